Context: an optimization exercise on an open-source flow, tuned for small area and a short achievable clock period. The choices shown serve that exercise and are no tape-out recipe.
RTL that was checked went through simulation tests only; none was proved equivalent to the original.
Runs are listed by start time; runs that overlapped did not see each other's results, and the first one shown may already differ from the original design.
The series may have gaps, and a smaller design here may also do less where the tests do not look.
Function not checked in runs 1 to 5, 7 to 10, 12 and 13: the RTL went through the layout flow alone.

File: design.v
module multiCycleDatapath #(parameter N = 32)(
	input [N-1:0] program_data, addr, init_PC,
	input pmode,
	input clk, reset,
	input SysCallAddr,
	output [1:0] flags,
	output wb_en,
	output [4:0] wb_addr,
	output [N-1:0] wb_data
);
function [3:0] encode;
	input [5:0] op;
	input [5:0] fn;
	begin
		if (op == 6'b000000) begin
			case (fn)
				6'b100000: encode = 4'b1000;
				6'b100010: encode = 4'b1001;
				6'b101010: encode = 4'b1010;
				6'b100100: encode = 4'b1011;
				6'b100110: encode = 4'b1101;
				6'b100111: encode = 4'b1110;
				6'b001000, 6'b001100: encode = 4'b1111;
				default: encode = 4'b1100;
			endcase
		end else begin
			case (op)
				6'b000001, 6'b000010, 6'b000011, 6'b000100, 6'b000101,
				6'b001111: encode = 4'b1111;
				6'b100011: encode = 4'b0111;
				6'b101011: encode = 4'b0001;
				6'b001000: encode = 4'b0000;
				6'b001010: encode = 4'b0010;
				6'b001100: encode = 4'b0011;
				6'b001101: encode = 4'b0110;
				6'b001110: encode = 4'b0101;
				default: encode = 4'b0100;
			endcase
		end
	end
endfunction
wire rst = reset & ~pmode;
reg        pm_r;
reg [5:0]  pa_r;
reg [29:0] pd_r;
always @(posedge clk) begin
	pm_r <= pmode;
	pa_r <= addr[5:0];
	pd_r <= {encode(program_data[31:26], program_data[5:0]), program_data[25:0]};
end
reg S0, S1, S2, S3, S4, S5, S6, S7, S8;
reg [N-1:0] PC;
reg [29:0]  IR;             
reg [5:0]   addr_r;         
reg [1:0]   flags_r;
reg         wb_en_r;
reg [4:0]   wb_addr_r;
reg [N-1:0] wb_data_r;
assign flags   = flags_r;
assign wb_en   = wb_en_r;
assign wb_addr = wb_addr_r;
assign wb_data = wb_data_r;
wire [3:0]  cls = IR[29:26];
wire [4:0]  rs  = IR[25:21];
wire [4:0]  rt  = IR[20:16];
wire [4:0]  rd  = IR[15:11];
wire [15:0] imm = IR[15:0];
wire useY  = cls[3];
wire [2:0] k = cls[2:0];
wire isBR  = (cls == 4'b1111);
wire isMem = ~cls[3] & k[0] & (k[1] == k[2]);    
wire isSW  = (cls == 4'b0001);
wire sub   = (k == 3'b010) | (useY & (k == 3'b001)) | isBR;
reg [29:0]  imem [0:63];
reg [N-1:0] dmem [0:63];
reg [N-1:0] rf   [1:31];
always @(posedge clk) begin
	if (pm_r) imem[pa_r] <= pd_r;
end
wire [29:0] fetch = imem[PC[7:2]];
wire [N-1:0] X = (rs == 5'd0) ? {N{1'b0}} : rf[rs];
wire [N-1:0] Y = (rt == 5'd0) ? {N{1'b0}} : rf[rt];
always @(posedge clk) begin
	if (wb_en_r && wb_addr_r != 5'd0) rf[wb_addr_r] <= wb_data_r;
end
always @(posedge clk) begin
	if (S6) dmem[addr_r] <= Y;
end
wire [N-1:0] dout = dmem[addr_r];
function [1:0] f0;
	input [N-1:0] p;
	begin
		f0[1] = (&p[31:2]) & ~p[1] & ~p[0];
		f0[0] = ~p[31] & (&p[30:2]);
	end
endfunction
function zsum;
	input [N-1:0] a, b;
	input cin;
	begin
		zsum = &(~(a ^ b ^ {a[N-2:0] | b[N-2:0], cin}));
	end
endfunction
wire [N-1:0] PCp4 = {PC[31:2] + 30'd1, PC[1:0]};
wire [N-1:0] bimm = {{14{fetch[15]}}, fetch[15:0], 2'b00};
wire [N-1:0] c31a = {1'b0, PCp4[30:0]} + {1'b0, bimm[30:0]};
wire zS1 = zsum(PCp4, bimm, 1'b0);
wire oS1 = (PCp4[31] == bimm[31]) & (c31a[31] ^ PCp4[31]);
wire [N-1:0] B   = useY ? Y : {{16{imm[15]}}, imm};
wire [N-1:0] Bx  = B ^ {N{sub}};
wire [N-1:0] sum = X + Bx + {{N-1{1'b0}}, sub};
wire zE = zsum(X, Bx, sub);
wire oE = (X[31] == Bx[31]) & (sum[31] ^ X[31]);
wire slt = sum[31] & ~oE;
reg [N-1:0] res;
always @(*) begin
	case (k)
		3'b000, 3'b001: res = sum;
		3'b010: res = {{N-1{1'b0}}, slt};
		3'b011: res = X & B;
		3'b100: res = {B[15:0], 16'b0};
		3'b101: res = X ^ B;
		default: res = useY ? ~(X | B) : (X | B);
	endcase
end
always @(posedge clk) begin
	if (rst) begin
		{S0, S1, S2, S3, S4, S5, S6, S7, S8} <= 9'b100000000;
	end else begin
		S0 <= S4 | S5 | S6 | S8;
		S1 <= S0;
		S2 <= S1 & isMem;
		S5 <= S1 & isBR;
		S7 <= S1 & ~isMem & ~isBR;
		S3 <= S2 & ~isSW;
		S6 <= S2 & isSW;
		S4 <= S3;
		S8 <= S7;
	end
	if (rst) PC <= init_PC;
	else if (S0) PC <= PCp4;
	if (S0) IR <= fetch;
	addr_r <= sum[5:0];
	if (rst) flags_r <= f0(init_PC);
	else if (S0) flags_r <= {zS1, oS1};
	else if (S1) flags_r <= {zE, oE};
	else flags_r <= f0(PC);
	wb_en_r <= ~rst & (S3 | S7);
	wb_addr_r <= useY ? rd : rt;
	wb_data_r <= S3 ? dout : res;
end
endmodule
File: run.sh
#!/bin/bash
# synth_recipe.tcl (not shown) runs the flow's synth.tcl, then flattens the netlist and writes it again
# the make line also repeats each setting of config.mk as NAME=value (left out here)
make -C /OpenROAD-flow-scripts/flow DESIGN_CONFIG=/design/flow/config.mk WORK_HOME=/design/flow/orfs CLKGATE_MAP_FILE= SYNTH_SCRIPT=/design/flow/synth_recipe.tcl finish
File: config.mk
export PLATFORM = sky130hd
export DESIGN_NAME = multiCycleDatapath
export DESIGN_NICKNAME = multiCycleDatapath
export VERILOG_FILES = /design/flow/design.v
export SDC_FILE = /design/flow/constraint.sdc
export NUM_CORES = 8
export LEC_CHECK = 0
export CAP_MARGIN = 20
export CORE_MARGIN = 2
export CORE_UTILIZATION = 40
export SLEW_MARGIN = 20
export SYNTH_MEMORY_MAX_BITS = 8192
File: constraint.sdc
create_clock -name core_clock -period 17.5 [get_ports {clk}]
set_input_delay 3.5000 -clock core_clock [delete_from_list [all_inputs] [get_ports {clk}]]
set_output_delay 3.5000 -clock core_clock [all_outputs]
set_load 0.01 [all_outputs]
==> summary.md, run 1 <==
| Metric | Value |
|---|---|
| Post-layout min period | 8.515 ns |
| Max-Cap Viols | 0 |
| Initial antenna violation count | 31 |
| # fillers | 42430 |
| Reg-to-reg setup timing slack | 8.99 ns |
| I/O pin count | 140 |
| Crit end category | register |
| Worst path arrival time | 9.48 ns |
| Routed vias | 110000 |
| Multi-input logic area | 0.05076 sq mm |
| Pin count of the biggest net entering global routing | 148 |
| CP startpoint kind | register |
| First-pass DRT Iterations | 5 |
| Number of flops mapped to enable cells by yosys | 5022 |
| FF-to-FF path depth | 20 |
| Clock latency on the worst-skew pair | 1.08 ns |
| Area of placed instances | 0.2171 sq mm |
| Hold buffers post-CTS | 0 |
| Avg Inst Size Synth | 19.99 sq um |
| GPL Wtd Cong | 0.8725 |
| Max frequency | 117.4 MHz |
| Asr flop ratio synth | 0% |
| Most frequent cell after synthesis | edfxtp_1 |
| PnR worst setup slack | 8.985 ns |
| Cts repair resizes | 0 |
| CP max stage delay | 0.93 ns |
| Clk_skew | 0.07647 ns |
| Syn Nets | 10560 |
| Die footprint | 0.5189 sq mm |
| Post-detail-place hpwl | 339300 um |
| Area leader, netlist | edfxtp_1 |
| Seq/Total Area, Yosys | 74.52% |
| Die Span X | 720.3 um |
| Slew HR | 17.13% |
| CP Cell Sequence | buf_12 > buf_12 > buf_4 > mux4_2 > mux4_2 > nand2_1 > a21oi_1 > inv_2 > mux2i_2 > fa_1 > a21o_1 > a21oi_1 > o21a_1 > o32a_1 > nor3b_1 > o31ai_1 > o21ai_0 > or4b_1 > o31a_1 > o21ai_1 |
| Min Hold Slack | 0.3718 ns |
| Critical path type | register to register |
| WL final | 608200 um |
| Max-slew violation count | 0 |
| Layout area overhead | 14.21% |
| Design area | 0.2344 sq mm |
| CTS tree | built |
| Final Hold Vio Count | 0 |
| Area share of the leading cell type in the synthesized netlist | 73.47% |
| First-pass GRT wire length | 846500 um |
| CTS sink count | 5130 |
| Share of layout cells above drive strength 1 | 23.98% |
| Crit path capture | wb_data_r[28] |
| Grt ovf | 0 |
| Initial Util | 40.09% |
| # DRC | 0 |
| Die Span Y | 720.3 um |
| Least-Margin Pin Slew | 1.232 ns |
| Input/output buffers | 112 |
| Mapped Area | 0.2053 sq mm |
| Initial DRC Count | 14020 |
| Core area | 0.5120 sq mm |
| Final-report setup violation count | 0 |
| Part of the cycle the worst path needs | 48.65% |
| Tightest Hold Check Type | register to register |
| Crit-path leading delay family | compound AO/OA/AOI/OAI gates |
| Post-synthesis cell type count | 83 |
| FP Rows | 263 |
| Via-to-Cell Ratio | 6.168 |
| Ys flop type | edfxtp_1 |
| Seq cells post-synth | 5130 |
| Outcome | no timing/DRC/antenna violations |
| Yosys warning count | 1 |
| Clock root cell | clkbuf_16 |
| Longest Clk Path Bufs | 4 |
| Cts bufs inserted | 531 |
| Post-Synthesis Cells | 10270 |
| H-tree depth | 6 |
| Storage element area | 0.1531 sq mm |
| Post-detailed-route wirelength per cell | 34.10 um |
| Buffers plus inverters on the worst setup path | 4 |
| Gr usage total | 22.91% |
| Fin nets | 10930 |
| Clk pin slew, worst setup/hold paths | 0.06 ns |
| Post-route ant nets | 0 |
| Required @ worst endpoint | 18.46 ns |
| Worst reg2reg path endpoint | wb_data_r[28] |
| Critical path depth | 20 |
| CP max stage cell | buf_4 |
| RSZ-0062 raised after global routing | false |
| Pre-CTS setup slack | 8.930 ns |
| CP max FO | 90 |
| Setup TNS Final | 0 ns |
| Post-CTS Setup Inserts | 0 |
| Number of global-route vias before repair | 110400 |
| Synth top area cells | edfxtp_1 (73%), mux4_2 (13%), a22oi_1 (2.6%) |
| Most frequent cells after synthesis | edfxtp_1 (5022), mux4_2 (1203), a22oi_1 (722), clkbuf_1 (438), nor2_1 (368) |
registers in the layout, indices dropped and copies added (netlist names), 2 cells and up, named ones only:
register / count
wb_data_r: 32
PC: 32
wb_addr_r: 5
IR: 30
addr_r: 6
pd_r: 30
pa_r: 6
rf: 992
imem: 1920
dmem: 2048
flags_r: 2
cells in the final DEF, fill, tap and decap left out, drive strengths merged, types with 186 or more instances in the layout:
cell	count
edfxtp	5022
mux4	1203
a22oi	722
clkbuf	686
buf	369
nor2	368
a21oi	266
nand2	210
inv	202
clkinv	191
ha	186
metal layers:
metal / share of wire (%) / vias up / global-route usage [%] / wire [um]
li1: - / 44220 / - / -
met1: 38 / 58740 / 30.63 / 231900
met2: 48 / 5859 / 37.27 / 292300
met3: 9.1 / 1174 / 4.093 / 55430
met4: 4.7 / 20 / 9.368 / 28410
met5: 0.021 / - / 0 / 130
worst min-delay path: stages (launching register included):
cell and delay [ns]:
dfxtp_1 0.30, nor4_1 0.04, nand2_1 0.05
worst min-delay path by stage:
stage | start | endpoint | slack (ns) | cells after the start
after floorplan | S8 | S0 | 0.40 | 2
after global placement | S8 | S0 | 0.41 | 2
after detailed placement | S8 | S0 | 0.41 | 2
after CTS | S8 | S0 | 0.39 | 2
after global routing | S8 | S0 | 0.43 | 2
final | S8 | S0 | 0.37 | 2
logic make-up after synthesis:
family                     after synthesis  share of synthesized area, %
xor gates and xnor gates               176                        0.7601
DFF                                   5130                         74.52
buffers and inverters                  811                         1.533
and+or+nand+nor                        919                         2.088
adders and majority gates              187                         1.144
AOI/OAI and AO/OA                     1698                         6.026
muxes                                 1347                         13.93
through the flow:
stage | utilization (%) | cells
floorplan | - | 10270
global placement | 42.38 | 16860
detailed placement | 42.40 | 16860
CTS | 45.75 | 17820
global route | 45.78 | 17820
finish | 45.78 | 17840
cell type report:
| cell class | instances | share of cell area, % |
|---|---|---|
| multi-input combinational | 4327 | 21.65 |
| antenna | 13 | 0.01388 |
| inverter | 172 | 0.2754 |
| tap | 6757 | 3.606 |
| sequential | 5130 | 65.33 |
| clock inverter | 269 | 1.250 |
| clock buffer | 686 | 6.071 |
| timing repair buffer | 481 | 1.803 |
Power of run 1 is not shown: the default activity estimate is doubtful for this run.
==> run 2: changes to the inputs <==
--- a/design.v
+++ b/design.v
@@ -1 +1,43 @@
+module ramOneHot #(parameter W = 32, parameter D = 64)(
+	input clk,
+	input [D-1:0] we,
+	input [W-1:0] din,
+	input [D-1:0] rsel,
+	output [W-1:0] dout
+);
+wire [W-1:0] acc [0:D];
+assign acc[0] = {W{1'b0}};
+genvar i;
+generate
+	for (i = 0; i < D; i = i + 1) begin: word
+		reg [W-1:0] m;
+		always @(posedge clk) if (we[i]) m <= din;
+		assign acc[i+1] = acc[i] | (m & {W{rsel[i]}});
+	end
+endgenerate
+assign dout = acc[D];
+endmodule
+module ramOneHot2 #(parameter W = 32, parameter D = 32)(
+	input clk,
+	input [D-1:0] we,
+	input [W-1:0] din,
+	input [D-1:0] rsel1, rsel2,
+	output [W-1:0] dout1, dout2
+);
+wire [W-1:0] acc1 [0:D];
+wire [W-1:0] acc2 [0:D];
+assign acc1[0] = {W{1'b0}};
+assign acc2[0] = {W{1'b0}};
+genvar i;
+generate
+	for (i = 0; i < D; i = i + 1) begin: word
+		reg [W-1:0] m;
+		always @(posedge clk) if (we[i]) m <= din;
+		assign acc1[i+1] = acc1[i] | (m & {W{rsel1[i]}});
+		assign acc2[i+1] = acc2[i] | (m & {W{rsel2[i]}});
+	end
+endgenerate
+assign dout1 = acc1[D];
+assign dout2 = acc2[D];
+endmodule
 module multiCycleDatapath #(parameter N = 32)(
@@ -73,18 +115,16 @@
 wire sub   = (k == 3'b010) | (useY & (k == 3'b001)) | isBR;
-reg [29:0]  imem [0:63];
-reg [N-1:0] dmem [0:63];
-reg [N-1:0] rf   [1:31];
-always @(posedge clk) begin
-	if (pm_r) imem[pa_r] <= pd_r;
-end
-wire [29:0] fetch = imem[PC[7:2]];
-wire [N-1:0] X = (rs == 5'd0) ? {N{1'b0}} : rf[rs];
-wire [N-1:0] Y = (rt == 5'd0) ? {N{1'b0}} : rf[rt];
-always @(posedge clk) begin
-	if (wb_en_r && wb_addr_r != 5'd0) rf[wb_addr_r] <= wb_data_r;
-end
-always @(posedge clk) begin
-	if (S6) dmem[addr_r] <= Y;
-end
-wire [N-1:0] dout = dmem[addr_r];
+wire [63:0] ia_dec = 64'd1 << pa_r;
+wire [63:0] pc_dec = 64'd1 << PC[7:2];
+wire [63:0] da_dec = 64'd1 << addr_r;
+wire [31:0] rs_dec = 32'd1 << rs;
+wire [31:0] rt_dec = 32'd1 << rt;
+wire [31:0] wa_dec = 32'd1 << wb_addr_r;
+wire [29:0] fetch;
+ramOneHot #(30, 64) IMEM(.clk(clk), .we(ia_dec & {64{pm_r}}), .din(pd_r),
+	.rsel(pc_dec), .dout(fetch));
+wire [N-1:0] X, Y, dout;
+ramOneHot2 #(N, 31) RF(.clk(clk), .we(wa_dec[31:1] & {31{wb_en_r}}), .din(wb_data_r),
+	.rsel1(rs_dec[31:1]), .rsel2(rt_dec[31:1]), .dout1(X), .dout2(Y));
+ramOneHot #(N, 64) DMEM(.clk(clk), .we(da_dec & {64{S6}}), .din(Y),
+	.rsel(da_dec), .dout(dout));
 function [1:0] f0;
==> flow/run.sh (new file) <==
#!/bin/bash
# Standard ORFS layout, with repair_timing aiming at a setup slack margin so
# that the optimiser works on the real critical paths (the clock period and
# the SDC are the design's, unchanged).
set -euo pipefail
bash standard.sh SETUP_SLACK_MARGIN=12 finish > standard_flow.log 2>&1
==> standard.sh (new file) <==
#!/bin/bash
# synth_recipe.tcl (not shown) runs the flow's synth.tcl, then flattens the netlist and writes it again
# the make line also repeats each setting of config.mk as NAME=value (left out here)
make -C /OpenROAD-flow-scripts/flow DESIGN_CONFIG=/design/flow/config.mk WORK_HOME=/design/flow/orfs CLKGATE_MAP_FILE= SYNTH_SCRIPT=/design/flow/synth_recipe.tcl "${@:-finish}"
--- a/config.mk
+++ b/config.mk
@@ -9,3 +9,6 @@
 export CORE_MARGIN = 2
-export CORE_UTILIZATION = 40
+export CORE_UTILIZATION = 55
+export CTS_BUF_LIST = sky130_fd_sc_hd__clkbuf_16
+export CTS_CLUSTER_DIAMETER = 60
+export CTS_CLUSTER_SIZE = 30
 export SLEW_MARGIN = 20
removed: run.sh
==> run 2 against run 1 <==
Net effect: clock skew up 0.028 ns; critical path depth up 5; critical endpoint is now wb_data_r[30]; non-clock buffer count up 656; via count up 24%; sequential share of layout area up 1.4 points; cell count down 2.0%; synthesized area down 4.7%; hold slack better by 0.065 ns; global-route usage up 25 points.
==> summary.md, run 2 <==
| Metric | Value |
|---|---|
| FF-to-FF Start | IR[16] |
| Max-Cap Viols | 0 |
| Min Hold Slack | 0.4373 ns |
| Post-synthesis cell type count | 94 |
| Max-slew violation count | 0 |
| Met1 usage | 61.04% |
| First-pass GRT wire length | 1148000 um |
| RSZ-0062 raised after global routing | true |
| Crit. Startpoint | IR[16] |
| Outcome | no timing/DRC/antenna violations |
| Initial Util | 55.10% |
| Largest reg by FF count | DMEM.word.m |
| Hold wc startpoint | S8 |
| GPL Wtd Cong | 0.9482 |
| Compound-Gate Fraction of Synth Area | 12.97% |
| # fillers | 24850 |
| Most frequent cell after synthesis | edfxtp_1 |
| Global route hottest layer | met2 |
| Seq cells post-synth | 5114 |
| Initial antenna violation count | 50 |
| Dpl cells | 16260 |
| Longest Clk Path Bufs | 4 |
| Post-Synthesis Cells | 11560 |
| Required @ worst endpoint | 18.38 ns |
| Max frequency | 174.6 MHz |
| Final Hold Vio Count | 0 |
| Part of the cycle the worst path needs | 32.73% |
| Cell Count, Final, Fillers Out | 17470 |
| Critical path type | register to register |
| Clock root cell | clkbuf_16 |
| Mux contribution to synthesized area | 0.2449% |
| Post-layout min period | 5.729 ns |
| Post-detail-place hpwl | 464500 um |
| Tightest Hold Check Type | register to register |
| First-pass DRT Iterations | 9 |
| Clk pin slew, worst setup/hold paths | 0.08 ns |
| Grt ovf | 0 |
| Synth Area in Simple Gates | 5.139% |
| Top flop regs | DMEM.word.m (2048), IMEM.word.m (1920), RF.word.m (992) |
| CTS sink count | 5114 |
| Share of layout cells above drive strength 1 | 19.55% |
| Layout area overhead | 16.98% |
| CP max FO | 11 |
| Clk_skew | 0.1042 ns |
| Synth top area cells | edfxtp_1 (77%), a22oi_1 (6.8%), a221oi_1 (2.5%) |
| Core area | 0.3551 sq mm |
| Syn Nets | 11830 |
| Adder-cell share of the synthesized area | 1.123% |
| Commonest non-fill, non-tap cell in the layout | edfxtp_1 |
| Die Span Y | 600.5 um |
| Die footprint | 0.3606 sq mm |
| Cts bufs inserted | 360 |
| Avg Inst Size Synth | 16.93 sq um |
| Via-to-Cell Ratio | 7.826 |
| Max FFs per register | 2048 |
| XOR/XNOR share of the synthesized area | 0.7692% |
| FP Rows | 219 |
| Setup TNS Final | 0 ns |
| Most frequent cells after synthesis | edfxtp_1 (5022), a22oi_1 (1765), a221oi_1 (556), clkbuf_1 (534), a22o_1 (515) |
| Routed vias | 136800 |
| Yosys warning count | 4 |
| Mapped Area | 0.1957 sq mm |
| I/O pin count | 140 |
| Area leader, netlist | edfxtp_1 |
| Fin nets | 12640 |
| Final-report setup violation count | 0 |
| CP startpoint kind | register |
| # DRC | 0 |
| Asr flop ratio synth | 0% |
| Post-detailed-route wirelength per cell | 50.31 um |
| Input/output buffers | 112 |
| Combinational family with the most area after synthesis | compound AO/OA/AOI/OAI gates |
| WL final | 879100 um |
| Slew HR | 13.16% |
| GR Util met2 | 67.73% |
| Gr usage total | 47.74% |
| H-tree depth | 5 |
| Die Span X | 600.5 um |
| Initial DRC Count | 29120 |
| Clock latency on the worst-skew pair | 1.06 ns |
| Seq/Total Area, Yosys | 78.01% |
| Leading cell types in the layout, fill and taps excluded | edfxtp_1 (5022), a22oi_1 (1756), buf_4 (753) |
| CTS tree | built |
| Pin count of the biggest net entering global routing | 66 |
| Area share of the leading cell type in the synthesized netlist | 77.06% |
| Least-Margin Pin Slew | 1.296 ns |
| Ys flop type | edfxtp_1 |
| Global routing usage on met3 | 14.92% |
| Worst path arrival time | 6.61 ns |
| Crit end category | register |
| Number of flops mapped to enable cells by yosys | 5022 |
| Number of global-route vias before repair | 126100 |
| Post-layout util | 64.46% |
| Post-route ant nets | 0 |
## run 2: worst max-delay path, cell delays in order, from the launching register on
cell,delay [ns]
edfxtp_1,0.53
buf_6,0.20
nand2b_4,0.10
buf_12,0.12
buf_4,0.11
nor2_4,0.09
buf_4,0.21
buf_16,0.21
a221oi_2,0.33
nand4_1,0.17
or3_4,0.44
mux2_4,0.38
xnor2_4,0.17
ha_4,0.32
a21o_1,0.16
a21o_1,0.20
a21oi_4,0.21
a211oi_4,0.12
nor2_2,0.18
o21a_4,0.21
buf_6,0.12
o31ai_4,0.07
o41a_1,0.44
xor2_1,0.16
a221oi_1,0.25
o21ai_1,0.09
## run 2: worst paths after layout
path              endpoint  slack [ns]  depth (start not counted)
min reg2reg             S0        0.44                          2
min                     S0        0.44                          2
max reg2reg  wb_data_r[30]       11.77                         25
max          wb_data_r[30]       11.77                         25
## run 2: area by class of cell
class                   instances  area, sq um  share of cell area (%)
repair buffers               1137        11840                   5.170
clock inverters               303         4244                   1.854
flip-flops and latches       5114       152800                   66.77
multi-input cells            5564        44060                   19.25
inverters                     187        704.4                  0.3077
well taps                    4751         5944                   2.597
diodes                         52        130.1                 0.05684
clock buffers                 366         9159                   4.001
## run 2: logic make-up (layout without fill, tap and decap cells)
group                    Yosys count  after routing
flip-flops                      5114           5114
AO/OA/AOI/OAI                   3213           3213
AND/OR/NAND/NOR                 1952           1960
buffers and inverters            886           1993
adder cells (fa/ha/maj)          175            175
XOR/XNOR                         171            171
multiplexers                      45             45
other                              0             52
## run 2: metrics by stage
stage	setup slack [ns]	area [sq um]
floorplan	11.58	195900
global placement	9.148	206600
detailed placement	9.139	206600
CTS	12.00	227000
global route	11.70	228800
finish	11.77	228900
## run 2: metal layers
metal / vias to the layer above / wire length, um / share of wire [%]
met5: - / 221 / 0.025
met1: 68730 / 282600 / 32
met2: 14290 / 364700 / 41
met4: 28 / 90930 / 10
met3: 3722 / 140600 / 16
li1: 49990 / - / -
## run 2: what timing repair did
| action | CTS | global route |
|---|---|---|
| pin swaps | 171 | 71 |
| cloned | 44 | 8 |
| setup buffers | 360 | 78 |
| setup endpoints to repair | 79 | 27 |
| hold buffers | 0 | 0 |
| resized for setup | 668 | 149 |
Power of run 2 is not shown: the default activity estimate is doubtful for this run.
==> run 3: changes to the inputs <==
==> run.sh (new file) <==
#!/bin/bash
# synth_recipe.tcl (not shown) runs the flow's synth.tcl, then flattens the netlist and writes it again
# the make line also repeats each setting of config.mk as NAME=value (left out here)
make -C /OpenROAD-flow-scripts/flow DESIGN_CONFIG=/design/flow/config.mk WORK_HOME=/design/flow/orfs CLKGATE_MAP_FILE= SYNTH_SCRIPT=/design/flow/synth_recipe.tcl finish
--- a/config.mk
+++ b/config.mk
@@ -7,2 +7,3 @@
 export LEC_CHECK = 0
+export ABC_CLOCK_PERIOD_IN_PS = 5000
 export CAP_MARGIN = 20
removed: flow/run.sh
removed: standard.sh
==> run 3 against run 2 <==
Net effect: still clean on timing, DRC and antenna; synthesized area stayed put; non-clock buffer count is 512 lower; synthesized cell count stayed put; fmax is 34% lower; clock skew is 0.041 ns lower; cell count is 3.2% lower; via count is 3.5% lower; hold slack better by 0.014 ns; register-to-register slack worse by 3.0 ns; count of clock-buffer cells in the layout is 9 lower; critical path type unchanged.
==> summary.md, run 3 <==
| Metric | Value |
|---|---|
| Largest reg by FF count | DMEM.word.m |
| Clock root cell | clkbuf_16 |
| Share of layout cells above drive strength 1 | 13.53% |
| Worst Hold End | S8 |
| Max FFs per register | 2048 |
| Cts repair resizes | 0 |
| Cts bufs inserted | 350 |
| Post-Synthesis Cells | 11560 |
| Clock latency on the worst-skew pair | 1.02 ns |
| Max-slew violation count | 0 |
| GR Util met2 | 67.12% |
| Longest Clk Path Bufs | 4 |
| Yosys warning count | 4 |
| Core area | 0.3551 sq mm |
| Die footprint | 0.3606 sq mm |
| Hold buffers post-CTS | 0 |
| Hold path depth | 1 |
| Pre-CTS setup slack | 8.887 ns |
| Post-route ant nets | 0 |
| Outcome | no timing/DRC/antenna violations |
| CP Cell Sequence | nand2b_1 > nor3_2 > buf_4 > a22o_1 > a221oi_1 > and3_1 > nand4_1 > buf_4 > mux2_2 > xnor2_1 > ha_1 > nand3_1 > o221ai_1 > nand3_1 > a211oi_1 > nor2_1 > o21a_1 > o21ai_0 > nand2_1 > mux2i_1 > a21oi_1 > a211oi_1 |
| Worst path arrival time | 9.50 ns |
| Clk_skew | 0.06306 ns |
| Top flop regs | DMEM.word.m (2048), IMEM.word.m (1920), RF.word.m (992) |
| Initial Util | 55.10% |
| Max-Cap Viols | 0 |
| Global route hottest layer | met2 |
| Critical path type | register to register |
| Leading cell types in the layout, fill and taps excluded | edfxtp_1 (5022), a22oi_1 (1765), a221oi_1 (556) |
| Via-to-Cell Ratio | 7.801 |
| Mapped Area | 0.1957 sq mm |
| Seq cells post-synth | 5114 |
| Post-detailed-route wirelength per cell | 49.79 um |
| GPL Wtd Cong | 0.9287 |
| Asr flop ratio synth | 0% |
| Commonest non-fill, non-tap cell in the layout | edfxtp_1 |
| FF-to-FF Start | IR[16] |
| CP startpoint kind | register |
| Design area | 0.2193 sq mm |
| Area share of the leading cell type in the synthesized netlist | 77.06% |
| Synth top area cells | edfxtp_1 (77%), a22oi_1 (6.8%), a221oi_1 (2.5%) |
| I/O pin count | 140 |
| Storage element area | 0.1527 sq mm |
| Max frequency | 115.1 MHz |
| Post-detail-place hpwl | 462500 um |
| Final-report setup violation count | 0 |
| Input/output buffers | 112 |
| Post-synthesis cell type count | 94 |
| # DRC | 0 |
| Avg Inst Size Synth | 16.93 sq um |
| Seq/Total Area, Yosys | 78.01% |
| FF-to-FF path depth | 22 |
| Initial antenna violation count | 37 |
| WL final | 842300 um |
| Post-layout min period | 8.686 ns |
| Part of the cycle the worst path needs | 49.63% |
| PnR worst setup slack | 8.814 ns |
| Multi-input logic area | 0.04200 sq mm |
| Setup TNS Final | 0 ns |
| Crit-path leading delay family | compound AO/OA/AOI/OAI gates |
| Crit end category | register |
| Pin count of the biggest net entering global routing | 66 |
| Worst reg2reg path endpoint | wb_data_r[24] |
| Post-CTS Setup Inserts | 0 |
| Slew HR | 15.24% |
| # fillers | 25700 |
| Met1 usage | 60.06% |
| Critical path depth | 22 |
| Area leader, netlist | edfxtp_1 |
| Number of flops mapped to enable cells by yosys | 5022 |
| Gr usage total | 45.86% |
| Post-layout util | 61.76% |
| Final Hold Vio Count | 0 |
| Hold wc startpoint | S7 |
| Most frequent cells after synthesis | edfxtp_1 (5022), a22oi_1 (1765), a221oi_1 (556), clkbuf_1 (534), a22o_1 (515) |
| Least-Margin Pin Slew | 1.271 ns |
| Ys flop type | edfxtp_1 |
| Fin nets | 12110 |
| First-pass GRT wire length | 1107000 um |
| Number of global-route vias before repair | 122300 |
| CP max stage cell | edfxtp_1 |
| FP Rows | 219 |
| First-pass DRT Iterations | 7 |
| Initial DRC Count | 28160 |
| H-tree depth | 5 |
| Required @ worst endpoint | 18.31 ns |
| CTS tree | built |
| CP max stage delay | 0.84 ns |
| Most frequent cell after synthesis | edfxtp_1 |
| Grt ovf | 0 |
| CTS sink count | 5114 |
| Tightest Hold Check Type | register to register |
| Die Span Y | 600.5 um |
| Routed vias | 132000 |
| CP max FO | 65 |
| RSZ-0062 raised after global routing | false |
| Global routing usage on met3 | 12.11% |
| Area of placed instances | 0.2063 sq mm |
| Buffers plus inverters on the worst setup path | 2 |
| Die Span X | 600.5 um |
| Layout area overhead | 12.09% |
| Reg-to-reg setup timing slack | 8.81 ns |
| Clk pin slew, worst setup/hold paths | 0.09 ns |
| Syn Nets | 11830 |
run 3: cell counts after synthesis:
Identical to the previous run, type by type.
run 3: layout make-up:
type | instances | share of cell area [%]
multi-input combinational | 5556 | 19.15
inverter | 187 | 0.3200
clock buffer | 357 | 4.073
tap | 4751 | 2.710
clock inverter | 291 | 1.791
timing repair buffer | 625 | 2.285
antenna | 35 | 0.03993
sequential | 5114 | 69.63
run 3: worst max-delay path by stage:
stage                      start             to  slack, ns
after floorplan           IR[20]  wb_data_r[30]      11.07
after global placement    IR[16]     flags_r[0]       8.96
after detailed placement  IR[16]     flags_r[0]       8.89
after CTS                 IR[16]     flags_r[0]       8.77
after global routing      IR[16]  wb_data_r[24]       8.78
final                     IR[16]  wb_data_r[24]       8.81
run 3: cells by family after synthesis:
logic type               after synthesis  share of synthesized area (%)
AO/OA/AOI/OAI                       3213                          12.97
XOR/XNOR                             171                         0.7692
adder cells (fa/ha/maj)              175                          1.123
buffers and inverters                886                          1.746
flip-flops                          5114                          78.01
multiplexers                          45                         0.2449
AND/OR/NAND/NOR                     1952                          5.139
run 3: routing by layer:
layer,vias to the layer above,wire length [um],part of all wire (%)
met2,13140,361900,43
li1,48820,-,-
met4,32,76250,9.1
met1,66900,276600,33
met5,-,286,0.034
met3,3066,127300,15
run 3: through the flow:
stage / cells / hold slack (ns)
3_5_place_dp: 16230 / 0.4346
2_1_floorplan: 11560 / 0.3960
3_3_place_gp: 16230 / 0.4182
4_1_cts: 16880 / 0.4545
5_1_grt: 16890 / 0.4551
6_report: 16920 / 0.4515
Power of run 3 is not shown: the default activity estimate is doubtful for this run.
==> run 4: changes to the inputs <==
--- a/design.v
+++ b/design.v
@@ -18,25 +18,2 @@
 assign dout = acc[D];
-endmodule
-module ramOneHot2 #(parameter W = 32, parameter D = 32)(
-	input clk,
-	input [D-1:0] we,
-	input [W-1:0] din,
-	input [D-1:0] rsel1, rsel2,
-	output [W-1:0] dout1, dout2
-);
-wire [W-1:0] acc1 [0:D];
-wire [W-1:0] acc2 [0:D];
-assign acc1[0] = {W{1'b0}};
-assign acc2[0] = {W{1'b0}};
-genvar i;
-generate
-	for (i = 0; i < D; i = i + 1) begin: word
-		reg [W-1:0] m;
-		always @(posedge clk) if (we[i]) m <= din;
-		assign acc1[i+1] = acc1[i] | (m & {W{rsel1[i]}});
-		assign acc2[i+1] = acc2[i] | (m & {W{rsel2[i]}});
-	end
-endgenerate
-assign dout1 = acc1[D];
-assign dout2 = acc2[D];
 endmodule
@@ -84,13 +61,5 @@
 wire rst = reset & ~pmode;
-reg        pm_r;
-reg [5:0]  pa_r;
-reg [29:0] pd_r;
-always @(posedge clk) begin
-	pm_r <= pmode;
-	pa_r <= addr[5:0];
-	pd_r <= {encode(program_data[31:26], program_data[5:0]), program_data[25:0]};
-end
 reg S0, S1, S2, S3, S4, S5, S6, S7, S8;
 reg [N-1:0] PC;
-reg [29:0]  IR;             
+reg [24:0]  IR;             
 reg [5:0]   addr_r;         
@@ -104,4 +73,3 @@
 assign wb_data = wb_data_r;
-wire [3:0]  cls = IR[29:26];
-wire [4:0]  rs  = IR[25:21];
+wire [3:0]  cls = IR[24:21];
 wire [4:0]  rt  = IR[20:16];
@@ -115,15 +83,19 @@
 wire sub   = (k == 3'b010) | (useY & (k == 3'b001)) | isBR;
-wire [63:0] ia_dec = 64'd1 << pa_r;
+wire [63:0] ia_dec = 64'd1 << addr[5:0];
 wire [63:0] pc_dec = 64'd1 << PC[7:2];
 wire [63:0] da_dec = 64'd1 << addr_r;
-wire [31:0] rs_dec = 32'd1 << rs;
-wire [31:0] rt_dec = 32'd1 << rt;
 wire [31:0] wa_dec = 32'd1 << wb_addr_r;
 wire [29:0] fetch;
-ramOneHot #(30, 64) IMEM(.clk(clk), .we(ia_dec & {64{pm_r}}), .din(pd_r),
+ramOneHot #(30, 64) IMEM(.clk(clk), .we(ia_dec & {64{pmode}}),
+	.din({encode(program_data[31:26], program_data[5:0]), program_data[25:0]}),
 	.rsel(pc_dec), .dout(fetch));
-wire [N-1:0] X, Y, dout;
-ramOneHot2 #(N, 31) RF(.clk(clk), .we(wa_dec[31:1] & {31{wb_en_r}}), .din(wb_data_r),
-	.rsel1(rs_dec[31:1]), .rsel2(rt_dec[31:1]), .dout1(X), .dout2(Y));
-ramOneHot #(N, 64) DMEM(.clk(clk), .we(da_dec & {64{S6}}), .din(Y),
+wire [4:0]  ra = S0 ? fetch[25:21] : rt;
+wire [31:0] ra_dec = 32'd1 << ra;
+wire [N-1:0] rdata, Y, dout;
+ramOneHot #(N, 31) RF(.clk(clk), .we(wa_dec[31:1] & {31{wb_en_r}}), .din(wb_data_r),
+	.rsel(ra_dec[31:1]), .dout(rdata));
+assign Y = rdata;
+reg [N-1:0] X;
+always @(posedge clk) if (S0) X <= rdata;
+ramOneHot #(N, 64) DMEM(.clk(clk), .we(da_dec & {64{S6}}), .din(Yr),
 	.rsel(da_dec), .dout(dout));
@@ -148,8 +120,15 @@
 wire oS1 = (PCp4[31] == bimm[31]) & (c31a[31] ^ PCp4[31]);
-wire [N-1:0] B   = useY ? Y : {{16{imm[15]}}, imm};
+wire [N-1:0] BF  = useY ? Y : {{16{imm[15]}}, imm};
+wire [N-1:0] BFx = BF ^ {N{sub}};
+wire [N:0]   sF  = {X, 1'b1} + {BFx, sub};
+wire zE = zsum(X, BFx, sub);
+wire oE = (X[31] == BFx[31]) & (sF[N] ^ X[31]);
+reg [N-1:0] Yr;
+always @(posedge clk) Yr <= Y;
+wire [N-1:0] B   = useY ? Yr : {{16{imm[15]}}, imm};
 wire [N-1:0] Bx  = B ^ {N{sub}};
-wire [N-1:0] sum = X + Bx + {{N-1{1'b0}}, sub};
-wire zE = zsum(X, Bx, sub);
-wire oE = (X[31] == Bx[31]) & (sum[31] ^ X[31]);
-wire slt = sum[31] & ~oE;
+wire [N:0]   sR  = {X, 1'b1} + {Bx, sub};
+wire [N-1:0] sum = sR[N:1];
+wire oR  = (X[31] == Bx[31]) & (sum[31] ^ X[31]);
+wire slt = sum[31] & ~oR;
 reg [N-1:0] res;
@@ -181,3 +160,3 @@
 	else if (S0) PC <= PCp4;
-	if (S0) IR <= fetch;
+	if (S0) IR <= {fetch[29:26], fetch[20:0]};
 	addr_r <= sum[5:0];
==> flow/run.sh (new file) <==
#!/bin/bash
# Standard ORFS layout, with repair_timing aiming at a setup slack margin so
# that the optimiser works on the real critical paths (the clock period and
# the SDC are the design's, unchanged).
set -euo pipefail
bash standard.sh SETUP_SLACK_MARGIN=12.5 finish > standard_flow.log 2>&1
==> standard.sh (new file) <==
#!/bin/bash
# synth_recipe.tcl (not shown) runs the flow's synth.tcl, then flattens the netlist and writes it again
# the make line also repeats each setting of config.mk as NAME=value (left out here)
make -C /OpenROAD-flow-scripts/flow DESIGN_CONFIG=/design/flow/config.mk WORK_HOME=/design/flow/orfs CLKGATE_MAP_FILE= SYNTH_SCRIPT=/design/flow/synth_recipe.tcl "${@:-finish}"
--- a/config.mk
+++ b/config.mk
@@ -7,3 +7,2 @@
 export LEC_CHECK = 0
-export ABC_CLOCK_PERIOD_IN_PS = 5000
 export CAP_MARGIN = 20
removed: run.sh
==> run 4 against run 3 <==
Net effect: still clean on timing, DRC and antenna; synthesized cell count shrank 4.9%; cell area up 2.3%; wire length decreased by 7.4%; first-iteration DRC count is 12% lower; fmax up 15%; count of clock-buffer cells in the layout down 10; critical path depth grew 10; critical path type unchanged; critical endpoint is now flags_r[0].
==> summary.md, run 4 <==
| Metric | Value |
|---|---|
| Cts bufs inserted | 340 |
| Worst path arrival time | 8.41 ns |
| Number of flops mapped to enable cells by yosys | 5049 |
| Post-layout min period | 7.546 ns |
| H-tree depth | 5 |
| Global route hottest layer | met2 |
| Area share of the leading cell type in the synthesized netlist | 78.53% |
| Max-slew violation count | 0 |
| Max FFs per register | 2048 |
| Post-detail-place hpwl | 409300 um |
| Clock latency on the worst-skew pair | 1.04 ns |
| Avg Inst Size Synth | 17.57 sq um |
| Initial DRC Count | 24760 |
| CTS tree | built |
| Die footprint | 0.3558 sq mm |
| Pin count of the biggest net entering global routing | 70 |
| Clock root cell | clkbuf_16 |
| WL final | 780200 um |
| Initial antenna violation count | 39 |
| Largest reg by FF count | DMEM.word.m |
| First-pass GRT wire length | 1030000 um |
| Clk pin slew, worst setup/hold paths | 0.08 ns |
| Post-route ant nets | 0 |
| Ys flop type | edfxtp_1 |
| Hold path depth | 2 |
| GPL Wtd Cong | 0.9149 |
| Initial Util | 55.25% |
| RSZ-0062 raised after global routing | true |
| Min Hold Slack | 0.4406 ns |
| Mapped Area | 0.1931 sq mm |
| Seq/Total Area, Yosys | 79.44% |
| CTS sink count | 5136 |
| Die Span X | 596.5 um |
| First-pass DRT Iterations | 8 |
| Slew HR | 12.70% |
| Number of global-route vias before repair | 116600 |
| # DRC | 0 |
| Final Hold Vio Count | 0 |
| Critical path type | register to register |
| Global routing usage on met3 | 11.22% |
| Commonest non-fill, non-tap cell in the layout | edfxtp_1 |
| Asr flop ratio synth | 0% |
| Gr usage total | 43.30% |
| Input/output buffers | 112 |
| Least-Margin Pin Slew | 1.310 ns |
| CP max stage delay | 0.55 ns |
| Layout area overhead | 16.27% |
| Leading cell types in the layout, fill and taps excluded | edfxtp_1 (5049), a22oi_1 (1243), buf_4 (698) |
| GR Util met2 | 64.28% |
| Die Span Y | 596.5 um |
| Max frequency | 132.5 MHz |
| Crit end category | register |
| I/O pin count | 140 |
| Setup TNS Final | 0 ns |
| Most frequent cell after synthesis | edfxtp_1 |
| Post-Synthesis Cells | 10990 |
| Hold buffers post-CTS | 0 |
| Fin nets | 12170 |
| Via-to-Cell Ratio | 7.485 |
| Top flop regs | DMEM.word.m (2048), IMEM.word.m (1920), RF.word.m (992) |
| Seq cells post-synth | 5136 |
| FP Rows | 217 |
| Share of layout cells above drive strength 1 | 19.27% |
| Met1 usage | 56.52% |
| Clk_skew | 0.08178 ns |
| Longest Clk Path Bufs | 4 |
| Post-detailed-route wirelength per cell | 46.50 um |
| Core area | 0.3494 sq mm |
| Synth top area cells | edfxtp_1 (79%), a22oi_1 (4.9%), a221oi_1 (2.1%) |
| Part of the cycle the worst path needs | 43.12% |
| Design area | 0.2245 sq mm |
| Routed vias | 125600 |
| Required @ worst endpoint | 18.37 ns |
| Outcome | no timing/DRC/antenna violations |
| CP startpoint kind | register |
| Syn Nets | 11310 |
| Grt ovf | 0 |
| # fillers | 24000 |
| Most frequent cells after synthesis | edfxtp_1 (5049), a22oi_1 (1248), a221oi_1 (456), a22o_1 (447), nand2_1 (427) |
| Yosys warning count | 4 |
| Area of placed instances | 0.2036 sq mm |
| CP max stage cell | or4_4 |
| Post-synthesis cell type count | 95 |
| Final-report setup violation count | 0 |
| CP max FO | 28 |
| Area leader, netlist | edfxtp_1 |
| Max-Cap Viols | 0 |
| Tightest Hold Check Type | register to register |
| FF-to-FF path depth | 32 |
-- run 4: area by class of cell --
cell class | count | area [sq um] | area share (%)
multi-input combinational | 5139 | 40530 | 18.06
inverter | 145 | 546.8 | 0.2436
clock buffer | 347 | 8683 | 3.869
antenna | 40 | 100.1 | 0.04459
sequential | 5136 | 153600 | 68.41
clock inverter | 282 | 3597 | 1.603
timing repair buffer | 1090 | 11690 | 5.207
tap | 4599 | 5754 | 2.564
-- run 4: repair_timing --
item | in CTS | in global routing
endpoints found under the hold margin | 0 | 0
gates cloned | 54 | 2
endpoints found under the setup margin | 1671 | 1051
buffers inserted | 353 | 53
pin swaps | 142 | 86
resized for setup | 838 | 165
-- run 4: path summary, 6_finish.rpt --
| check | to | start | slack [ns] |
|---|---|---|---|
| worst min register to register | S0 | S5 | 0.44 |
| worst max register to register | flags_r[0] | PC[7] | 9.95 |
| worst min-delay path | S0 | S5 | 0.44 |
| worst max-delay path | flags_r[0] | PC[7] | 9.95 |
-- run 4: worst max-delay path: cells and delay by family (launching register included) --
family | cells | cell delay (ns)
DFF | 1 | 0.37
xor gates and xnor gates | 1 | 0.26
adders and majority gates | 1 | 0.39
and+or+nand+nor | 12 | 2.79
buffers and inverters | 8 | 1.71
AOI/OAI and AO/OA | 9 | 1.72
muxes | 1 | 0.15
-- run 4: per-layer routing --
layer	vias up	wire length, um
met5	-	136
met4	22	67350
met3	2584	115500
met2	11550	340800
met1	64090	256400
li1	47330	-
-- run 4: cell families after synthesis --
| logic type | synth area share, % |
|---|---|
| simple gates | 5.152 |
| flops | 79.44 |
| fa+ha+maj | 1.439 |
| xor+xnor | 1.084 |
| compound gates | 11.14 |
| mux | 0.2288 |
| buf+inv | 1.522 |
-- run 4: metrics by stage --
stage | utilization [%] | cells | setup WS, ns
6_report | 64.24 | 16780 | 9.954
5_1_grt | 64.22 | 16760 | 9.866
4_1_cts | 63.86 | 16680 | 10.33
3_5_place_dp | 58.27 | 15650 | 7.305
3_3_place_gp | 58.27 | 15650 | 7.253
2_1_floorplan | - | 10990 | 11.32
Power of run 4 is not shown: the default activity estimate is doubtful for this run.
==> run 5: changes to the inputs <==
--- a/flow/run.sh
+++ b/flow/run.sh
@@ -5,2 +5,2 @@
 set -euo pipefail
-bash standard.sh SETUP_SLACK_MARGIN=12.5 finish > standard_flow.log 2>&1
+bash standard.sh SETUP_SLACK_MARGIN=13 finish > standard_flow.log 2>&1
==> run 5 against run 4 <==
Net effect: still clean; global-route usage up 1.2 points; critical path depth is 3 higher; sequential cell count is the same; fmax is 1.1% lower; cell count increased by 1.2%; count of clock-buffer cells in the layout is 10 higher; via count is 3.0% higher; register-to-register slack worse by 0.08 ns.
==> summary.md, run 5 <==
| Metric | Value |
|---|---|
| Layout area overhead | 18.29% |
| Syn Nets | 11310 |
| Post-detail-place hpwl | 421800 um |
| WL final | 805300 um |
| Setup TNS Final | 0 ns |
| Core area | 0.3494 sq mm |
| Area leader, netlist | edfxtp_1 |
| FF-to-FF path depth | 35 |
| Post-layout util | 65.35% |
| Cts bufs inserted | 355 |
| Yosys warning count | 4 |
| First-pass GRT wire length | 1052000 um |
| Number of global-route vias before repair | 117000 |
| Design area | 0.2284 sq mm |
| Least-Margin Pin Slew | 1.299 ns |
| CTS sink count | 5136 |
| Initial Util | 55.25% |
| Gr usage total | 44.45% |
| Pin count of the biggest net entering global routing | 71 |
| # fillers | 23580 |
| Synth Area in Simple Gates | 5.152% |
| Outcome | no timing/DRC/antenna violations |
| XOR/XNOR share of the synthesized area | 1.084% |
| Tightest Hold Check Type | register to register |
| Top flop regs | DMEM.word.m (2048), IMEM.word.m (1920), RF.word.m (992) |
| Clock latency on the worst-skew pair | 1.03 ns |
| Avg Inst Size Synth | 17.57 sq um |
| Slew HR | 13.41% |
| Crit end category | register |
| Routed vias | 129400 |
| Commonest non-fill, non-tap cell in the layout | edfxtp_1 |
| CTS tree | built |
| Post-synthesis cell type count | 95 |
| Min Hold Slack | 0.4424 ns |
| Clock root cell | clkbuf_16 |
| Required @ worst endpoint | 18.47 ns |
| CP max stage cell | or4_4 |
| Ys flop type | edfxtp_1 |
| Hold path depth | 2 |
| Mapped Area | 0.1931 sq mm |
| Seq cells post-synth | 5136 |
| Input/output buffers | 112 |
| Share of layout cells above drive strength 1 | 21.36% |
| Final-report setup violation count | 0 |
| Compound-Gate Fraction of Synth Area | 11.14% |
| Post-route ant nets | 0 |
| Die footprint | 0.3558 sq mm |
| CP max FO | 13 |
| Clk pin slew, worst setup/hold paths | 0.10 ns |
| Critical path type | register to register |
| Max-Cap Viols | 0 |
| Adder-cell share of the synthesized area | 1.439% |
| Post-detailed-route wirelength per cell | 47.44 um |
| Combinational family with the most area after synthesis | compound AO/OA/AOI/OAI gates |
| Post-Synthesis Cells | 10990 |
| CP max stage delay | 0.60 ns |
| FP Rows | 217 |
| CP startpoint kind | register |
| Largest reg by FF count | DMEM.word.m |
| Fin nets | 12340 |
| RSZ-0062 raised after global routing | true |
| H-tree depth | 5 |
| Die Span X | 596.5 um |
| Number of flops mapped to enable cells by yosys | 5049 |
| Seq/Total Area, Yosys | 79.44% |
| GPL Wtd Cong | 0.9391 |
| Leading cell types in the layout, fill and taps excluded | edfxtp_1 (5049), a22oi_1 (1230), buf_4 (731) |
| Post-layout min period | 7.629 ns |
| Most frequent cell after synthesis | edfxtp_1 |
| Mux contribution to synthesized area | 0.2288% |
| Area of placed instances | 0.2037 sq mm |
| Longest Clk Path Bufs | 4 |
| Grt ovf | 0 |
| Via-to-Cell Ratio | 7.622 |
| Max FFs per register | 2048 |
| Part of the cycle the worst path needs | 43.59% |
| Initial antenna violation count | 72 |
| Most frequent cells after synthesis | edfxtp_1 (5049), a22oi_1 (1248), a221oi_1 (456), a22o_1 (447), nand2_1 (427) |
| Asr flop ratio synth | 0% |
| Die Span Y | 596.5 um |
| Worst path arrival time | 8.60 ns |
| Max frequency | 131.1 MHz |
| # DRC | 0 |
| Initial DRC Count | 26910 |
| I/O pin count | 140 |
| Final Hold Vio Count | 0 |
| First-pass DRT Iterations | 9 |
| Synth top area cells | edfxtp_1 (79%), a22oi_1 (4.9%), a221oi_1 (2.1%) |
| Area share of the leading cell type in the synthesized netlist | 78.53% |
| Clk_skew | 0.05586 ns |
| Max-slew violation count | 0 |
[run 5: area by class of cell]
class                           count  area [sq um]  area share, %
Sequential cell                  5136        153600          67.25
Multi-Input combinational cell   5140         41310          18.09
Timing Repair Buffer             1236         13880          6.080
Clock buffer                      357          8934          3.912
Tap cell                         4599          5754          2.520
Clock inverter                    309          4210          1.844
Inverter                          145         556.8         0.2438
Antenna cell                       52         130.1        0.05698
Timing Repair inverter              1         7.507       0.003287
[run 5: final timing paths]
path              startpoint          to  slack, ns
setup / recovery       PC[6]  flags_r[0]       9.87
hold / removal            S2          S3       0.44
setup reg to reg       PC[6]  flags_r[0]       9.87
hold reg to reg           S2          S3       0.44
[run 5: repair_timing]
item / 4_1_cts / 5_1_grt
hold buffers: 0 / 0
gates resized for setup: 1134 / 197
pin swaps: 181 / 141
gates cloned: 67 / 11
buffers inserted: 447 / 107
setup endpoints to repair: 2469 / 1381
[run 5: critical path, delay by kind of cell (launching register included)]
family	cells	cell delay, ns
compound gates	13	3.04
buf+inv	11	1.81
simple gates	8	1.47
flops	1	0.48
mux	1	0.42
fa+ha+maj	1	0.20
xor+xnor	1	0.15
[run 5: per-layer routing]
metal	part of all wire, %	GRT usage, %	up-vias
li1	-	-	47770
met1	34	60.57	65600
met2	41	61.71	13320
met3	18	16.03	2644
met4	7.7	26.01	52
met5	0.059	0	-
[run 5: cells by family after synthesis]
group / count (synthesis)
and+or+nand+nor: 1908
xor gates and xnor gates: 239
adders and majority gates: 222
DFF: 5136
AOI/OAI and AO/OA: 2721
buffers and inverters: 720
muxes: 42
[run 5: stage by stage]
stage	cells	setup WS [ns]
after floorplan	10990	11.32
after global placement	15620	6.773
after detailed placement	15620	6.845
after CTS	16800	10.14
after global routing	16930	9.751
final	16980	9.871
Power of run 5 is not shown: the default activity estimate is doubtful for this run.
==> run 6: changes to the inputs <==
--- a/design.v
+++ b/design.v
@@ -84,3 +84,4 @@
 wire [63:0] ia_dec = 64'd1 << addr[5:0];
-wire [63:0] pc_dec = 64'd1 << PC[7:2];
+wire [5:0]  fa     = reset ? init_PC[7:2] : PC[7:2];
+wire [63:0] fa_dec = 64'd1 << fa;
 wire [63:0] da_dec = 64'd1 << addr_r;
@@ -90,4 +91,6 @@
 	.din({encode(program_data[31:26], program_data[5:0]), program_data[25:0]}),
-	.rsel(pc_dec), .dout(fetch));
-wire [4:0]  ra = S0 ? fetch[25:21] : rt;
+	.rsel(fa_dec), .dout(fetch));
+reg [29:0] NIR;             
+always @(posedge clk) NIR <= fetch;
+wire [4:0]  ra = S0 ? NIR[25:21] : rt;
 wire [31:0] ra_dec = 32'd1 << ra;
@@ -116,3 +119,3 @@
 wire [N-1:0] PCp4 = {PC[31:2] + 30'd1, PC[1:0]};
-wire [N-1:0] bimm = {{14{fetch[15]}}, fetch[15:0], 2'b00};
+wire [N-1:0] bimm = {{14{NIR[15]}}, NIR[15:0], 2'b00};
 wire [N-1:0] c31a = {1'b0, PCp4[30:0]} + {1'b0, bimm[30:0]};
@@ -160,3 +163,3 @@
 	else if (S0) PC <= PCp4;
-	if (S0) IR <= {fetch[29:26], fetch[20:0]};
+	if (S0) IR <= {NIR[29:26], NIR[20:0]};
 	addr_r <= sum[5:0];
--- a/flow/run.sh
+++ b/flow/run.sh
@@ -5,2 +5,2 @@
 set -euo pipefail
-bash standard.sh SETUP_SLACK_MARGIN=13 finish > standard_flow.log 2>&1
+bash standard.sh SETUP_SLACK_MARGIN=12.5 finish > standard_flow.log 2>&1
==> run 6 against run 5 <==
Net effect: still clean on timing, DRC and antenna; synthesized area up 0.18%; fmax up 41%; cell area down 0.88%; count of clock-buffer cells in the layout down 5; sequential cell count up 30; via count down 1.2%; hold slack worse by 0.033 ns; non-clock buffer count down 266.
==> summary.md, run 6 <==
| Metric | Value |
|---|---|
| Outcome | no timing/DRC/antenna violations |
| # DRC | 0 |
| Compound-Gate Fraction of Synth Area | 11.69% |
| Hold buffers post-CTS | 0 |
| Pre-CTS setup slack | 9.313 ns |
| Grt ovf | 0 |
| Combinational family with the most area after synthesis | compound AO/OA/AOI/OAI gates |
| Worst path arrival time | 6.32 ns |
| RSZ-0062 raised after global routing | true |
| FP Rows | 217 |
| Critical path type | register to register |
| Fin nets | 11970 |
| Initial DRC Count | 26340 |
| Via-to-Cell Ratio | 7.695 |
| First-pass DRT Iterations | 6 |
| Longest Clk Path Bufs | 4 |
| WL final | 823900 um |
| Initial Util | 55.30% |
| Share of layout cells above drive strength 1 | 20.68% |
| XOR/XNOR share of the synthesized area | 1.064% |
| Syn Nets | 11240 |
| Ys flop type | edfxtp_1 |
| Clock root cell | clkbuf_16 |
| Dpl cells | 15460 |
| Number of global-route vias before repair | 114800 |
| PnR worst setup slack | 12.09 ns |
| Most frequent cell after synthesis | edfxtp_1 |
| First-pass GRT wire length | 1065000 um |
| Post-detailed-route wirelength per cell | 49.58 um |
| Layout area overhead | 17.04% |
| Required @ worst endpoint | 18.41 ns |
| Top flop regs | DMEM.word.m (2048), IMEM.word.m (1920), RF.word.m (992) |
| Yosys warning count | 4 |
| Die footprint | 0.3564 sq mm |
| Max frequency | 184.9 MHz |
| Tightest Hold Check Type | register to register |
| Cell Count, Final, Fillers Out | 16620 |
| CTS sink count | 5166 |
| Largest reg by FF count | DMEM.word.m |
| CP max FO | 15 |
| Post-route ant nets | 0 |
| Gr usage total | 45.30% |
| Mux contribution to synthesized area | 0.1999% |
| Initial antenna violation count | 61 |
| Post-detail-place hpwl | 422500 um |
| Area share of the leading cell type in the synthesized netlist | 78.39% |
| Max FFs per register | 2048 |
| Avg Inst Size Synth | 17.71 sq um |
| Clock latency on the worst-skew pair | 1.07 ns |
| Asr flop ratio synth | 0% |
| CP startpoint kind | register |
| Leading cell types in the layout, fill and taps excluded | edfxtp_1 (5049), a22oi_1 (1411), buf_4 (526) |
| H-tree depth | 5 |
| Pin count of the biggest net entering global routing | 71 |
| Commonest non-fill, non-tap cell in the layout | edfxtp_1 |
| Setup TNS Final | 0 ns |
| Post-synthesis cell type count | 99 |
| Synth top area cells | edfxtp_1 (78%), a22oi_1 (5.6%), a22o_1 (2.3%) |
| CTS tree | built |
| # fillers | 23750 |
| Final-report setup violation count | 0 |
| Number of flops mapped to enable cells by yosys | 5049 |
| Clk_skew | 0.09648 ns |
| Input/output buffers | 112 |
| Seq cells post-synth | 5166 |
| I/O pin count | 140 |
| Most frequent cells after synthesis | edfxtp_1 (5049), a22oi_1 (1433), a22o_1 (498), a221oi_1 (495), clkbuf_1 (425) |
| Final Hold Vio Count | 0 |
| Die Span X | 597.0 um |
| Die Span Y | 597.0 um |
| Seq/Total Area, Yosys | 79.61% |
| Area leader, netlist | edfxtp_1 |
| Cts bufs inserted | 350 |
| Adder-cell share of the synthesized area | 1.404% |
| Post-Synthesis Cells | 10920 |
| Max-slew violation count | 0 |
| Post-layout util | 64.73% |
| Mapped Area | 0.1934 sq mm |
| Clk pin slew, worst setup/hold paths | 0.09 ns |
| Synth Area in Simple Gates | 4.487% |
| Post-layout min period | 5.407 ns |
| Routed vias | 127900 |
| Reg-to-reg setup timing slack | 12.09 ns |
| Least-Margin Pin Slew | 1.270 ns |
| Part of the cycle the worst path needs | 30.90% |
| Core area | 0.3497 sq mm |
| Crit end category | register |
| Slew HR | 15.30% |
| GPL Wtd Cong | 0.9252 |
| Max-Cap Viols | 0 |
## run 6: metal layers
layer | share of wire, % | global-route usage, % | vias to the layer above
met4 | 9.8 | 34.40 | 26
li1 | - | - | 47000
met5 | 0.020 | 0 | -
met1 | 32 | 57.68 | 64810
met3 | 15 | 12.33 | 3171
met2 | 43 | 66.69 | 12850
## run 6: cell families after synthesis
| logic type | count (synthesis) |
|---|---|
| buf+inv | 748 |
| xor+xnor | 234 |
| flops | 5166 |
| fa+ha+maj | 217 |
| compound gates | 2876 |
| mux | 34 |
| simple gates | 1646 |
## run 6: timing repair
item / CTS / global route
gates resized for setup: 941 / 307
gates cloned: 38 / 10
endpoints found under the setup margin: 2146 / 826
buffers inserted: 297 / 86
pin swaps: 151 / 140
hold endpoints to repair: 0 / 0
## run 6: final timing paths
path,startpoint,end,cells after the start
hold / removal,NIR[17],IR[17],0
setup / recovery,S0,flags_r[0],26
setup reg to reg,S0,flags_r[0],26
hold reg to reg,NIR[17],IR[17],0
## run 6: stage by stage
step	area, sq um	hold slack [ns]
after floorplan	195900	0.3855
after global routing	226200	0.4155
after global placement	204100	0.3889
after CTS	223900	0.4054
after detailed placement	204200	0.3887
final	226400	0.4098
## run 6: cell type report
type	count	area [sq um]	area share (%)
repair buffers	970	11310	4.997
clock buffers	352	8808	3.892
well taps	4599	5754	2.542
inverters	149	565.5	0.2499
flip-flops and latches	5166	154200	68.11
diodes	67	167.7	0.07407
multi-input cells	5010	41360	18.27
clock inverters	303	4210	1.860
repair inverters	1	5.005	0.002211
## run 6: critical path, stage by stage, from the launching register on
cell and delay (ns):
dfxtp_4 0.39, buf_6 0.11, buf_12 0.13, buf_12 0.15
nor4b_4 0.06, nor2_2 0.22, buf_6 0.15, nor2_4 0.07
buf_4 0.15, clkbuf_16 0.20, a22oi_1 0.20, nand3_1 0.23
or4_1 0.73, a21o_1 0.26, xor2_1 0.18, inv_1 0.07
ha_1 0.36, nand4_1 0.13, nor2_2 0.23, o2111ai_4 0.18
nor2_4 0.24, a211oi_2 0.08, o311a_4 0.20, o41ai_4 0.08
buf_12 0.19, o311a_1 0.17, o311ai_2 0.10
Power of run 6 is not shown: the default activity estimate is doubtful for this run.
==> run 7: changes to the inputs <==
--- a/design.v
+++ b/design.v
@@ -18,2 +18,25 @@
 assign dout = acc[D];
+endmodule
+module ramOneHot2 #(parameter W = 32, parameter D = 32)(
+	input clk,
+	input [D-1:0] we,
+	input [W-1:0] din,
+	input [D-1:0] rsel1, rsel2,
+	output [W-1:0] dout1, dout2
+);
+wire [W-1:0] acc1 [0:D];
+wire [W-1:0] acc2 [0:D];
+assign acc1[0] = {W{1'b0}};
+assign acc2[0] = {W{1'b0}};
+genvar i;
+generate
+	for (i = 0; i < D; i = i + 1) begin: word
+		reg [W-1:0] m;
+		always @(posedge clk) if (we[i]) m <= din;
+		assign acc1[i+1] = acc1[i] | (m & {W{rsel1[i]}});
+		assign acc2[i+1] = acc2[i] | (m & {W{rsel2[i]}});
+	end
+endgenerate
+assign dout1 = acc1[D];
+assign dout2 = acc2[D];
 endmodule
@@ -60,2 +83,22 @@
 endfunction
+function [1:0] f0;
+	input [N-1:0] p;
+	begin
+		f0[1] = (&p[31:2]) & ~p[1] & ~p[0];
+		f0[0] = ~p[31] & (&p[30:2]);
+	end
+endfunction
+function zsum;
+	input [N-1:0] a, b;
+	input cin;
+	begin
+		zsum = &(~(a ^ b ^ {a[N-2:0] | b[N-2:0], cin}));
+	end
+endfunction
+function [7:0] dec3;
+	input [2:0] a;
+	begin
+		dec3 = 8'd1 << a;
+	end
+endfunction
 wire rst = reset & ~pmode;
@@ -63,4 +106,5 @@
 reg [N-1:0] PC;
-reg [24:0]  IR;             
-reg [5:0]   addr_r;         
+reg [29:0]  IR;             
+reg [N-1:0] Xr, Yr;         
+reg [7:0]   aLo, aHi;       
 reg [1:0]   flags_r;
@@ -73,3 +117,4 @@
 assign wb_data = wb_data_r;
-wire [3:0]  cls = IR[24:21];
+wire [3:0]  cls = IR[29:26];
+wire [4:0]  rs  = IR[25:21];
 wire [4:0]  rt  = IR[20:16];
@@ -83,39 +128,33 @@
 wire sub   = (k == 3'b010) | (useY & (k == 3'b001)) | isBR;
-wire [63:0] ia_dec = 64'd1 << addr[5:0];
-wire [5:0]  fa     = reset ? init_PC[7:2] : PC[7:2];
-wire [63:0] fa_dec = 64'd1 << fa;
-wire [63:0] da_dec = 64'd1 << addr_r;
+wire [7:0] pmLo = dec3(addr[2:0]);
+wire [7:0] pmHi = dec3(addr[5:3]) & {8{pmode}};
+wire [29:0] pdin = {encode(program_data[31:26], program_data[5:0]), program_data[25:0]};
+wire [63:0] ime;
+genvar gi;
+generate
+	for (gi = 0; gi < 64; gi = gi + 1) begin: imwe
+		assign ime[gi] = pmHi[gi / 8] & pmLo[gi % 8];
+	end
+endgenerate
+wire [63:0] fa_dec = 64'd1 << PC[7:2];
+wire [29:0] fetch;
+ramOneHot #(30, 64) IMEM(.clk(clk), .we(ime), .din(pdin),
+	.rsel(fa_dec), .dout(fetch));
 wire [31:0] wa_dec = 32'd1 << wb_addr_r;
-wire [29:0] fetch;
-ramOneHot #(30, 64) IMEM(.clk(clk), .we(ia_dec & {64{pmode}}),
-	.din({encode(program_data[31:26], program_data[5:0]), program_data[25:0]}),
-	.rsel(fa_dec), .dout(fetch));
-reg [29:0] NIR;             
-always @(posedge clk) NIR <= fetch;
-wire [4:0]  ra = S0 ? NIR[25:21] : rt;
-wire [31:0] ra_dec = 32'd1 << ra;
-wire [N-1:0] rdata, Y, dout;
-ramOneHot #(N, 31) RF(.clk(clk), .we(wa_dec[31:1] & {31{wb_en_r}}), .din(wb_data_r),
-	.rsel(ra_dec[31:1]), .dout(rdata));
-assign Y = rdata;
-reg [N-1:0] X;
-always @(posedge clk) if (S0) X <= rdata;
-ramOneHot #(N, 64) DMEM(.clk(clk), .we(da_dec & {64{S6}}), .din(Yr),
-	.rsel(da_dec), .dout(dout));
-function [1:0] f0;
-	input [N-1:0] p;
-	begin
-		f0[1] = (&p[31:2]) & ~p[1] & ~p[0];
-		f0[0] = ~p[31] & (&p[30:2]);
-	end
-endfunction
-function zsum;
-	input [N-1:0] a, b;
-	input cin;
-	begin
-		zsum = &(~(a ^ b ^ {a[N-2:0] | b[N-2:0], cin}));
-	end
-endfunction
+wire [31:0] rs_dec = 32'd1 << rs;
+wire [31:0] rt_dec = 32'd1 << rt;
+wire [N-1:0] X, Y;
+ramOneHot2 #(N, 31) RF(.clk(clk), .we(wa_dec[31:1] & {31{wb_en_r}}), .din(wb_data_r),
+	.rsel1(rs_dec[31:1]), .rsel2(rt_dec[31:1]), .dout1(X), .dout2(Y));
+wire [63:0] dsel;
+generate
+	for (gi = 0; gi < 64; gi = gi + 1) begin: dmsel
+		assign dsel[gi] = aHi[gi / 8] & aLo[gi % 8];
+	end
+endgenerate
+wire [N-1:0] dout;
+ramOneHot #(N, 64) DMEM(.clk(clk), .we(dsel & {64{S6}}), .din(Yr),
+	.rsel(dsel), .dout(dout));
 wire [N-1:0] PCp4 = {PC[31:2] + 30'd1, PC[1:0]};
-wire [N-1:0] bimm = {{14{NIR[15]}}, NIR[15:0], 2'b00};
+wire [N-1:0] bimm = {{14{fetch[15]}}, fetch[15:0], 2'b00};
 wire [N-1:0] c31a = {1'b0, PCp4[30:0]} + {1'b0, bimm[30:0]};
@@ -128,9 +167,7 @@
 wire oE = (X[31] == BFx[31]) & (sF[N] ^ X[31]);
-reg [N-1:0] Yr;
-always @(posedge clk) Yr <= Y;
 wire [N-1:0] B   = useY ? Yr : {{16{imm[15]}}, imm};
 wire [N-1:0] Bx  = B ^ {N{sub}};
-wire [N:0]   sR  = {X, 1'b1} + {Bx, sub};
+wire [N:0]   sR  = {Xr, 1'b1} + {Bx, sub};
 wire [N-1:0] sum = sR[N:1];
-wire oR  = (X[31] == Bx[31]) & (sum[31] ^ X[31]);
+wire oR  = (Xr[31] == Bx[31]) & (sum[31] ^ Xr[31]);
 wire slt = sum[31] & ~oR;
@@ -141,6 +178,6 @@
 		3'b010: res = {{N-1{1'b0}}, slt};
-		3'b011: res = X & B;
+		3'b011: res = Xr & B;
 		3'b100: res = {B[15:0], 16'b0};
-		3'b101: res = X ^ B;
-		default: res = useY ? ~(X | B) : (X | B);
+		3'b101: res = Xr ^ B;
+		default: res = useY ? ~(Xr | B) : (Xr | B);
 	endcase
@@ -163,4 +200,7 @@
 	else if (S0) PC <= PCp4;
-	if (S0) IR <= {NIR[29:26], NIR[20:0]};
-	addr_r <= sum[5:0];
+	if (S0) IR <= fetch;
+	Xr <= X;
+	Yr <= Y;
+	aLo <= dec3(sum[2:0]);
+	aHi <= dec3(sum[5:3]);
 	if (rst) flags_r <= f0(init_PC);
--- a/flow/run.sh
+++ b/flow/run.sh
@@ -5,2 +5,2 @@
 set -euo pipefail
-bash standard.sh SETUP_SLACK_MARGIN=12.5 finish > standard_flow.log 2>&1
+bash standard.sh SETUP_SLACK_MARGIN=13 finish > standard_flow.log 2>&1
--- a/config.mk
+++ b/config.mk
@@ -9,3 +9,3 @@
 export CORE_MARGIN = 2
-export CORE_UTILIZATION = 55
+export CORE_UTILIZATION = 60
 export CTS_BUF_LIST = sky130_fd_sc_hd__clkbuf_16
==> run 7 against run 6 <==
Net effect: wire length rose by 5.1%; count of clock-buffer cells in the layout is 20 lower; die area shrank 5.8%; still clean on timing, DRC and antenna; setup slack got worse by 0.013 ns; synthesized cell count grew 8.5%; synthesized area is 2.7% higher; fmax is 0.24% lower.
==> summary.md, run 7 <==
| Metric | Value |
|---|---|
| Mapped Area | 0.1986 sq mm |
| Layout area overhead | 14.00% |
| Initial antenna violation count | 57 |
| Max-Cap Viols | 0 |
| Cell Count, Final, Fillers Out | 17070 |
| Required @ worst endpoint | 18.42 ns |
| Dpl cells | 16080 |
| Initial Util | 60.22% |
| Post-layout min period | 5.420 ns |
| Ys flop type | edfxtp_1 |
| Mux contribution to synthesized area | 0.1537% |
| Post-layout util | 68.65% |
| Pre-CTS setup slack | 10.53 ns |
| Outcome | no timing/DRC/antenna violations |
| First-pass GRT wire length | 1131000 um |
| I/O pin count | 140 |
| Pin count of the biggest net entering global routing | 71 |
| Post-detail-place hpwl | 467200 um |
| Max frequency | 184.5 MHz |
| Most frequent cells after synthesis | edfxtp_1 (5022), a22oi_1 (1690), clkbuf_1 (539), a22o_1 (513), a221oi_1 (498) |
| XOR/XNOR share of the synthesized area | 0.9571% |
| Hold buffers post-CTS | 0 |
| Top flop regs | DMEM.word.m (2048), IMEM.word.m (1920), RF.word.m (992) |
| Critical path type | register to register |
| Crit end category | register |
| Commonest non-fill, non-tap cell in the layout | edfxtp_1 |
| RSZ-0062 raised after global routing | true |
| Seq/Total Area, Yosys | 77.24% |
| Slew HR | 10.62% |
| Least-Margin Pin Slew | 1.341 ns |
| Synth Area in Simple Gates | 5.457% |
| Tightest Hold Check Type | register to register |
| Area leader, netlist | edfxtp_1 |
| CP max FO | 26 |
| Clk_skew | 0.06707 ns |
| Post-route ant nets | 0 |
| # DRC | 0 |
| Post-synthesis cell type count | 112 |
| CTS sink count | 5151 |
| CTS tree | built |
| Post-Synthesis Cells | 11850 |
| Worst path arrival time | 6.34 ns |
| Core area | 0.3297 sq mm |
| Gr usage total | 50.99% |
| Max FFs per register | 2048 |
| First-pass DRT Iterations | 10 |
| Seq cells post-synth | 5151 |
| Most frequent cell after synthesis | edfxtp_1 |
| Input/output buffers | 112 |
| CP startpoint kind | register |
| Compound-Gate Fraction of Synth Area | 13.02% |
| Yosys warning count | 4 |
| Adder-cell share of the synthesized area | 1.292% |
| GPL Wtd Cong | 0.9634 |
| Fin nets | 12670 |
| Die footprint | 0.3356 sq mm |
| PnR worst setup slack | 12.08 ns |
| Longest Clk Path Bufs | 4 |
| Clock root cell | clkbuf_16 |
| Grt ovf | 0 |
| Number of flops mapped to enable cells by yosys | 5022 |
| Synth top area cells | edfxtp_1 (76%), a22oi_1 (6.4%), a22o_1 (2.3%) |
| Share of layout cells above drive strength 1 | 17.05% |
| Part of the cycle the worst path needs | 30.97% |
| Clock latency on the worst-skew pair | 1.05 ns |
| WL final | 865900 um |
| Clk pin slew, worst setup/hold paths | 0.08 ns |
| Avg Inst Size Synth | 16.76 sq um |
| Cts bufs inserted | 321 |
| Die Span Y | 579.3 um |
| H-tree depth | 5 |
| Post-detailed-route wirelength per cell | 50.74 um |
| Largest reg by FF count | DMEM.word.m |
| Final Hold Vio Count | 0 |
| Final-report setup violation count | 0 |
| Combinational family with the most area after synthesis | compound AO/OA/AOI/OAI gates |
| Area share of the leading cell type in the synthesized netlist | 75.94% |
| Leading cell types in the layout, fill and taps excluded | edfxtp_1 (5022), a22oi_1 (1685), buf_4 (620) |
| Syn Nets | 12150 |
| Reg-to-reg setup timing slack | 12.08 ns |
| Asr flop ratio synth | 0% |
| Initial DRC Count | 31180 |
| Number of global-route vias before repair | 127300 |
| Via-to-Cell Ratio | 8.111 |
| Routed vias | 138400 |
| Die Span X | 579.3 um |
| Max-slew violation count | 0 |
| FP Rows | 211 |
| Setup TNS Final | 0 ns |
[run 7: cell families after synthesis]
logic type	count (synthesis)
buffers and inverters	938
DFF	5151
adders and majority gates	205
AOI/OAI and AO/OA	3262
and+or+nand+nor	2044
xor gates and xnor gates	217
muxes	29
[run 7: cell type report]
type / count / area [sq um]
Antenna cell: 56 / 140.1
Clock buffer: 332 / 8308
Clock inverter: 265 / 3694
Fill cell: 21600 / 103400
Inverter: 184 / 714.4
Multi-Input combinational cell: 5758 / 44550
Sequential cell: 5151 / 153600
Tap cell: 4366 / 5463
Timing Repair Buffer: 952 / 9898
Timing Repair inverter: 1 / 7.507
[run 7: critical path, cell delays in order (launching register included)]
cell	delay [ns]
edfxtp_1	0.57
or3b_4	0.51
nor2_4	0.39
buf_4	0.79
a22oi_1	0.31
and4_1	0.31
nand4_1	0.50
inv_1	0.11
ha_1	0.22
xor2_1	0.26
nand4_1	0.14
nor4_1	0.28
nand4_1	0.27
o31ai_1	0.38
a21oi_1	0.16
o31ai_1	0.08
[run 7: path summary, 6_finish.rpt]
kind                from          to  cells after the start
setup reg to reg  IR[25]  flags_r[1]                     15
hold reg to reg       S8          S0                      2
hold / removal        S8          S0                      2
setup / recovery  IR[25]  flags_r[1]                     15
[run 7: repair_timing]
action | in CTS | in global routing
setup buffers | 256 | 37
gates cloned | 25 | 9
setup endpoints to repair | 2238 | 1171
resized for setup | 804 | 129
endpoints found under the hold margin | 0 | 0
pin swaps | 98 | 39
[run 7: metal layers]
layer	routed length [um]	GRT usage, %	vias to the layer above	part of all wire [%]
met3	161400	21.44	4005	19
met5	500	0.8508	-	0.058
li1	-	-	50460	-
met4	81680	36.48	34	9.4
met2	356800	71.59	15390	41
met1	265500	63.87	68510	31
[run 7: metrics by stage]
step | instance area (sq um) | hold slack, ns
floorplan | 199400 | 0.3960
global placement | 208000 | 0.4169
detailed placement | 208100 | 0.4276
CTS | 225100 | 0.4481
global route | 226300 | 0.4660
finish | 226400 | 0.4506
Power of run 7 is not shown: the default activity estimate is doubtful for this run.
==> run 8: changes to the inputs <==
--- a/design.v
+++ b/design.v
@@ -109,2 +109,3 @@
 reg [7:0]   aLo, aHi;       
+reg [31:1]  rsSel, rtSel;   
 reg [1:0]   flags_r;
@@ -143,7 +144,5 @@
 wire [31:0] wa_dec = 32'd1 << wb_addr_r;
-wire [31:0] rs_dec = 32'd1 << rs;
-wire [31:0] rt_dec = 32'd1 << rt;
 wire [N-1:0] X, Y;
 ramOneHot2 #(N, 31) RF(.clk(clk), .we(wa_dec[31:1] & {31{wb_en_r}}), .din(wb_data_r),
-	.rsel1(rs_dec[31:1]), .rsel2(rt_dec[31:1]), .dout1(X), .dout2(Y));
+	.rsel1(rsSel), .rsel2(rtSel), .dout1(X), .dout2(Y));
 wire [63:0] dsel;
@@ -184,2 +183,6 @@
 end
+wire [4:0]  nrs = S0 ? fetch[25:21] : rs;
+wire [4:0]  nrt = S0 ? fetch[20:16] : rt;
+wire [31:0] nrs_dec = 32'd1 << nrs;
+wire [31:0] nrt_dec = 32'd1 << nrt;
 always @(posedge clk) begin
@@ -201,2 +204,4 @@
 	if (S0) IR <= fetch;
+	rsSel <= nrs_dec[31:1];
+	rtSel <= nrt_dec[31:1];
 	Xr <= X;
--- a/flow/run.sh
+++ b/flow/run.sh
@@ -5,2 +5,2 @@
 set -euo pipefail
-bash standard.sh SETUP_SLACK_MARGIN=13 finish > standard_flow.log 2>&1
+bash standard.sh SETUP_SLACK_MARGIN=12.5 finish > standard_flow.log 2>&1
==> run 8 against run 7 <==
Net effect: first-iteration DRC count decreased by 2.8%; sequential share of layout area grew 0.56 points; hold slack got worse by 0.015 ns; cell count hardly changed; critical path depth is 7 higher; synthesized area up 0.32%; clock skew down 0.0076 ns; critical path type unchanged.
==> summary.md, run 8 <==
| Metric | Value |
|---|---|
| Outcome | no timing/DRC/antenna violations |
| Final-report setup violation count | 0 |
| Clock latency on the worst-skew pair | 1.03 ns |
| RSZ-0062 raised after global routing | true |
| Synth top area cells | edfxtp_1 (76%), a22oi_1 (6.4%), a221oi_1 (2.4%) |
| Max frequency | 176.5 MHz |
| Worst reg2reg path endpoint | flags_r[0] |
| Required @ worst endpoint | 18.35 ns |
| First-pass GRT wire length | 1112000 um |
| FF-to-FF Start | PC[2] |
| Largest reg by FF count | DMEM.word.m |
| Clock root cell | clkbuf_16 |
| Syn Nets | 12150 |
| Asr flop ratio synth | 0% |
| CTS tree | built |
| Cts bufs inserted | 339 |
| Setup TNS Final | 0 ns |
| Post-synthesis cell type count | 84 |
| Top flop regs | DMEM.word.m (2048), IMEM.word.m (1920), RF.word.m (992) |
| Die Span Y | 580.2 um |
| Share of layout cells above drive strength 1 | 16.89% |
| CTS sink count | 5213 |
| Reg-to-reg setup timing slack | 11.83 ns |
| Max FFs per register | 2048 |
| Post-detailed-route wirelength per cell | 49.56 um |
| Most frequent cells after synthesis | edfxtp_1 (5022), a22oi_1 (1699), clkbuf_1 (579), a221oi_1 (546), a22o_1 (538) |
| Number of flops mapped to enable cells by yosys | 5022 |
| Max-slew violation count | 0 |
| Die footprint | 0.3366 sq mm |
| I/O pin count | 140 |
| Gr usage total | 49.40% |
| FF-to-FF path depth | 22 |
| Grt ovf | 0 |
| Routed vias | 137800 |
| Cell Count, Final, Fillers Out | 17060 |
| Input/output buffers | 112 |
| Core area | 0.3303 sq mm |
| CP max FO | 14 |
| Most frequent cell after synthesis | edfxtp_1 |
| Tightest Hold Check Type | register to register |
| Dpl cells | 16140 |
| Final Hold Vio Count | 0 |
| Area leader, netlist | edfxtp_1 |
| Die Span X | 580.2 um |
| Fin nets | 12680 |
| Initial antenna violation count | 31 |
| Longest Clk Path Bufs | 4 |
| Slew HR | 11.25% |
| Hold path depth | 2 |
| CP startpoint kind | register |
| Clk pin slew, worst setup/hold paths | 0.09 ns |
| Mapped Area | 0.1992 sq mm |
| Max-Cap Viols | 0 |
| Via-to-Cell Ratio | 8.078 |
| Yosys warning count | 4 |
| Crit end category | register |
| Area share of the leading cell type in the synthesized netlist | 75.70% |
| Post-Synthesis Cells | 11850 |
| Post-layout min period | 5.666 ns |
| Avg Inst Size Synth | 16.81 sq um |
| H-tree depth | 5 |
| Post-layout util | 68.57% |
| Initial DRC Count | 30320 |
| Commonest non-fill, non-tap cell in the layout | edfxtp_1 |
| Post-route ant nets | 0 |
| Least-Margin Pin Slew | 1.321 ns |
| Part of the cycle the worst path needs | 32.38% |
| Clk_skew | 0.05948 ns |
| Critical path type | register to register |
| Leading cell types in the layout, fill and taps excluded | edfxtp_1 (5022), a22oi_1 (1692), buf_4 (610) |
| WL final | 845700 um |
| GPL Wtd Cong | 0.9706 |
| Pin count of the biggest net entering global routing | 70 |
| Number of global-route vias before repair | 126500 |
| Min Hold Slack | 0.4359 ns |
| Layout area overhead | 13.69% |
| Ys flop type | edfxtp_1 |
| Post-detail-place hpwl | 454900 um |
| Initial Util | 60.32% |
| Seq cells post-synth | 5213 |
| Seq/Total Area, Yosys | 77.62% |
| FP Rows | 211 |
| Worst path arrival time | 6.52 ns |
| # DRC | 0 |
| First-pass DRT Iterations | 14 |
| Hold wc startpoint | S8 |
| Worst Hold End | S0 |
run 8: changes by cell type after synthesis, moves of 27 or more:
cell / delta
clkbuf_1: +40
nand4_1: -33
nand3_1: -27
a221o_1: -28
nor2_1: -30
mux2i_1: +27
dfxtp_1: +62
buf_2: -34
a21oi_1: +29
a221oi_1: +48
run 8: repair_timing:
item	4_1_cts	5_1_grt
cloned	24	2
gates resized for setup	662	141
endpoints found under the setup margin	1631	519
pin swaps	72	53
hold buffers	0	0
setup buffers	192	42
run 8: layer usage:
layer / up-vias / routed length (um) / global-route usage, %
li1: 50300 / - / -
met1: 68600 / 266900 / 63.02
met2: 15030 / 352600 / 70.62
met3: 3885 / 144200 / 17.63
met4: 24 / 81850 / 35.13
met5: - / 257 / 0.1843
run 8: how the worst max path moves through the flow:
stage | start | to | slack [ns]
2_1_floorplan | program_data[5] | IMEM.word[0].m[27] | 11.93
3_3_place_gp | PC[2] | flags_r[0] | 10.21
3_5_place_dp | PC[2] | flags_r[0] | 10.16
4_1_cts | PC[2] | flags_r[0] | 11.97
5_1_grt | PC[2] | flags_r[0] | 11.81
6_report | PC[2] | flags_r[0] | 11.83
run 8: kinds of logic (layout without fill, tap and decap cells):
family,count (synthesis),after routing,share of synthesized area [%]
buf+inv,943,1762,1.836
xor+xnor,210,210,0.9233
simple gates,1915,1915,5.003
flops,5213,5213,77.62
fa+ha+maj,205,205,1.288
mux,57,57,0.3002
compound gates,3306,3306,13.03
other cells,0,30,0
run 8: through the flow:
stage	setup slack, ns	cell area [sq um]
finish	11.83	226500
global route	11.81	226400
CTS	11.97	225300
global placement	10.21	208600
floorplan	11.93	200000
detailed placement	10.16	208600
run 8: layout make-up:
class / count / area (sq um)
clock buffers: 343 / 8583
diodes: 30 / 75.07
repair buffers: 920 / 9102
well taps: 4366 / 5463
fillers: 21660 / 103800
clock inverters: 290 / 4000
flip-flops and latches: 5213 / 154900
multi-input cells: 5693 / 43520
inverters: 209 / 789.5
run 8: critical path, cell delays in order (launching register included):
cell and delay (ns):
edfxtp_1 0.50, inv_2 0.17, ha_4 0.25, nand2b_4 0.16
buf_4 0.18, nor2_4 0.48, buf_4 0.45, buf_4 0.34
a22oi_1 0.14, and3_1 0.21, nand3_1 0.08, or2_4 0.22
ha_4 0.23, a2111o_1 0.47, a211oi_2 0.21, nand2_1 0.11
o22ai_4 0.21, o41a_1 0.23, o22ai_2 0.09, o31ai_2 0.25
nand4_1 0.17, mux2i_1 0.20, o311ai_1 0.11
Power of run 8 is not shown: the default activity estimate is doubtful for this run.
==> run 9: changes to the inputs <==
--- a/design.v
+++ b/design.v
@@ -110,2 +110,3 @@
 reg [31:1]  rsSel, rtSel;   
+reg [7:0]   pcLo, pcHi;     
 reg [1:0]   flags_r;
@@ -139,3 +140,8 @@
 endgenerate
-wire [63:0] fa_dec = 64'd1 << PC[7:2];
+wire [63:0] fa_dec;
+generate
+	for (gi = 0; gi < 64; gi = gi + 1) begin: fasel
+		assign fa_dec[gi] = pcHi[gi / 8] & pcLo[gi % 8];
+	end
+endgenerate
 wire [29:0] fetch;
@@ -203,2 +209,9 @@
 	else if (S0) PC <= PCp4;
+	if (rst) begin
+		pcLo <= dec3(init_PC[4:2]);
+		pcHi <= dec3(init_PC[7:5]);
+	end else if (S0) begin
+		pcLo <= {pcLo[6:0], pcLo[7]};
+		if (pcLo[7]) pcHi <= {pcHi[6:0], pcHi[7]};
+	end
 	if (S0) IR <= fetch;
--- a/flow/run.sh
+++ b/flow/run.sh
@@ -5,2 +5,2 @@
 set -euo pipefail
-bash standard.sh SETUP_SLACK_MARGIN=12.5 finish > standard_flow.log 2>&1
+bash standard.sh SETUP_SLACK_MARGIN=13 finish > standard_flow.log 2>&1
==> run 9 against run 8 <==
Net effect: count of clock-buffer cells in the layout down 7; synthesized area up 0.22%; critical endpoint is now flags_r[1]; first-iteration DRC count increased by 8.9%; die area rose by 0.22%; highest routed layer unchanged; clock skew grew 0.0091 ns.
==> summary.md, run 9 <==
| Metric | Value |
|---|---|
| Outcome | no timing/DRC/antenna violations |
| Die footprint | 0.3374 sq mm |
| Final-report setup violation count | 0 |
| Yosys warning count | 4 |
| Max-Cap Viols | 0 |
| Layout area overhead | 14.28% |
| Slew HR | 14.19% |
| Die Span Y | 580.9 um |
| CP max stage cell | o31ai_4 |
| Clk_skew | 0.06855 ns |
| First-pass DRT Iterations | 10 |
| Storage element area | 0.1555 sq mm |
| Post-detailed-route wirelength per cell | 52.50 um |
| Post-synthesis cell type count | 80 |
| Post-detail-place hpwl | 469600 um |
| # fillers | 21510 |
| Clock root cell | clkbuf_16 |
| Required @ worst endpoint | 18.44 ns |
| Initial DRC Count | 33020 |
| Most frequent cells after synthesis | edfxtp_1 (5038), a22oi_1 (1540), a22o_1 (672), a221oi_1 (609), clkbuf_1 (574) |
| Via-to-Cell Ratio | 8.289 |
| Synth top area cells | edfxtp_1 (76%), a22oi_1 (5.8%), a22o_1 (2.9%) |
| Tightest Hold Check Type | register to register |
| FF-to-FF Start | rsSel[17] |
| Post-layout min period | 5.262 ns |
| Syn Nets | 12150 |
| Share of layout cells above drive strength 1 | 17.38% |
| Reg-to-reg setup timing slack | 12.24 ns |
| Number of flops mapped to enable cells by yosys | 5038 |
| Die Span X | 580.9 um |
| Max frequency | 190.1 MHz |
| CP Cell Sequence | buf_4 > a22oi_1 > nand4_1 > nor3_1 > nand2_1 > ha_4 > xor2_4 > nand4_1 > nor4_4 > nand4_1 > o31ai_4 > a221o_1 |
| Fin nets | 12740 |
| Crit end category | register |
| Seq/Total Area, Yosys | 77.69% |
| CTS tree | built |
| Pin count of the biggest net entering global routing | 70 |
| Initial Util | 60.36% |
| Crit-path leading delay family | simple AND/OR/NAND/NOR gates |
| CP startpoint kind | register |
| Number of global-route vias before repair | 129200 |
| Leading cell types in the layout, fill and taps excluded | edfxtp_1 (5038), a22oi_1 (1534), a22o_1 (672) |
| Initial antenna violation count | 56 |
| Seq cells post-synth | 5229 |
| Buffers plus inverters on the worst setup path | 1 |
| WL final | 900500 um |
| Design area | 0.2282 sq mm |
| CP max stage delay | 0.83 ns |
| Critical path type | register to register |
| Max FFs per register | 2048 |
| H-tree depth | 5 |
| Crit path capture | flags_r[1] |
| Global route hottest layer | met2 |
| Input/output buffers | 112 |
| Gr usage total | 52.41% |
| Hold buffers post-CTS | 0 |
| GR Util met2 | 71.77% |
| Cts bufs inserted | 331 |
| Top flop regs | DMEM.word.m (2048), IMEM.word.m (1920), RF.word.m (992) |
| CP max FO | 25 |
| First-pass GRT wire length | 1169000 um |
| Met1 usage | 65.68% |
| Clk pin slew, worst setup/hold paths | 0.09 ns |
| Clock latency on the worst-skew pair | 1.05 ns |
| Worst reg2reg path endpoint | flags_r[1] |
| Mapped Area | 0.1997 sq mm |
| Largest reg by FF count | DMEM.word.m |
| Critical path depth | 12 |
| CTS sink count | 5229 |
| Asr flop ratio synth | 0% |
| FP Rows | 211 |
| Routed vias | 142200 |
| Part of the cycle the worst path needs | 30.07% |
| Setup TNS Final | 0 ns |
| Core area | 0.3308 sq mm |
| RSZ-0062 raised after global routing | true |
| Max-slew violation count | 0 |
| Least-Margin Pin Slew | 1.287 ns |
| Most frequent cell after synthesis | edfxtp_1 |
| Global routing usage on met3 | 20.90% |
| FF-to-FF path depth | 12 |
| Area share of the leading cell type in the synthesized netlist | 75.77% |
| Ys flop type | edfxtp_1 |
| Crit. Startpoint | rsSel[17] |
| Final Hold Vio Count | 0 |
| Worst path arrival time | 6.21 ns |
| Post-Synthesis Cells | 11850 |
| Grt ovf | 0 |
| Area leader, netlist | edfxtp_1 |
| Commonest non-fill, non-tap cell in the layout | edfxtp_1 |
| I/O pin count | 140 |
| Area of placed instances | 0.2088 sq mm |
| Most frequent CP cell | nand4_1 |
| Multi-input logic area | 0.04347 sq mm |
| Longest Clk Path Bufs | 4 |
| # DRC | 0 |
| Avg Inst Size Synth | 16.85 sq um |
| Post-route ant nets | 0 |
| Post-layout util | 68.98% |
| GPL Wtd Cong | 0.9522 |
## run 9: per-layer routing
layer,part of all wire [%],wire length [um]
met1,30,274000
met3,18,165500
met2,40,362800
met4,11,97800
met5,0.046,417
## run 9: worst min-delay path by stage
stage	cells past startpoint	to	slack, ns	startpoint
after floorplan	2	S0	0.40	S8
final	2	S0	0.44	S5
after detailed placement	2	S0	0.42	S5
after global placement	2	S0	0.41	S8
after global routing	2	S0	0.48	S8
after CTS	2	S0	0.44	S5
## run 9: cell families after synthesis
family | Yosys count | share of synthesized area (%)
AO/OA/AOI/OAI | 3423 | 13.57
XOR/XNOR | 206 | 0.9037
adder cells (fa/ha/maj) | 201 | 1.259
buffers and inverters | 958 | 1.831
flip-flops | 5229 | 77.69
multiplexers | 20 | 0.1072
AND/OR/NAND/NOR | 1809 | 4.643
## run 9: stage by stage
step / setup WS, ns / instances / hold WS, ns
finish: 12.24 / 17150 / 0.4372
global route: 12.29 / 17100 / 0.4804
CTS: 12.25 / 17030 / 0.4442
detailed placement: 10.47 / 16110 / 0.4195
global placement: 10.57 / 16110 / 0.4128
floorplan: 12.07 / 11850 / 0.3953
## run 9: worst register-to-register path, delay by kind of cell (launching register included)
family / cells / cell delay [ns]
fa+ha+maj: 1 / 0.32
xor+xnor: 1 / 0.28
buf+inv: 1 / 0.77
compound gates: 3 / 1.44
simple gates: 6 / 1.71
flops: 1 / 0.68
## run 9: layout make-up
| type | instances | area share, % |
|---|---|---|
| Clock inverter | 282 | 1.626 |
| Clock buffer | 336 | 3.685 |
| Timing Repair Buffer | 991 | 4.652 |
| Tap cell | 4366 | 2.394 |
| Multi-Input combinational cell | 5660 | 19.05 |
| Sequential cell | 5229 | 68.13 |
| Antenna cell | 61 | 0.06690 |
| Timing Repair inverter | 2 | 0.006580 |
| Inverter | 225 | 0.3855 |
## run 9: repair_timing
| item | in CTS | in global routing |
|---|---|---|
| resized for setup | 884 | 137 |
| endpoints found under the hold margin | 0 | 0 |
| pin swaps | 110 | 43 |
| setup endpoints to repair | 2288 | 883 |
| gates cloned | 33 | 5 |
| buffers inserted | 268 | 56 |
Power of run 9 is not shown: the default activity estimate is doubtful for this run.
==> run 10: changes to the inputs <==
--- a/design.v
+++ b/design.v
@@ -1 +1,27 @@
+module ksCarry #(parameter W = 32)(
+	input [W-1:0] a, b,
+	input cin,
+	output cout
+);
+localparam L = $clog2(W + 1);
+wire [W:0] g [0:L];
+wire [W:0] p [0:L];
+assign g[0] = {a & b, cin};
+assign p[0] = {a | b, 1'b0};
+genvar l, i;
+generate
+	for (l = 0; l < L; l = l + 1) begin: lv
+		for (i = 0; i <= W; i = i + 1) begin: bt
+			if (i >= (1 << l)) begin: m
+				assign g[l+1][i] = g[l][i] | (p[l][i] & g[l][i - (1 << l)]);
+				assign p[l+1][i] = p[l][i] & p[l][i - (1 << l)];
+			end else begin: k
+				assign g[l+1][i] = g[l][i];
+				assign p[l+1][i] = p[l][i];
+			end
+		end
+	end
+endgenerate
+assign cout = g[L][W];
+endmodule
 module ramOneHot #(parameter W = 32, parameter D = 64)(
@@ -115,2 +141,5 @@
 reg [N-1:0] wb_data_r;
+reg         rfw_en;
+reg [4:0]   rfw_addr;
+reg [N-1:0] rfw_data;
 assign flags   = flags_r;
@@ -149,5 +178,5 @@
 	.rsel(fa_dec), .dout(fetch));
-wire [31:0] wa_dec = 32'd1 << wb_addr_r;
+wire [31:0] wa_dec = 32'd1 << rfw_addr;
 wire [N-1:0] X, Y;
-ramOneHot2 #(N, 31) RF(.clk(clk), .we(wa_dec[31:1] & {31{wb_en_r}}), .din(wb_data_r),
+ramOneHot2 #(N, 31) RF(.clk(clk), .we(wa_dec[31:1] & {31{rfw_en}}), .din(rfw_data),
 	.rsel1(rsSel), .rsel2(rtSel), .dout1(X), .dout2(Y));
@@ -164,10 +193,13 @@
 wire [N-1:0] bimm = {{14{fetch[15]}}, fetch[15:0], 2'b00};
-wire [N-1:0] c31a = {1'b0, PCp4[30:0]} + {1'b0, bimm[30:0]};
 wire zS1 = zsum(PCp4, bimm, 1'b0);
-wire oS1 = (PCp4[31] == bimm[31]) & (c31a[31] ^ PCp4[31]);
+wire c18a;
+ksCarry #(16) C18A(.a(PCp4[17:2]), .b(fetch[15:0]), .cin(1'b0), .cout(c18a));
+wire c31a = fetch[15] ? (c18a | (|PCp4[30:18])) : (c18a & (&PCp4[30:18]));
+wire oS1 = (PCp4[31] == fetch[15]) & (c31a ^ PCp4[31]);
 wire [N-1:0] BF  = useY ? Y : {{16{imm[15]}}, imm};
 wire [N-1:0] BFx = BF ^ {N{sub}};
-wire [N:0]   sF  = {X, 1'b1} + {BFx, sub};
+wire c31e;
+ksCarry #(31) C31E(.a(X[30:0]), .b(BFx[30:0]), .cin(sub), .cout(c31e));
 wire zE = zsum(X, BFx, sub);
-wire oE = (X[31] == BFx[31]) & (sF[N] ^ X[31]);
+wire oE = (X[31] == BFx[31]) & (c31e ^ X[31]);
 wire [N-1:0] B   = useY ? Yr : {{16{imm[15]}}, imm};
@@ -230,2 +262,5 @@
 	wb_data_r <= S3 ? dout : res;
+	rfw_en   <= wb_en_r;
+	rfw_addr <= wb_addr_r;
+	rfw_data <= wb_data_r;
 end
==> flow/run.sh (replaced) <==
#!/bin/bash
set -euo pipefail
bash standard.sh place > standard_place.log 2>&1
bash standard.sh SETUP_SLACK_MARGIN=13 finish > standard_finish.log 2>&1
==> run 10 against run 9 <==
Net effect: still clean; register-to-register slack improved by 0.60 ns; critical path depth fell by 11; count of clock-buffer cells in the layout is 22 higher; setup slack better by 0.072 ns; cell area rose by 0.20%; synthesized cell count is 0.62% higher; critical endpoint is now wb_data[12]; largest cell class unchanged; highest routed layer unchanged.
==> summary.md, run 10 <==
| Metric | Value |
|---|---|
| Most frequent cells after synthesis | edfxtp_1 (5038), a22oi_1 (1551), a22o_1 (654), a221oi_1 (619), clkbuf_1 (562) |
| Longest Clk Path Bufs | 4 |
| Post-detailed-route wirelength per cell | 51.99 um |
| Layout area overhead | 13.98% |
| Number of flops mapped to enable cells by yosys | 5038 |
| Post-route ant nets | 0 |
| Die Span X | 582.2 um |
| Yosys warning count | 6 |
| First-pass GRT wire length | 1159000 um |
| Min Hold Slack | 0.3962 ns |
| Mapped Area | 0.2006 sq mm |
| Avg Inst Size Synth | 16.83 sq um |
| Buffers plus inverters on the worst setup path | 1 |
| Gr usage total | 51.76% |
| Top flop regs | DMEM.word.m (2048), IMEM.word.m (1920), RF.word.m (992) |
| Routed vias | 141900 |
| Area share of the leading cell type in the synthesized netlist | 75.42% |
| First-pass DRT Iterations | 10 |
| Max frequency | 192.7 MHz |
| Via-to-Cell Ratio | 8.258 |
| Seq cells post-synth | 5267 |
| Synth top area cells | edfxtp_1 (75%), a22oi_1 (5.8%), a22o_1 (2.9%) |
| Fin nets | 12720 |
| CP max stage cell | dfxtp_4 |
| CP Cell Sequence | buf_6 |
| Asr flop ratio synth | 0% |
| Syn Nets | 12220 |
| Leading cell types in the layout, fill and taps excluded | edfxtp_1 (5038), a22oi_1 (1549), a22o_1 (654) |
| Post-layout util | 68.62% |
| Clock latency on the worst-skew pair | 1.05 ns |
| # DRC | 0 |
| CP max FO | 4 |
| Input/output buffers | 112 |
| FF-to-FF Start | pcHi[3] |
| Part of the cycle the worst path needs | 29.65% |
| Number of global-route vias before repair | 127300 |
| Initial Util | 60.20% |
| Crit-path leading delay family | flip-flops |
| WL final | 893200 um |
| H-tree depth | 5 |
| Tightest Hold Check Type | register to register |
| Worst path arrival time | 1.69 ns |
| CTS sink count | 5267 |
| Clock root cell | clkbuf_16 |
| Cell Count, Final, Fillers Out | 17180 |
| Initial DRC Count | 32700 |
| Seq/Total Area, Yosys | 77.71% |
| # fillers | 21680 |
| Reg-to-reg setup timing slack | 12.84 ns |
| I/O pin count | 140 |
| Max FFs per register | 2048 |
| CP startpoint kind | register |
| CTS tree | built |
| Ys flop type | edfxtp_1 |
| Critical path type | register to output port |
| Post-Synthesis Cells | 11920 |
| RSZ-0062 raised after global routing | true |
| Die Span Y | 582.2 um |
| Outcome | no timing/DRC/antenna violations |
| Hold path depth | 0 |
| Clk_skew | 0.07509 ns |
| Initial antenna violation count | 79 |
| Most frequent cell after synthesis | edfxtp_1 |
| Largest reg by FF count | DMEM.word.m |
| Final Hold Vio Count | 0 |
| Multi-input logic area | 0.04344 sq mm |
| Hold wc startpoint | wb_data_r[25] |
| Core area | 0.3332 sq mm |
| Setup TNS Final | 0 ns |
| FP Rows | 212 |
| Post-layout min period | 5.190 ns |
| Least-Margin Pin Slew | 1.307 ns |
| Post-detail-place hpwl | 476600 um |
| Storage element area | 0.1562 sq mm |
| Crit end category | output port |
| Pin count of the biggest net entering global routing | 70 |
| Area leader, netlist | edfxtp_1 |
| Commonest non-fill, non-tap cell in the layout | edfxtp_1 |
| Slew HR | 12.77% |
| Required @ worst endpoint | 14.00 ns |
| Grt ovf | 0 |
| Clk pin slew, worst setup/hold paths | 0.09 ns |
| Dpl cells | 16190 |
| FF-to-FF path depth | 20 |
| Max-Cap Viols | 0 |
| GPL Wtd Cong | 0.9524 |
| Final-report setup violation count | 0 |
| Cts bufs inserted | 353 |
| Die footprint | 0.3389 sq mm |
| Post-synthesis cell type count | 80 |
| CP max stage delay | 0.52 ns |
| Worst Hold End | rfw_data[25] |
| Worst reg2reg path endpoint | flags_r[0] |
| Share of layout cells above drive strength 1 | 16.82% |
| Max-slew violation count | 0 |
[run 10: changes by cell type in the layout (fill, tap and decap cells not counted), sizes merged, moves of 10 or more]
cell | before | now
a21oi | 195 | 208
bufbuf | 29 | 18
and2 | 115 | 131
a22o | 672 | 654
a221oi | 609 | 621
dfxtp | 191 | 229
a22oi | 1541 | 1551
xor2 | 71 | 112
clkbuf | 347 | 371
xnor2 | 135 | 102
nor2 | 418 | 439
clkinv | 108 | 119
buf | 908 | 811
inv | 364 | 391
[run 10: area by class of cell]
type	count	share of cell area [%]
well taps	4387	2.401
repair buffers	884	4.105
clock buffers	358	3.918
inverters	229	0.3918
flip-flops and latches	5267	68.34
diodes	69	0.07552
clock inverters	303	1.767
multi-input cells	5684	19.00
[run 10: cells by family after synthesis]
family / count (synthesis) / synth area share [%]
XOR/XNOR: 215 / 0.9457
flip-flops: 5267 / 77.71
multiplexers: 15 / 0.08359
buffers and inverters: 970 / 1.851
AO/OA/AOI/OAI: 3414 / 13.44
adder cells (fa/ha/maj): 204 / 1.273
AND/OR/NAND/NOR: 1835 / 4.696
[run 10: metrics by stage]
step                instance area, sq um  setup slack [ns]
floorplan                         200600             6.759
global placement                  209300             10.61
detailed placement                209300             10.59
CTS                               226900             12.34
global route                      228500             12.35
finish                            228600             12.31
[run 10: how the worst max path moves through the flow]
| stage | cells past startpoint | start | to | slack (ns) |
|---|---|---|---|---|
| after floorplan | 3 | program_data[29] | IMEM.word[0].m[29] | 6.76 |
| after global placement | 5 | addr[3] | IMEM.word[30].m[1] | 10.61 |
| after detailed placement | 5 | addr[3] | IMEM.word[30].m[27] | 10.59 |
| after CTS | 1 | wb_addr_r[4] | wb_addr[4] | 12.34 |
| after global routing | 1 | wb_data_r[1] | wb_data[1] | 12.35 |
| final | 1 | wb_data_r[12] | wb_data[12] | 12.31 |
[run 10: repair_timing]
item,in CTS,in global routing
hold buffers,0,0
setup endpoints to repair,2401,1720
setup buffers,180,59
resized for setup,815,207
gates cloned,19,7
pin swaps,92,63
[run 10: metal layers]
metal | vias to the layer above | wire [um] | track usage, % | share of wire [%]
met5 | - | 743 | 0.6662 | 0.083
met4 | 68 | 77410 | 32.38 | 8.7
met3 | 4240 | 179300 | 24.57 | 20
met2 | 16740 | 354400 | 69.99 | 40
met1 | 70200 | 281400 | 67.28 | 32
li1 | 50630 | - | - | -
Power of run 10 is not shown: the default activity estimate is doubtful for this run.
==> run 11: changes to the inputs <==
--- a/design.v
+++ b/design.v
@@ -141,5 +141,2 @@
 reg [N-1:0] wb_data_r;
-reg         rfw_en;
-reg [4:0]   rfw_addr;
-reg [N-1:0] rfw_data;
 assign flags   = flags_r;
@@ -178,5 +175,5 @@
 	.rsel(fa_dec), .dout(fetch));
-wire [31:0] wa_dec = 32'd1 << rfw_addr;
+wire [31:0] wa_dec = 32'd1 << wb_addr_r;
 wire [N-1:0] X, Y;
-ramOneHot2 #(N, 31) RF(.clk(clk), .we(wa_dec[31:1] & {31{rfw_en}}), .din(rfw_data),
+ramOneHot2 #(N, 31) RF(.clk(clk), .we(wa_dec[31:1] & {31{wb_en_r}}), .din(wb_data_r),
 	.rsel1(rsSel), .rsel2(rtSel), .dout1(X), .dout2(Y));
@@ -262,5 +259,2 @@
 	wb_data_r <= S3 ? dout : res;
-	rfw_en   <= wb_en_r;
-	rfw_addr <= wb_addr_r;
-	rfw_data <= wb_data_r;
 end
==> run 11 against run 10 <==
Net effect: register-to-register slack worse by 0.32 ns; fmax is 1.0% higher; hold slack better by 0.046 ns; wire length is 0.46% higher; sequential cell count is 38 lower; largest cell class unchanged; highest routed layer unchanged.
==> summary.md, run 11 <==
| Metric | Value |
|---|---|
| Mapped Area | 0.2000 sq mm |
| Worst path arrival time | 1.64 ns |
| Layout area overhead | 14.79% |
| Ys flop type | edfxtp_1 |
| FP Rows | 212 |
| Die Span Y | 581.4 um |
| H-tree depth | 5 |
| Final Hold Vio Count | 0 |
| Crit-path leading delay family | flip-flops |
| Number of global-route vias before repair | 129000 |
| CP max stage cell | dfxtp_4 |
| Via-to-Cell Ratio | 8.239 |
| Leading cell types in the layout, fill and taps excluded | edfxtp_1 (5038), a22oi_1 (1441), a22o_1 (739) |
| CP max FO | 2 |
| Outcome | no timing/DRC/antenna violations |
| Post-detail-place hpwl | 461700 um |
| Cell Count, Final, Fillers Out | 17180 |
| Clock latency on the worst-skew pair | 1.04 ns |
| Setup TNS Final | 0 ns |
| PnR worst setup slack | 12.36 ns |
| GPL Wtd Cong | 0.9507 |
| Largest reg by FF count | DMEM.word.m |
| Most frequent cell after synthesis | edfxtp_1 |
| Area share of the leading cell type in the synthesized netlist | 75.64% |
| Fin nets | 12740 |
| Seq/Total Area, Yosys | 77.55% |
| Max FFs per register | 2048 |
| RSZ-0062 raised after global routing | true |
| Commonest non-fill, non-tap cell in the layout | edfxtp_1 |
| Tightest Hold Check Type | register to register |
| Core area | 0.3326 sq mm |
| Grt ovf | 0 |
| Slew HR | 16.40% |
| Clk pin slew, worst setup/hold paths | 0.09 ns |
| Post-Synthesis Cells | 11840 |
| Top flop regs | DMEM.word.m (2048), IMEM.word.m (1920), RF.word.m (992) |
| CP Cell Sequence | buf_12 > buf_8 |
| CTS tree | built |
| Buffers plus inverters on the worst setup path | 2 |
| Gr usage total | 52.03% |
| Max-Cap Viols | 0 |
| Final-report setup violation count | 0 |
| First-pass GRT wire length | 1164000 um |
| Part of the cycle the worst path needs | 29.35% |
| Area leader, netlist | edfxtp_1 |
| Avg Inst Size Synth | 16.89 sq um |
| Clk_skew | 0.06852 ns |
| Die footprint | 0.3380 sq mm |
| First-pass DRT Iterations | 13 |
| Crit end category | output port |
| Clock root cell | clkbuf_16 |
| Cts bufs inserted | 355 |
| # fillers | 21660 |
| Die Span X | 581.4 um |
| Pre-CTS setup slack | 10.51 ns |
| Max-slew violation count | 0 |
| Most frequent cells after synthesis | edfxtp_1 (5038), a22oi_1 (1446), a22o_1 (742), a221oi_1 (656), clkbuf_1 (547) |
| Asr flop ratio synth | 0% |
| Seq cells post-synth | 5229 |
| # DRC | 0 |
| Max frequency | 194.7 MHz |
| Share of layout cells above drive strength 1 | 17.85% |
| Initial DRC Count | 31990 |
| Input/output buffers | 112 |
| Post-synthesis cell type count | 83 |
| CP max stage delay | 0.37 ns |
| Synth top area cells | edfxtp_1 (76%), a22oi_1 (5.4%), a22o_1 (3.2%) |
| Initial Util | 60.13% |
| CP startpoint kind | register |
| Syn Nets | 12150 |
| Number of flops mapped to enable cells by yosys | 5038 |
| Hold buffers post-CTS | 0 |
| CTS sink count | 5229 |
| Post-route ant nets | 0 |
| Required @ worst endpoint | 14.00 ns |
| Post-layout util | 69.02% |
| Yosys warning count | 6 |
| I/O pin count | 140 |
| Pin count of the biggest net entering global routing | 71 |
| WL final | 897300 um |
| Longest Clk Path Bufs | 4 |
| Post-layout min period | 5.136 ns |
| Routed vias | 141600 |
| Critical path type | register to output port |
| Least-Margin Pin Slew | 1.254 ns |
| Dpl cells | 16130 |
| Post-detailed-route wirelength per cell | 52.22 um |
| Initial antenna violation count | 60 |
==> run 11: changes by cell type after synthesis, sizes merged, moves of 15 or more <==
cell    previous run  this run
xnor2            102       130
buf              179       197
nor2             439       381
a21oi            208       187
and2             131       147
nand2            234       215
dfxtp            229       191
clkbuf           562       547
a221oi           621       656
a22o             654       742
xor2             112        81
a22oi           1551      1447
==> run 11: cells by family (layout without fill, tap and decap cells) <==
family                     Yosys count  count (layout)  synth area share [%]
DFF                               5229            5229                 77.55
AOI/OAI and AO/OA                 3420            3420                 13.61
and+or+nand+nor                   1773            1775                 4.628
buffers and inverters              987            1889                 1.921
xor gates and xnor gates           211             211                0.9239
adders and majority gates          204             204                 1.276
muxes                               17              17               0.09383
other                                0              52                     0
==> run 11: worst min-delay path, cell delays in order (launching register included) <==
cell and delay [ns]:
dfxtp_1 0.32, nor4_1 0.04, nand2_1 0.06
==> run 11: timing repair <==
item / in CTS / in global routing
resized for setup: 938 / 168
pin swaps: 131 / 106
setup buffers: 219 / 69
endpoints found under the setup margin: 2323 / 1349
cloned: 40 / 10
==> run 11: cell type report <==
class	instances	area (sq um)	area share (%)
clock buffer	362	9059	3.946
clock inverter	304	4035	1.758
tap	4387	5489	2.391
antenna	52	130.1	0.05668
inverter	243	925.9	0.4033
sequential	5229	155500	67.72
timing repair buffer	980	10850	4.725
multi-input combinational	5627	43620	19.00
==> run 11: final timing paths <==
path                       from           to  slack (ns)  cells after the start
hold reg to reg              S8           S0        0.44                      2
setup / recovery  wb_data_r[19]  wb_data[19]       12.36                      2
setup reg to reg      rsSel[12]   flags_r[1]       12.52                     14
hold / removal               S8           S0        0.44                      2
==> run 11: metal layers <==
metal / track usage [%] / part of all wire [%]
met1: 65.80 / 31
met2: 72.46 / 41
met3: 19.12 / 18
met4: 41.51 / 11
met5: 0.5953 / 0.060
==> run 11: through the flow <==
step	area (sq um)	hold slack [ns]
floorplan	200000	0.3960
global placement	208800	0.4120
detailed placement	208800	0.4210
CTS	227800	0.4462
global route	229500	0.4637
finish	229600	0.4422
Power of run 11 is not shown: the default activity estimate is doubtful for this run.
==> run 12: changes to the inputs <==
--- a/design.v
+++ b/design.v
@@ -141,2 +141,5 @@
 reg [N-1:0] wb_data_r;
+reg         rfw_en;
+reg [4:0]   rfw_addr;
+reg [N-1:0] rfw_data;
 assign flags   = flags_r;
@@ -175,5 +178,5 @@
 	.rsel(fa_dec), .dout(fetch));
-wire [31:0] wa_dec = 32'd1 << wb_addr_r;
+wire [31:0] wa_dec = 32'd1 << rfw_addr;
 wire [N-1:0] X, Y;
-ramOneHot2 #(N, 31) RF(.clk(clk), .we(wa_dec[31:1] & {31{wb_en_r}}), .din(wb_data_r),
+ramOneHot2 #(N, 31) RF(.clk(clk), .we(wa_dec[31:1] & {31{rfw_en}}), .din(rfw_data),
 	.rsel1(rsSel), .rsel2(rtSel), .dout1(X), .dout2(Y));
@@ -259,2 +262,5 @@
 	wb_data_r <= S3 ? dout : res;
+	rfw_en   <= wb_en_r;
+	rfw_addr <= wb_addr_r;
+	rfw_data <= wb_data_r;
 end
==> flow/run.sh (replaced) <==
#!/bin/bash
set -euo pipefail
bash standard.sh place > standard_place.log 2>&1
bash standard.sh SETUP_SLACK_MARGIN=12.8 TNS_END_PERCENT=10 finish > standard_finish.log 2>&1
--- a/config.mk
+++ b/config.mk
@@ -9,3 +9,3 @@
 export CORE_MARGIN = 2
-export CORE_UTILIZATION = 60
+export CORE_UTILIZATION = 70
 export CTS_BUF_LIST = sky130_fd_sc_hd__clkbuf_16
==> run 12 against run 11 <==
Net effect: register-to-register slack got worse by 0.13 ns; core utilization rose by 8.6 points; count of clock-buffer cells in the layout fell by 66; hold slack got worse by 0.032 ns; wire length fell by 6.7%; via count rose by 1.1%; first-iteration DRC count rose by 12%; fmax fell by 1.9%; clock skew rose by 0.021 ns; critical path depth rose by 3; cell count fell by 5.2%; critical path type is now input port to register; largest cell class unchanged; highest routed layer unchanged.
==> summary.md, run 12 <==
| Metric | Value |
|---|---|
| Outcome | no timing/DRC/antenna violations |
| Required @ worst endpoint | 18.04 ns |
| Seq/Total Area, Yosys | 77.71% |
| # fillers | 15360 |
| Worst path arrival time | 5.78 ns |
| Worst reg2reg path endpoint | flags_r[1] |
| CP max FO | 30 |
| Most frequent cell after synthesis | edfxtp_1 |
| Tightest Hold Check Type | register to register |
| Post-detailed-route wirelength per cell | 51.38 um |
| Die footprint | 0.2908 sq mm |
| Initial DRC Count | 35760 |
| Yosys warning count | 6 |
| Post-route ant nets | 0 |
| Gr usage total | 56.71% |
| Worst Hold End | rfw_data[17] |
| Min Hold Slack | 0.4105 ns |
| Layout area overhead | 10.40% |
| Share of layout cells above drive strength 1 | 13.73% |
| Mapped Area | 0.2006 sq mm |
| First-pass DRT Iterations | 12 |
| Hold buffers post-CTS | 0 |
| FP Rows | 196 |
| Part of the cycle the worst path needs | 29.93% |
| CTS sink count | 5267 |
| Multi-input logic area | 0.04243 sq mm |
| # DRC | 0 |
| Grt ovf | 0 |
| Hold path depth | 0 |
| Core area | 0.2852 sq mm |
| Ys flop type | edfxtp_1 |
| RSZ-0062 raised after global routing | true |
| Most frequent cells after synthesis | edfxtp_1 (5038), a22oi_1 (1551), a22o_1 (654), a221oi_1 (619), clkbuf_1 (562) |
| Routed vias | 143100 |
| Area of placed instances | 0.2084 sq mm |
| Via-to-Cell Ratio | 8.783 |
| Area share of the leading cell type in the synthesized netlist | 75.42% |
| FF-to-FF Start | rtSel[6] |
| Design area | 0.2214 sq mm |
| Avg Inst Size Synth | 16.83 sq um |
| Critical path type | input port to register |
| H-tree depth | 5 |
| Post-synthesis cell type count | 80 |
| Clk pin slew, worst setup/hold paths | 0.09 ns |
| Max-Cap Viols | 0 |
| Commonest non-fill, non-tap cell in the layout | edfxtp_1 |
| Longest Clk Path Bufs | 4 |
| Hold wc startpoint | wb_data_r[17] |
| Die Span Y | 539.3 um |
| Slew HR | 12.71% |
| Number of flops mapped to enable cells by yosys | 5038 |
| Clock root cell | clkbuf_16 |
| Initial antenna violation count | 85 |
| Syn Nets | 12220 |
| Pin count of the biggest net entering global routing | 82 |
| Max FFs per register | 2048 |
| Max frequency | 190.9 MHz |
| Post-Synthesis Cells | 11920 |
| First-pass GRT wire length | 1101000 um |
| Largest reg by FF count | DMEM.word.m |
| Max-slew violation count | 0 |
| CTS tree | built |
| Clk_skew | 0.08976 ns |
| WL final | 837200 um |
| Asr flop ratio synth | 0% |
| Cts bufs inserted | 287 |
| Die Span X | 539.3 um |
| Input/output buffers | 112 |
| CP startpoint kind | input port |
| Area leader, netlist | edfxtp_1 |
| Initial Util | 70.33% |
| Setup TNS Final | 0 ns |
| Fin nets | 12530 |
| Synth top area cells | edfxtp_1 (75%), a22oi_1 (5.8%), a22o_1 (2.9%) |
| Least-Margin Pin Slew | 1.299 ns |
| Final-report setup violation count | 0 |
| Clock latency on the worst-skew pair | 1.01 ns |
| GPL Wtd Cong | 0.9879 |
| Top flop regs | DMEM.word.m (2048), IMEM.word.m (1920), RF.word.m (992) |
| Post-layout min period | 5.238 ns |
| Number of global-route vias before repair | 130300 |
| Seq cells post-synth | 5267 |
| Crit end category | register |
| FF-to-FF path depth | 16 |
| Reg-to-reg setup timing slack | 12.39 ns |
| Storage element area | 0.1562 sq mm |
| Final Hold Vio Count | 0 |
| I/O pin count | 140 |
| Post-detail-place hpwl | 453300 um |
| Leading cell types in the layout, fill and taps excluded | edfxtp_1 (5038), a22oi_1 (1551), a22o_1 (654) |
-- run 12: cell types whose count changed after synthesis, sizes merged, moves of 15 or more --
cell,before,now
a22oi,1447,1551
a22o,742,654
nor2,381,439
dfxtp,191,229
a221oi,656,621
xor2,81,112
xnor2,130,102
a21oi,187,208
nand2,215,234
buf,197,179
and2,147,131
clkbuf,547,562
-- run 12: worst max-delay path, cell delays in order --
cell,delay (ns)
clkdlybuf4s50_1,0.63
nor2b_2,0.32
nand3_4,0.27
nor2_4,0.20
buf_4,0.84
-- run 12: kinds of logic (layout without fill, tap and decap cells) --
| family | count (synthesis) | in the layout | synth area share [%] |
|---|---|---|---|
| muxes | 15 | 15 | 0.08359 |
| xor gates and xnor gates | 215 | 215 | 0.9457 |
| buffers and inverters | 970 | 1499 | 1.851 |
| adders and majority gates | 204 | 204 | 1.273 |
| other | 0 | 84 | 0 |
| and+or+nand+nor | 1835 | 1835 | 4.696 |
| DFF | 5267 | 5267 | 77.71 |
| AOI/OAI and AO/OA | 3414 | 3414 | 13.44 |
-- run 12: timing repair --
item | in CTS | in global routing
gates cloned | 0 | 2
buffers inserted | 132 | 19
pin swaps | 53 | 5
endpoints found under the setup margin | 2193 | 2099
gates resized for setup | 486 | 55
-- run 12: worst max path at each step --
stage / slack, ns / cells past startpoint / from / end
after floorplan: 6.76 / 3 / program_data[29] / IMEM.word[0].m[29]
after global placement: 10.49 / 5 / pmode / IMEM.word[46].m[21]
after detailed placement: 10.42 / 5 / pmode / IMEM.word[46].m[21]
after CTS: 12.36 / 1 / wb_data_r[16] / wb_data[16]
after global routing: 12.34 / 5 / addr[3] / IMEM.word[30].m[16]
final: 12.26 / 5 / addr[3] / IMEM.word[30].m[16]
-- run 12: final cells by class --
cell class	count	area share [%]
Tap cell	3762	2.126
Sequential cell	5267	70.54
Clock buffer	296	3.345
Inverter	229	0.3961
Clock inverter	218	1.281
Timing Repair Buffer	756	3.056
Multi-Input combinational cell	5683	19.16
Antenna cell	84	0.09493
-- run 12: through the flow --
stage	std cells	setup slack, ns	utilization, %
floorplan	11920	6.759	-
global placement	15540	10.49	73.05
detailed placement	15540	10.42	73.06
CTS	16190	12.36	77.40
global route	16230	12.34	77.58
finish	16300	12.26	77.64
-- run 12: routing by layer --
layer	vias up	GRT usage, %	wire length (um)
met4	88	43.34	92600
met2	19600	75.27	325600
met5	-	2.121	1412
met3	5812	31.51	185400
met1	67540	68.59	232200
li1	50080	-	-
Power of run 12 is not shown: the default activity estimate is doubtful for this run.
==> run 13: changes to the inputs <==
--- a/config.mk
+++ b/config.mk
@@ -9,3 +9,3 @@
 export CORE_MARGIN = 2
-export CORE_UTILIZATION = 70
+export CORE_UTILIZATION = 60
 export CTS_BUF_LIST = sky130_fd_sc_hd__clkbuf_16
==> run 13 against run 12 <==
Net effect: core utilization is 10 points lower; sequential share of layout area is 1.3 points lower; critical path type is now register to output port; still clean on timing, DRC and antenna; count of clock-buffer cells in the layout is 62 higher; setup slack better by 0.032 ns; largest cell class unchanged; register-to-register slack better by 0.06 ns; cell area is 1.8% higher.
==> summary.md, run 13 <==
| Metric | Value |
|---|---|
| Outcome | no timing/DRC/antenna violations |
| CP max stage cell | dfxtp_4 |
| Initial antenna violation count | 80 |
| Area leader, netlist | edfxtp_1 |
| Clock latency on the worst-skew pair | 1.06 ns |
| Most frequent cells after synthesis | edfxtp_1 (5038), a22oi_1 (1551), a22o_1 (654), a221oi_1 (619), clkbuf_1 (562) |
| Area of placed instances | 0.2093 sq mm |
| CP Cell Sequence | buf_6 |
| WL final | 880800 um |
| Area share of the leading cell type in the synthesized netlist | 75.42% |
| Core area | 0.3332 sq mm |
| Syn Nets | 12220 |
| Ys flop type | edfxtp_1 |
| Die footprint | 0.3389 sq mm |
| Yosys warning count | 6 |
| Layout area overhead | 12.41% |
| Share of layout cells above drive strength 1 | 15.20% |
| Post-synthesis cell type count | 80 |
| Largest reg by FF count | DMEM.word.m |
| First-pass GRT wire length | 1146000 um |
| FF-to-FF path depth | 12 |
| Max-slew violation count | 0 |
| Slew HR | 15.08% |
| CP max stage delay | 0.53 ns |
| Tightest Hold Check Type | register to register |
| CTS sink count | 5267 |
| Leading cell types in the layout, fill and taps excluded | edfxtp_1 (5038), a22oi_1 (1551), a22o_1 (654) |
| Buffers plus inverters on the worst setup path | 1 |
| Post-route ant nets | 0 |
| Critical path type | register to output port |
| Setup TNS Final | 0 ns |
| Die Span X | 582.2 um |
| First-pass DRT Iterations | 10 |
| Clk_skew | 0.08115 ns |
| Asr flop ratio synth | 0% |
| RSZ-0062 raised after global routing | true |
| Required @ worst endpoint | 14.00 ns |
| Seq cells post-synth | 5267 |
| Post-detailed-route wirelength per cell | 51.58 um |
| Cts bufs inserted | 353 |
| Fin nets | 12610 |
| Top flop regs | DMEM.word.m (2048), IMEM.word.m (1920), RF.word.m (992) |
| Grt ovf | 0 |
| Least-Margin Pin Slew | 1.272 ns |
| CTS tree | built |
| Crit end category | output port |
| H-tree depth | 5 |
| Post-layout min period | 5.207 ns |
| Post-Synthesis Cells | 11920 |
| Die Span Y | 582.2 um |
| Routed vias | 140900 |
| CP startpoint kind | register |
| Via-to-Cell Ratio | 8.250 |
| Clk pin slew, worst setup/hold paths | 0.09 ns |
| Longest Clk Path Bufs | 4 |
| Commonest non-fill, non-tap cell in the layout | edfxtp_1 |
| Number of flops mapped to enable cells by yosys | 5038 |
| Synth top area cells | edfxtp_1 (75%), a22oi_1 (5.8%), a22o_1 (2.9%) |
| Initial Util | 60.20% |
| Pre-CTS setup slack | 10.59 ns |
| Final-report setup violation count | 0 |
| GPL Wtd Cong | 0.9524 |
| Part of the cycle the worst path needs | 29.75% |
| Critical path depth | 1 |
| Avg Inst Size Synth | 16.83 sq um |
| Crit-path leading delay family | flip-flops |
| Pin count of the biggest net entering global routing | 70 |
| # DRC | 0 |
| Clock root cell | clkbuf_16 |
| Design area | 0.2255 sq mm |
| Hold path depth | 0 |
| CP max FO | 4 |
| Gr usage total | 51.03% |
| Max-Cap Viols | 0 |
| Initial DRC Count | 32530 |
| Post-layout util | 67.67% |
| Post-detail-place hpwl | 476600 um |
| FP Rows | 212 |
| Max frequency | 192.1 MHz |
| I/O pin count | 140 |
| Mapped Area | 0.2006 sq mm |
| Seq/Total Area, Yosys | 77.71% |
| Input/output buffers | 112 |
| PnR worst setup slack | 12.29 ns |
| Worst path arrival time | 1.71 ns |
| Number of global-route vias before repair | 126400 |
| Most frequent cell after synthesis | edfxtp_1 |
| Max FFs per register | 2048 |
| Final Hold Vio Count | 0 |
[run 13: changes by cell type in the layout (fill, tap and decap cells not counted), moves of 12 or more]
| cell | before | now |
|---|---|---|
| and2_2 | 83 | 95 |
| inv_12 | 18 | 49 |
| inv_8 | 23 | 53 |
| clkbuf_16 | 298 | 363 |
| and2_1 | 45 | 30 |
| clkinv_8 | 38 | 73 |
[run 13: path summary, 6_finish.rpt]
path / startpoint / endpoint / slack (ns)
worst max-delay path: wb_data_r[12] / wb_data[12] / 12.29
worst min-delay path: wb_data_r[25] / rfw_data[25] / 0.40
worst max register to register: pcHi[3] / rtSel[2] / 12.45
worst min register to register: wb_data_r[25] / rfw_data[25] / 0.40
[run 13: layout make-up]
class / instances / area [sq um]
Inverter: 229 / 879.6
Multi-Input combinational cell: 5684 / 42690
Sequential cell: 5267 / 156200
Antenna cell: 78 / 195.2
Timing Repair Buffer: 770 / 6989
Clock buffer: 358 / 8959
Fill cell: 22150 / 107700
Clock inverter: 303 / 4040
Tap cell: 4387 / 5489
[run 13: logic make-up (layout without fill, tap and decap cells)]
logic type	after synthesis	count (layout)	share of synthesized area (%)
adder cells (fa/ha/maj)	204	204	1.273
other	0	78	0
multiplexers	15	15	0.08359
buffers and inverters	970	1660	1.851
AND/OR/NAND/NOR	1835	1836	4.696
flip-flops	5267	5267	77.71
AO/OA/AOI/OAI	3414	3414	13.44
XOR/XNOR	215	215	0.9457
[run 13: per-layer routing]
layer / part of all wire [%] / wire length, um / global-route usage, % / up-vias
met3: 20 / 175700 / 22.78 / 4020
met1: 32 / 279800 / 67.38 / 69810
met2: 40 / 351800 / 69.49 / 16580
met4: 8.3 / 72910 / 30.79 / 54
li1: - / - / - / 50420
met5: 0.072 / 630 / 0.7512 / -
[run 13: what timing repair did]
item / CTS / global route
gates cloned: 2 / 5
endpoints found under the hold margin: 0 / 0
resized for setup: 520 / 118
setup endpoints to repair: 2263 / 2088
setup buffers: 117 / 26
pin swaps: 44 / 8
hold buffers: 0 / 0
[run 13: metrics by stage]
step,hold slack [ns],cells
3_3_place_gp,0.3615,16180
2_1_floorplan,0.3817,11920
6_report,0.3984,17080
5_1_grt,0.4204,17020
4_1_cts,0.4096,16970
3_5_place_dp,0.3650,16190
Power of run 13 is not shown: the default activity estimate is doubtful for this run.
==> run 14: changes to the inputs <==
--- a/design.v
+++ b/design.v
@@ -159,5 +159,9 @@
 wire sub   = (k == 3'b010) | (useY & (k == 3'b001)) | isBR;
-wire [7:0] pmLo = dec3(addr[2:0]);
-wire [7:0] pmHi = dec3(addr[5:3]) & {8{pmode}};
-wire [29:0] pdin = {encode(program_data[31:26], program_data[5:0]), program_data[25:0]};
+reg [7:0]  pmLo, pmHi;
+reg [29:0] pdin;
+always @(posedge clk) begin
+	pmLo <= dec3(addr[2:0]);
+	pmHi <= dec3(addr[5:3]) & {8{pmode}};
+	pdin <= {encode(program_data[31:26], program_data[5:0]), program_data[25:0]};
+end
 wire [63:0] ime;
--- a/config.mk
+++ b/config.mk
@@ -9,3 +9,3 @@
 export CORE_MARGIN = 2
-export CORE_UTILIZATION = 60
+export CORE_UTILIZATION = 70
 export CTS_BUF_LIST = sky130_fd_sc_hd__clkbuf_16
==> run 14 against run 13 <==
Net effect: register-to-register slack improved by 0.28 ns; largest cell class unchanged; still clean on timing, DRC and antenna; synthesized cell count about the same; setup slack got worse by 0.073 ns; wire length decreased by 6.1%; cell count decreased by 5.1%; hold slack got worse by 0.029 ns; global-route usage increased by 4.6 points.
==> summary.md, run 14 <==
| Metric | Value |
|---|---|
| Post-synthesis cell type count | 83 |
| FF-to-FF Start | aLo[7] |
| Initial antenna violation count | 63 |
| First-pass DRT Iterations | 17 |
| Reg-to-reg setup timing slack | 12.73 ns |
| Seq cells post-synth | 5313 |
| Cts bufs inserted | 284 |
| Asr flop ratio synth | 0% |
| Post-route ant nets | 0 |
| Commonest non-fill, non-tap cell in the layout | edfxtp_1 |
| Die footprint | 0.2924 sq mm |
| Critical path type | input port to register |
| Clock latency on the worst-skew pair | 1.02 ns |
| Gr usage total | 55.65% |
| CTS tree | built |
| Final-report setup violation count | 0 |
| Share of layout cells above drive strength 1 | 13.03% |
| Most frequent cell after synthesis | edfxtp_1 |
| Largest reg by FF count | DMEM.word.m |
| Tightest Hold Check Type | register to register |
| Hold wc startpoint | wb_data_r[20] |
| Worst reg2reg path endpoint | wb_data_r[16] |
| Max-slew violation count | 0 |
| I/O pin count | 140 |
| Design area | 0.2206 sq mm |
| Area share of the leading cell type in the synthesized netlist | 75.01% |
| Max frequency | 189.4 MHz |
| Post-detail-place hpwl | 435800 um |
| Syn Nets | 12230 |
| XOR/XNOR share of the synthesized area | 0.9598% |
| Routed vias | 140600 |
| GPL Wtd Cong | 0.9750 |
| Area leader, netlist | edfxtp_1 |
| Most frequent CP cell | nor2_1 |
| CP max stage delay | 1.01 ns |
| Fin nets | 12450 |
| Post-layout min period | 5.280 ns |
| Crit-path leading delay family | compound AO/OA/AOI/OAI gates |
| Max-Cap Viols | 0 |
| Slew HR | 11.45% |
| Clk pin slew, worst setup/hold paths | 0.10 ns |
| Die Span X | 540.8 um |
| Initial Util | 70.17% |
| Adder-cell share of the synthesized area | 1.266% |
| Post-Synthesis Cells | 11930 |
| FF-to-FF path depth | 10 |
| Clk_skew | 0.08055 ns |
| Combinational family with the most area after synthesis | compound AO/OA/AOI/OAI gates |
| Hold path depth | 0 |
| FP Rows | 197 |
| Compound-Gate Fraction of Synth Area | 13.37% |
| Via-to-Cell Ratio | 8.672 |
| Top flop regs | DMEM.word.m (2048), IMEM.word.m (1920), RF.word.m (992) |
| Least-Margin Pin Slew | 1.328 ns |
| Outcome | no timing/DRC/antenna violations |
| Ys flop type | edfxtp_1 |
| Die Span Y | 540.8 um |
| Core area | 0.2874 sq mm |
| Initial DRC Count | 33540 |
| Required @ worst endpoint | 18.26 ns |
| Pin count of the biggest net entering global routing | 122 |
| First-pass GRT wire length | 1083000 um |
| Synth Area in Simple Gates | 4.696% |
| Worst path arrival time | 6.04 ns |
| Longest Clk Path Bufs | 4 |
| Clock root cell | clkbuf_16 |
| Avg Inst Size Synth | 16.91 sq um |
| Crit end category | register |
| Mapped Area | 0.2017 sq mm |
| CP max FO | 5 |
| Number of flops mapped to enable cells by yosys | 5038 |
| Area of placed instances | 0.2089 sq mm |
| RSZ-0062 raised after global routing | true |
| Synth top area cells | edfxtp_1 (75%), a22oi_1 (5.8%), a22o_1 (2.9%) |
| Input/output buffers | 112 |
| Mux contribution to synthesized area | 0.09182% |
| Seq/Total Area, Yosys | 77.74% |
| Grt ovf | 0 |
| CP max stage cell | a211oi_2 |
| Worst Hold End | rfw_data[20] |
| WL final | 827100 um |
| Hold buffers post-CTS | 0 |
| Max FFs per register | 2048 |
| CTS sink count | 5313 |
| Number of global-route vias before repair | 128800 |
| CP startpoint kind | input port |
| Post-detailed-route wirelength per cell | 51.03 um |
| Layout area overhead | 9.378% |
| H-tree depth | 5 |
| CP Cell Sequence | clkdlybuf4s50_1 > nand2b_1 > nor3_1 > a41oi_1 > nor2_1 > nor2_1 > a211oi_2 |
| Most frequent cells after synthesis | edfxtp_1 (5038), a22oi_1 (1545), a22o_1 (678), a221oi_1 (621), clkbuf_1 (548) |
| Yosys warning count | 6 |
| # DRC | 0 |
| Setup TNS Final | 0 ns |
| Leading cell types in the layout, fill and taps excluded | edfxtp_1 (5038), a22oi_1 (1544), a22o_1 (678) |
| Part of the cycle the worst path needs | 30.17% |
| Final Hold Vio Count | 0 |
| Buffers plus inverters on the worst setup path | 1 |
==> run 14: cell count changes in the layout (fill, tap and decap cells not counted), sizes merged, moves of 21 or more <==
cell	previous run	this run
diode	78	57
inv	394	321
a22o	654	678
and2	131	210
nor2	439	339
clkdlybuf4s50	43	71
buf	715	567
clkbuf	366	303
dfxtp	229	275
==> run 14: per-layer routing <==
metal / track usage [%] / vias to the layer above / share of wire [%]
met5: 1.332 / - / 0.12
met3: 28.04 / 5399 / 21
met2: 74.33 / 18010 / 39
li1: - / 49830 / -
met1: 68.67 / 67240 / 28
met4: 43.39 / 82 / 11
==> run 14: layout make-up <==
class | count | area [sq um]
Clock buffer | 298 | 7457
Timing Repair Buffer | 663 | 5532
Sequential cell | 5313 | 157200
Inverter | 227 | 865.8
Fill cell | 16160 | 66810
Timing Repair inverter | 1 | 5.005
Antenna cell | 57 | 142.6
Multi-Input combinational cell | 5651 | 42160
Tap cell | 3781 | 4731
Clock inverter | 218 | 2545
==> run 14: worst max path at each step <==
stage | startpoint | endpoint | cells after the start
3_5_place_dp | pmode | flags_r[0] | 7
2_1_floorplan | pmode | flags_r[0] | 5
4_1_cts | wb_data_r[31] | wb_data[31] | 1
5_1_grt | wb_data_r[6] | wb_data[6] | 1
3_3_place_gp | pmode | flags_r[0] | 7
6_report | program_data[3] | pdin[27] | 7
==> run 14: per-stage QoR <==
step / std cells / worst slack, ns / hold slack [ns] / util (%)
after detailed placement: 15540 / 11.46 / 0.3556 / 72.68
final: 16210 / 12.22 / 0.3689 / 76.75
after global placement: 15540 / 11.53 / 0.3407 / 72.67
after floorplan: 11930 / 12.29 / 0.3817 / -
after global routing: 16160 / 12.38 / 0.3839 / 76.71
after CTS: 16090 / 12.38 / 0.3744 / 76.31
==> run 14: worst reg2reg max path, delay by kind of cell (launching register included) <==
family / cells / cell delay (ns)
AO/OA/AOI/OAI: 3 / 1.25
AND/OR/NAND/NOR: 5 / 1.39
buffers and inverters: 2 / 1.00
flip-flops: 1 / 0.91
==> run 14: timing repair <==
item | CTS | global route
resized for setup | 210 | 144
pin swaps | 4 | 17
setup endpoints to repair | 93 | 86
cloned | 1 | 6
endpoints found under the hold margin | 0 | 0
buffers inserted | 37 | 51
==> run 14: kinds of logic after synthesis <==
logic type               count (synthesis)
flip-flops                            5313
XOR/XNOR                               221
multiplexers                            16
adder cells (fa/ha/maj)                204
AND/OR/NAND/NOR                       1801
AO/OA/AOI/OAI                         3405
buffers and inverters                  967
Power of run 14 is not shown: the default activity estimate is doubtful for this run.
==> run 15: changes to the inputs <==
==> flow/run.sh (replaced) <==
#!/bin/bash
set -euo pipefail
bash standard.sh place > standard_place.log 2>&1
bash standard.sh SETUP_SLACK_MARGIN=13 finish > standard_finish.log 2>&1
--- a/config.mk
+++ b/config.mk
@@ -9,3 +9,3 @@
 export CORE_MARGIN = 2
-export CORE_UTILIZATION = 70
+export CORE_UTILIZATION = 60
 export CTS_BUF_LIST = sky130_fd_sc_hd__clkbuf_16
==> run 15 against run 14 <==
Net effect: cell count is 5.0% higher; via count is 0.80% lower; register-to-register slack better by 0.16 ns; critical path depth is 6 lower; die area is 17% higher; hold slack better by 0.0043 ns; still clean; first-iteration DRC count is 7.3% lower.
==> summary.md, run 15 <==
| Metric | Value |
|---|---|
| Synth top area cells | edfxtp_1 (75%), a22oi_1 (5.8%), a22o_1 (2.9%) |
| Largest reg by FF count | DMEM.word.m |
| Clk pin slew, worst setup/hold paths | 0.08 ns |
| Ys flop type | edfxtp_1 |
| Number of flops mapped to enable cells by yosys | 5038 |
| RSZ-0062 raised after global routing | true |
| Post-Synthesis Cells | 11930 |
| Synth Area in Simple Gates | 4.696% |
| Slew HR | 12.17% |
| Pin count of the biggest net entering global routing | 66 |
| Critical path type | register to output port |
| Combinational family with the most area after synthesis | compound AO/OA/AOI/OAI gates |
| Adder-cell share of the synthesized area | 1.266% |
| WL final | 875700 um |
| Least-Margin Pin Slew | 1.310 ns |
| Gr usage total | 50.64% |
| Top flop regs | DMEM.word.m (2048), IMEM.word.m (1920), RF.word.m (992) |
| CTS tree | built |
| CP startpoint kind | register |
| Compound-Gate Fraction of Synth Area | 13.37% |
| Layout area overhead | 11.96% |
| Post-layout min period | 5.141 ns |
| Initial Util | 60.39% |
| I/O pin count | 140 |
| Area share of the leading cell type in the synthesized netlist | 75.01% |
| Commonest non-fill, non-tap cell in the layout | edfxtp_1 |
| Mux contribution to synthesized area | 0.09182% |
| Routed vias | 139400 |
| Most frequent cells after synthesis | edfxtp_1 (5038), a22oi_1 (1545), a22o_1 (678), a221oi_1 (621), clkbuf_1 (548) |
| Worst path arrival time | 1.64 ns |
| Final-report setup violation count | 0 |
| Buffers plus inverters on the worst setup path | 1 |
| Seq cells post-synth | 5313 |
| Die Span X | 583.8 um |
| Avg Inst Size Synth | 16.91 sq um |
| Share of layout cells above drive strength 1 | 15.23% |
| Outcome | no timing/DRC/antenna violations |
| Core area | 0.3340 sq mm |
| CP max stage delay | 0.50 ns |
| First-pass DRT Iterations | 9 |
| Post-synthesis cell type count | 83 |
| Max frequency | 194.5 MHz |
| Input/output buffers | 112 |
| Seq/Total Area, Yosys | 77.74% |
| Initial DRC Count | 31090 |
| Hold buffers post-CTS | 0 |
| Fin nets | 12590 |
| Longest Clk Path Bufs | 4 |
| H-tree depth | 5 |
| Max FFs per register | 2048 |
| Clock root cell | clkbuf_16 |
| Crit-path leading delay family | flip-flops |
| # DRC | 0 |
| Syn Nets | 12230 |
| Final Hold Vio Count | 0 |
| Initial antenna violation count | 57 |
| Post-detailed-route wirelength per cell | 51.44 um |
| Most frequent cell after synthesis | edfxtp_1 |
| Post-detail-place hpwl | 468200 um |
| Mapped Area | 0.2017 sq mm |
| Leading cell types in the layout, fill and taps excluded | edfxtp_1 (5038), a22oi_1 (1544), a22o_1 (678) |
| Yosys warning count | 6 |
| Tightest Hold Check Type | register to register |
| CP Cell Sequence | buf_6 |
| Cts bufs inserted | 344 |
| FP Rows | 212 |
| GPL Wtd Cong | 0.9497 |
| CTS sink count | 5313 |
| Part of the cycle the worst path needs | 29.38% |
| Max-slew violation count | 0 |
| Required @ worst endpoint | 14.00 ns |
| CP max FO | 2 |
| Via-to-Cell Ratio | 8.190 |
| Clock latency on the worst-skew pair | 1.04 ns |
| Crit end category | output port |
| Post-route ant nets | 0 |
| Area leader, netlist | edfxtp_1 |
| Die Span Y | 583.8 um |
| Setup TNS Final | 0 ns |
| Clk_skew | 0.07743 ns |
| Grt ovf | 0 |
| Number of global-route vias before repair | 126800 |
| XOR/XNOR share of the synthesized area | 0.9598% |
| Max-Cap Viols | 0 |
| First-pass GRT wire length | 1140000 um |
| CP max stage cell | dfxtp_4 |
| Die footprint | 0.3408 sq mm |
| Asr flop ratio synth | 0% |
==> run 15: final timing paths <==
kind / cells past startpoint / from / slack (ns) / end
worst max-delay path: 1 / wb_data_r[9] / 12.36 / wb_data[9]
worst min-delay path: 0 / wb_addr_r[4] / 0.37 / rfw_addr[4]
worst max register to register: 20 / pcLo[6] / 12.89 / flags_r[0]
worst min register to register: 0 / wb_addr_r[4] / 0.37 / rfw_addr[4]
==> run 15: cell type report <==
cell class,instances,area [sq um]
multi-input cells,5650,42510
flip-flops and latches,5313,157200
diodes,60,150.1
repair buffers,745,6774
clock buffers,354,8859
fillers,22180,108200
clock inverters,290,3955
well taps,4387,5489
inverters,227,864.6
==> run 15: repair_timing <==
action	4_1_cts	5_1_grt
gates cloned	5	5
pin swaps	29	53
gates resized for setup	479	136
endpoints found under the setup margin	208	60
hold endpoints to repair	0	0
buffers inserted	84	68
==> run 15: logic make-up (layout without fill, tap and decap cells) <==
family          after synthesis  in the layout
xor+xnor                    221            221
flops                      5313           5313
other cells                   0             60
buf+inv                     967           1616
mux                          16             16
compound gates             3405           3405
fa+ha+maj                   204            204
simple gates               1801           1804
==> run 15: per-layer routing <==
metal | vias to the layer above | GRT usage [%] | share of wire, %
met5 | - | 0 | 0.040
met4 | 49 | 37.04 | 9.5
met3 | 4115 | 19.33 | 18
met2 | 15700 | 70.37 | 41
met1 | 69310 | 65.12 | 31
li1 | 50260 | - | -
==> run 15: through the flow <==
step	area (sq um)	cells	util (%)	hold slack [ns]	worst slack [ns]
6_report	225800	17030	67.61	0.3733	12.36
4_1_cts	224300	16890	67.17	0.3726	12.34
3_3_place_gp	209800	16160	62.81	0.3447	11.24
2_1_floorplan	201700	11930	-	0.3817	12.29
3_5_place_dp	209800	16160	62.82	0.3430	11.20
5_1_grt	225700	16980	67.58	0.3802	12.39
Power of run 15 is not shown: the default activity estimate is doubtful for this run.
==> run 16: changes to the inputs <==
--- a/design.v
+++ b/design.v
@@ -141,5 +141,4 @@
 reg [N-1:0] wb_data_r;
-reg         rfw_en;
-reg [4:0]   rfw_addr;
-reg [N-1:0] rfw_data;
+reg         rfw_en;         
+reg [N-1:0] rfw_data;       
 assign flags   = flags_r;
@@ -182,3 +181,3 @@
 	.rsel(fa_dec), .dout(fetch));
-wire [31:0] wa_dec = 32'd1 << rfw_addr;
+wire [31:0] wa_dec = 32'd1 << (useY ? rd : rt);    
 wire [N-1:0] X, Y;
@@ -266,5 +265,4 @@
 	wb_data_r <= S3 ? dout : res;
-	rfw_en   <= wb_en_r;
-	rfw_addr <= wb_addr_r;
-	rfw_data <= wb_data_r;
+	rfw_en <= S4 | S8;
+	if (S3 | S7) rfw_data <= S3 ? dout : res;
 end
==> run 16 against run 15 <==
Net effect: critical path depth stayed put; still clean on timing, DRC and antenna; first-iteration DRC count barely moved; clock skew increased by 0.019 ns; critical endpoint unchanged; cell count is 0.20% lower; cell area fell by 0.14%; global-route usage rose by 0.47 points; register-to-register slack lost 0.18 ns; hold slack better by 0.063 ns; core utilization is 0.46 points lower; sequential share of layout area rose by 0.18 points; count of clock-buffer cells in the layout fell by 13; wire length grew 1.3%.
==> summary.md, run 16 <==
| Metric | Value |
|---|---|
| Initial Util | 60.13% |
| Required @ worst endpoint | 14.00 ns |
| Commonest non-fill, non-tap cell in the layout | edfxtp_1 |
| Clock latency on the worst-skew pair | 1.06 ns |
| Least-Margin Pin Slew | 1.284 ns |
| PnR worst setup slack | 12.42 ns |
| Buffers plus inverters on the worst setup path | 1 |
| Seq/Total Area, Yosys | 77.77% |
| WL final | 887200 um |
| CTS tree | built |
| Max FFs per register | 2048 |
| Avg Inst Size Synth | 16.94 sq um |
| Syn Nets | 12220 |
| Mapped Area | 0.2019 sq mm |
| First-pass GRT wire length | 1150000 um |
| CP startpoint kind | register |
| CP max FO | 1 |
| Number of global-route vias before repair | 127400 |
| Asr flop ratio synth | 0% |
| Critical path depth | 1 |
| Final-report setup violation count | 0 |
| RSZ-0062 raised after global routing | true |
| Share of layout cells above drive strength 1 | 14.83% |
| Post-route ant nets | 0 |
| Max frequency | 196.8 MHz |
| Leading cell types in the layout, fill and taps excluded | edfxtp_1 (5070), a22oi_1 (1575), a22o_1 (638) |
| Post-Synthesis Cells | 11920 |
| Cell Count, Final, Fillers Out | 16990 |
| Crit end category | output port |
| First-pass DRT Iterations | 10 |
| Post-detail-place hpwl | 463500 um |
| Post-layout min period | 5.082 ns |
| H-tree depth | 5 |
| Most frequent cells after synthesis | edfxtp_1 (5070), a22oi_1 (1575), a22o_1 (638), a221oi_1 (613), clkbuf_1 (548) |
| Die Span X | 584.1 um |
| Synth top area cells | edfxtp_1 (75%), a22oi_1 (5.9%), a22o_1 (2.8%) |
| Longest Clk Path Bufs | 4 |
| Routed vias | 140600 |
| FP Rows | 213 |
| Max-slew violation count | 0 |
| Ys flop type | edfxtp_1 |
| Most frequent cell after synthesis | edfxtp_1 |
| CP Cell Sequence | buf_6 |
| Post-synthesis cell type count | 90 |
| Part of the cycle the worst path needs | 29.04% |
| Crit-path leading delay family | flip-flops |
| Initial antenna violation count | 62 |
| Die footprint | 0.3412 sq mm |
| Via-to-Cell Ratio | 8.275 |
| Initial DRC Count | 31110 |
| Tightest Hold Check Type | register to register |
| CP max stage delay | 0.46 ns |
| FF-to-FF path depth | 9 |
| Number of flops mapped to enable cells by yosys | 5070 |
| Setup TNS Final | 0 ns |
| Seq cells post-synth | 5308 |
| Clk pin slew, worst setup/hold paths | 0.09 ns |
| Core area | 0.3358 sq mm |
| Pre-CTS setup slack | 11.17 ns |
| Dpl cells | 16160 |
| Gr usage total | 51.11% |
| Worst path arrival time | 1.58 ns |
| CP max stage cell | dfxtp_4 |
| Clk_skew | 0.09608 ns |
| Top flop regs | DMEM.word.m (2048), IMEM.word.m (1920), RF.word.m (992) |
| Layout area overhead | 11.68% |
| Clock root cell | clkbuf_16 |
| Hold path depth | 1 |
| Largest reg by FF count | DMEM.word.m |
| Max-Cap Viols | 0 |
| Pin count of the biggest net entering global routing | 66 |
| Final Hold Vio Count | 0 |
| Die Span Y | 584.1 um |
| Post-detailed-route wirelength per cell | 52.21 um |
| Fin nets | 12520 |
| Critical path type | register to output port |
| I/O pin count | 140 |
| Input/output buffers | 112 |
| Grt ovf | 0 |
| GPL Wtd Cong | 0.9539 |
| # DRC | 0 |
| CTS sink count | 5308 |
| Slew HR | 14.16% |
| Outcome | no timing/DRC/antenna violations |
| Area share of the leading cell type in the synthesized netlist | 75.41% |
| Area leader, netlist | edfxtp_1 |
| Yosys warning count | 6 |
| Cts bufs inserted | 334 |
| # fillers | 22490 |
## run 16: cell types whose count changed after synthesis, moves of 15 or more
cell      before   now
nor3_1        80    95
nand3_1      370   339
edfxtp_1    5038  5070
nand4_1      298   326
a22o_1       678   638
a22oi_1     1545  1575
dfxtp_1      275   238
nor2_1       337   322
and2_1       179   151
xnor2_1       97    71
and2_0        27    44
xor2_1       124   140
o22ai_1       13    38
## run 16: cell families (layout without fill, tap and decap cells)
family | Yosys count | count (layout) | synth area share, %
AO/OA/AOI/OAI | 3415 | 3415 | 13.36
XOR/XNOR | 211 | 211 | 0.9153
adder cells (fa/ha/maj) | 204 | 204 | 1.264
buffers and inverters | 966 | 1549 | 1.840
flip-flops | 5308 | 5308 | 77.77
multiplexers | 25 | 25 | 0.1320
other | 0 | 81 | 0
AND/OR/NAND/NOR | 1788 | 1792 | 4.726
## run 16: stage by stage
stage | area, sq um | hold WS, ns | util (%)
after detailed placement | 210100 | 0.4077 | 62.58
after global placement | 210100 | 0.4130 | 62.58
after CTS | 224100 | 0.4388 | 66.74
after floorplan | 201900 | 0.3951 | -
final | 225500 | 0.4366 | 67.15
after global routing | 225300 | 0.4527 | 67.10
## run 16: area by class of cell
cell class	instances	area, sq um	share of cell area, %
Clock inverter	284	3819	1.694
Antenna cell	81	202.7	0.08989
Sequential cell	5308	157400	69.80
Inverter	239	918.4	0.4073
Timing Repair Buffer	685	6464	2.867
Tap cell	4407	5514	2.445
Clock buffer	341	8533	3.784
Multi-Input combinational cell	5647	42650	18.92
## run 16: worst paths after layout
kind	from	to	slack [ns]
setup / recovery	wb_data_r[9]	wb_data[9]	12.42
hold / removal	S5	S0	0.44
setup reg to reg	aHi[4]	rfw_data[13]	12.71
hold reg to reg	S5	S0	0.44
## run 16: timing repair
action                     in CTS  in global routing
gates resized for setup       525                130
pin swaps                      34                 38
cloned                          9                  4
hold buffers                    0                  0
setup endpoints to repair     200                 89
buffers inserted               60                 46
## run 16: per-layer routing
layer | wire length [um] | vias up | GRT usage, % | share of wire (%)
li1 | - | 50290 | - | -
met1 | 278300 | 69780 | 65.85 | 31
met2 | 362000 | 16310 | 70.75 | 41
met3 | 164800 | 4207 | 20.55 | 19
met4 | 81820 | 38 | 35.93 | 9.2
met5 | 357 | - | 0.4623 | 0.040
Power of run 16 is not shown: the default activity estimate is doubtful for this run.
==> run 17: changes to the inputs <==
==> flow/run.sh (replaced) <==
#!/bin/bash
set -euo pipefail
bash standard.sh place > standard_place.log 2>&1
bash standard.sh SETUP_SLACK_MARGIN=12.7 finish > standard_finish.log 2>&1
==> run 17 against run 16 <==
Net effect: clock skew decreased by 0.020 ns; cell count decreased by 0.57%; non-clock buffer count decreased by 77; still clean; synthesized area unchanged.
==> summary.md, run 17 <==
| Metric | Value |
|---|---|
| Avg Inst Size Synth | 16.94 sq um |
| Layout area overhead | 10.82% |
| Leading cell types in the layout, fill and taps excluded | edfxtp_1 (5070), a22oi_1 (1575), a22o_1 (638) |
| CP Cell Sequence | buf_6 |
| Cts bufs inserted | 334 |
| First-pass GRT wire length | 1140000 um |
| Max-Cap Viols | 0 |
| Pin count of the biggest net entering global routing | 66 |
| Storage element area | 0.1574 sq mm |
| CP startpoint kind | register |
| Required @ worst endpoint | 14.00 ns |
| Longest Clk Path Bufs | 4 |
| Commonest non-fill, non-tap cell in the layout | edfxtp_1 |
| CTS tree | built |
| Core area | 0.3358 sq mm |
| Least-Margin Pin Slew | 1.301 ns |
| Mapped Area | 0.2019 sq mm |
| Gr usage total | 50.58% |
| Clock root cell | clkbuf_16 |
| Final-report setup violation count | 0 |
| Initial antenna violation count | 61 |
| Post-synthesis cell type count | 90 |
| Syn Nets | 12220 |
| Asr flop ratio synth | 0% |
| I/O pin count | 140 |
| Seq cells post-synth | 5308 |
| WL final | 876900 um |
| Largest reg by FF count | DMEM.word.m |
| Crit end category | output port |
| Number of global-route vias before repair | 126700 |
| Critical path type | register to output port |
| Via-to-Cell Ratio | 8.245 |
| Tightest Hold Check Type | register to register |
| Number of flops mapped to enable cells by yosys | 5070 |
| Final Hold Vio Count | 0 |
| Post-route ant nets | 0 |
| CP max stage cell | dfxtp_4 |
| Outcome | no timing/DRC/antenna violations |
| Most frequent cell after synthesis | edfxtp_1 |
| Min Hold Slack | 0.4353 ns |
| Reg-to-reg setup timing slack | 12.46 ns |
| Multi-input logic area | 0.04228 sq mm |
| Most frequent cells after synthesis | edfxtp_1 (5070), a22oi_1 (1575), a22o_1 (638), a221oi_1 (613), clkbuf_1 (548) |
| Part of the cycle the worst path needs | 29.00% |
| # DRC | 0 |
| Top flop regs | DMEM.word.m (2048), IMEM.word.m (1920), RF.word.m (992) |
| RSZ-0062 raised after global routing | true |
| Area share of the leading cell type in the synthesized netlist | 75.41% |
| Hold path depth | 1 |
| FF-to-FF path depth | 15 |
| Yosys warning count | 6 |
| Worst Hold End | S0 |
| Post-detailed-route wirelength per cell | 51.90 um |
| Synth top area cells | edfxtp_1 (75%), a22oi_1 (5.9%), a22o_1 (2.8%) |
| Routed vias | 139300 |
| Buffers plus inverters on the worst setup path | 1 |
| Post-detail-place hpwl | 463500 um |
| Initial Util | 60.13% |
| Hold buffers post-CTS | 0 |
| Fin nets | 12440 |
| CTS sink count | 5308 |
| Hold wc startpoint | S5 |
| Post-Synthesis Cells | 11920 |
| Critical path depth | 1 |
| Initial DRC Count | 31690 |
| # fillers | 22650 |
| FP Rows | 213 |
| Worst path arrival time | 1.57 ns |
| Slew HR | 12.97% |
| Clk pin slew, worst setup/hold paths | 0.08 ns |
| Grt ovf | 0 |
| Crit. Startpoint | flags_r[1] |
| CP max FO | 1 |
| Die Span Y | 584.1 um |
| FF-to-FF Start | pcLo[6] |
| Clk_skew | 0.07559 ns |
| Input/output buffers | 112 |
| Worst reg2reg path endpoint | flags_r[0] |
| GPL Wtd Cong | 0.9539 |
| Die Span X | 584.1 um |
| First-pass DRT Iterations | 10 |
| Post-layout util | 66.63% |
| Max-slew violation count | 0 |
| Post-layout min period | 5.075 ns |
| Max FFs per register | 2048 |
| Clock latency on the worst-skew pair | 1.04 ns |
| Seq/Total Area, Yosys | 77.77% |
| Share of layout cells above drive strength 1 | 13.56% |
| Max frequency | 197.1 MHz |
| Setup TNS Final | 0 ns |
| Die footprint | 0.3412 sq mm |
| Crit-path leading delay family | flip-flops |
| Ys flop type | edfxtp_1 |
| H-tree depth | 5 |
| Area leader, netlist | edfxtp_1 |
| CP max stage delay | 0.43 ns |
run 17: changes by cell type in the layout (fill, tap and decap cells not counted), moves of 12 or more:
cell / before / now
diode_2: 81 / 63
buf_4: 466 / 452
buf_12: 37 / 8
a21oi_2: 20 / 8
a21oi_1: 173 / 186
or4_4: 21 / 9
buf_6: 69 / 52
or4_1: 29 / 41
clkdlybuf4s50_1: 37 / 66
run 17: what timing repair did:
item / 4_1_cts / 5_1_grt
buffers inserted: 30 / 4
pin swaps: 12 / 2
cloned: 4 / 1
resized for setup: 320 / 30
setup endpoints to repair: 152 / 90
endpoints found under the hold margin: 0 / 0
run 17: through the flow:
step | std cells | worst slack (ns) | cell area (sq um)
floorplan | 11920 | 12.27 | 201900
global placement | 16160 | 10.91 | 210100
detailed placement | 16160 | 11.17 | 210100
CTS | 16820 | 12.41 | 223300
global route | 16840 | 12.42 | 223600
finish | 16900 | 12.43 | 223700
run 17: how the worst max path moves through the flow:
stage                         to  slack [ns]
finish                  flags[1]       12.43
detailed placement  rfw_data[24]       11.17
floorplan             flags_r[1]       12.27
global placement    rfw_data[16]       10.91
CTS                     flags[1]       12.41
global route            flags[1]       12.42
run 17: routing by layer:
metal	up-vias	routed length [um]	global-route usage [%]
li1	50070	-	-
met1	69400	279200	65.58
met2	15830	360800	70.50
met3	3962	157900	19.60
met4	42	78670	34.88
met5	-	331	0
run 17: layout make-up:
type                       count  area share, %
sequential                  5308          70.33
multi-input combinational   5645          18.90
clock buffer                 341          3.814
tap                         4407          2.464
timing repair buffer         608          2.307
clock inverter               284          1.707
inverter                     239         0.4088
antenna                       63        0.07046
run 17: cell families (layout without fill, tap and decap cells):
group	after synthesis	in the layout	share of synthesized area [%]
buf+inv	966	1472	1.840
other cells	0	63	0
xor+xnor	211	211	0.9153
simple gates	1788	1790	4.726
mux	25	25	0.1320
fa+ha+maj	204	204	1.264
compound gates	3415	3415	13.36
flops	5308	5308	77.77
Power of run 17 is not shown: the default activity estimate is doubtful for this run.
==> run 18: changes to the inputs <==
==> flow/run.sh (replaced) <==
#!/bin/bash
set -euo pipefail
bash standard.sh place > standard_place.log 2>&1
bash standard.sh SETUP_SLACK_MARGIN=13.3 finish > standard_finish.log 2>&1
==> run 18 against run 17 <==
Net effect: first-iteration DRC count rose by 0.88%; synthesized area unchanged; clock skew is 0.0033 ns lower; fmax about the same; wire length grew 1.8%; count of clock-buffer cells in the layout unchanged; global-route usage grew 0.66 points; register-to-register slack better by 0.44 ns; hold slack gained 0.00062 ns; synthesized cell count did not move.
==> summary.md, run 18 <==
| Metric | Value |
|---|---|
| Post-synthesis cell type count | 90 |
| CP max stage delay | 0.46 ns |
| Buffers plus inverters on the worst setup path | 1 |
| Clk pin slew, worst setup/hold paths | 0.09 ns |
| DR WL met2 | 363600 um |
| Initial Util | 60.13% |
| # DRC | 0 |
| Mapped Area | 0.2019 sq mm |
| CP startpoint kind | register |
| Area leader, netlist | edfxtp_1 |
| Die footprint | 0.3412 sq mm |
| Share of layout cells above drive strength 1 | 16.41% |
| Mux contribution to synthesized area | 0.1320% |
| Clock latency on the worst-skew pair | 1.04 ns |
| Synth top area cells | edfxtp_1 (75%), a22oi_1 (5.9%), a22o_1 (2.8%) |
| First-pass GRT wire length | 1153000 um |
| Initial DRC Count | 31970 |
| Multi-input logic area | 0.04349 sq mm |
| Routed vias | 140900 |
| CP Cell Sequence | buf_6 |
| Required @ worst endpoint | 14.00 ns |
| Compound-Gate Fraction of Synth Area | 13.36% |
| Layout area overhead | 12.62% |
| Post-detail-place hpwl | 463500 um |
| H-tree depth | 5 |
| CTS tree | built |
| Seq cells post-synth | 5308 |
| Combinational family with the most area after synthesis | compound AO/OA/AOI/OAI gates |
| Commonest non-fill, non-tap cell in the layout | edfxtp_1 |
| # fillers | 22350 |
| CP max FO | 1 |
| Final-report setup violation count | 0 |
| I/O pin count | 140 |
| Setup TNS Final | 0 ns |
| Via-to-Cell Ratio | 8.255 |
| Synth Area in Simple Gates | 4.726% |
| Number of flops mapped to enable cells by yosys | 5070 |
| PnR worst setup slack | 12.42 ns |
| DR WL met3 | 168700 um |
| Max-Cap Viols | 0 |
| Max-slew violation count | 0 |
| Die Span Y | 584.1 um |
| Max frequency | 196.9 MHz |
| Area share of the leading cell type in the synthesized netlist | 75.41% |
| Most frequent cells after synthesis | edfxtp_1 (5070), a22oi_1 (1575), a22o_1 (638), a221oi_1 (613), clkbuf_1 (548) |
| Post-layout min period | 5.079 ns |
| Final Hold Vio Count | 0 |
| Largest reg by FF count | DMEM.word.m |
| Highest routed layer | met5 |
| Fin nets | 12620 |
| Slew HR | 13.20% |
| Pre-CTS setup slack | 11.17 ns |
| Initial antenna violation count | 60 |
| Most frequent cell after synthesis | edfxtp_1 |
| Cts bufs inserted | 334 |
| GPL Wtd Cong | 0.9539 |
| Post-Synthesis Cells | 11920 |
| Part of the cycle the worst path needs | 29.02% |
| Clock root cell | clkbuf_16 |
| Critical path type | register to output port |
| Clk_skew | 0.07233 ns |
| Pin count of the biggest net entering global routing | 66 |
| Adder-cell share of the synthesized area | 1.264% |
| Seq/Total Area, Yosys | 77.77% |
| Syn Nets | 12220 |
| Input/output buffers | 112 |
| Post-route ant nets | 0 |
| Met1 WL | 277900 um |
| First-pass DRT Iterations | 11 |
| Reg-to-reg setup timing slack | 12.90 ns |
| Number of global-route vias before repair | 127600 |
| Max FFs per register | 2048 |
| CP max stage cell | dfxtp_4 |
| Area of placed instances | 0.2101 sq mm |
| FP Rows | 213 |
| Worst path arrival time | 1.58 ns |
| Die Span X | 584.1 um |
| Core area | 0.3358 sq mm |
| Post-detailed-route wirelength per cell | 52.28 um |
| Asr flop ratio synth | 0% |
| Design area | 0.2274 sq mm |
| WL final | 892700 um |
| CTS sink count | 5308 |
| Tightest Hold Check Type | register to register |
| RSZ-0062 raised after global routing | true |
| Crit end category | output port |
| Grt ovf | 0 |
| Top flop regs | DMEM.word.m (2048), IMEM.word.m (1920), RF.word.m (992) |
| Crit-path leading delay family | flip-flops |
| XOR/XNOR share of the synthesized area | 0.9153% |
| Ys flop type | edfxtp_1 |
| Leading cell types in the layout, fill and taps excluded | edfxtp_1 (5070), a22oi_1 (1575), a22o_1 (638) |
| Storage element area | 0.1574 sq mm |
| Avg Inst Size Synth | 16.94 sq um |
| Outcome | no timing/DRC/antenna violations |
| Yosys warning count | 6 |
| Longest Clk Path Bufs | 4 |
| Least-Margin Pin Slew | 1.302 ns |
| Gr usage total | 51.24% |
run 18: path summary, 6_finish.rpt:
path | endpoint | depth (start not counted) | from
hold reg to reg | S0 | 1 | S5
hold / removal | S0 | 1 | S5
setup reg to reg | flags_r[0] | 15 | rsSel[24]
setup / recovery | wb_data[9] | 1 | wb_data_r[9]
run 18: through the flow:
stage               util (%)  std cells  hold slack [ns]
floorplan                  -      11920           0.3951
global placement       62.58      16160           0.4130
detailed placement     62.58      16160           0.4077
CTS                    67.02      16910           0.4388
global route           67.67      17020           0.4527
finish                 67.71      17080           0.4359
run 18: per-layer routing:
layer  global-route usage [%]  vias to the layer above
li1                         -                    50460
met1                    66.00                    70040
met2                    70.83                    16170
met3                    20.82                     4233
met4                    35.99                       38
met5                   0.1121                        -
run 18: timing repair:
item                                    CTS  global route
pin swaps                                73            88
gates cloned                             12             6
gates resized for setup                 646           253
endpoints found under the setup margin  640           235
hold buffers                              0             0
buffers inserted                        108            89
run 18: kinds of logic (layout without fill, tap and decap cells):
logic type | after synthesis | in the layout
adder cells (fa/ha/maj) | 204 | 204
multiplexers | 25 | 25
AND/OR/NAND/NOR | 1788 | 1793
AO/OA/AOI/OAI | 3415 | 3415
flip-flops | 5308 | 5308
buffers and inverters | 966 | 1644
XOR/XNOR | 211 | 211
other | 0 | 68
run 18: final cells by class:
cell class	count	area share (%)
antenna	68	0.07484
inverter	239	0.4088
sequential	5308	69.22
multi-input combinational	5648	19.13
clock buffer	341	3.753
timing repair buffer	780	3.311
tap	4407	2.425
clock inverter	284	1.679
Power of run 18 is not shown: the default activity estimate is doubtful for this run.
==> run 19: changes to the inputs <==
==> flow/run.sh (replaced) <==
#!/bin/bash
set -euo pipefail
bash standard.sh place > standard_place.log 2>&1
bash standard.sh SETUP_SLACK_MARGIN=13 finish > standard_finish.log 2>&1
--- a/config.mk
+++ b/config.mk
@@ -9,3 +9,3 @@
 export CORE_MARGIN = 2
-export CORE_UTILIZATION = 60
+export CORE_UTILIZATION = 65
 export CTS_BUF_LIST = sky130_fd_sc_hd__clkbuf_16
==> run 19 against run 18 <==
Net effect: still clean on timing, DRC and antenna; core utilization up 5.1 points; die area decreased by 7.6%; sequential share of layout area rose by 0.79 points; global-route usage up 2.5 points; register-to-register slack worse by 0.15 ns; hold slack gained 0.0021 ns; highest routed layer unchanged.
==> summary.md, run 19 <==
| Metric | Value |
|---|---|
| Outcome | no timing/DRC/antenna violations |
| Number of global-route vias before repair | 129100 |
| Clk_skew | 0.06990 ns |
| Longest Clk Path Bufs | 4 |
| GPL Wtd Cong | 1.001 |
| Max-Cap Viols | 0 |
| H-tree depth | 5 |
| CTS sink count | 5308 |
| Setup TNS Final | 0 ns |
| Yosys warning count | 6 |
| Leading cell types in the layout, fill and taps excluded | edfxtp_1 (5070), a22oi_1 (1572), a22o_1 (638) |
| Least-Margin Pin Slew | 1.418 ns |
| CP max stage delay | 0.42 ns |
| Post-layout min period | 5.074 ns |
| Area leader, netlist | edfxtp_1 |
| Input/output buffers | 112 |
| Crit-path leading delay family | flip-flops |
| CP startpoint kind | register |
| Core area | 0.3088 sq mm |
| Part of the cycle the worst path needs | 29.00% |
| Area share of the leading cell type in the synthesized netlist | 75.41% |
| Ys flop type | edfxtp_1 |
| Critical path type | register to output port |
| Final-report setup violation count | 0 |
| FP Rows | 204 |
| I/O pin count | 140 |
| Seq cells post-synth | 5308 |
| Pin count of the biggest net entering global routing | 66 |
| Grt ovf | 0 |
| Synth top area cells | edfxtp_1 (75%), a22oi_1 (5.9%), a22o_1 (2.8%) |
| Tightest Hold Check Type | register to register |
| Initial antenna violation count | 68 |
| CTS tree | built |
| CP max FO | 1 |
| Layout area overhead | 11.34% |
| Worst path arrival time | 1.57 ns |
| RSZ-0062 raised after global routing | true |
| Die Span X | 561.3 um |
| Max FFs per register | 2048 |
| Avg Inst Size Synth | 16.94 sq um |
| Final Hold Vio Count | 0 |
| Post-Synthesis Cells | 11920 |
| Most frequent cells after synthesis | edfxtp_1 (5070), a22oi_1 (1575), a22o_1 (638), a221oi_1 (613), clkbuf_1 (548) |
| Post-detailed-route wirelength per cell | 51.56 um |
| Die Span Y | 561.3 um |
| Die footprint | 0.3151 sq mm |
| Asr flop ratio synth | 0% |
| Mapped Area | 0.2019 sq mm |
| Syn Nets | 12220 |
| CP Cell Sequence | buf_6 |
| Required @ worst endpoint | 14.00 ns |
| Clk pin slew, worst setup/hold paths | 0.10 ns |
| CP max stage cell | dfxtp_4 |
| # DRC | 0 |
| Post-detail-place hpwl | 460800 um |
| Min Hold Slack | 0.4380 ns |
| Fin nets | 12560 |
| Post-synthesis cell type count | 90 |
| Clock latency on the worst-skew pair | 1.04 ns |
| Max frequency | 197.1 MHz |
| Post-route ant nets | 0 |
| Via-to-Cell Ratio | 8.515 |
| Cts bufs inserted | 316 |
| Clock root cell | clkbuf_16 |
| Number of flops mapped to enable cells by yosys | 5070 |
| Routed vias | 142200 |
| Top flop regs | DMEM.word.m (2048), IMEM.word.m (1920), RF.word.m (992) |
| First-pass DRT Iterations | 22 |
| Max-slew violation count | 0 |
| Hold buffers post-CTS | 0 |
| Slew HR | 4.682% |
| Buffers plus inverters on the worst setup path | 1 |
| Seq/Total Area, Yosys | 77.77% |
| Gr usage total | 53.70% |
| Initial Util | 65.37% |
| Most frequent cell after synthesis | edfxtp_1 |
| Share of layout cells above drive strength 1 | 15.23% |
| Commonest non-fill, non-tap cell in the layout | edfxtp_1 |
| Largest reg by FF count | DMEM.word.m |
| Crit end category | output port |
| Initial DRC Count | 35090 |
| First-pass GRT wire length | 1122000 um |
| WL final | 861000 um |
[run 19: cell counts after synthesis]
Identical to the previous run, type by type.
[run 19: repair_timing]
item                       CTS  global route
gates cloned                 8             5
gates resized for setup    514           237
pin swaps                   39            58
setup endpoints to repair  184            84
setup buffers               57            67
[run 19: metal layers]
metal,up-vias,part of all wire [%],track usage (%)
met5,-,0.21,1.928
met4,96,9.6,37.88
met3,4783,21,26.34
met2,17960,39,71.64
met1,69040,30,68.40
li1,50310,-,-
[run 19: area by class of cell]
| cell class | count | area, sq um |
|---|---|---|
| flip-flops and latches | 5308 | 157400 |
| fillers | 18800 | 84050 |
| multi-input cells | 5645 | 42840 |
| clock buffers | 326 | 8158 |
| repair buffers | 750 | 6938 |
| well taps | 4120 | 5155 |
| clock inverters | 256 | 3271 |
| inverters | 239 | 923.4 |
| diodes | 54 | 135.1 |
[run 19: metrics by stage]
step / utilization, % / std cells / setup slack, ns / instance area [sq um]
final: 72.79 / 16700 / 12.43 / 224800
after global routing: 72.75 / 16650 / 12.45 / 224700
after CTS: 72.21 / 16570 / 12.44 / 223000
after detailed placement: 68.04 / 15920 / 11.28 / 210100
after global placement: 68.04 / 15920 / 11.32 / 210100
after floorplan: - / 11920 / 12.27 / 201900
[run 19: path summary, 6_finish.rpt]
kind,from,endpoint,slack [ns],cells past startpoint
setup / recovery,wb_data_r[22],wb_data[22],12.43,1
hold / removal,S8,rfw_en,0.44,1
setup reg to reg,aHi[7],rfw_data[28],12.75,9
hold reg to reg,S8,rfw_en,0.44,1
[run 19: logic make-up after synthesis]
logic type / count (synthesis) / share of synthesized area, %
flops: 5308 / 77.77
compound gates: 3415 / 13.36
simple gates: 1788 / 4.726
buf+inv: 966 / 1.840
xor+xnor: 211 / 0.9153
fa+ha+maj: 204 / 1.264
mux: 25 / 0.1320
Power of run 19 is not shown: the default activity estimate is doubtful for this run.

afterwards: timing with drivers on the ports:
The flow's constraints put no driver on any port. The routed layouts listed below were extracted and timed again, unchanged, in two steps. Step 1: set_driving_cell puts a clkbuf_16 on clk and a buf_2 on each other input, an assumption about the parent block. Step 2 adds t to the input delays and takes it off the output delays; t is the mean of the earliest and latest rising clock arrival at the registers after step 1. Input paths then give back, and output paths get back, about the clock's delay inside the block. Three values: ideal, step 1, step 2; two values: the first two.
run | shift t [ns] | slack for setup (ns) | worst setup path at the end | slew at the worst register clock pin (ns)
run 1 | 1.155 | 8.985 / 8.985 / 8.985 | register to register | 0.07 / 0.07
run 2 | 1.137 | 11.772 / 11.772 / 11.361 | input to register | 0.11 / 0.11
run 3 | 1.103 | 8.814 / 8.814 / 8.814 | register to register | 0.11 / 0.11
run 4 | 1.113 | 9.954 / 9.954 / 9.954 | register to register | 0.11 / 0.11
run 5 | 1.124 | 9.871 / 9.871 / 9.871 | register to register | 0.11 / 0.11
run 6 | 1.144 | 12.093 / 12.093 / 11.030 | input to register | 0.11 / 0.11
run 7 | 1.121 | 12.080 / 12.080 / 11.825 | input to register | 0.11 / 0.11
run 8 | 1.120 | 11.834 / 11.834 / 11.332 | input to register | 0.11 / 0.11
run 9 | 1.141 | 12.238 / 12.134 / 11.590 | input to register | 0.11 / 0.11
run 10 | 1.120 | 12.310 / 12.198 / 11.875 | input to register | 0.11 / 0.11
run 11 | 1.137 | 12.364 / 12.233 / 11.914 | input to register | 0.11 / 0.11
run 12 | 1.077 | 12.262 / 12.173 / 11.278 | input to register | 0.11 / 0.11
run 13 | 1.125 | 12.293 / 12.179 / 11.302 | input to register | 0.11 / 0.11
run 14 | 1.103 | 12.220 / 12.225 / 11.176 | input to register | 0.12 / 0.12
run 15 | 1.114 | 12.359 / 12.247 / 11.928 | input to register | 0.11 / 0.11
run 16 | 1.128 | 12.418 / 12.292 / 11.888 | input to register | 0.11 / 0.11
run 17 | 1.119 | 12.425 / 12.300 / 11.624 | input to register | 0.11 / 0.11
run 18 | 1.125 | 12.421 / 12.297 / 11.928 | input to register | 0.11 / 0.11
run 19 | 1.128 | 12.426 / 12.300 / 11.918 | input to register | 0.11 / 0.11
After both steps every run listed still meets setup and hold. For run 6, which loses most, drivers alone change the setup slack by 0.000 ns; drivers and shift together by -1.063 ns.
